This is an optimization exercise on Yosys and OpenROAD, whose aim is small area and a short achievable clock period, not a production implementation.
RTL that was checked went through simulation tests only; none was proved equivalent to the original.
Order is by start time. A run may have started before the one above it ended, and the first run may already hold edits.
The series may have gaps, and a smaller design here may also do less where the tests do not look.
The RTL of runs 4 to 7, 10, 12 and 24 was laid out without a check of its function.
The flow treats the clock pin as an ideal source. Dropping or thinning the clock tree relies on that and would not hold on a real chip.

==> design.v <==
module mux2 #(parameter WIDTH=16)(
	input s, 
	input [WIDTH-1:0] in1, in2,
	output [WIDTH-1:0] out);
	assign out = s ? in2 : in1;
endmodule
module mux3 #(parameter WIDTH=16)(
	input[1:0] s, 
	input[WIDTH-1:0] a, b, c,
	output reg[WIDTH-1:0] out);
	always@(*) begin
		case(s)
			2'b0:  out <= a;
			2'b1:  out <= b;
			2'b10: out <= c;
			default: out <= a;
		endcase
	end
endmodule 
module mux4 #(parameter WIDTH=16)(
	input[1:0] s, 
	input[WIDTH-1:0] a, b, c, d,
	output reg[WIDTH-1:0] out);
	always@(*) begin
		case(s)
			2'b0:  out <= a;
			2'b1:  out <= b;
			2'b10: out <= c;
			2'b11: out <= d;
			default: out <= a;
		endcase
	end
endmodule 
module en_register #(parameter SIZE=16)
	(input reset, clk, en,
	input [SIZE-1:0] d, 
	output reg [SIZE-1:0] q);
	always @(posedge clk) begin
		if(~reset)
			q <= 16'b0;
		else if(en)
			q <= d;
		else
			q <= q;
	end
endmodule 
module PSR_reg
	(input reset, clk, en,
	input [1:0] cond_group1,  
	input [2:0] cond_group2,  
	output reg [1:0] final_group1, 
	output reg [2:0] final_group2
	);
	always @(posedge clk) begin
		if(!reset) begin
			final_group1 <= 2'b00;
			final_group2 <= 3'b000;
		end
		else
			begin
				if(en) begin
					final_group1 <= cond_group1;
					final_group2 <= cond_group2;
				end
				else begin
					final_group1 <= final_group1;
					final_group2 <= final_group2;
				end
			end
	end
endmodule 
`timescale 1ns / 1ns
module registerFile #(parameter SIZE = 16, REGBITS = 4) (	
	input								clk, reset,
	input 							writeEn,						 
	input[SIZE-1:0] 				writeData,					 
	input[REGBITS-1:0]			srcAddr, dstAddr,			 
	output reg[SIZE-1:0] 		readData1, readData2		 
	);
	reg [SIZE-1:0] regFile [(1<<REGBITS)-1:0];  
	integer i;
	always @(negedge clk) begin
		if(!reset) begin
			for(i = 0; i < SIZE; i = i + 1) begin 
				regFile[i] <= 0;							
			end
		end
		else begin	
			if(writeEn) begin
				regFile[dstAddr] <= writeData;	 
			end
		end
		readData1 <= regFile[dstAddr];			 
		readData2 <= regFile[srcAddr];
	end
endmodule 
module alu
(	input clk, reset, setZNL,
	input 		[3:0] aluOp,
	input     	[15:0] aluIn1, aluIn2,	 
	output reg 	[15:0] aluOut, 
	output reg	[1:0]cond_group1,	 
	output reg	[2:0] cond_group2
);
parameter WIDTH = 16;
parameter AND		=	4'b0000;
parameter OR		=	4'b0001;
parameter XOR 		= 	4'b0010;
parameter ADD 		= 	4'b0011;
parameter SUB		=	4'b0100;
parameter NOT 		= 	4'b0101;
parameter SLL 		= 	4'b0110; 	 
parameter SRL 		= 	4'b0111; 	 
reg cOut;
always@(posedge clk) begin 
	if(!reset) begin
		cond_group1 <= 2'b0;
		cond_group2 <= 3'b0;
	end
	else begin
	if(setZNL) begin
		cond_group2[2:0] <= 3'b0;
		if(aluIn1 == aluIn2)
			cond_group2[1] <= 1'b1;
	end
		casex(aluOp) 
			ADD: begin
				cond_group1[1:0] <= 2'b0;
				if ((~aluOut[WIDTH-1] & aluIn1[WIDTH-1] & aluIn2[WIDTH-1]) | (aluOut[WIDTH-1] & ~aluIn1[WIDTH-1] & ~aluIn2[WIDTH-1]))
					cond_group1[1] <= 1'b1;
				if(cOut == 1'b1)
					cond_group1[0] <= 1'b1;
			end
			SUB: begin
				cond_group1[1:0] <= 2'b0;
				if ((~aluOut[WIDTH-1] & aluIn1[WIDTH-1] & aluIn2[WIDTH-1]) | (aluOut[WIDTH-1] & ~aluIn1[WIDTH-1] & ~aluIn2[WIDTH-1]))
					cond_group1[1] <= 1'b1;  
				if(aluIn1 < aluIn2) begin
					cond_group1[0] <= 1'b1; 		 
					if(setZNL)
						cond_group2[0] <= 1'b1;  
				end	
				if($signed(aluIn1) < $signed(aluIn2))
				begin
					cond_group1[1] <= 1'b1;
					if(setZNL)
						cond_group2[2] <= 1'b1;  
				end
				if(setZNL)
					if(aluIn1 == aluIn2)
						cond_group2[1] <= 1'b1;  
				end
			endcase
	end
		end
		always@(posedge clk) begin  
			aluOut <= {WIDTH{1'b0}};
			casex(aluOp)
				AND:begin 
				aluOut <= aluIn1 & aluIn2;
			end
			OR: begin
				aluOut <= aluIn1 | aluIn2;
			end
			XOR: begin
				aluOut <= aluIn1 ^ aluIn2;
			end
			ADD: begin
				{cOut, aluOut} <= $signed(aluIn1) + $signed(aluIn2);
			end
			SUB:
			begin
				aluOut <= aluIn1 - aluIn2;					
				{cOut, aluOut} <= $signed(aluIn1) - $signed(aluIn2);
			end
			NOT:
			begin
				aluOut <= ~aluIn1;
			end
			SLL: 
			begin
				if(aluIn2[WIDTH-1])
					aluOut <= aluIn1 >> (~aluIn2+1'b1);
				else
					aluOut <= aluIn1 << aluIn2;
			end
			SRL:
			begin
				aluOut <= aluIn1 >> 1;
			end
		endcase
		if(!reset)
			cOut <= 1'b0;
	end
endmodule
module datapath #(parameter SIZE = 16) (
	input clk, reset,
	input MemW1en, RFen, PSRen, PCen, INSTRen,	 
	input Movm, A1m, setZNL,										 
	input[1:0] PCm, MAm, A2m, RWm,								 
	input[3:0] aluOp,
	output[(SIZE-1):0] memAddr, memWData,
	output memWe,
	input[(SIZE-1):0] memRData,
	output[(SIZE-1):0] instr,										 
	output[1:0] flags1out,
	output[2:0] flags2out
	);
	wire[(SIZE-1):0] PC, nextPC;											 
	wire[(SIZE-1):0] RFwrite, RFread1, RFread2;						 
	wire[(SIZE-1):0] MemWrite1, MemWrite2, MemRead1, MemRead2,
						  MemAddr1, MemAddr2;								 
	wire[(SIZE-1):0] A1MuxOut, A2MuxOut, aluOut, 					
						  LuiMuxOut, MovMuxOut, PcMuxOut, AddrOut;	 
	wire[1:0] flags1;	
	wire[2:0] flags2;
	wire[(SIZE-1):0] immd;
	assign immd = instr[7:0];  
	wire[SIZE-1:0] luiImmd;
	assign luiImmd = immd << 8;  
	wire[(SIZE-1):0] seImmd; 
	assign seImmd = instr[7] ? {{8{1'b1}},instr[7:0]} : {{8{1'b0}},instr[7:0]};  
	assign nextPC = MemAddr1 + 1'b1;  
	en_register		PC_Reg(.clk(clk), .reset(reset), .d(PcMuxOut), .q(MemAddr1), .en(PCen));
	en_register		Instr_Reg(.clk(clk), .reset(reset), .d(MemRead1), .q(instr), .en(INSTRen)); 
	assign memAddr = AddrOut;
	assign memWData = RFread1;
	assign memWe = MemW1en;
	assign MemRead1 = memRData;
	registerFile	regFile(
		.clk(clk), .reset(reset),
		.writeEn(RFen), .writeData(RFwrite),
		.srcAddr(instr[3:0]), .dstAddr(instr[11:8]),
		.readData1(RFread1), .readData2(RFread2)
	);
	alu	myAlu(
		.clk(clk), .reset(reset),
		.setZNL(setZNL),
		.aluOp(aluOp),
		.aluIn1(A1MuxOut), .aluIn2(A2MuxOut),  
		.aluOut(aluOut),
		.cond_group1(flags1), .cond_group2(flags2)
	);
	PSR_reg	psr(
		.clk(clk), .reset(reset), 
		.en(PSRen),
		.cond_group1(flags1), .cond_group2(flags2),
		.final_group1(flags1out), .final_group2(flags2out)
	);
	mux3	PCmux(
		.s(PCm),
		.a(nextPC), .b(RFread2), .c(aluOut),
		.out(PcMuxOut)
	);
	mux2	MemAddrMux(
		.s(MAm),
		.in1(MemAddr1),
		.in2(RFread2),
		.out(AddrOut)
	);
	mux4	RWritemux(
		.s(RWm),
		.a(MemRead1), .b(nextPC), .c(MovMuxOut), .d(luiImmd),
		.out(RFwrite)
	);
	mux2	MovMux(
		.s(Movm),
		.in1(A2MuxOut), .in2(aluOut),
		.out(MovMuxOut)
	);
	mux2	Alu1Mux(
		.s(A1m),
		.in1(RFread1),
		.in2(MemAddr1),
		.out(A1MuxOut)	 
	);
	mux3 	Alu2Mux(
		.s(A2m),
		.a(RFread2), .b( {instr[3:0]} ), .c( seImmd ),
		.out(A2MuxOut)	 
	);
endmodule 
module controller (
	input clk, reset,
	input[15:0] instr,	 
	input[1:0] flag1, 
	input[2:0] flag2,
	output reg RFen, PSRen,	INSTRen,		 
	output reg[3:0] AluOp,					 
	output reg PCen, setZNL,				 
	output reg[1:0] PCm, 					 
	output reg MemW1en, MemW2en,			 
	output reg Movm, A1m, MAm,					 
	output reg[1:0] A2m, RWm 				 
	); 
	wire[3:0] op, opExt; 
	assign op		= instr[15:12];
	assign opExt	= instr[7:4];
	parameter SIZE = 16;
	parameter FETCH		= 4'd0;
	parameter DECODE	= 4'd1;
	parameter REX		= 4'd2;
	parameter IEX		= 4'd3;
	parameter LEX		= 4'd4;
	parameter JEX		= 4'd5;
	parameter SEX		= 4'd6;
	parameter BEX		= 4'd7;
	parameter RWB		= 4'd8;
	parameter IWB		= 4'd9;
	parameter LWB		= 4'd10;
	parameter JWB		= 4'd11;
	parameter SWB		= 4'd12;
	parameter BWB		= 4'd13;
	parameter EXT0		= 4'b0000;
	parameter ADD		= 4'b0101;
	parameter SUB		= 4'b1001;
	parameter CMP		= 4'b1011;
	parameter AND		= 4'b0001;
	parameter OR 		= 4'b0010;
	parameter XOR		= 4'b0011;
	parameter MOV		= 4'b1101;
	parameter LSH		= 4'b1000;
	parameter E_LSH	= 4'b0100;
	parameter E_LSHI	= 4'b000x;
	parameter LUI		= 4'b1111;
	parameter LJS		= 4'b0100;
	parameter E_LOAD	= 4'b0000;
	parameter E_STORE	= 4'b0100;
	parameter B			= 4'b1100;
	parameter E_J		= 4'b1100;
	parameter E_JAL		= 4'b1000;
	parameter ALU_AND			=	4'b0000;
	parameter ALU_OR			=	4'b0001;
	parameter ALU_XOR 		= 	4'b0010;
	parameter ALU_ADD 		= 	4'b0011;
	parameter ALU_SUB			=	4'b0100;
	parameter ALU_NOT 		= 	4'b0101;
	parameter ALU_SLL 		= 	4'b0110; 	 
	parameter ALU_SRL 		= 	4'b0111; 	 
	parameter EQ		= 4'b0000;
	parameter NE		= 4'b0001;
	parameter CS		= 4'b0010;
	parameter CC		= 4'b0011;
	parameter HI		= 4'b0100;
	parameter LS		= 4'b0101;
	parameter GT		= 4'b0110;
	parameter LE		= 4'b0111;
	parameter FS		= 4'b1000;
	parameter FC		= 4'b1001;
	parameter LO		= 4'b1010;
	parameter HS		= 4'b1011;
	parameter LT		= 4'b1100;
	parameter GE		= 4'b1101;
	parameter UC		= 4'b1110;
	parameter NJ		= 4'b1111; 
	wire carry, overFlow, low, zero, neg;
	assign carry		= flag1[0];
	assign overFlow	= flag1[1];
	assign low			= flag2[0];
	assign zero			= flag2[1];
	assign neg			= flag2[2];
	reg[3:0] state, nextState;
	always @(posedge clk)
		if (~reset)	state <= FETCH;
		else			state <= nextState;
	always @(*) begin
		case(state)
			FETCH: nextState <= DECODE;
			DECODE:	case(op)  
					EXT0:	nextState <= REX;
					ADD:	nextState <= IEX;
					SUB:	nextState <= IEX;
					CMP:	nextState <= IEX;
					AND:	nextState <= IEX;
					OR:	nextState <= IEX;
					XOR:	nextState <= IEX;
					MOV:	nextState <= IEX;
					LSH:	nextState <= opExt[2] ? REX : IEX;
					LUI:	nextState <= IEX;
					LJS: case(opExt)
						E_LOAD: nextState <= LEX;
						E_STORE: nextState <= SEX;
						default: nextState <= JEX;
					endcase
					B:		nextState <= BEX;
					default: nextState <= FETCH;  
				endcase
			REX:	nextState <= RWB;
			IEX:	nextState <= IWB;
			LEX:	nextState <= LWB;
			JEX:	nextState <= JWB;
			SEX:	nextState <= SWB;
			BEX:	nextState <= BWB;
			default: nextState <= FETCH;
		endcase
	end
	always @(*) begin
		INSTRen <= 1'b0;
		MAm <= 1'b1;
		RFen <= 1'b0; PSRen <= 1'b0;
		AluOp <= 4'b0000; 
		setZNL <= 1'b0;
		PCm <= 2'b0;  
		PCen <= 1'b0;
		MemW1en <= 1'b0; MemW2en <= 1'b0;
		Movm <= 1'b0;
		A1m <= 1'b0;
		A2m <= 2'b00; RWm <= 2'b00;
		case(state)
			FETCH: begin
				INSTRen <= 1'b1;
				MAm <= 1'b0;
			end
			DECODE: begin
				MAm <= 1'b0;
				INSTRen <= 1'b1;
			end
			REX: begin
				PSRen <= 1'b1;
				case(opExt)
					AND:  AluOp <= ALU_AND;
					OR:   AluOp <= ALU_OR;
					XOR:  AluOp <= ALU_XOR;
					ADD:  AluOp <= ALU_ADD;
					SUB:  AluOp <= ALU_SUB;
					E_LSH: AluOp <= ALU_SLL;  
					CMP: begin
						AluOp <= ALU_SUB;
						setZNL <= 1'b1;
					end
					default: AluOp <= ALU_AND;
				endcase
				RWm <= 2'd2;
				A2m <= 2'b0;
				A1m <= 1'b0;
				PCm <= 2'b0;
				Movm <= (opExt == MOV) ? 1'b0 : 1'b1;
			end
			IEX: begin
				PSRen <= 1'b1;
				case(op)
					AND:  AluOp <= ALU_AND;
					OR:   AluOp <= ALU_OR;
					XOR:  AluOp <= ALU_XOR;
					ADD:  AluOp <= ALU_ADD;
					SUB:  AluOp <= ALU_SUB;
					LSH:  AluOp <= ALU_SLL;
					CMP: begin
						AluOp <= ALU_SUB;
						setZNL <= 1'b1;
					end
					default: AluOp <= ALU_AND;
				endcase
				RWm <= (op == LUI) ? 2'd3 : 2'd2;
				A2m <= 2'd2;
				A1m <= 1'b0;
				PCm <= 2'b0;
				Movm <= (op == MOV) ? 1'b0: 1'b1;
			end
			LEX: begin
				RWm <= 2'b0;
				PCm <= 2'b0;
				MAm <= 1'b1;
			end
			SEX: begin
				MAm <= 1'b1;
			end
			JEX: begin
				case(instr[11:8])
					EQ: PCm <= zero ? 2'b1 : 2'b0;
					NE: PCm <= ~zero ? 2'b1 : 2'b0;
					GE: PCm <= (neg | zero) ? 2'b1 : 2'b0;
					CS: PCm <= carry ? 2'b1 : 2'b0;
					CC: PCm <= ~carry ? 2'b1 : 2'b0;
					HI: PCm <= low ? 2'b1 : 2'b0;
					LS: PCm <= ~low ? 2'b1 : 2'b0;
					LO: PCm <= (~low & ~zero) ? 2'b1 : 2'b0;
					HS: PCm <= (low & zero) ? 2'b1 : 2'b0;
					GT: PCm <= neg ? 2'b1 : 2'b0;
					LE: PCm <= ~neg ? 2'b1 : 2'b0;
					FS: PCm <= overFlow ? 2'b1 : 2'b0;
					FC: PCm <= ~overFlow ? 2'b1 : 2'b0;
					LT: PCm <= (~neg & ~zero) ? 2'b1 : 2'b0;
					UC: PCm <= 2'b1;
					default: PCm <= 2'b0;  
				endcase
				if(opExt == E_JAL) begin
					RWm <= 2'b1;
				end
			end
			BEX: begin
				case(instr[11:8])
					EQ: PCm <= zero ? 2'd2 : 2'b0;
					NE: PCm <= ~zero ? 2'd2 : 2'b0;
					GE: PCm <= (neg | zero) ? 2'd2 : 2'b0;
					CS: PCm <= carry ? 2'd2 : 2'b0;
					CC: PCm <= ~carry ? 2'd2 : 2'b0;
					HI: PCm <= low ? 2'd2 : 2'b0;
					LS: PCm <= ~low ? 2'd2 : 2'b0;
					LO: PCm <= (~low & ~zero) ? 2'd2 : 2'b0;
					HS: PCm <= (low & zero) ? 2'd2 : 2'b0;
					GT: PCm <= neg ? 2'd2 : 2'b0;
					LE: PCm <= ~neg ? 2'd2 : 2'b0;
					FS: PCm <= overFlow ? 2'd2 : 2'b0;
					FC: PCm <= ~overFlow ? 2'd2 : 2'b0;
					LT: PCm <= (~neg & ~zero) ? 2'd2 : 2'b0;
					UC: PCm <= 2'd2;
					default: PCm <= 2'd0;  
				endcase
				A1m <= 1'b1;
				A2m <= 2'd2;
				AluOp <= ALU_ADD;
				PCm <= 2'b10;
			end
			RWB: begin
				if(opExt != CMP)
					RFen <= 1'b1;
				PCen <= 1'b1;
				PSRen <= 1'b1;
				MAm <= 1'b0;
				case(opExt)
					AND:  AluOp <= ALU_AND;
					OR:   AluOp <= ALU_OR;
					XOR:  AluOp <= ALU_XOR;
					ADD:  AluOp <= ALU_ADD;
					SUB:  AluOp <= ALU_SUB;
					CMP: begin
						AluOp <= ALU_SUB;
						setZNL <= 1'b1;
					end
					LSH: AluOp <= ALU_SLL;  
					default: AluOp <= ALU_AND;
				endcase
				RWm <= 2'd2;
				A2m <= 2'b0;
				A1m <= 1'b0;
				PCm <= 2'b0;
				Movm <= (opExt == MOV) ? 1'b0 : 1'b1;
			end
			IWB: begin
				MAm <= 1'b0;
				PSRen <= 1'b1;
				if(op != CMP)
					RFen <= 1'b1;
				case(op)
					AND:  AluOp <= ALU_AND;
					OR:   AluOp <= ALU_OR;
					XOR:  AluOp <= ALU_XOR;
					ADD:  AluOp <= ALU_ADD;
					SUB:  AluOp <= ALU_SUB;
					LSH:  AluOp <= ALU_SLL;
					CMP: begin
						AluOp <= ALU_SUB;
						setZNL <= 1'b1;
					end
					default: AluOp <= ALU_AND;
				endcase
				RWm <= (op == LUI) ? 2'd3 : 2'd2;
				A2m <= 2'd2;
				A1m <= 1'b0;
				PCen <= 1'b1;
				Movm <= (op == MOV) ? 1'b0: 1'b1;
			end
			LWB: begin
				RFen <= 1'b1;
				PCen <= 1'b1;
				RWm <= 2'b0;
				PCm <= 2'b0;
				MAm <= 1'b1;
			end
			SWB: begin
				MemW1en <= 1'b1;
				PCen <= 1'b1;
				MAm <= 1'b1;
			end
			JWB: begin
				case(instr[11:8])
					EQ: PCm <= zero ? 2'b1 : 2'b0;
					NE: PCm <= ~zero ? 2'b1 : 2'b0;
					GE: PCm <= (neg | zero) ? 2'b1 : 2'b0;
					CS: PCm <= carry ? 2'b1 : 2'b0;
					CC: PCm <= ~carry ? 2'b1 : 2'b0;
					HI: PCm <= low ? 2'b1 : 2'b0;
					LS: PCm <= ~low ? 2'b1 : 2'b0;
					LO: PCm <= (~low & ~zero) ? 2'b1 : 2'b0;
					HS: PCm <= (low & zero) ? 2'b1 : 2'b0;
					GT: PCm <= neg ? 2'b1 : 2'b0;
					LE: PCm <= ~neg ? 2'b1 : 2'b0;
					FS: PCm <= overFlow ? 2'b1 : 2'b0;
					FC: PCm <= ~overFlow ? 2'b1 : 2'b0;
					LT: PCm <= (~neg & ~zero) ? 2'b1 : 2'b0;
					UC: PCm <= 2'b1;
					default: PCm <= 2'b0;  
				endcase
				if(opExt == E_JAL) begin
					RWm <= 2'b1;
				end
				PCen <= 1'b1;
				MAm <= 1'b0;
				if(opExt == E_JAL)
					RFen <= 1'b1;
			end
			BWB: begin
				PCen <= 1'b1;
				MAm <= 1'b0;
				case(instr[11:8])
					EQ: PCm <= zero ? 2'd2 : 2'b0;
					NE: PCm <= ~zero ? 2'd2 : 2'b0;
					GE: PCm <= (neg | zero) ? 2'd2 : 2'b0;
					CS: PCm <= carry ? 2'd2 : 2'b0;
					CC: PCm <= ~carry ? 2'd2 : 2'b0;
					HI: PCm <= low ? 2'd2 : 2'b0;
					LS: PCm <= ~low ? 2'd2 : 2'b0;
					LO: PCm <= (~low & ~zero) ? 2'd2 : 2'b0;
					HS: PCm <= (low & zero) ? 2'd2 : 2'b0;
					GT: PCm <= neg ? 2'd2 : 2'b0;
					LE: PCm <= ~neg ? 2'd2 : 2'b0;
					FS: PCm <= overFlow ? 2'd2 : 2'b0;
					FC: PCm <= ~overFlow ? 2'd2 : 2'b0;
					LT: PCm <= (~neg & ~zero) ? 2'd2 : 2'b0;
					UC: PCm <= 2'd2;
					default: PCm <= 2'd0;  
				endcase
				A1m <= 1'b1;
				A2m <= 2'd2;
				AluOp <= ALU_ADD;
			end
			default: PCen <= 1'b0;  
		endcase
	end
endmodule 
module cpu_core(
	input clk, reset,
	output[15:0] mem_addr,
	output[15:0] mem_wdata,
	output mem_we,
	input[15:0] mem_rdata
	);
	wire[15:0] instr;
	wire RFen, PSRen, PCen, MemW1en, MemW2en, Movm, INSTRen, A1m, setZNL;
	wire[3:0] AluOp;
	wire[1:0] A2m, RWm, PCm;
	wire[1:0] flags1out;
	wire[2:0] flags2out;
	wire MAm;
	datapath dp(.clk(clk), .reset(reset),
		.MemW1en(MemW1en), .RFen(RFen),
		.PSRen(PSRen), .PCen(PCen), .INSTRen(INSTRen),
		.Movm(Movm), .A1m(A1m), .setZNL(setZNL),
		.PCm(PCm), .A2m(A2m), .RWm(RWm), .MAm({1'b0, MAm}),
		.aluOp(AluOp),
		.instr(instr),
		.flags1out(flags1out), .flags2out(flags2out),
		.memAddr(mem_addr), .memWData(mem_wdata),
		.memWe(mem_we), .memRData(mem_rdata)
	);
	controller cont(.clk(clk), .reset(reset),
		.instr(instr),
		.flag1(flags1out), .flag2(flags2out),
		.RFen(RFen), .PSRen(PSRen), .INSTRen(INSTRen),
		.PCen(PCen),
		.AluOp(AluOp),
		.PCm(PCm), .setZNL(setZNL),
		.MemW1en(MemW1en), .MemW2en(MemW2en),
		.Movm(Movm), .A1m(A1m), .A2m(A2m), .RWm(RWm), .MAm(MAm)
	);
endmodule
==> run.sh <==
#!/bin/bash
# synth_recipe.tcl (not shown) runs the flow's synth.tcl, then flattens the netlist and writes it again
# the make line also repeats each setting of config.mk as NAME=value (left out here)
make -C /OpenROAD-flow-scripts/flow DESIGN_CONFIG=/design/flow/config.mk WORK_HOME=/design/flow/orfs CLKGATE_MAP_FILE= SYNTH_SCRIPT=/design/flow/synth_recipe.tcl finish
==> config.mk <==
export PLATFORM = sky130hd
export DESIGN_NAME = cpu_core
export DESIGN_NICKNAME = cpu_core
export VERILOG_FILES = /design/flow/design.v
export SDC_FILE = /design/flow/constraint.sdc
export NUM_CORES = 4
export LEC_CHECK = 0
export CAP_MARGIN = 20
export CORE_MARGIN = 2
export CORE_UTILIZATION = 40
export SLEW_MARGIN = 20
==> constraint.sdc <==
create_clock -name core_clock -period 10.0 [get_ports {clk}]
set_input_delay 2.0000 -clock core_clock [delete_from_list [all_inputs] [get_ports {clk}]]
set_output_delay 2.0000 -clock core_clock [all_outputs]
set_load 0.01 [all_outputs]
==> out/metrics.cfg, run 1 <==
[global_routing]
grt_pass1_vias=19150
grt_overflow=0
grt_usage_pct=26.88
grt_max_degree=63
grt_pass1_wl_um=115400
antenna_found_initial=3

[synthesis]
synth-edff-count=256
synth-simple-area-share_pct=14.99
yosysUniqueCellTypes=89
syn-cell-area_mm2=0.02217
syn-num-nets=2171
muxShareOfSynthArea_pct=19.91
synth_cells=2098
yosys_warnings=9
syn_area_per_cell_um2=10.57
synth_most_common_cell=nor2_1
async_flop_share_pct=0
synth_area_leaders=edfxtp_1 35%, mux4_2 16%, dfxtp_1 8.6%
synth_xor_xnor_area_share_pct=1.332
synth_ff_type=edfxtp_1
yosysTopAreaCellShare_pct=34.68
ys_seq_area_share_pct=43.26
synth_top_family_by_area=multiplexers
synth_common_cells=375 x nor2_1, 256 x edfxtp_1, 160 x mux4_2, 160 x nand2_1, 129 x clkbuf_1
synthAdderAreaFrac_pct=3.172
ys_ff_latch=351
synth-compound-area-share_pct=12.72
yosysTopAreaCell=edfxtp_1

[setup_path]
required_ps=8000
cp-start-kind=register
worst_r2r_path_depth=13
setup.worst_path.class=register to primary output
worstPathArrival_ps=7140
cp_max_fo=7
cp-end-kind=primary output

[placed_design]
place_congestion=0.9368
hpwlAfterDp_um=55160
port_buffers=50

[floorplan]
rows=86
pin_count=51
initial_core_util_pct=40.32
coreArea_mm2=0.05499
dieArea_mm2=0.05732
die_w_um=239.4
die_h_um=239.4

[route]
via_per_inst=6.003
wirelength_um=76760
drt-initial-drc-count=2138
via_count=19010
drc_errors=0
drt-pass1-iter-count=8
ant_nets=0
wl_per_cell_um=24.24

[sta]
rsz0062_at_grt=no
setup_viol=0
fin_skew_ps=66.00
hold_viol_final=0
setup_tns_ps=0
max-slew-margin-rel_pct=25.88
finalMaxSlewViolations=0
tightest_slew_ps=1100

[min_path]
hold_depth=2
hold_path.class=register to register

[clocking]
cts-resized-gates=0
path_clk_slew_ps=70
hold_buffers=0
clock_path_buffers=3
cts_made_buffers=41
cts_setup_buffers=0
cts_sinks=351
cts_max_level=2
clockRootBuffer=clkbuf_16
clock_latency_ps=620
cts_tree=done

[finish]
n_fill_cell=5107
drive_gt1_share_pct=15.21
num_antenna_cells=0
areaGrowthSynthToFinish_pct=17.24
nNetsFinal=2461

[outcome]
status=complete, no violations

[run]
cap_violations=0

## sequential cells by signal, indices dropped and copies added, names as in the netlist, named ones only
signal                flops
dp.psr.final_group1       2
dp.regFile.readData1     16
cont.state                4
dp.myAlu.cond_group1      2
dp.psr.final_group2       3
dp.regFile.regFile      256
dp.myAlu.aluOut          16
dp.myAlu.cOut             1
dp.regFile.readData2     16
dp.PC_Reg.q              16
dp.Instr_Reg.q           16
## per-stage QoR
stage          utilization, %  std cells  setup WS [ps]  instance area (µm²)  hold slack [ps]
6_report                47.27       3167          862.8                25990            499.3
3_3_place_gp            42.85       2806          453.2                23560            488.4
4_1_cts                 47.24       3167          818.3                25980            497.6
3_5_place_dp            42.85       2806          511.4                23560            480.8
5_1_grt                 47.27       3167          634.9                25990            520.9
2_1_floorplan               -       2098          565.3                22170            435.8
## cell type report
type	count	area [µm²]	share of cell area [%]
Clock inverter	318	1316	5.064
Inverter	72	270.3	1.040
Clock buffer	44	1101	4.236
Sequential cell	351	9607	36.96
Multi-Input combinational cell	1494	11590	44.59
Timing Repair Buffer	140	1171	4.506
Tap cell	748	935.9	3.601
## layout by cell type, fill, tap and decap left out, drive strengths merged, types with 44 or more instances in the layout
cell type and n:
a21oi 119, buf 91, clkbuf 44, clkdlybuf4s50 49, dfxtp 95, edfxtp 256, ha 53, inv 379
mux2i 67, mux4 160, nand2 161, nor2 378, o21ai 71
## critical path, cell delays in order (launching register included)
cell and delay [ps]:
dfxtp_1 600, nand2_1 80, o21ai_0 180, clkdlybuf4s50_1 660
## kinds of logic (layout without fill, tap and decap cells)
logic type,Yosys count,in the layout
buffers and inverters,253,574
AOI/OAI and AO/OA,430,430
muxes,236,236
xor gates and xnor gates,32,32
and+or+nand+nor,741,741
adders and majority gates,55,55
DFF,351,351
## final timing paths
path	from	endpoint	slack, ps
hold / removal	dp.psr.final_group1[0]$_SDFFE_PN0P_	dp.psr.final_group1[0]$_SDFFE_PN0P_	500
hold reg to reg	dp.psr.final_group1[0]$_SDFFE_PN0P_	dp.psr.final_group1[0]$_SDFFE_PN0P_	500
setup / recovery	dp.regFile.readData2[5]$_DFF_N_	mem_addr[5]	860
setup reg to reg	dp.regFile.readData2[0]$_DFF_N_	dp.myAlu.aluOut[14]$_DFF_P_	880
## routing by layer
layer	part of all wire [%]	global-route usage, %
met1	39	33.62
met2	49	44.62
met3	8.6	5.555
met4	4.0	12.71
met5	0	0
Power of run 1 is not shown: the default activity estimate is doubtful for this run.
==> run 2: changes to the inputs <==
==> design.v (replaced) <==
module cpu_core(
	input clk, reset,
	output[15:0] mem_addr,
	output[15:0] mem_wdata,
	output mem_we,
	input[15:0] mem_rdata
	);
	localparam FETCH = 2'd0, DECODE = 2'd1, EX = 2'd2, WB = 2'd3;
	reg [1:0] ph;
	reg [15:0] instr, pc, addr_q, opa, alu_q;
	reg we_q;
	reg cout, b15_q, ult_q, eq_q;
	reg [1:0] cg1, psr1;	 
	reg [2:0] cg2, psr2;	 
	wire fetch = ph == FETCH;
	wire dec = ph == DECODE;
	wire ex = ph == EX;
	wire wb = ph == WB;
	assign mem_addr = addr_q;
	assign mem_wdata = opa;
	assign mem_we = we_q;
	wire [3:0] op = instr[15:12];
	wire [3:0] ox = instr[7:4];
	wire [3:0] rd = instr[11:8];
	wire [3:0] rs = instr[3:0];
	wire c_r = (op == 4'b0000) | (op == 4'b1000 & ox[2]);
	wire c_i = (op == 4'b0101) | (op == 4'b1001) | (op == 4'b1011) | (op == 4'b0001) |
	           (op == 4'b0010) | (op == 4'b0011) | (op == 4'b1101) | (op == 4'b1111) |
	           (op == 4'b1000 & ~ox[2]);
	wire c_l = (op == 4'b0100) & (ox == 4'b0000);
	wire c_s = (op == 4'b0100) & (ox == 4'b0100);
	wire c_j = (op == 4'b0100) & (ox != 4'b0000) & (ox != 4'b0100);
	wire c_b = (op == 4'b1100);
	wire known = c_r | c_i | c_l | c_s | c_j | c_b;
	wire c_ri = c_r | c_i;
	wire [3:0] f = c_r ? ox : op;		 
	wire f_and = f == 4'b0001, f_or = f == 4'b0010, f_xor = f == 4'b0011;
	wire f_add = f == 4'b0101, f_sub = f == 4'b1001, f_cmp = f == 4'b1011;
	wire f_sll = c_r ? (ox == 4'b0100) : (op == 4'b1000);
	wire f_mov = c_r ? (ox == 4'b1101) : (op == 4'b1101 | op == 4'b1111);
	wire lui = ~c_r & (op == 4'b1111);
	wire act = ex | wb;
	wire is_add = act & (c_ri & f_add | c_b);
	wire is_sub = act & c_ri & (f_sub | f_cmp);
	wire setznl = act & c_ri & f_cmp;
	reg [15:0] rf [0:15];
	reg [15:0] rda, rdb;
	integer i;
	always @(*) begin
		rda = 16'd0;
		rdb = 16'd0;
		for (i = 0; i < 16; i = i + 1) begin
			rda = rda | ({16{rd == i}} & rf[i]);
			rdb = rdb | ({16{rs == i}} & rf[i]);
		end
	end
	wire rf_we = wb & (c_r & ~f_cmp | c_i & ~f_cmp | c_l | c_j & (ox == 4'b1000));
	always @(posedge clk)
		for (i = 0; i < 16; i = i + 1)
			if (~reset)
				rf[i] <= 16'd0;
			else if (rf_we & (rd == i))
				rf[i] <= alu_q;
	wire [15:0] se_imm = {{8{instr[7]}}, instr[7:0]};
	wire [15:0] b = c_r ? addr_q : lui ? {instr[7:0], 8'd0} : se_imm;
	wire [15:0] a = opa;
	wire [15:0] bx = is_sub ? ~b : b;
	wire [16:0] sum = {1'b0, a} + {1'b0, bx} + {16'd0, is_sub};
	wire c16 = sum[16];
	wire sign17 = a[15] ^ bx[15] ^ c16;
	wire eq = a == b;
	wire [31:0] shl = {16'd0, a} << b[3:0];
	wire [15:0] sll = b[15] ? ((b[14:4] == 11'h7ff) ? shl[31:16] : 16'd0)
	                        : ((b[14:4] == 11'h000) ? shl[15:0] : 16'd0);
	wire [15:0] pc1 = pc + 16'd1;
	reg [15:0] res;
	always @(*) begin
		if (c_l) res = mem_rdata;
		else if (c_j) res = pc1;
		else if (c_b) res = sum[15:0];
		else if (f_mov) res = b;
		else if (f_or) res = a | b;
		else if (f_xor) res = a ^ b;
		else if (f_add | f_sub | f_cmp) res = sum[15:0];
		else if (f_sll) res = sll;
		else res = a & b;
	end
	wire rwb = wb & c_r;		 
	wire fb15 = rwb ? b15_q : b[15];
	wire fult = rwb ? ult_q : ~c16;
	wire feq = rwb ? eq_q : eq;
	wire fsgn = rwb ? cout : sign17;
	wire p15 = alu_q[15];
	wire ovf = (~p15 & a[15] & fb15) | (p15 & ~a[15] & ~fb15);
	always @(posedge clk) begin
		b15_q <= b[15];
		ult_q <= ~c16;
		eq_q <= eq;
		if (~reset) begin
			cg1 <= 2'b0;
			cg2 <= 3'b0;
			cout <= 1'b0;
		end else begin
			if (is_add) begin
				cg1 <= {ovf, cout};
				cout <= fsgn;
			end
			if (is_sub) begin
				cg1 <= {ovf | fsgn, fult};
				cout <= fsgn;
			end
			if (setznl)
				cg2 <= {fsgn, feq, fult};
		end
	end
	always @(posedge clk)
		if (~reset) begin
			psr1 <= 2'b0;
			psr2 <= 3'b0;
		end else if (act & c_ri) begin
			psr1 <= cg1;
			psr2 <= cg2;
		end
	wire carry = psr1[0], fl = psr1[1], low = psr2[0], zero = psr2[1], neg = psr2[2];
	reg cond;
	always @(*)
		case (rd)
			4'b0000: cond = zero;
			4'b0001: cond = ~zero;
			4'b0010: cond = carry;
			4'b0011: cond = ~carry;
			4'b0100: cond = low;
			4'b0101: cond = ~low;
			4'b0110: cond = neg;
			4'b0111: cond = ~neg;
			4'b1000: cond = fl;
			4'b1001: cond = ~fl;
			4'b1010: cond = ~low & ~zero;
			4'b1011: cond = low & zero;
			4'b1100: cond = ~neg & ~zero;
			4'b1101: cond = neg | zero;
			4'b1110: cond = 1'b1;
			default: cond = 1'b0;
		endcase
	wire [15:0] target = (c_j & cond) ? opa : (c_b & cond) ? alu_q : pc1;
	wire [15:0] pc_next = wb ? target : pc;
	wire next_ma = dec & known | ex & (c_l | c_s);
	always @(posedge clk) begin
		if (~reset) begin
			ph <= FETCH;
			pc <= 16'd0;
			instr <= 16'd0;
			addr_q <= 16'd0;
			we_q <= 1'b0;
		end else begin
			case (ph)
				FETCH: ph <= DECODE;
				DECODE: ph <= known ? EX : FETCH;
				EX: ph <= WB;
				default: ph <= FETCH;
			endcase
			pc <= pc_next;
			if (fetch)
				instr <= mem_rdata;
			addr_q <= next_ma ? rdb : pc_next;
			we_q <= ex & c_s;
		end
		opa <= c_b ? pc : c_j ? rdb : rda;
		alu_q <= dec ? {rda[15] & rdb[15], res[14:0]} : res;
	end
endmodule
==> out/metrics.cfg, run 2 <==
[outcome]
status=complete, no violations

[synthesis]
synth_ff_type=dfxtp_1
ys_seq_area_share_pct=33.35  ; -9.9 points
synth_cells=2702  ; +29%
syn-num-nets=2770  ; +28%
synth_common_cells=649 x nand2_1, 353 x dfxtp_1, 253 x a21boi_0
ys_ff_latch=353  ; +0.57%
async_flop_share_pct=0  ; unchanged
synth_area_leaders=dfxtp_1 33%, nand2_1 11%, a21boi_0 9.0%
synth_most_common_cell=nand2_1
syn_area_per_cell_um2=7.842  ; -26%
synth-edff-count=0  ; -100%
yosysTopAreaCell=dfxtp_1
yosysTopAreaCellShare_pct=33.35  ; -1.3 points
syn-cell-area_mm2=0.02119  ; -4.4%
yosysUniqueCellTypes=92  ; +3.4%
yosys_warnings=2  ; -7

[sta]
period_minus_slack_ps=5339
setup_tns_ps=0  ; unchanged
rsz0062_at_grt=no
clock.fmax_mhz=187.3
setup_viol=0  ; unchanged
tightest_slew_ps=1332  ; +232.3 ps
hold_viol_final=0  ; unchanged
fin_skew_ps=46.16  ; -19.84 ps
finalMaxSlewViolations=0  ; unchanged
fin_crit_sh_pct=53.39
max-slew-margin-rel_pct=11.19  ; -15 points

[global_routing]
grt_pass1_vias=20870  ; +9.0%
grt_pass1_wl_um=140300  ; +22%
antenna_found_initial=0  ; -3
grt_usage_pct=34.77  ; +7.9 points
grt_max_degree=122  ; +94%
grt_overflow=0  ; unchanged

[finish]
nNetsFinal=2690  ; +9.3%
drive_gt1_share_pct=8.258  ; -7.0 points
largest_register_ff_count=256  ; unchanged
areaGrowthSynthToFinish_pct=11.02
fin_cells=3340  ; +5.5%
final_cell_mix=647 x nand2_1, 353 x dfxtp_1, 253 x a21boi_0
post-route-util_pct=44.85  ; -2.4 points
final_common_cell=nand2_1
num_antenna_cells=0  ; unchanged
stdcell_area_mm2=0.02352  ; -9.5%
largest_register=rf

[route]
wirelength_um=97270  ; +27%
drt-pass1-iter-count=7  ; -1
drc_errors=0  ; unchanged
wl_per_cell_um=29.12  ; +20%
top_layer=met4
via_per_inst=6.638  ; +11%
ant_nets=0  ; unchanged
via_count=22170  ; +17%
route.met3.wl_um=11970  ; +81%
wl_met1_um=36190  ; +22%
route.met2.wl_um=41710  ; +12%
drt-initial-drc-count=3129  ; +46%

[setup_path]
crit_path_end=cg2[0]$_SDFFE_PN0P_
cp-start-kind=register
cpMostUsedCell=o21ai_0
r2r-end=cg2[0]$_SDFFE_PN0P_
cp_max_fo=22  ; +15
worst_r2r_path_depth=17  ; +4
setup.worst_path.class=register to register
r2r_start=instr[15]$_SDFFE_PN0P_
timing.critical_path.cells=nand2b_1, a31oi_1, buf_4, nor4b_4, buf_4, xnor2_1, inv_1, fa_1, nor2b_1, o21ai_0, a21boi_0, o21ai_0, a211oi_1, o21a_1, o21ai_0, a22oi_1, a21oi_1
cp-end-kind=register
r2r_slack_ps=4660  ; +3780 ps
cp-startpoint=instr[15]$_SDFFE_PN0P_
critPathMaxStageDelay_ps=920  ; +260 ps
critPathSlowestCell=dfxtp_1
worstPathArrival_ps=5760  ; -1380 ps
required_ps=10420  ; +2420 ps

[clocking]
clock_latency_ps=600  ; -20 ps
cts-resized-gates=0  ; unchanged
cts_tree=done
hold_buffers=0  ; unchanged
cts_sinks=353  ; +0.57%
path_clk_slew_ps=70  ; about the same
clockRootBuffer=clkbuf_16
cts_max_level=2  ; unchanged
cts_made_buffers=40  ; -2.4%
clock_path_buffers=3  ; unchanged
cts_setup_buffers=0  ; unchanged

[floorplan]
die_h_um=234.2  ; -2.2%
coreArea_mm2=0.05245  ; -4.6%
die_w_um=234.2  ; -2.2%
rows=84  ; -2.3%
initial_core_util_pct=40.40  ; +0.082 points
pin_count=51  ; unchanged
dieArea_mm2=0.05483  ; -4.4%

[placed_design]
place_congestion=0.9871  ; +5.4%
hpwlAfterDp_um=61670  ; +12%
dp_cells=3268  ; +16%
dpl_cell_area_mm2=0.02224  ; -5.6%
port_buffers=50  ; unchanged

[run]
cap_violations=0  ; unchanged

[min_path]
hp-start=rf[5][12]$_SDFFE_PN0P_
hold_path.class=register to register

## run 2: layout make-up
type                       instances  area (µm²)
clock buffer                      64        1161
clock inverter                     8       111.4
fill                            5162       28920
inverter                          53       198.9
multi-input combinational       2060       13130
sequential                       353        7067
tap                              688       860.8
timing repair buffer             114       989.7
## run 2: through the flow
stage / hold WS (ps) / worst slack [ps]
floorplan: 445.6 / 5764
global placement: 462.7 / 4803
detailed placement: 467.3 / 4750
CTS: 475.6 / 4723
global route: 493.3 / 4227
finish: 480.2 / 4661
## run 2: metal layers
layer  global-route usage (%)  up-vias
met2                    53.69     1639
met3                    9.448      490
li1                         -     9596
met5                        0        -
met4                    22.92        0
met1                    42.42    10450
## run 2: how the worst min path moves through the flow
stage,endpoint,slack [ps],cells past startpoint
global placement,rf[6][7]$_SDFFE_PN0P_,460,2
finish,rf[5][12]$_SDFFE_PN0P_,480,2
floorplan,cg2[2]$_SDFFE_PN0P_,450,2
global route,rf[6][7]$_SDFFE_PN0P_,490,2
detailed placement,rf[6][7]$_SDFFE_PN0P_,470,2
CTS,rf[6][7]$_SDFFE_PN0P_,480,2
## run 2: worst max-delay path: cells and delay by family (launching register included)
kind,cells,cell delay (ps)
AO/OA/AOI/OAI,9,2260
flip-flops,1,920
AND/OR/NAND/NOR,3,740
buffers and inverters,3,620
adder cells (fa/ha/maj),1,400
XOR/XNOR,1,250
## run 2: logic make-up (layout without fill, tap and decap cells)
family | after synthesis | count (layout) | share of synthesized area, %
DFF | 353 | 353 | 33.35
xor gates and xnor gates | 36 | 36 | 1.488
adders and majority gates | 50 | 50 | 2.988
AOI/OAI and AO/OA | 892 | 892 | 31.70
and+or+nand+nor | 1020 | 1020 | 21.41
buffers and inverters | 289 | 239 | 5.799
muxes | 62 | 62 | 3.266
Power of run 2 is not shown: the default activity estimate is doubtful for this run.
==> run 3: changes to the inputs <==
==> design.v (replaced) <==
module cpu_core(
	input clk, reset,
	output[15:0] mem_addr,
	output[15:0] mem_wdata,
	output mem_we,
	input[15:0] mem_rdata
	);
	localparam FETCH = 2'd0, DECODE = 2'd1, EX = 2'd2, WB = 2'd3;
	reg [1:0] ph;
	reg [15:0] instr, pc, addr_q, opa, opb, alu_q;
	reg we_q, rst_q;
	reg cout;
	reg [1:0] cg1, psr1;	 
	reg [2:0] cg2, psr2;	 
	wire fetch = ph == FETCH;
	wire dec = ph == DECODE;
	wire ex = ph == EX;
	wire wb = ph == WB;
	assign mem_addr = addr_q;	 
	assign mem_wdata = opa;		 
	assign mem_we = we_q;
	wire [3:0] op = instr[15:12];
	wire [3:0] ox = instr[7:4];
	wire [3:0] rd = instr[11:8];
	wire [3:0] rs = instr[3:0];
	wire c_r = (op == 4'b0000) | (op == 4'b1000 & ox[2]);
	wire c_i = (op == 4'b0101) | (op == 4'b1001) | (op == 4'b1011) | (op == 4'b0001) |
	           (op == 4'b0010) | (op == 4'b0011) | (op == 4'b1101) | (op == 4'b1111) |
	           (op == 4'b1000 & ~ox[2]);
	wire c_l = (op == 4'b0100) & (ox == 4'b0000);
	wire c_s = (op == 4'b0100) & (ox == 4'b0100);
	wire c_j = (op == 4'b0100) & (ox != 4'b0000) & (ox != 4'b0100);
	wire c_b = (op == 4'b1100);
	wire known = c_r | c_i | c_l | c_s | c_j | c_b;
	wire c_ri = c_r | c_i;
	wire [3:0] f = c_r ? ox : op;		 
	wire f_or = f == 4'b0010, f_xor = f == 4'b0011;
	wire f_add = f == 4'b0101, f_sub = f == 4'b1001, f_cmp = f == 4'b1011;
	wire f_sll = c_r ? (ox == 4'b0100) : (op == 4'b1000);
	wire lui = ~c_r & (op == 4'b1111);
	wire f_mov = c_r ? (ox == 4'b1101) : (op == 4'b1101) | lui;
	wire d_sub = c_ri & (f_sub | f_cmp);
	wire nx_act = dec & known | ex;
	reg is_add, is_sub, setznl, psr_en, rf_we;
	reg s_l, s_j, s_sum, s_mov, s_or, s_xor, s_sll;
	always @(posedge clk) begin
		is_add <= nx_act & (c_ri & f_add | c_b);
		is_sub <= nx_act & d_sub;
		setznl <= nx_act & c_ri & f_cmp;
		psr_en <= nx_act & c_ri;
		rf_we <= ex & (c_ri & ~f_cmp | c_l | c_j & (ox == 4'b1000));
		s_l <= c_l;
		s_j <= c_j;
		s_sum <= nx_act & (c_b | c_ri & (f_add | f_sub | f_cmp));
		s_mov <= c_ri & f_mov;
		s_or <= c_ri & f_or;
		s_xor <= c_ri & f_xor;
		s_sll <= c_ri & f_sll;
	end
	reg [15:0] rf [0:15];
	reg [15:0] rda, rdb;
	integer i;
	always @(*) begin
		rda = 16'd0;
		rdb = 16'd0;
		for (i = 0; i < 16; i = i + 1) begin
			rda = rda | ({16{rd == i}} & rf[i]);
			rdb = rdb | ({16{rs == i}} & rf[i]);
		end
	end
	always @(posedge clk)
		rst_q <= ~reset;
	wire [15:0] rf_d = alu_q & {16{~rst_q}};
	always @(posedge clk)
		for (i = 0; i < 16; i = i + 1)
			if (rst_q | rf_we & (rd == i))
				rf[i] <= rf_d;
	wire [15:0] se_imm = {{8{instr[7]}}, instr[7:0]};
	wire [15:0] b_src = c_r ? rdb : lui ? {instr[7:0], 8'd0} : se_imm;
	wire [15:0] a = opa;
	wire [15:0] b = opb ^ {16{is_sub}};
	wire [16:0] sum = {1'b0, a} + {1'b0, opb} + {16'd0, is_sub};
	wire c16 = sum[16];
	wire sign17 = a[15] ^ opb[15] ^ c16;	 
	wire eq = &(a ^ opb);			 
	wire [31:0] shl = {16'd0, a} << b[3:0];
	wire [15:0] sll = b[15] ? ((b[14:4] == 11'h7ff) ? shl[31:16] : 16'd0)
	                        : ((b[14:4] == 11'h000) ? shl[15:0] : 16'd0);
	wire [15:0] pc1 = pc + 16'd1;
	reg [15:0] other;
	always @(*) begin
		if (s_l) other = mem_rdata;
		else if (s_j) other = pc1;
		else if (s_mov) other = b;
		else if (s_or) other = a | b;
		else if (s_xor) other = a ^ b;
		else if (s_sll) other = sll;
		else other = a & b;
		if (dec) other[15] = rda[15] & rdb[15];
	end
	wire [15:0] res = s_sum ? sum[15:0] : other;
	wire p15 = alu_q[15];
	wire ovf = (~p15 & a[15] & b[15]) | (p15 & ~a[15] & ~b[15]);
	always @(posedge clk) begin
		if (rst_q) begin
			cg1 <= 2'b0;
			cg2 <= 3'b0;
			cout <= 1'b0;
		end else begin
			if (is_add) begin
				cg1 <= {ovf, cout};
				cout <= sign17;
			end
			if (is_sub) begin
				cg1 <= {ovf | sign17, ~c16};
				cout <= sign17;
			end
			if (setznl)
				cg2 <= {sign17, eq, ~c16};
		end
		if (rst_q) begin
			psr1 <= 2'b0;
			psr2 <= 3'b0;
		end else if (psr_en) begin
			psr1 <= cg1;
			psr2 <= cg2;
		end
	end
	wire carry = psr1[0], fl = psr1[1], low = psr2[0], zero = psr2[1], neg = psr2[2];
	reg cond;
	always @(*)
		case (rd)
			4'b0000: cond = zero;
			4'b0001: cond = ~zero;
			4'b0010: cond = carry;
			4'b0011: cond = ~carry;
			4'b0100: cond = low;
			4'b0101: cond = ~low;
			4'b0110: cond = neg;
			4'b0111: cond = ~neg;
			4'b1000: cond = fl;
			4'b1001: cond = ~fl;
			4'b1010: cond = ~low & ~zero;
			4'b1011: cond = low & zero;
			4'b1100: cond = ~neg & ~zero;
			4'b1101: cond = neg | zero;
			4'b1110: cond = 1'b1;
			default: cond = 1'b0;
		endcase
	wire [15:0] target = (c_j & cond) ? opa : (c_b & cond) ? alu_q : pc1;
	wire [15:0] pc_next = wb ? target : pc;
	wire next_ma = dec & known | ex & (c_l | c_s);
	always @(posedge clk) begin
		if (~reset) begin
			ph <= FETCH;
			pc <= 16'd0;
			addr_q <= 16'd0;
			we_q <= 1'b0;
		end else begin
			case (ph)
				FETCH: ph <= DECODE;
				DECODE: ph <= known ? EX : FETCH;
				EX: ph <= WB;
				default: ph <= FETCH;
			endcase
			pc <= pc_next;
			addr_q <= next_ma ? rdb : pc_next;
			we_q <= ex & c_s;
		end
		if (fetch)
			instr <= mem_rdata;
		opa <= c_b ? pc : c_j ? rdb : rda;
		opb <= b_src ^ {16{d_sub}};
		alu_q <= res;
	end
endmodule
==> out/metrics.cfg, run 3 <==
[clocking]
cts_sinks=379  ; +7.4%
path_clk_slew_ps=60  ; about the same
cts_setup_buffers=0  ; unchanged
hold_buffers=0  ; unchanged
clock_latency_ps=570  ; -30 ps
cts_max_level=2  ; unchanged
cts-resized-gates=0  ; unchanged
cts_made_buffers=39  ; -2.5%
clockRootBuffer=clkbuf_16
clock_path_buffers=3  ; unchanged
cts_tree=done

[synthesis]
synth_area_leaders=edfxtp_1 41%, dfxtp_1 11%, a221oi_1 4.0%
syn-cell-area_mm2=0.01991  ; -6.1%
synth_common_cells=272 x edfxtp_1, 119 x nor2_1, 116 x nand2_1
syn_area_per_cell_um2=11.14  ; +42%
synth_cells=1787  ; -34%
ys_ff_latch=379  ; +7.4%
async_flop_share_pct=0  ; unchanged
yosysUniqueCellTypes=84  ; -8.7%
synth_most_common_cell=edfxtp_1
ys_seq_area_share_pct=51.79  ; +18 points
synth_ff_type=edfxtp_1
yosys_warnings=2  ; unchanged
syn-num-nets=1857  ; -33%
yosysTopAreaCell=edfxtp_1
synth-edff-count=272  ; +272
yosysTopAreaCellShare_pct=41.03  ; +7.7 points

[global_routing]
grt_max_degree=44  ; -64%
grt_pass1_vias=16070  ; -23%
grt_overflow=0  ; unchanged
grt_usage_pct=29.95  ; -4.8 points
antenna_found_initial=2  ; +2
grt_pass1_wl_um=111300  ; -21%

[finish]
largest_register_ff_count=256  ; unchanged
areaGrowthSynthToFinish_pct=13.36
nNetsFinal=1874  ; -30%
largest_register=rf
final_cell_mix=272 x edfxtp_1, 118 x nor2_1, 116 x nand2_1
final_common_cell=edfxtp_1
drive_gt1_share_pct=9.929  ; +1.7 points

[sta]
hold_viol_final=0  ; unchanged
clock.fmax_mhz=244.8  ; +31%
setup_viol=0  ; unchanged
rsz0062_at_grt=no
setup_tns_ps=0  ; unchanged
fin_skew_ps=13.46  ; -32.69 ps
max-slew-margin-rel_pct=18.04  ; +6.8 points
period_minus_slack_ps=4086  ; -1253 ps
fin_crit_sh_pct=40.86  ; -13 points
tightest_slew_ps=1229  ; -102.7 ps
finalMaxSlewViolations=0  ; unchanged

[placed_design]
place_congestion=0.9324  ; -5.5%
port_buffers=50  ; unchanged
hpwlAfterDp_um=48980  ; -21%

[route]
wl_per_cell_um=31.22  ; +7.2%
ant_nets=0  ; unchanged
drt-pass1-iter-count=6  ; -1
drc_errors=0  ; unchanged
drt-initial-drc-count=2869  ; -8.3%
via_per_inst=6.841  ; +3.1%
wirelength_um=78000  ; -20%
via_count=17090  ; -23%

[setup_path]
worstPathArrival_ps=2090  ; -3670 ps
cp_max_fo=11  ; -50%
critPathSlowestCell=dfxtp_1
setup.worst_path.class=register to primary output
r2r-end=alu_q[1]$_DFF_P_
cp-end-kind=primary output
cp-start-kind=register
timing.critical_path.cells=clkdlybuf4s50_1
required_ps=8000  ; -2420 ps
r2r_slack_ps=6190  ; +1530 ps
worst_r2r_path_depth=8  ; -9
critPathMaxStageDelay_ps=840  ; -80 ps
critPathBufInv=1  ; -2
crit_family=flip-flops
r2r_start=is_sub$_DFF_P_

[floorplan]
initial_core_util_pct=40.58  ; +0.18 points
dieArea_mm2=0.05156  ; -6.0%
die_w_um=227.1  ; -3.0%
rows=81  ; -3.6%
pin_count=51  ; unchanged
coreArea_mm2=0.04905  ; -6.5%
die_h_um=227.1  ; -3.0%

[min_path]
hp-start=cg2[0]$_SDFFE_PP0P_
hold_path.class=register to register
hold_depth=2  ; unchanged
min_to=cg2[0]$_SDFFE_PP0P_

[outcome]
status=complete, no violations

[run]
cap_violations=0  ; unchanged

==> run 3: layer usage <==
layer	global-route usage, %	up-vias	wire [µm]
li1	-	7098	-
met1	39.69	8301	29610
met2	45.11	1385	33950
met3	8.067	303	10020
met4	15.29	2	4398
met5	0	-	15
==> run 3: worst max-delay path by stage <==
stage | from | endpoint | cells after the start
2_1_floorplan | reset | addr_q[6]$_SDFF_PN0_ | 5
4_1_cts | opa[1]$_DFF_P_ | mem_wdata[1] | 1
3_3_place_gp | reset | addr_q[11]$_SDFF_PN0_ | 5
5_1_grt | is_sub$_DFF_P_ | alu_q[14]$_DFF_P_ | 10
6_report | opa[1]$_DFF_P_ | mem_wdata[1] | 1
3_5_place_dp | reset | addr_q[11]$_SDFF_PN0_ | 5
==> run 3: tightest hold or removal path, cell delays in order (launching register included) <==
cell      delay, ps
dfxtp_1         310
nand2b_1         60
a21oi_1          60
==> run 3: through the flow <==
step	hold WS (ps)	worst slack (ps)	utilization, %	std cells	area, µm²
after floorplan	444.9	7020	-	1787	19910
after global placement	470.0	5857	43.54	2425	21360
after detailed placement	468.0	5822	43.57	2426	21370
after CTS	484.2	5918	45.93	2496	22530
after global routing	509.2	5857	46.00	2497	22560
final	480.8	5914	46.00	2498	22560
==> run 3: cell families (layout without fill, tap and decap cells) <==
| family | Yosys count | after routing | share of synthesized area, % |
|---|---|---|---|
| AO/OA/AOI/OAI | 576 | 576 | 21.86 |
| multiplexers | 50 | 50 | 3.413 |
| XOR/XNOR | 56 | 56 | 2.747 |
| AND/OR/NAND/NOR | 476 | 476 | 12.79 |
| buffers and inverters | 198 | 244 | 4.061 |
| flip-flops | 379 | 379 | 51.79 |
| adder cells (fa/ha/maj) | 52 | 52 | 3.344 |
| other | 0 | 1 | 0 |
==> run 3: layout make-up <==
class | instances | area [µm²]
Sequential cell | 379 | 10310
Fill cell | 4525 | 26490
Clock buffer | 48 | 1030
Clock inverter | 22 | 130.1
Timing Repair Buffer | 112 | 980.9
Inverter | 62 | 232.7
Multi-Input combinational cell | 1210 | 9046
Antenna cell | 1 | 2.502
Tap cell | 664 | 830.8
Power of run 3 is not shown: the default activity estimate is doubtful for this run.
==> run 4: changes to the inputs <==
--- a/design.v
+++ b/design.v
@@ -8,7 +8,7 @@
 	localparam FETCH = 2'd0, DECODE = 2'd1, EX = 2'd2, WB = 2'd3;
 	reg [1:0] ph;
 	reg [15:0] instr, pc, addr_q, opa, opb, alu_q;
-	reg we_q, rst_q;
+	reg we_q, rst_q, r15_q;
 	reg cout;
 	reg [1:0] cg1, psr1;	 
 	reg [2:0] cg2, psr2;	 
@@ -41,32 +41,32 @@
 	wire f_mov = c_r ? (ox == 4'b1101) : (op == 4'b1101) | lui;
 	wire d_sub = c_ri & (f_sub | f_cmp);
 	wire nx_act = dec & known | ex;
-	reg is_add, is_sub, setznl, psr_en, rf_we;
+	wire nx_wb = ex;
+	reg is_add, is_sub, setznl, psr_en, rf_we, imm_ovf;
 	reg s_l, s_j, s_sum, s_mov, s_or, s_xor, s_sll;
 	always @(posedge clk) begin
-		is_add <= nx_act & (c_ri & f_add | c_b);
-		is_sub <= nx_act & d_sub;
-		setznl <= nx_act & c_ri & f_cmp;
-		psr_en <= nx_act & c_ri;
-		rf_we <= ex & (c_ri & ~f_cmp | c_l | c_j & (ox == 4'b1000));
+		is_add <= nx_wb & (c_ri & f_add | c_b);
+		is_sub <= nx_wb & d_sub;
+		setznl <= nx_wb & c_ri & f_cmp;
+		psr_en <= nx_wb & c_ri;
+		imm_ovf <= c_i;
+		rf_we <= wb & (c_ri & ~f_cmp | c_l | c_j & (ox == 4'b1000));
 		s_l <= c_l;
 		s_j <= c_j;
-		s_sum <= nx_act & (c_b | c_ri & (f_add | f_sub | f_cmp));
+		s_sum <= nx_act & c_b | nx_wb & c_ri & (f_add | f_sub | f_cmp);
 		s_mov <= c_ri & f_mov;
 		s_or <= c_ri & f_or;
 		s_xor <= c_ri & f_xor;
 		s_sll <= c_ri & f_sll;
 	end
 	reg [15:0] rf [0:15];
-	reg [15:0] rda, rdb;
+	wire [3:0] ra = dec ? rs : rd;
+	reg [15:0] port;
 	integer i;
 	always @(*) begin
-		rda = 16'd0;
-		rdb = 16'd0;
-		for (i = 0; i < 16; i = i + 1) begin
-			rda = rda | ({16{rd == i}} & rf[i]);
-			rdb = rdb | ({16{rs == i}} & rf[i]);
-		end
+		port = 16'd0;
+		for (i = 0; i < 16; i = i + 1)
+			port = port | ({16{ra == i}} & rf[i]);
 	end
 	always @(posedge clk)
 		rst_q <= ~reset;
@@ -76,9 +76,11 @@
 			if (rst_q | rf_we & (rd == i))
 				rf[i] <= rf_d;
 	wire [15:0] se_imm = {{8{instr[7]}}, instr[7:0]};
-	wire [15:0] b_src = c_r ? rdb : lui ? {instr[7:0], 8'd0} : se_imm;
+	wire [15:0] b_src = (c_ri & ~c_r) ? (lui ? {instr[7:0], 8'd0} : se_imm) :
+	                    c_b ? se_imm : port;
 	wire [15:0] a = opa;
-	wire [15:0] b = opb ^ {16{is_sub}};
+	wire [15:0] b = opb;			 
+	wire b15 = opb[15] ^ is_sub;
 	wire [16:0] sum = {1'b0, a} + {1'b0, opb} + {16'd0, is_sub};
 	wire c16 = sum[16];
 	wire sign17 = a[15] ^ opb[15] ^ c16;	 
@@ -89,30 +91,30 @@
 	wire [15:0] pc1 = pc + 16'd1;
 	reg [15:0] other;
 	always @(*) begin
-		if (s_l) other = mem_rdata;
+		if (s_l) other = ex ? mem_rdata : alu_q;
 		else if (s_j) other = pc1;
 		else if (s_mov) other = b;
 		else if (s_or) other = a | b;
 		else if (s_xor) other = a ^ b;
 		else if (s_sll) other = sll;
 		else other = a & b;
-		if (dec) other[15] = rda[15] & rdb[15];
 	end
 	wire [15:0] res = s_sum ? sum[15:0] : other;
-	wire p15 = alu_q[15];
-	wire ovf = (~p15 & a[15] & b[15]) | (p15 & ~a[15] & ~b[15]);
+	wire ovf_e = imm_ovf & a[15] & b15 & ~r15_q;
+	wire ovf_w = (~sum[15] & a[15] & b15) | (sum[15] & ~a[15] & ~b15);
 	always @(posedge clk) begin
+		r15_q <= addr_q[15];		 
 		if (rst_q) begin
 			cg1 <= 2'b0;
 			cg2 <= 3'b0;
 			cout <= 1'b0;
 		end else begin
 			if (is_add) begin
-				cg1 <= {ovf, cout};
+				cg1 <= {ovf_w, sign17};
 				cout <= sign17;
 			end
 			if (is_sub) begin
-				cg1 <= {ovf | sign17, ~c16};
+				cg1 <= {ovf_w | sign17, ~c16};
 				cout <= sign17;
 			end
 			if (setznl)
@@ -122,8 +124,8 @@
 			psr1 <= 2'b0;
 			psr2 <= 3'b0;
 		end else if (psr_en) begin
-			psr1 <= cg1;
-			psr2 <= cg2;
+			psr1 <= is_add ? {ovf_e, cout} : is_sub ? {ovf_e | sign17, ~c16} : cg1;
+			psr2 <= setznl ? {sign17, eq, ~c16} : cg2;
 		end
 	end
 	wire carry = psr1[0], fl = psr1[1], low = psr2[0], zero = psr2[1], neg = psr2[2];
@@ -147,9 +149,8 @@
 			4'b1110: cond = 1'b1;
 			default: cond = 1'b0;
 		endcase
-	wire [15:0] target = (c_j & cond) ? opa : (c_b & cond) ? alu_q : pc1;
+	wire [15:0] target = (c_j & cond) ? opb : (c_b & cond) ? alu_q : pc1;
 	wire [15:0] pc_next = wb ? target : pc;
-	wire next_ma = dec & known | ex & (c_l | c_s);
 	always @(posedge clk) begin
 		if (~reset) begin
 			ph <= FETCH;
@@ -164,13 +165,15 @@
 				default: ph <= FETCH;
 			endcase
 			pc <= pc_next;
-			addr_q <= next_ma ? rdb : pc_next;
+			addr_q <= (dec & known) ? port : (ex & (c_l | c_s)) ? opb : pc_next;
 			we_q <= ex & c_s;
 		end
 		if (fetch)
 			instr <= mem_rdata;
-		opa <= c_b ? pc : c_j ? rdb : rda;
-		opb <= b_src ^ {16{d_sub}};
+		if (dec)
+			opb <= b_src ^ {16{d_sub}};
+		if (~wb)
+			opa <= c_b ? pc : port;
 		alu_q <= res;
 	end
 endmodule
==> flow/run.sh (new file) <==
#!/bin/bash
set -euo pipefail
export SETUP_SLACK_MARGIN=7
bash standard.sh > standard.log 2>&1
==> standard.sh (new file) <==
#!/bin/bash
# synth_recipe.tcl (not shown) runs the flow's synth.tcl, then flattens the netlist and writes it again
# the make line also repeats each setting of config.mk as NAME=value (left out here)
make -C /OpenROAD-flow-scripts/flow DESIGN_CONFIG=/design/flow/config.mk WORK_HOME=/design/flow/orfs CLKGATE_MAP_FILE= SYNTH_SCRIPT=/design/flow/synth_recipe.tcl "${@:-finish}"
removed: run.sh
==> out/metrics.cfg, run 4 <==
[clocking]
clock_latency_ps=550  ; -20 ps
cts_max_level=2  ; unchanged
cts_sinks=381  ; +0.53%
clockRootBuffer=clkbuf_16
cts_made_buffers=40  ; +2.6%
path_clk_slew_ps=60  ; about the same
clock_path_buffers=3  ; unchanged
cts_tree=done
hold_buffers=0  ; unchanged

[setup_path]
worstPathArrival_ps=1270  ; -820 ps
setup.worst_path.class=register to primary output
r2r_start=opa[1]$_DFFE_PP_
cp-start-kind=register
cp_max_fo=2  ; -9
cp-end-kind=primary output
critPathSlowestCell=edfxtp_1
timing.critical_path.cells=buf_2
critPathMaxStageDelay_ps=520  ; -320 ps
required_ps=8000  ; about the same
r2r_slack_ps=6890  ; +700 ps
crit_family=flip-flops
r2r-end=cg1[1]$_SDFFE_PP0P_
worst_r2r_path_depth=13  ; +5
critPathBufInv=1  ; unchanged

[finish]
final_cell_mix=320 x edfxtp_1, 103 x nor2_1, 103 x a21oi_1
largest_register_ff_count=256  ; unchanged
stdcell_area_mm2=0.02193  ; -2.8%
areaGrowthSynthToFinish_pct=18.66
final_common_cell=edfxtp_1
nNetsFinal=1705  ; -9.0%
n_fill_cell=4072  ; -10%
largest_register=rf
drive_gt1_share_pct=21.99  ; +12 points

[global_routing]
grt_pass1_vias=13500  ; -16%
grt_overflow=0  ; unchanged
grt_usage_pct=26.28  ; -3.7 points
grt_pass1_wl_um=91880  ; -17%
grt_max_degree=46  ; +4.5%
antenna_found_initial=1  ; -1

[min_path]
hp-start=addr_q[15]$_SDFF_PN0_
min_to=r15_q$_DFF_P_
hold_depth=0  ; -2
hold_path.class=register to register

[floorplan]
coreArea_mm2=0.04548  ; -7.3%
die_w_um=219.0  ; -3.6%
pin_count=51  ; unchanged
dieArea_mm2=0.04795  ; -7.0%
die_h_um=219.0  ; -3.6%
initial_core_util_pct=40.65  ; +0.066 points
rows=78  ; -3.7%

[synthesis]
yosysUniqueCellTypes=84  ; unchanged
syn-num-nets=1605  ; -14%
synth_common_cells=320 x edfxtp_1, 110 x a21oi_1, 109 x nor2_1
yosysTopAreaCell=edfxtp_1
synth_most_common_cell=edfxtp_1
ys_ff_latch=381  ; +0.53%
syn_area_per_cell_um2=11.92  ; +7.0%
ys_seq_area_share_pct=58.59  ; +6.8 points
synth_ff_type=edfxtp_1
yosys_warnings=2  ; unchanged
async_flop_share_pct=0  ; unchanged
synth-edff-count=320  ; +18%
syn-cell-area_mm2=0.01849  ; -7.1%
synth_area_leaders=edfxtp_1 52%, dfxtp_1 6.6%, a21oi_1 3.0%
yosysTopAreaCellShare_pct=51.98  ; +11 points
synth_cells=1551  ; -13%

[sta]
tightest_slew_ps=1101  ; -128.1 ps
period_minus_slack_ps=3273  ; -813.0 ps
finalMaxSlewViolations=0  ; unchanged
setup_tns_ps=0  ; unchanged
clock.fmax_mhz=305.6  ; +25%
fin_skew_ps=18.64  ; +5.181 ps
fin_crit_sh_pct=32.73  ; -8.1 points
hold_viol_final=0  ; unchanged
setup_viol=0  ; unchanged
rsz0062_at_grt=yes
max-slew-margin-rel_pct=26.58  ; +8.5 points

[route]
drt-initial-drc-count=1578  ; -45%
via_count=14400  ; -16%
wl_per_cell_um=28.44  ; -8.9%
drc_errors=0  ; unchanged
via_per_inst=6.317  ; -7.7%
wirelength_um=64850  ; -17%
drt-pass1-iter-count=6  ; unchanged
ant_nets=0  ; unchanged

[placed_design]
hpwlAfterDp_um=40930  ; -16%
place_congestion=0.9389  ; +0.70%
dpl_cell_area_mm2=0.01962  ; -8.2%
port_buffers=50  ; unchanged

[run]
cap_violations=0  ; unchanged

[outcome]
status=complete, no violations

==> run 4: final cells by class <==
type / instances / area [µm²] / area share (%)
Tap cell: 600 / 750.7 / 3.423
Timing Repair inverter: 1 / 7.507 / 0.03423
Inverter: 59 / 245.2 / 1.118
Clock inverter: 18 / 225.2 / 1.027
Multi-Input combinational cell: 1006 / 7415 / 33.80
Timing Repair Buffer: 162 / 1339 / 6.103
Clock buffer: 51 / 1094 / 4.985
Sequential cell: 381 / 10850 / 49.48
Antenna cell: 2 / 5.005 / 0.02282
==> run 4: how the worst max path moves through the flow <==
stage                            from              endpoint  slack [ps]  depth (start not counted)
global route         opa[1]$_DFFE_PP_          mem_wdata[1]        6710                          1
CTS                 opa[10]$_DFFE_PP_         mem_wdata[10]        6730                          1
global placement                reset  addr_q[0]$_SDFF_PN0_        6010                          4
finish              opa[10]$_DFFE_PP_         mem_wdata[10]        6730                          1
floorplan            opb[2]$_DFFE_PN_   cg1[1]$_SDFFE_PP0P_        7060                         11
detailed placement              reset  addr_q[0]$_SDFF_PN0_        5980                          4
==> run 4: metrics by stage <==
stage	utilization [%]	hold slack [ps]	setup slack (ps)	instances
floorplan	-	381.7	7056	1551
global placement	43.15	395.5	6005	2130
detailed placement	43.15	396.6	5979	2130
CTS	46.70	391.1	6729	2229
global route	48.22	392.1	6713	2278
finish	48.23	392.0	6727	2280
==> run 4: logic make-up (layout without fill, tap and decap cells) <==
kind of cell,count (synthesis),after routing,share of synthesized area (%)
AOI/OAI and AO/OA,478,478,18.38
buffers and inverters,166,291,3.743
adders and majority gates,36,36,2.518
other,0,2,0
and+or+nand+nor,401,403,11.25
muxes,47,47,3.533
xor gates and xnor gates,42,42,1.990
DFF,381,381,58.59
==> run 4: layer usage <==
| metal | GRT usage, % | share of wire, % | wire [µm] |
|---|---|---|---|
| met5 | 0 | 0.026 | 17 |
| met4 | 12.16 | 4.8 | 3132 |
| met1 | 34.11 | 39 | 25070 |
| met2 | 43.27 | 47 | 30720 |
| met3 | 4.144 | 9.1 | 5905 |
==> run 4: timing repair <==
item | in CTS | in global routing
buffers inserted | 29 | 46
endpoints found under the setup margin | 124 | 90
gates resized for setup | 217 | 83
pin swaps | 4 | 32
cloned | 1 | 3
Power of run 4 is not shown: the default activity estimate is doubtful for this run.
==> run 5: changes to the inputs <==
--- a/design.v
+++ b/design.v
@@ -9,6 +9,7 @@
 	reg [1:0] ph;
 	reg [15:0] instr, pc, addr_q, opa, opb, alu_q;
 	reg we_q, rst_q, r15_q;
+	reg [15:0] wdata_q;
 	reg cout;
 	reg [1:0] cg1, psr1;	 
 	reg [2:0] cg2, psr2;	 
@@ -17,7 +18,7 @@
 	wire ex = ph == EX;
 	wire wb = ph == WB;
 	assign mem_addr = addr_q;	 
-	assign mem_wdata = opa;		 
+	assign mem_wdata = wdata_q;	 
 	assign mem_we = we_q;
 	wire [3:0] op = instr[15:12];
 	wire [3:0] ox = instr[7:4];
@@ -85,7 +86,11 @@
 	wire c16 = sum[16];
 	wire sign17 = a[15] ^ opb[15] ^ c16;	 
 	wire eq = &(a ^ opb);			 
-	wire [31:0] shl = {16'd0, a} << b[3:0];
+	reg [3:0] sh_amt;
+	always @(posedge clk)
+		if (dec)
+			sh_amt <= b_src[3:0];
+	wire [31:0] shl = {16'd0, a} << sh_amt;
 	wire [15:0] sll = b[15] ? ((b[14:4] == 11'h7ff) ? shl[31:16] : 16'd0)
 	                        : ((b[14:4] == 11'h000) ? shl[15:0] : 16'd0);
 	wire [15:0] pc1 = pc + 16'd1;
@@ -174,6 +179,7 @@
 			opb <= b_src ^ {16{d_sub}};
 		if (~wb)
 			opa <= c_b ? pc : port;
+		wdata_q <= port;		 
 		alu_q <= res;
 	end
 endmodule
==> out/metrics.cfg, run 5 <==
[setup_path]
crit_family=flip-flops
r2r_slack_ps=7010  ; +120 ps
r2r_start=opb[0]$_DFFE_PN_
path_depth=1  ; unchanged
critPathSlowestCell=dfxtp_4
worst_r2r_path_depth=11  ; -2
cp-startpoint=addr_q[9]$_SDFF_PN0_
crit_path_end=mem_addr[9]
critPathMaxStageDelay_ps=380  ; -140 ps
timing.critical_path.cells=buf_6
cp_max_fo=1  ; -1
setup.worst_path.class=register to primary output
r2r-end=psr2[0]$_SDFFE_PP0P_
cp-end-kind=primary output
required_ps=8000  ; about the same
cp-start-kind=register
worstPathArrival_ps=1070  ; -200 ps
critPathBufInv=1  ; unchanged

[synthesis]
yosysTopAreaCell=edfxtp_1
synth_area_leaders=edfxtp_1 50%, dfxtp_1 7.9%, nand3_1 2.9%
synth_ff_type=edfxtp_1
syn_area_per_cell_um2=11.44  ; -4.0%
yosys_warnings=2  ; unchanged
synth_cells=1700  ; +9.6%
yosysUniqueCellTypes=89  ; +6.0%
synth_most_common_cell=edfxtp_1
synth-edff-count=324  ; +1.3%
syn-cell-area_mm2=0.01945  ; +5.2%
async_flop_share_pct=0  ; unchanged
yosysTopAreaCellShare_pct=50.02  ; -2.0 points
ys_seq_area_share_pct=57.95  ; -0.64 points
syn-num-nets=1753  ; +9.2%
ys_ff_latch=401  ; +5.2%
synth_common_cells=324 x edfxtp_1, 119 x nor2_1, 112 x nand3_1

[floorplan]
coreArea_mm2=0.04785  ; +5.2%
dieArea_mm2=0.05040  ; +5.1%
die_h_um=224.5  ; +2.5%
rows=80  ; +2.6%
initial_core_util_pct=40.65  ; about the same
pin_count=51  ; unchanged
die_w_um=224.5  ; +2.5%

[sta]
clock.fmax_mhz=325.3  ; +6.5%
rsz0062_at_grt=yes
setup_viol=0  ; unchanged
hold_viol_final=0  ; unchanged
fin_skew_ps=13.88  ; -4.767 ps
fin_crit_sh_pct=30.74  ; -2.0 points
period_minus_slack_ps=3074  ; -198.8 ps
setup_tns_ps=0  ; unchanged
tightest_slew_ps=1138  ; +36.67 ps
max-slew-margin-rel_pct=23.98  ; -2.6 points
finalMaxSlewViolations=0  ; unchanged

[global_routing]
grt_pass1_vias=14490  ; +7.3%
grt_usage_pct=26.31  ; +0.032 points
grt_max_degree=44  ; -4.3%
antenna_found_initial=1  ; unchanged
grt_pass1_wl_um=97660  ; +6.3%
grt_overflow=0  ; unchanged

[finish]
largest_register_ff_count=256  ; unchanged
seqCellArea_mm2=0.01132  ; +4.3%
nNetsFinal=1861  ; +9.1%
final_common_cell=edfxtp_1
n_fill_cell=4313  ; +5.9%
post-route-util_pct=48.37  ; +0.13 points
drive_gt1_share_pct=20.35  ; -1.6 points
multi_input_area_mm2=0.007760  ; +4.7%
largest_register=rf
final_cell_mix=324 x edfxtp_1, 115 x nor2_1, 111 x nand3_1
areaGrowthSynthToFinish_pct=18.98
num_antenna_cells=0  ; -2

[route]
wl_per_cell_um=27.71  ; -2.6%
via_count=15370  ; +6.7%
ant_nets=0  ; unchanged
drt-initial-drc-count=1879  ; +19%
via_per_inst=6.253  ; -1.0%
drc_errors=0  ; unchanged
wirelength_um=68110  ; +5.0%
drt-pass1-iter-count=6  ; unchanged

[outcome]
status=complete, no violations

[clocking]
cts_max_level=2  ; unchanged
hold_buffers=0  ; unchanged
clock_path_buffers=3  ; unchanged
clockRootBuffer=clkbuf_16
cts_tree=done
cts_made_buffers=43  ; +7.5%
path_clk_slew_ps=60  ; about the same
clock_latency_ps=590  ; +40 ps
cts_sinks=401  ; +5.2%

[run]
cap_violations=0  ; unchanged

[placed_design]
port_buffers=50  ; unchanged
hpwlAfterDp_um=44000  ; +7.5%
place_congestion=0.9903  ; +5.5%

[min_path]
hold_path.class=register to register

==> run 5: layout make-up <==
type	count	share of cell area [%]
Sequential cell	401	48.92
Clock buffer	51	4.780
Timing Repair Buffer	178	6.932
Clock inverter	29	1.238
Multi-Input combinational cell	1108	33.53
Inverter	76	1.271
Tap cell	615	3.325
==> run 5: cells by family (layout without fill, tap and decap cells) <==
logic type                 count (synthesis)  in the layout  share of synthesized area (%)
AOI/OAI and AO/OA                        448            448                          16.04
xor gates and xnor gates                  42             42                          1.891
adders and majority gates                 35             35                          2.329
buffers and inverters                    195            334                          4.124
DFF                                      401            401                          57.95
muxes                                     52             55                          3.602
and+or+nand+nor                          527            528                          14.06
==> run 5: per-stage QoR <==
stage | instances | setup WS (ps) | instance area [µm²] | hold slack (ps)
global route | 2458 | 6892 | 23140 | 386.1
floorplan | 1700 | 7165 | 19450 | 381.7
global placement | 2278 | 6006 | 20550 | 370.9
finish | 2458 | 6926 | 23140 | 373.7
CTS | 2404 | 6901 | 22480 | 382.1
detailed placement | 2278 | 5903 | 20570 | 370.2
==> run 5: routing by layer <==
layer / global-route usage, % / wire length, µm / up-vias
li1: - / - / 6706
met1: 35.67 / 27140 / 7534
met2: 41.76 / 31010 / 945
met3: 3.932 / 6331 / 183
met4: 12.28 / 3609 / 2
met5: 0 / 13 / -
==> run 5: how the worst min path moves through the flow <==
stage                           from            end  slack (ps)  cells after the start
3_5_place_dp   addr_q[15]$_SDFF_PN0_  r15_q$_DFF_P_         370                      0
3_3_place_gp   addr_q[15]$_SDFF_PN0_  r15_q$_DFF_P_         370                      0
5_1_grt        addr_q[15]$_SDFF_PN0_  r15_q$_DFF_P_         390                      0
6_report       addr_q[15]$_SDFF_PN0_  r15_q$_DFF_P_         370                      0
4_1_cts        addr_q[15]$_SDFF_PN0_  r15_q$_DFF_P_         380                      0
2_1_floorplan  addr_q[15]$_SDFF_PN0_  r15_q$_DFF_P_         380                      0
==> run 5: what timing repair did <==
action                                  CTS  global route
pin swaps                                 9            12
cloned                                    2             4
setup buffers                            44            50
endpoints found under the setup margin  127            87
resized for setup                       231            45
Power of run 5 is not shown: the default activity estimate is doubtful for this run.
==> run 6: changes to the inputs <==
--- a/config.mk
+++ b/config.mk
@@ -7,5 +7,7 @@
 export LEC_CHECK = 0
 export CAP_MARGIN = 20
 export CORE_MARGIN = 2
-export CORE_UTILIZATION = 40
+export CORE_UTILIZATION = 60
+export CTS_CLUSTER_DIAMETER = 100
+export CTS_CLUSTER_SIZE = 20
 export SLEW_MARGIN = 20
==> out/metrics.cfg, run 6 <==
[sta]
period_minus_slack_ps=3078  ; +3.580 ps
finalMaxSlewViolations=0  ; unchanged
clock.fmax_mhz=324.9  ; -0.12%
fin_skew_ps=42.21  ; +28.33 ps
fin_crit_sh_pct=30.78  ; +0.036 points
hold_viol_final=0  ; unchanged
hold_ws_ps=380.7  ; +7.022 ps
rsz0062_at_grt=yes
max-slew-margin-rel_pct=20.61  ; -3.4 points
tightest_slew_ps=1182  ; +43.76 ps
setup_tns_ps=0  ; unchanged
setup_viol=0  ; unchanged

[setup_path]
cp-end-kind=primary output
cp_max_fo=1  ; unchanged
cp-start-kind=register
setup.worst_path.class=register to primary output
critPathSlowestCell=dfxtp_4
critPathBufInv=1  ; unchanged
timing.critical_path.cells=buf_6
worstPathArrival_ps=1080  ; about the same
critPathMaxStageDelay_ps=390  ; about the same
required_ps=8000  ; about the same
crit_family=flip-flops

[global_routing]
grt_pass1_vias=14050  ; -3.1%
grt_pass1_wl_um=89790  ; -8.1%
grt_max_degree=44  ; unchanged
antenna_found_initial=0  ; -1
grt_usage_pct=36.31  ; +10 points
grt_overflow=0  ; unchanged

[synthesis]
synth-edff-count=324  ; unchanged
ys_ff_latch=401  ; unchanged
syn-cell-area_mm2=0.01945  ; unchanged
syn-num-nets=1753  ; unchanged
syn_area_per_cell_um2=11.44  ; unchanged
synth_common_cells=324 x edfxtp_1, 119 x nor2_1, 112 x nand3_1
async_flop_share_pct=0  ; unchanged
yosysTopAreaCell=edfxtp_1
synth_area_leaders=edfxtp_1 50%, dfxtp_1 7.9%, nand3_1 2.9%
ys_seq_area_share_pct=57.95  ; unchanged
synth-simple-area-share_pct=14.06  ; unchanged
synth_cells=1700  ; unchanged
synth_xor_xnor_area_share_pct=1.891  ; unchanged
synth_most_common_cell=edfxtp_1
synth-compound-area-share_pct=16.04  ; unchanged
synth_ff_type=edfxtp_1
synthAdderAreaFrac_pct=2.329  ; unchanged
synth_top_family_by_area=compound AO/OA/AOI/OAI gates
muxShareOfSynthArea_pct=3.602  ; unchanged
yosys_warnings=2  ; unchanged
yosysTopAreaCellShare_pct=50.02  ; unchanged
yosysUniqueCellTypes=89  ; unchanged

[finish]
final_common_cell=edfxtp_1
drive_gt1_share_pct=18.76  ; -1.6 points
num_antenna_cells=0  ; unchanged
fin_cells=2204  ; -10%
nNetsFinal=1837  ; -1.3%
final_cell_mix=324 x edfxtp_1, 116 x nor2_1, 111 x nand3_1
largest_register=rf
areaGrowthSynthToFinish_pct=13.76
n_fill_cell=2302  ; -47%
largest_register_ff_count=256  ; unchanged

[route]
wl_per_cell_um=28.72  ; +3.6%
drc_errors=0  ; unchanged
drt-pass1-iter-count=7  ; +1
drt-initial-drc-count=2214  ; +18%
via_count=15340  ; -0.18%
wirelength_um=63290  ; -7.1%
via_per_inst=6.961  ; +11%
ant_nets=0  ; unchanged

[clocking]
clock_path_buffers=3  ; unchanged
cts_sinks=401  ; unchanged
clockRootBuffer=clkbuf_16
cts_made_buffers=24  ; -44%
path_clk_slew_ps=90  ; +30 ps
cts_max_level=1  ; -1
hold_buffers=0  ; unchanged
cts_tree=done
clock_latency_ps=580  ; about the same

[floorplan]
coreArea_mm2=0.03172  ; -34%
die_h_um=184.0  ; -18%
rows=65  ; -19%
pin_count=51  ; unchanged
die_w_um=184.0  ; -18%
dieArea_mm2=0.03387  ; -33%
initial_core_util_pct=61.32  ; +21 points

[placed_design]
port_buffers=50  ; unchanged
place_congestion=0.9957  ; +0.55%
hpwlAfterDp_um=40590  ; -7.7%
dp_cells=2066  ; -9.3%

[outcome]
status=complete, no violations

[min_path]
hold_path.class=register to register

[run]
cap_violations=0  ; unchanged

run 6: cell counts after synthesis:
Identical to the previous run, type by type.
run 6: repair_timing:
action	in CTS	in global routing
gates cloned	1	5
pin swaps	3	24
endpoints found under the setup margin	126	84
gates resized for setup	217	64
buffers inserted	37	51
run 6: final timing paths:
kind / startpoint / endpoint / slack (ps) / depth (start not counted)
hold / removal: addr_q[15]$_SDFF_PN0_ / r15_q$_DFF_P_ / 380 / 0
hold reg to reg: addr_q[15]$_SDFF_PN0_ / r15_q$_DFF_P_ / 380 / 0
setup reg to reg: instr[10]$_DFFE_PP_ / addr_q[0]$_SDFF_PN0_ / 6960 / 14
setup / recovery: addr_q[9]$_SDFF_PN0_ / mem_addr[9] / 6920 / 1
run 6: layer usage:
layer | up-vias | global-route usage (%) | part of all wire, %
met5 | - | 0 | 0
met4 | 0 | 20.35 | 6.4
met3 | 189 | 4.596 | 10
met2 | 1106 | 57.10 | 46
met1 | 7416 | 49.31 | 37
li1 | 6632 | - | -
run 6: cell families (layout without fill, tap and decap cells):
| family | after synthesis | in the layout |
|---|---|---|
| AO/OA/AOI/OAI | 448 | 448 |
| XOR/XNOR | 42 | 42 |
| adder cells (fa/ha/maj) | 35 | 35 |
| buffers and inverters | 195 | 293 |
| flip-flops | 401 | 401 |
| multiplexers | 52 | 55 |
| AND/OR/NAND/NOR | 527 | 528 |
run 6: area by class of cell:
type	instances	area [µm²]	share of cell area, %
Clock buffer	41	685.7	3.099
Clock inverter	3	25.02	0.1131
Inverter	76	290.3	1.312
Multi-Input combinational cell	1108	7825	35.37
Sequential cell	401	11310	51.10
Tap cell	402	503.0	2.273
Timing Repair Buffer	173	1490	6.735
run 6: through the flow:
stage | setup WS (ps) | utilization [%] | instance area (µm²)
after detailed placement | 6049 | 63.98 | 20290
final | 6922 | 69.76 | 22130
after CTS | 6932 | 67.55 | 21430
after floorplan | 7165 | - | 19450
after global routing | 6857 | 69.76 | 22130
after global placement | 6085 | 63.96 | 20290
Power of run 6 is not shown: the default activity estimate is doubtful for this run.
==> run 7: changes to the inputs <==
--- a/config.mk
+++ b/config.mk
@@ -5,6 +5,7 @@
 export SDC_FILE = /design/flow/constraint.sdc
 export NUM_CORES = 4
 export LEC_CHECK = 0
+export ABC_AREA = 1
 export CAP_MARGIN = 20
 export CORE_MARGIN = 2
 export CORE_UTILIZATION = 60
==> out/metrics.cfg, run 7 <==
[sta]
hold_viol_final=0  ; unchanged
tightest_slew_ps=1115  ; -66.71 ps
period_minus_slack_ps=3053  ; -24.10 ps
setup_ws_ps=6947  ; +24.10 ps
fin_skew_ps=16.41  ; -25.80 ps
finalMaxSlewViolations=0  ; unchanged
rsz0062_at_grt=yes
setup_tns_ps=0  ; unchanged
max-slew-margin-rel_pct=25.49  ; +4.9 points
setup_viol=0  ; unchanged
fin_crit_sh_pct=30.53  ; -0.24 points
clock.fmax_mhz=327.5  ; +0.79%

[synthesis]
synth_xor_xnor_area_share_pct=0.8279  ; -1.1 points
syn_area_per_cell_um2=8.485  ; -26%
syn-cell-area_mm2=0.02010  ; +3.3%
synth_common_cells=888 x nand2_1, 324 x edfxtp_1, 216 x nand3_1
async_flop_share_pct=0  ; unchanged
synth-simple-area-share_pct=28.21  ; +14 points
yosysUniqueCellTypes=41  ; -54%
synth_top_family_by_area=simple AND/OR/NAND/NOR gates
synth-compound-area-share_pct=5.851  ; -10 points
synth_most_common_cell=nand2_1
ys_seq_area_share_pct=56.07  ; -1.9 points
synthAdderAreaFrac_pct=2.253  ; -0.075 points
yosysTopAreaCell=edfxtp_1
yosys_warnings=2  ; unchanged
yosysTopAreaCellShare_pct=48.40  ; -1.6 points
muxShareOfSynthArea_pct=0  ; -3.6 points
synth_area_leaders=edfxtp_1 48%, nand2_1 17%, dfxtp_1 7.7%
ys_ff_latch=401  ; unchanged
syn-num-nets=2422  ; +38%
synth_cells=2369  ; +39%
synth_ff_type=edfxtp_1
synth-edff-count=324  ; unchanged

[finish]
drive_gt1_share_pct=7.501  ; -11 points
num_antenna_cells=0  ; unchanged
nNetsFinal=2448  ; +33%
largest_register_ff_count=256  ; unchanged
n_fill_cell=2811  ; +22%
areaGrowthSynthToFinish_pct=8.989
largest_register=rf
final_cell_mix=885 x nand2_1, 324 x edfxtp_1, 216 x nand3_1
final_common_cell=nand2_1
post-route-util_pct=65.83  ; -3.9 points

[global_routing]
use_met2_pct=54.82  ; -2.3 points
grt_max_degree=37  ; -16%
grt_pass1_wl_um=94030  ; +4.7%
busiest_layer=met2
grt_usage_pct=35.85  ; -0.45 points
grt_overflow=0  ; unchanged
grt_pass1_vias=15600  ; +11%
antenna_found_initial=0  ; unchanged
grt_use_met1_pct=53.08  ; +3.8 points
met3_usage_pct=5.216  ; +0.62 points

[setup_path]
cp_max_fo=2  ; +1
setup.worst_path.class=register to primary output
cp-start-kind=register
critPathMaxStageDelay_ps=370  ; -20 ps
critPathSlowestCell=dfxtp_4
crit_family=flip-flops
cp-end-kind=primary output
required_ps=8000  ; about the same
worstPathArrival_ps=1050  ; -30 ps
critPathBufInv=1  ; unchanged
timing.critical_path.cells=buf_6

[route]
wirelength_um=63010  ; -0.46%
drt-initial-drc-count=2405  ; +8.6%
via_count=16950  ; +10%
wl_per_cell_um=22.02  ; -23%
ant_nets=0  ; unchanged
via_per_inst=5.925  ; -15%
drc_errors=0  ; unchanged
drt-pass1-iter-count=6  ; -1

[run]
cap_violations=0  ; unchanged

[outcome]
status=complete, no violations

[clocking]
path_clk_slew_ps=80  ; about the same
cts_sinks=401  ; unchanged
cts_made_buffers=24  ; unchanged
cts_max_level=1  ; unchanged
clockRootBuffer=clkbuf_16
cts_tree=done
clock_path_buffers=3  ; unchanged
clock_latency_ps=570  ; about the same
hold_buffers=0  ; unchanged

[floorplan]
die_w_um=187.0  ; +1.6%
dieArea_mm2=0.03498  ; +3.3%
rows=67  ; +3.1%
die_h_um=187.0  ; +1.6%
initial_core_util_pct=60.40  ; -0.92 points
pin_count=51  ; unchanged
coreArea_mm2=0.03328  ; +4.9%

[placed_design]
hpwlAfterDp_um=43420  ; +7.0%
place_congestion=0.9940  ; -0.17%
dp_worst_setup_slack_ps=6006  ; -43.65 ps
port_buffers=50  ; unchanged

[min_path]
hold_path.class=register to register

==> run 7: cell types whose count changed after synthesis, sizes merged, moves of 20 or more <==
cell | previous run | this run
nand2 | 101 | 890
clkbuf | 85 | 48
inv | 73 | 211
nor2 | 119 | 194
nand3 | 112 | 217
and3 | 23 | 0
nor2b | 24 | 0
a221oi | 27 | 0
a211oi | 20 | 0
a22o | 27 | 0
a21oi | 106 | 85
a22oi | 26 | 0
mux2i | 28 | 0
xnor2 | 26 | 1
==> run 7: logic make-up after synthesis <==
logic type | after synthesis
AO/OA/AOI/OAI | 219
XOR/XNOR | 19
adder cells (fa/ha/maj) | 35
buffers and inverters | 311
flip-flops | 401
AND/OR/NAND/NOR | 1384
==> run 7: final timing paths <==
path	from	cells after the start	end	slack (ps)
setup / recovery	addr_q[15]$_SDFF_PN0_	1	mem_addr[15]	6950
hold / removal	addr_q[15]$_SDFF_PN0_	0	r15_q$_DFF_P_	420
setup reg to reg	opb[15]$_DFFE_PN_	14	alu_q[2]$_DFFE_PP_	7050
hold reg to reg	addr_q[15]$_SDFF_PN0_	0	r15_q$_DFF_P_	420
==> run 7: per-stage QoR <==
stage | hold slack [ps] | cell area, µm² | cells
after floorplan | 381.7 | 20100 | 2369
after global placement | 418.4 | 20790 | 2791
after detailed placement | 410.7 | 20810 | 2792
after CTS | 414.8 | 21520 | 2839
after global routing | 418.0 | 21910 | 2861
final | 416.0 | 21910 | 2861
==> run 7: what timing repair did <==
item / CTS / global route
setup endpoints to repair: 131 / 105
gates resized for setup: 179 / 52
gates cloned: 1 / 0
pin swaps: 0 / 5
buffers inserted: 2 / 21
==> run 7: layout make-up <==
| cell class | instances | area (µm²) | area share (%) |
|---|---|---|---|
| Sequential cell | 401 | 11300 | 51.58 |
| Multi-Input combinational cell | 1657 | 7647 | 34.91 |
| Timing Repair Buffer | 94 | 853.3 | 3.895 |
| Inverter | 216 | 823.3 | 3.758 |
| Clock buffer | 42 | 668.1 | 3.050 |
| Tap cell | 448 | 560.5 | 2.559 |
| Clock inverter | 2 | 50.05 | 0.2285 |
| Timing Repair inverter | 1 | 5.005 | 0.02285 |
==> run 7: routing by layer <==
metal / vias to the layer above / routed length (µm)
met5: - / 0
met4: 0 / 2259
met3: 151 / 7634
met2: 1164 / 27620
met1: 7821 / 25490
li1: 7816 / -
Power of run 7 is not shown: the default activity estimate is doubtful for this run.
==> run 8: changes to the inputs <==
--- a/design.v
+++ b/design.v
@@ -51,7 +51,7 @@
 		setznl <= nx_wb & c_ri & f_cmp;
 		psr_en <= nx_wb & c_ri;
 		imm_ovf <= c_i;
-		rf_we <= wb & (c_ri & ~f_cmp | c_l | c_j & (ox == 4'b1000));
+		rf_we <= wb & c_ri & ~f_cmp | ex & (c_l | c_j & (ox == 4'b1000));
 		s_l <= c_l;
 		s_j <= c_j;
 		s_sum <= nx_act & c_b | nx_wb & c_ri & (f_add | f_sub | f_cmp);
@@ -86,17 +86,13 @@
 	wire c16 = sum[16];
 	wire sign17 = a[15] ^ opb[15] ^ c16;	 
 	wire eq = &(a ^ opb);			 
-	reg [3:0] sh_amt;
-	always @(posedge clk)
-		if (dec)
-			sh_amt <= b_src[3:0];
-	wire [31:0] shl = {16'd0, a} << sh_amt;
+	wire [31:0] shl = {16'd0, a} << b[3:0];
 	wire [15:0] sll = b[15] ? ((b[14:4] == 11'h7ff) ? shl[31:16] : 16'd0)
 	                        : ((b[14:4] == 11'h000) ? shl[15:0] : 16'd0);
 	wire [15:0] pc1 = pc + 16'd1;
 	reg [15:0] other;
 	always @(*) begin
-		if (s_l) other = ex ? mem_rdata : alu_q;
+		if (s_l) other = mem_rdata;
 		else if (s_j) other = pc1;
 		else if (s_mov) other = b;
 		else if (s_or) other = a | b;
@@ -177,8 +173,7 @@
 			instr <= mem_rdata;
 		if (dec)
 			opb <= b_src ^ {16{d_sub}};
-		if (~wb)
-			opa <= c_b ? pc : port;
+		opa <= c_b ? pc : port;
 		wdata_q <= port;		 
 		alu_q <= res;
 	end
==> out/metrics.cfg, run 8 <==
[setup_path]
r2r-end=addr_q[6]$_SDFF_PN0_
r2r_start=instr[11]$_DFFE_PP_
critPathMaxStageDelay_ps=420  ; +50 ps
timing.critical_path.cells=buf_6
cp-start-kind=register
cp-startpoint=addr_q[15]$_SDFF_PN0_
cp-end-kind=primary output
critPathBufInv=1  ; unchanged
required_ps=8000  ; about the same
crit_family=flip-flops
cp_max_fo=2  ; unchanged
r2r_slack_ps=7060  ; about the same
critPathSlowestCell=dfxtp_4
worstPathArrival_ps=1070  ; +20 ps
setup.worst_path.class=register to primary output
worst_r2r_path_depth=14  ; unchanged

[finish]
final_cell_mix=830 x nand2_1, 288 x edfxtp_1, 263 x nand3_1
nNetsFinal=2465  ; +0.69%
largest_register=rf
final_common_cell=nand2_1
areaGrowthSynthToFinish_pct=9.024  ; about the same
largest_register_ff_count=256  ; unchanged
num_antenna_cells=0  ; unchanged
drive_gt1_share_pct=8.776  ; +1.3 points

[route]
wl_met1_um=26450  ; +3.8%
via_count=17380  ; +2.5%
via_per_inst=6.056  ; +2.2%
wirelength_um=67150  ; +6.6%
drc_errors=0  ; unchanged
drt-pass1-iter-count=6  ; unchanged
ant_nets=0  ; unchanged
route.met2.wl_um=28650  ; +3.7%
top_layer=met5
route.met3.wl_um=9177  ; +20%
drt-initial-drc-count=3212  ; +34%
wl_per_cell_um=23.41  ; +6.3%

[global_routing]
grt_pass1_wl_um=96880  ; +3.0%
antenna_found_initial=1  ; +1
grt_usage_pct=38.56  ; +2.7 points
grt_overflow=0  ; unchanged
grt_pass1_vias=15870  ; +1.7%
grt_max_degree=33  ; -11%

[synthesis]
syn-cell-area_mm2=0.01981  ; -1.4%
synth_area_leaders=edfxtp_1 44%, nand2_1 16%, dfxtp_1 11%
synth_ff_type=edfxtp_1
syn-num-nets=2430  ; +0.33%
synth_cells=2376  ; +0.30%
synth-edff-count=288  ; -11%
ys_seq_area_share_pct=54.66  ; -1.4 points
async_flop_share_pct=0  ; unchanged
synth_common_cells=834 x nand2_1, 288 x edfxtp_1, 264 x nand3_1
ys_ff_latch=397  ; -1.0%
yosys_warnings=2  ; unchanged
syn_area_per_cell_um2=8.339  ; -1.7%
synth_most_common_cell=nand2_1
yosysTopAreaCell=edfxtp_1
yosysTopAreaCellShare_pct=43.65  ; -4.8 points
yosysUniqueCellTypes=43  ; +4.9%

[floorplan]
die_w_um=185.7  ; -0.70%
pin_count=51  ; unchanged
dieArea_mm2=0.03449  ; -1.4%
initial_core_util_pct=60.90  ; +0.50 points
rows=66  ; -1.5%
coreArea_mm2=0.03254  ; -2.2%
die_h_um=185.7  ; -0.70%

[clocking]
cts_made_buffers=23  ; -4.2%
clock_latency_ps=560  ; about the same
cts_sinks=397  ; -1.0%
cts_max_level=1  ; unchanged
cts_tree=done
clock_path_buffers=3  ; unchanged
path_clk_slew_ps=80  ; about the same
hold_buffers=0  ; unchanged
clockRootBuffer=clkbuf_16

[sta]
fin_crit_sh_pct=30.71  ; +0.17 points
clock.fmax_mhz=325.7  ; -0.56%
fin_skew_ps=35.23  ; +18.82 ps
finalMaxSlewViolations=0  ; unchanged
tightest_slew_ps=1170  ; +55.38 ps
period_minus_slack_ps=3071  ; +17.24 ps
setup_viol=0  ; unchanged
rsz0062_at_grt=yes
max-slew-margin-rel_pct=21.79  ; -3.7 points
hold_viol_final=0  ; unchanged
setup_tns_ps=0  ; unchanged

[min_path]
hold_depth=2  ; +2
min_to=cg1[1]$_SDFFE_PP0P_
hold_path.class=register to register
hp-start=cg1[1]$_SDFFE_PP0P_

[placed_design]
place_congestion=1.021  ; +2.8%
hpwlAfterDp_um=45510  ; +4.8%
port_buffers=50  ; unchanged

[outcome]
status=complete, no violations

[run]
cap_violations=0  ; unchanged

## run 8: changes by cell type after synthesis, moves of 10 or more
| cell | delta |
|---|---|
| a21oi_1 | +26 |
| and2_1 | -14 |
| clkbuf_1 | +10 |
| dfxtp_1 | +32 |
| edfxtp_1 | -36 |
| inv_1 | -11 |
| inv_2 | +15 |
| nand2_1 | -54 |
| nand3_1 | +48 |
| nand4_1 | -14 |
## run 8: worst max path at each step
| stage | to | slack (ps) | cells past startpoint |
|---|---|---|---|
| floorplan | cg1[1]$_SDFFE_PP0P_ | 7300 | 17 |
| global placement | we_q$_SDFF_PN0_ | 6430 | 3 |
| detailed placement | we_q$_SDFF_PN0_ | 6410 | 3 |
| CTS | mem_addr[15] | 6880 | 1 |
| global route | mem_addr[15] | 6910 | 1 |
| finish | mem_addr[15] | 6930 | 1 |
## run 8: per-layer routing
layer,up-vias,global-route usage [%]
li1,7850,-
met1,8081,57.28
met2,1264,57.38
met3,178,6.085
met4,2,14.14
met5,-,0
## run 8: what timing repair did
item / CTS / global route
endpoints found under the setup margin: 107 / 74
cloned: 2 / 3
pin swaps: 3 / 3
gates resized for setup: 170 / 42
setup buffers: 9 / 14
## run 8: per-stage QoR
step | utilization, % | instance area (µm²) | std cells | setup WS [ps] | hold WS, ps
finish | 66.39 | 21600 | 2869 | 6929 | 487.1
CTS | 65.52 | 21320 | 2851 | 6885 | 437.1
global route | 66.39 | 21600 | 2869 | 6908 | 506.8
detailed placement | 63.36 | 20620 | 2799 | 6411 | 473.6
floorplan | - | 19810 | 2376 | 7305 | 381.7
global placement | 63.34 | 20610 | 2799 | 6430 | 457.0
## run 8: logic make-up (layout without fill, tap and decap cells)
logic type               after synthesis  count (layout)  synth area share (%)
AND/OR/NAND/NOR                     1372            1374                 28.99
XOR/XNOR                              22              22                0.9725
buffers and inverters                309             358                 6.542
adder cells (fa/ha/maj)               36              36                 2.349
flip-flops                           397             397                 54.66
AO/OA/AOI/OAI                        240             240                 6.485
## run 8: area by class of cell
type / instances / area, µm²
clock buffers: 41 / 653.1
well taps: 442 / 553.0
fillers: 2739 / 10930
flip-flops and latches: 397 / 10860
repair inverters: 3 / 17.52
repair buffers: 96 / 773.2
inverters: 218 / 852.1
multi-input cells: 1672 / 7896
Power of run 8 is not shown: the default activity estimate is doubtful for this run.
==> run 9: changes to the inputs <==
==> flow/run.sh (replaced) <==
#!/bin/bash
set -euo pipefail
export SETUP_SLACK_MARGIN=7.2
export BUFFER_PORTS_ARGS="-buffer_cell sky130_fd_sc_hd__buf_4"
bash standard.sh > standard.log 2>&1
==> out/metrics.cfg, run 9 <==
[outcome]
status=complete, no violations

[route]
drt-initial-drc-count=2918  ; -9.2%
drt-pass1-iter-count=8  ; +2
drc_errors=0  ; unchanged
route.met3.wl_um=9944  ; +8.4%
route.met2.wl_um=28900  ; +0.88%
wl_per_cell_um=23.84  ; +1.8%
ant_nets=0  ; unchanged
wirelength_um=68880  ; +2.6%
top_layer=met5
wl_met1_um=26970  ; +2.0%
via_per_inst=6.134  ; +1.3%
via_count=17730  ; +2.0%

[sta]
period_minus_slack_ps=3062  ; -8.730 ps
setup_tns_ps=0  ; unchanged
finalMaxSlewViolations=0  ; unchanged
clock.fmax_mhz=326.6  ; +0.29%
setup_ws_ps=6938  ; +8.730 ps
max-slew-margin-rel_pct=23.33  ; +1.5 points
fin_skew_ps=27.98  ; -7.249 ps
setup_viol=0  ; unchanged
fin_crit_sh_pct=30.62  ; -0.087 points
rsz0062_at_grt=yes
tightest_slew_ps=1146  ; -24.60 ps
hold_viol_final=0  ; unchanged

[synthesis]
ys_ff_latch=397  ; unchanged
async_flop_share_pct=0  ; unchanged
synth_common_cells=834 x nand2_1, 288 x edfxtp_1, 264 x nand3_1
yosysTopAreaCellShare_pct=43.65  ; unchanged
yosys_warnings=2  ; unchanged
synth_cells=2376  ; unchanged
synth_most_common_cell=nand2_1
yosysUniqueCellTypes=43  ; unchanged
ys_seq_area_share_pct=54.66  ; unchanged
synth-edff-count=288  ; unchanged
synth_area_leaders=edfxtp_1 44%, nand2_1 16%, dfxtp_1 11%
syn-num-nets=2430  ; unchanged
yosysTopAreaCell=edfxtp_1
synth_ff_type=edfxtp_1
syn-cell-area_mm2=0.01981  ; unchanged
syn_area_per_cell_um2=8.339  ; unchanged

[floorplan]
die_w_um=185.7  ; unchanged
initial_core_util_pct=60.90  ; unchanged
coreArea_mm2=0.03254  ; unchanged
pin_count=51  ; unchanged
rows=66  ; unchanged
dieArea_mm2=0.03449  ; unchanged
die_h_um=185.7  ; unchanged

[min_path]
hold_path.class=register to register

[global_routing]
grt_overflow=0  ; unchanged
grt_pass1_wl_um=100100  ; +3.3%
grt_max_degree=33  ; unchanged
grt_usage_pct=39.93  ; +1.4 points
grt_pass1_vias=16060  ; +1.2%
antenna_found_initial=1  ; unchanged

[run]
cap_violations=0  ; unchanged

[setup_path]
crit_family=flip-flops
cp-startpoint=addr_q[15]$_SDFF_PN0_
cp_max_fo=2  ; unchanged
critPathBufInv=1  ; unchanged
cp-end-kind=primary output
cp-start-kind=register
worst_r2r_path_depth=12  ; -2
crit_path_end=mem_addr[15]
critPathSlowestCell=dfxtp_4
timing.critical_path.cells=buf_6
r2r_slack_ps=7240  ; +180 ps
critPathMaxStageDelay_ps=410  ; about the same
worstPathArrival_ps=1060  ; about the same
required_ps=8000  ; about the same
r2r_start=opb[4]$_DFFE_PN_
r2r-end=alu_q[2]$_DFF_P_
path_depth=1  ; unchanged
setup.worst_path.class=register to primary output

[placed_design]
dp_worst_setup_slack_ps=6417  ; +5.730 ps
port_buffers=50  ; unchanged
hpwlAfterDp_um=46790  ; +2.8%
place_congestion=1.037  ; +1.5%

[finish]
final_common_cell=nand2_1
drive_gt1_share_pct=11.76  ; +3.0 points
areaGrowthSynthToFinish_pct=11.52
largest_register=rf
final_cell_mix=826 x nand2_1, 288 x edfxtp_1, 262 x nand3_1
nNetsFinal=2485  ; +0.81%
largest_register_ff_count=256  ; unchanged
num_antenna_cells=0  ; unchanged

[clocking]
path_clk_slew_ps=90  ; about the same
hold_buffers=0  ; unchanged
clock_latency_ps=560  ; about the same
cts_max_level=1  ; unchanged
clockRootBuffer=clkbuf_16
cts_tree=done
clock_path_buffers=3  ; unchanged
cts_made_buffers=23  ; unchanged
cts_sinks=397  ; unchanged

-- run 9: cell counts after synthesis --
No cell type changed its count.
-- run 9: area by class of cell --
type                            instances  area, µm²
Sequential cell                       397      10880
Fill cell                            2723      10440
Multi-Input combinational cell       1674       8058
Timing Repair Buffer                  116       1042
Inverter                              218      904.6
Clock buffer                           40      639.4
Tap cell                              442      553.0
Clock inverter                          2      13.76
Timing Repair inverter                  1      5.005
-- run 9: worst min path at each step --
| stage | start | end | slack (ps) | depth (start not counted) |
|---|---|---|---|---|
| 2_1_floorplan | addr_q[15]$_SDFF_PN0_ | r15_q$_DFF_P_ | 380 | 0 |
| 3_3_place_gp | ph[0]$_SDFF_PN0_ | ph[0]$_SDFF_PN0_ | 460 | 1 |
| 3_5_place_dp | cg1[1]$_SDFFE_PP0P_ | cg1[1]$_SDFFE_PP0P_ | 470 | 2 |
| 4_1_cts | cg1[1]$_SDFFE_PP0P_ | cg1[1]$_SDFFE_PP0P_ | 480 | 2 |
| 5_1_grt | cg1[1]$_SDFFE_PP0P_ | cg1[1]$_SDFFE_PP0P_ | 520 | 2 |
| 6_report | cg1[1]$_SDFFE_PP0P_ | cg1[1]$_SDFFE_PP0P_ | 470 | 2 |
-- run 9: cells by family (layout without fill, tap and decap cells) --
family                     after synthesis  count (layout)  share of synthesized area (%)
buffers and inverters                  309             377                          6.542
adders and majority gates               36              36                          2.349
DFF                                    397             397                          54.66
AOI/OAI and AO/OA                      240             240                          6.485
xor gates and xnor gates                22              22                         0.9725
and+or+nand+nor                       1372            1376                          28.99
-- run 9: what timing repair did --
action | 4_1_cts | 5_1_grt
endpoints found under the setup margin | 123 | 76
pin swaps | 5 | 13
setup buffers | 19 | 26
cloned | 3 | 2
resized for setup | 99 | 69
-- run 9: metrics by stage --
step	hold slack, ps	utilization (%)	cells	instance area [µm²]
floorplan	381.7	-	2376	19810
global placement	458.2	62.91	2797	20470
detailed placement	465.8	62.96	2797	20480
CTS	478.2	66.41	2861	21610
global route	524.3	67.91	2890	22100
finish	472.8	67.91	2890	22100
-- run 9: routing by layer --
layer  vias up  GRT usage [%]
li1       7912              -
met1      8256          59.11
met2      1356          58.02
met3       202          8.589
met4         2          14.30
met5         -              0
Power of run 9 is not shown: the default activity estimate is doubtful for this run.
==> run 10: changes to the inputs <==
--- a/design.v
+++ b/design.v
@@ -9,7 +9,6 @@
 	reg [1:0] ph;
 	reg [15:0] instr, pc, addr_q, opa, opb, alu_q;
 	reg we_q, rst_q, r15_q;
-	reg [15:0] wdata_q;
 	reg cout;
 	reg [1:0] cg1, psr1;	 
 	reg [2:0] cg2, psr2;	 
@@ -18,7 +17,7 @@
 	wire ex = ph == EX;
 	wire wb = ph == WB;
 	assign mem_addr = addr_q;	 
-	assign mem_wdata = wdata_q;	 
+	assign mem_wdata = opa;		 
 	assign mem_we = we_q;
 	wire [3:0] op = instr[15:12];
 	wire [3:0] ox = instr[7:4];
@@ -174,7 +173,6 @@
 		if (dec)
 			opb <= b_src ^ {16{d_sub}};
 		opa <= c_b ? pc : port;
-		wdata_q <= port;		 
 		alu_q <= res;
 	end
 endmodule
==> flow/run.sh (replaced) <==
#!/bin/bash
set -euo pipefail
export SETUP_SLACK_MARGIN=7
bash standard.sh > standard.log 2>&1
==> out/metrics.cfg, run 10 <==
[floorplan]
dieArea_mm2=0.03353  ; -2.8%
die_h_um=183.1  ; -1.4%
initial_core_util_pct=61.00  ; +0.097 points
pin_count=51  ; unchanged
rows=65  ; -1.5%
coreArea_mm2=0.03156  ; -3.0%
die_w_um=183.1  ; -1.4%

[sta]
clock.fmax_mhz=321.4  ; -1.6%
max-slew-margin-rel_pct=22.16  ; -1.2 points
setup_tns_ps=0  ; unchanged
fin_skew_ps=19.34  ; -8.640 ps
tightest_slew_ps=1165  ; +19.08 ps
finalMaxSlewViolations=0  ; unchanged
setup_viol=0  ; unchanged
rsz0062_at_grt=yes
period_minus_slack_ps=3111  ; +49.41 ps
hold_viol_final=0  ; unchanged
fin_crit_sh_pct=31.11  ; +0.49 points

[synthesis]
yosysUniqueCellTypes=38  ; -12%
syn-cell-area_mm2=0.01925  ; -2.9%
synth_cells=2344  ; -1.3%
synth_ff_type=edfxtp_1
synth_most_common_cell=nand2_1
ys_ff_latch=381  ; -4.0%
yosysTopAreaCellShare_pct=44.93  ; +1.3 points
synth-edff-count=288  ; unchanged
syn_area_per_cell_um2=8.211  ; -1.5%
synth_area_leaders=edfxtp_1 45%, nand2_1 17%, dfxtp_1 9.7%
yosysTopAreaCell=edfxtp_1
synth_common_cells=887 x nand2_1, 288 x edfxtp_1, 222 x inv_1
yosys_warnings=2  ; unchanged
ys_seq_area_share_pct=54.61  ; about the same
async_flop_share_pct=0  ; unchanged
syn-num-nets=2398  ; -1.3%

[route]
drc_errors=0  ; unchanged
drt-initial-drc-count=2653  ; -9.1%
via_per_inst=6.040  ; -1.5%
wirelength_um=63340  ; -8.0%
ant_nets=0  ; unchanged
via_count=16990  ; -4.2%
drt-pass1-iter-count=6  ; -2
wl_per_cell_um=22.52  ; -5.5%

[clocking]
cts_made_buffers=23  ; unchanged
cts_max_level=1  ; unchanged
clock_latency_ps=540  ; -20 ps
clockRootBuffer=clkbuf_16
cts_sinks=381  ; -4.0%
path_clk_slew_ps=90  ; about the same
cts_tree=done
clock_path_buffers=3  ; unchanged

[setup_path]
worstPathArrival_ps=1110  ; +50 ps
setup.worst_path.class=register to primary output
critPathSlowestCell=dfxtp_2
cp-start-kind=register
critPathMaxStageDelay_ps=320  ; -90 ps
critPathBufInv=2  ; +1
cp-end-kind=primary output
required_ps=8000  ; about the same
crit_family=flip-flops
timing.critical_path.cells=buf_6, buf_6
cpMostUsedCell=buf_6
cp_max_fo=2  ; unchanged
r2r_slack_ps=7170  ; -70 ps

[placed_design]
dpl_cell_area_mm2=0.01998  ; -2.4%
place_congestion=1.003  ; -3.3%
port_buffers=50  ; unchanged
hpwlAfterDp_um=42670  ; -8.8%

[global_routing]
grt_overflow=0  ; unchanged
grt_pass1_vias=15560  ; -3.1%
grt_max_degree=37  ; +12%
antenna_found_initial=0  ; -1
grt_pass1_wl_um=93630  ; -6.4%
grt_usage_pct=37.81  ; -2.1 points

[finish]
final_cell_mix=882 x nand2_1, 288 x edfxtp_1, 214 x inv_1
n_fill_cell=2576  ; -5.4%
largest_register=rf
areaGrowthSynthToFinish_pct=10.48
final_common_cell=nand2_1
post-route-util_pct=67.39  ; -0.53 points
nNetsFinal=2449  ; -1.4%
drive_gt1_share_pct=8.917  ; -2.8 points
num_antenna_cells=0  ; unchanged
stdcell_area_mm2=0.02126  ; -3.8%
largest_register_ff_count=256  ; unchanged

[min_path]
hold_path.class=register to register

[run]
cap_violations=0  ; unchanged

[outcome]
status=complete, no violations

## run 10: changes by cell type after synthesis, sizes merged, moves of 4 or more
cell | previous run | this run
buf | 33 | 40
a21oi | 111 | 95
inv | 215 | 231
o21ai | 110 | 120
clkbuf | 58 | 48
nor2 | 201 | 186
o211ai | 7 | 14
nand3 | 267 | 199
nand4 | 24 | 30
and2 | 3 | 7
nand2 | 843 | 888
dfxtp | 109 | 93
## run 10: what timing repair did
item,4_1_cts,5_1_grt
buffers inserted,26,15
cloned,2,1
pin swaps,0,1
hold buffers,0,0
endpoints found under the setup margin,124,68
gates resized for setup,223,22
## run 10: per-stage QoR
step           setup WS [ps]  std cells  hold slack (ps)
2_1_floorplan           7353       2344            381.7
3_3_place_gp            6210       2727            401.8
3_5_place_dp            6152       2727            395.2
4_1_cts                 6887       2796            403.1
5_1_grt                 6867       2813            415.6
6_report                6889       2813            413.4
## run 10: final timing paths
check	start	to	cells past startpoint
setup / recovery	opa[8]$_DFF_P_	mem_wdata[8]	2
hold / removal	addr_q[15]$_SDFF_PN0_	r15_q$_DFF_P_	0
setup reg to reg	instr[8]$_DFFE_PP_	addr_q[6]$_SDFF_PN0_	14
hold reg to reg	addr_q[15]$_SDFF_PN0_	r15_q$_DFF_P_	0
## run 10: layout make-up
type | instances | area (µm²) | share of cell area [%]
tap | 402 | 503.0 | 2.365
timing repair buffer | 111 | 1015 | 4.772
timing repair inverter | 2 | 10.01 | 0.04707
clock buffer | 40 | 639.4 | 3.007
clock inverter | 1 | 20.02 | 0.09415
inverter | 232 | 902.1 | 4.242
multi-input combinational | 1644 | 7589 | 35.69
sequential | 381 | 10590 | 49.79
## run 10: layer usage
layer  track usage, %  vias to the layer above  share of wire (%)
li1                 -                     7737                  -
met1            55.08                     7915                 40
met2            57.44                     1173                 43
met3            7.188                      166                 13
met4            12.61                        0                3.8
met5                0                        -                  0
## run 10: cell families after synthesis
| kind of cell | synth area share (%) |
|---|---|
| xor gates and xnor gates | 1.001 |
| AOI/OAI and AO/OA | 6.715 |
| adders and majority gates | 2.418 |
| DFF | 54.61 |
| and+or+nand+nor | 28.38 |
| buffers and inverters | 6.878 |
Power of run 10 is not shown: the default activity estimate is doubtful for this run.
==> run 11: changes to the inputs <==
--- a/design.v
+++ b/design.v
@@ -9,6 +9,7 @@
 	reg [1:0] ph;
 	reg [15:0] instr, pc, addr_q, opa, opb, alu_q;
 	reg we_q, rst_q, r15_q;
+	reg [15:0] wdata_q;
 	reg cout;
 	reg [1:0] cg1, psr1;	 
 	reg [2:0] cg2, psr2;	 
@@ -17,7 +18,7 @@
 	wire ex = ph == EX;
 	wire wb = ph == WB;
 	assign mem_addr = addr_q;	 
-	assign mem_wdata = opa;		 
+	assign mem_wdata = wdata_q;	 
 	assign mem_we = we_q;
 	wire [3:0] op = instr[15:12];
 	wire [3:0] ox = instr[7:4];
@@ -173,6 +174,7 @@
 		if (dec)
 			opb <= b_src ^ {16{d_sub}};
 		opa <= c_b ? pc : port;
+		wdata_q <= port;		 
 		alu_q <= res;
 	end
 endmodule
==> flow/run.sh (replaced) <==
#!/bin/bash
set -euo pipefail
export SETUP_SLACK_MARGIN=7.1
export BUFFER_PORTS_ARGS="-buffer_cell sky130_fd_sc_hd__buf_4"
export POST_CTS_TCL="$PWD/flow/clock_root.tcl"
bash standard.sh > standard.log 2>&1
==> flow/clock_root.tcl (new file) <==
# Hook run at the end of the CTS step (POST_CTS_TCL). Clock tree synthesis puts
# one root buffer at the clock port, and that buffer only drives the two or
# three buffers of the tree's first level. Those buffers are driven from the
# port directly instead (the port then feeds at most three cell pins), which
# takes one buffer delay off every register's clock arrival alike.
set block [ord::get_db_block]
set clk_net [$block findNet clk]
set port_loads [$clk_net getITerms]
if { [llength $port_loads] == 1 } {
  set root [[lindex $port_loads 0] getInst]
  set master [[$root getMaster] getName]
  set out_net [[$root findITerm X] getNet]
  set loads {}
  foreach it [$out_net getITerms] {
    if { [$it getInst] != $root } { lappend loads $it }
  }
  puts "clock root $master [$root getName] drives [llength $loads] pins"
  if { [string match "sky130_fd_sc_hd__clkbuf_*" $master] && [llength $loads] <= 3 } {
    foreach it $loads {
      $it disconnect
      $it connect $clk_net
    }
    [$root findITerm A] disconnect
    [$root findITerm X] disconnect
    odb::dbInst_destroy $root
    odb::dbNet_destroy $out_net
    puts "clock root buffer removed; the port drives [llength $loads] buffers"
  }
}
==> out/metrics.cfg, run 11 <==
[route]
via_count=17650  ; +3.9%
drc_errors=0  ; unchanged
ant_nets=0  ; unchanged
drt-initial-drc-count=3095  ; +17%
wl_per_cell_um=23.79  ; +5.6%
wirelength_um=68550  ; +8.2%
via_per_inst=6.124  ; +1.4%
drt-pass1-iter-count=8  ; +2

[floorplan]
initial_core_util_pct=60.90  ; -0.097 points
rows=66  ; +1.5%
die_w_um=185.7  ; +1.4%
dieArea_mm2=0.03449  ; +2.9%
die_h_um=185.7  ; +1.4%
coreArea_mm2=0.03254  ; +3.1%
pin_count=51  ; unchanged

[run]
cap_violations=0  ; unchanged

[setup_path]
crit_family=flip-flops
worstPathArrival_ps=940  ; -170 ps
required_ps=8000  ; about the same
critPathBufInv=1  ; -1
critPathSlowestCell=dfxtp_4
timing.critical_path.cells=buf_6
r2r_slack_ps=7150  ; -20 ps
r2r_start=opb[15]$_DFFE_PN_
setup.worst_path.class=register to primary output
worst_r2r_path_depth=12  ; -2
cp-start-kind=register
cp-end-kind=primary output
r2r-end=alu_q[2]$_DFF_P_
critPathMaxStageDelay_ps=420  ; +100 ps
cp_max_fo=2  ; unchanged

[min_path]
hp-start=cg1[1]$_SDFFE_PP0P_
hold_depth=2  ; +2
min_to=cg1[1]$_SDFFE_PP0P_
hold_path.class=register to register

[outcome]
status=complete, no violations

[synthesis]
syn_area_per_cell_um2=8.339  ; +1.6%
synth_common_cells=834 x nand2_1, 288 x edfxtp_1, 264 x nand3_1
yosysTopAreaCell=edfxtp_1
syn-cell-area_mm2=0.01981  ; +2.9%
synth_ff_type=edfxtp_1
yosys_warnings=2  ; unchanged
synth_most_common_cell=nand2_1
synth_area_leaders=edfxtp_1 44%, nand2_1 16%, dfxtp_1 11%
ys_ff_latch=397  ; +4.2%
yosysTopAreaCellShare_pct=43.65  ; -1.3 points
syn-num-nets=2430  ; +1.3%
async_flop_share_pct=0  ; unchanged
synth_cells=2376  ; +1.4%
synth-edff-count=288  ; unchanged
ys_seq_area_share_pct=54.66  ; about the same
yosysUniqueCellTypes=43  ; +13%

[placed_design]
place_congestion=1.037  ; +3.4%
port_buffers=50  ; unchanged
hpwlAfterDp_um=46790  ; +9.7%

[global_routing]
grt_usage_pct=39.54  ; +1.7 points
antenna_found_initial=1  ; +1
grt_pass1_vias=15980  ; +2.7%
grt_pass1_wl_um=99350  ; +6.1%
grt_overflow=0  ; unchanged
grt_max_degree=33  ; -11%

[sta]
setup_tns_ps=0  ; unchanged
tightest_slew_ps=1223  ; +57.94 ps
fin_crit_sh_pct=29.41  ; -1.7 points
fin_skew_ps=28.96  ; +9.612 ps
setup_viol=0  ; unchanged
finalMaxSlewViolations=0  ; unchanged
rsz0062_at_grt=yes
hold_viol_final=0  ; unchanged
period_minus_slack_ps=2941  ; -170.5 ps
max-slew-margin-rel_pct=18.18  ; -4.0 points
clock.fmax_mhz=340.0  ; +5.8%

[clocking]
clock_latency_ps=430  ; -110 ps
cts_tree=done
cts_sinks=397  ; +4.2%
path_clk_slew_ps=90  ; about the same

[finish]
largest_register=rf
multi_input_area_mm2=0.007963  ; +4.9%
areaGrowthSynthToFinish_pct=10.21
seqCellArea_mm2=0.01087  ; +2.7%
num_antenna_cells=0  ; unchanged
n_fill_cell=2769  ; +7.5%
nNetsFinal=2477  ; +1.1%
final_cell_mix=830 x nand2_1, 288 x edfxtp_1, 263 x nand3_1
drive_gt1_share_pct=10.57  ; +1.7 points
final_common_cell=nand2_1
largest_register_ff_count=256  ; unchanged

==> run 11: worst max path at each step <==
stage | from | end | slack, ps | depth (start not counted)
global placement | opb[0]$_DFFE_PN_ | cg1[1]$_SDFFE_PP0P_ | 6580 | 16
global route | ph[1]$_SDFF_PN0_ | opb[14]$_DFFE_PN_ | 7040 | 17
detailed placement | opb[0]$_DFFE_PN_ | cg1[1]$_SDFFE_PP0P_ | 6420 | 16
floorplan | opb[0]$_DFFE_PN_ | cg1[1]$_SDFFE_PP0P_ | 7300 | 17
finish | addr_q[15]$_SDFF_PN0_ | mem_addr[15] | 7060 | 1
==> run 11: cell families after synthesis <==
| family | after synthesis | share of synthesized area [%] |
|---|---|---|
| xor+xnor | 22 | 0.9725 |
| simple gates | 1372 | 28.99 |
| flops | 397 | 54.66 |
| fa+ha+maj | 36 | 2.349 |
| compound gates | 240 | 6.485 |
| buf+inv | 309 | 6.542 |
==> run 11: per-stage QoR <==
step	worst slack (ps)	instance area (µm²)	util, %	hold slack [ps]	cells
after global placement	6580	20470	62.91	458.2	2797
after detailed placement	6417	20480	62.96	465.8	2797
final	7059	21840	67.12	472.0	2882
after global routing	7040	21840	67.12	523.0	2882
after floorplan	7305	19810	-	381.7	2376
==> run 11: cell type report <==
cell class	instances	area share (%)
Inverter	218	3.902
Clock inverter	2	0.06303
Timing Repair Buffer	111	4.435
Clock buffer	39	2.813
Multi-Input combinational cell	1672	36.46
Sequential cell	397	49.77
Tap cell	442	2.533
Timing Repair inverter	1	0.02292
==> run 11: per-layer routing <==
layer	GRT usage (%)	vias to the layer above	routed length, µm
met5	0	-	14
li1	-	7888	-
met2	57.49	1354	28730
met1	58.96	8206	27240
met4	14.49	2	3142
met3	7.631	199	9428
Power of run 11 is not shown: the default activity estimate is doubtful for this run.
==> run 12: changes to the inputs <==
--- a/design.v
+++ b/design.v
@@ -62,13 +62,8 @@
 	end
 	reg [15:0] rf [0:15];
 	wire [3:0] ra = dec ? rs : rd;
-	reg [15:0] port;
+	wire [15:0] port = rf[ra];
 	integer i;
-	always @(*) begin
-		port = 16'd0;
-		for (i = 0; i < 16; i = i + 1)
-			port = port | ({16{ra == i}} & rf[i]);
-	end
 	always @(posedge clk)
 		rst_q <= ~reset;
 	wire [15:0] rf_d = alu_q & {16{~rst_q}};
@@ -86,7 +81,11 @@
 	wire c16 = sum[16];
 	wire sign17 = a[15] ^ opb[15] ^ c16;	 
 	wire eq = &(a ^ opb);			 
-	wire [31:0] shl = {16'd0, a} << b[3:0];
+	wire [16:0] sh0 = b[0] ? {a, 1'b0} : {1'b0, a};
+	wire [18:0] sh1 = b[1] ? {sh0, 2'b0} : {2'b0, sh0};
+	wire [22:0] sh2 = b[2] ? {sh1, 4'b0} : {4'b0, sh1};
+	wire [30:0] sh3 = b[3] ? {sh2, 8'b0} : {8'b0, sh2};
+	wire [31:0] shl = {1'b0, sh3};
 	wire [15:0] sll = b[15] ? ((b[14:4] == 11'h7ff) ? shl[31:16] : 16'd0)
 	                        : ((b[14:4] == 11'h000) ? shl[15:0] : 16'd0);
 	wire [15:0] pc1 = pc + 16'd1;
@@ -94,11 +93,8 @@
 	always @(*) begin
 		if (s_l) other = mem_rdata;
 		else if (s_j) other = pc1;
-		else if (s_mov) other = b;
-		else if (s_or) other = a | b;
-		else if (s_xor) other = a ^ b;
 		else if (s_sll) other = sll;
-		else other = a & b;
+		else other = s_mov ? b : s_or ? a | b : s_xor ? a ^ b : a & b;
 	end
 	wire [15:0] res = s_sum ? sum[15:0] : other;
 	wire ovf_e = imm_ovf & a[15] & b15 & ~r15_q;
==> out/metrics.cfg, run 12 <==
[clocking]
clock_latency_ps=450  ; +20 ps
cts_sinks=397  ; unchanged
path_clk_slew_ps=90  ; about the same
cts_tree=done

[route]
via_per_inst=6.245  ; +2.0%
wl_per_cell_um=24.58  ; +3.3%
drt-pass1-iter-count=9  ; +1
drc_errors=0  ; unchanged
ant_nets=0  ; unchanged
wirelength_um=70180  ; +2.4%
drt-initial-drc-count=2947  ; -4.8%
via_count=17830  ; +1.0%

[setup_path]
required_ps=8000  ; about the same
cp_max_fo=1  ; -1
critPathSlowestCell=dfxtp_4
critPathBufInv=1  ; unchanged
timing.critical_path.cells=buf_6
cp-end-kind=primary output
worstPathArrival_ps=960  ; +20 ps
cp-start-kind=register
crit_family=flip-flops
setup.worst_path.class=register to primary output
critPathMaxStageDelay_ps=400  ; -20 ps

[global_routing]
grt_overflow=0  ; unchanged
grt_use_met1_pct=60.02  ; +1.1 points
antenna_found_initial=1  ; unchanged
grt_pass1_wl_um=101000  ; +1.7%
met3_usage_pct=9.025  ; +1.4 points
busiest_layer=met2
grt_max_degree=38  ; +15%
use_met2_pct=60.18  ; +2.7 points
grt_usage_pct=40.61  ; +1.1 points
grt_pass1_vias=16380  ; +2.5%

[finish]
areaGrowthSynthToFinish_pct=13.01
nNetsFinal=2449  ; -1.1%
num_antenna_cells=0  ; unchanged
n_fill_cell=2523  ; -8.9%
drive_gt1_share_pct=11.44  ; +0.86 points
largest_register_ff_count=256  ; unchanged
final_common_cell=nand2_1
final_cell_mix=750 x nand2_1, 288 x edfxtp_1, 237 x inv_1
largest_register=rf

[synthesis]
yosysTopAreaCellShare_pct=43.92  ; +0.27 points
syn-cell-area_mm2=0.01969  ; -0.61%
async_flop_share_pct=0  ; unchanged
synth-edff-count=288  ; unchanged
yosys_warnings=2  ; unchanged
synth_common_cells=758 x nand2_1, 288 x edfxtp_1, 240 x inv_1
synth_ff_type=edfxtp_1
syn_area_per_cell_um2=8.485  ; +1.7%
yosysTopAreaCell=edfxtp_1
ys_seq_area_share_pct=55.00  ; +0.34 points
synth_cells=2321  ; -2.3%
syn-num-nets=2375  ; -2.3%
synth_area_leaders=edfxtp_1 44%, nand2_1 14%, dfxtp_1 11%
yosysUniqueCellTypes=46  ; +7.0%
synth_most_common_cell=nand2_1
ys_ff_latch=397  ; unchanged

[placed_design]
port_buffers=50  ; unchanged
place_congestion=0.9883  ; -4.7%
hpwlAfterDp_um=47440  ; +1.4%

[sta]
period_minus_slack_ps=2957  ; +16.52 ps
setup_tns_ps=0  ; unchanged
rsz0062_at_grt=yes
finalMaxSlewViolations=0  ; unchanged
fin_skew_ps=49.81  ; +20.85 ps
clock.fmax_mhz=338.1  ; -0.56%
fin_crit_sh_pct=29.57  ; +0.17 points
setup_viol=0  ; unchanged
hold_viol_final=0  ; unchanged
tightest_slew_ps=1217  ; -5.337 ps
max-slew-margin-rel_pct=18.64  ; +0.46 points

[run]
cap_violations=0  ; unchanged

[min_path]
hold_path.class=register to register

[outcome]
status=complete, no violations

[floorplan]
initial_core_util_pct=60.68  ; -0.22 points
dieArea_mm2=0.03429  ; -0.60%
coreArea_mm2=0.03245  ; -0.25%
die_h_um=185.2  ; -0.30%
pin_count=51  ; unchanged
rows=66  ; unchanged
die_w_um=185.2  ; -0.30%

-- run 12: changes by cell type in the layout (fill, tap and decap cells not counted), moves of 17 or more --
cell	before	now
nor2_1	186	137
o21ai_0	86	127
nand3_1	263	203
nand2_1	830	750
inv_1	196	237
nand4_1	18	38
a21oi_1	110	93
-- run 12: layout make-up --
class	count	area (µm²)	share of cell area [%]
Timing Repair Buffer	131	1310	5.886
Tap cell	442	553.0	2.485
Clock inverter	4	83.83	0.3767
Inverter	249	950.9	4.273
Sequential cell	397	10870	48.83
Timing Repair inverter	1	5.005	0.02249
Clock buffer	39	635.6	2.856
Multi-Input combinational cell	1592	7850	35.27
-- run 12: final timing paths --
kind / slack (ps) / start / cells after the start / endpoint
hold / removal: 480 / ph[0]$_SDFF_PN0_ / 1 / ph[0]$_SDFF_PN0_
setup reg to reg: 7090 / instr[8]$_DFFE_PP_ / 12 / addr_q[7]$_SDFF_PN0_
setup / recovery: 7040 / addr_q[10]$_SDFF_PN0_ / 1 / mem_addr[10]
hold reg to reg: 480 / ph[0]$_SDFF_PN0_ / 1 / ph[0]$_SDFF_PN0_
-- run 12: stage by stage --
stage | util [%] | instances | hold WS (ps) | cell area [µm²] | setup WS (ps)
floorplan | - | 2321 | 381.7 | 19690 | 7105
global placement | 63.18 | 2752 | 380.4 | 20500 | 6654
detailed placement | 63.22 | 2753 | 377.2 | 20520 | 6527
global route | 68.58 | 2855 | 495.1 | 22260 | 7040
finish | 68.58 | 2855 | 477.6 | 22260 | 7043
-- run 12: metal layers --
| layer | vias up | wire length, µm |
|---|---|---|
| met5 | - | 18 |
| met4 | 2 | 2301 |
| met3 | 214 | 10180 |
| met2 | 1446 | 30130 |
| met1 | 8350 | 27550 |
| li1 | 7817 | - |
-- run 12: logic make-up (layout without fill, tap and decap cells) --
family	count (synthesis)	after routing	share of synthesized area, %
multiplexers	5	5	0.2542
buffers and inverters	333	424	6.608
XOR/XNOR	20	20	0.8895
adder cells (fa/ha/maj)	36	36	2.364
AO/OA/AOI/OAI	296	296	8.450
flip-flops	397	397	55.00
AND/OR/NAND/NOR	1234	1235	26.44
Power of run 12 is not shown: the default activity estimate is doubtful for this run.
==> run 13: changes to the inputs <==
--- a/design.v
+++ b/design.v
@@ -62,8 +62,13 @@
 	end
 	reg [15:0] rf [0:15];
 	wire [3:0] ra = dec ? rs : rd;
-	wire [15:0] port = rf[ra];
+	reg [15:0] port;
 	integer i;
+	always @(*) begin
+		port = 16'd0;
+		for (i = 0; i < 16; i = i + 1)
+			port = port | ({16{ra == i}} & rf[i]);
+	end
 	always @(posedge clk)
 		rst_q <= ~reset;
 	wire [15:0] rf_d = alu_q & {16{~rst_q}};
@@ -81,11 +86,7 @@
 	wire c16 = sum[16];
 	wire sign17 = a[15] ^ opb[15] ^ c16;	 
 	wire eq = &(a ^ opb);			 
-	wire [16:0] sh0 = b[0] ? {a, 1'b0} : {1'b0, a};
-	wire [18:0] sh1 = b[1] ? {sh0, 2'b0} : {2'b0, sh0};
-	wire [22:0] sh2 = b[2] ? {sh1, 4'b0} : {4'b0, sh1};
-	wire [30:0] sh3 = b[3] ? {sh2, 8'b0} : {8'b0, sh2};
-	wire [31:0] shl = {1'b0, sh3};
+	wire [31:0] shl = {16'd0, a} << b[3:0];
 	wire [15:0] sll = b[15] ? ((b[14:4] == 11'h7ff) ? shl[31:16] : 16'd0)
 	                        : ((b[14:4] == 11'h000) ? shl[15:0] : 16'd0);
 	wire [15:0] pc1 = pc + 16'd1;
@@ -93,8 +94,11 @@
 	always @(*) begin
 		if (s_l) other = mem_rdata;
 		else if (s_j) other = pc1;
+		else if (s_mov) other = b;
+		else if (s_or) other = a | b;
+		else if (s_xor) other = a ^ b;
 		else if (s_sll) other = sll;
-		else other = s_mov ? b : s_or ? a | b : s_xor ? a ^ b : a & b;
+		else other = a & b;
 	end
 	wire [15:0] res = s_sum ? sum[15:0] : other;
 	wire ovf_e = imm_ovf & a[15] & b15 & ~r15_q;
==> flow/clock_root.tcl (replaced) <==
# Hook run at the end of the CTS step (POST_CTS_TCL).
# 1. Clock tree synthesis puts one root buffer at the clock port, and that
#    buffer only drives the buffers of the tree's first level. Those buffers
#    are driven from the port directly instead.
# 2. Each first-level buffer drives about ten leaf buffers spread over half the
#    die; each is split in two (a copy of the same cell takes the half of the
#    leaves on one side, and each of the two sits at the centre of its leaves),
#    so the port drives four buffers. The tree stays balanced: every register's
#    clock still passes the same number of buffers of the same cell.
set block [ord::get_db_block]
set clk_net [$block findNet clk]

proc loads_of { net drv } {
  set loads {}
  foreach it [$net getITerms] {
    if { [$it getInst] != $drv } { lappend loads $it }
  }
  return $loads
}

proc centre { loads } {
  set sx 0
  set sy 0
  foreach it $loads {
    set b [[$it getInst] getBBox]
    set sx [expr { $sx + ([$b xMin] + [$b xMax]) / 2 }]
    set sy [expr { $sy + ([$b yMin] + [$b yMax]) / 2 }]
  }
  set n [llength $loads]
  return [list [expr { $sx / $n }] [expr { $sy / $n }]]
}

proc move_to { inst xy } {
  set b [$inst getBBox]
  set w [expr { [$b xMax] - [$b xMin] }]
  set h [expr { [$b yMax] - [$b yMin] }]
  $inst setLocation [expr { int([lindex $xy 0] - $w / 2) }] [expr { int([lindex $xy 1] - $h / 2) }]
  $inst setPlacementStatus PLACED
}

# 1. bypass the root buffer
set port_loads [$clk_net getITerms]
if { [llength $port_loads] == 1 } {
  set root [[lindex $port_loads 0] getInst]
  set master [[$root getMaster] getName]
  set out_net [[$root findITerm X] getNet]
  set loads [loads_of $out_net $root]
  puts "clock root $master [$root getName] drives [llength $loads] pins"
  if { [string match "sky130_fd_sc_hd__clkbuf_*" $master] && [llength $loads] <= 2 } {
    foreach it $loads {
      $it disconnect
      $it connect $clk_net
    }
    [$root findITerm A] disconnect
    [$root findITerm X] disconnect
    odb::dbInst_destroy $root
    odb::dbNet_destroy $out_net
    puts "clock root buffer removed; the port drives [llength $loads] buffers"

    # 2. split each first-level buffer in two
    set k 0
    foreach it [$clk_net getITerms] {
      set bi [$it getInst]
      set out [[$bi findITerm X] getNet]
      set leaves [loads_of $out $bi]
      set n [llength $leaves]
      if { $n < 4 } { continue }
      set pts {}
      set xs {}
      set ys {}
      foreach l $leaves {
        set b [[$l getInst] getBBox]
        set x [expr { ([$b xMin] + [$b xMax]) / 2 }]
        set y [expr { ([$b yMin] + [$b yMax]) / 2 }]
        lappend pts [list $l $x $y]
        lappend xs $x
        lappend ys $y
      }
      set xs [lsort -integer $xs]
      set ys [lsort -integer $ys]
      set axis [expr { ([lindex $xs end] - [lindex $xs 0]) >= ([lindex $ys end] - [lindex $ys 0]) ? 1 : 2 }]
      set sorted [lsort -integer -index $axis $pts]
      set half [expr { $n / 2 }]
      set keep {}
      set moved {}
      foreach p [lrange $sorted 0 [expr { $half - 1 }]] { lappend keep [lindex $p 0] }
      foreach p [lrange $sorted $half end] { lappend moved [lindex $p 0] }
      set newi [odb::dbInst_create $block [$bi getMaster] "clkbuf_split_$k"]
      set newn [odb::dbNet_create $block "clknet_split_$k"]
      $newn setSigType CLOCK
      [$newi findITerm A] connect $clk_net
      [$newi findITerm X] connect $newn
      foreach l $moved {
        $l disconnect
        $l connect $newn
      }
      move_to $newi [centre $moved]
      move_to $bi [centre $keep]
      puts "split [$bi getName]: [llength $keep] + [llength $moved] leaves"
      incr k
    }
    global_connect
    detailed_placement
    check_placement -verbose
  }
}
==> out/metrics.cfg, run 13 <==
[outcome]
status=complete, no violations

[setup_path]
critPathBufInv=1  ; unchanged
cp-start-kind=register
crit_family=flip-flops
setup.worst_path.class=register to primary output
worstPathArrival_ps=880  ; -80 ps
critPathSlowestCell=dfxtp_4
required_ps=8000  ; about the same
worst_r2r_path_depth=12  ; unchanged
critPathMaxStageDelay_ps=420  ; +20 ps
r2r_slack_ps=7180  ; +90 ps
cp_max_fo=2  ; +1
timing.critical_path.cells=buf_6
cp-end-kind=primary output
r2r_start=opb[15]$_DFFE_PN_
r2r-end=alu_q[2]$_DFF_P_

[min_path]
hold_path.class=register to register
hold_depth=2  ; +1
hp-start=cg1[1]$_SDFFE_PP0P_
min_to=cg1[1]$_SDFFE_PP0P_

[route]
route.met3.wl_um=9680  ; -4.9%
ant_nets=0  ; unchanged
route.met2.wl_um=28890  ; -4.1%
wl_met1_um=27150  ; -1.5%
wirelength_um=68670  ; -2.1%
drt-pass1-iter-count=7  ; -2
drt-initial-drc-count=2868  ; -2.7%
via_count=17580  ; -1.4%
top_layer=met5
drc_errors=0  ; unchanged
wl_per_cell_um=23.83  ; -3.0%
via_per_inst=6.102  ; -2.3%

[placed_design]
port_buffers=50  ; unchanged
hpwlAfterDp_um=46790  ; -1.4%
place_congestion=1.037  ; +4.9%

[synthesis]
synth_area_leaders=edfxtp_1 44%, nand2_1 16%, dfxtp_1 11%
synth_ff_type=edfxtp_1
ys_seq_area_share_pct=54.66  ; -0.34 points
synth_common_cells=834 x nand2_1, 288 x edfxtp_1, 264 x nand3_1
yosysTopAreaCellShare_pct=43.65  ; -0.27 points
yosysTopAreaCell=edfxtp_1
yosysUniqueCellTypes=43  ; -6.5%
synth-edff-count=288  ; unchanged
synth_most_common_cell=nand2_1
ys_ff_latch=397  ; unchanged
yosys_warnings=2  ; unchanged
syn_area_per_cell_um2=8.339  ; -1.7%
syn-cell-area_mm2=0.01981  ; +0.62%
synth_cells=2376  ; +2.4%
syn-num-nets=2430  ; +2.3%
async_flop_share_pct=0  ; unchanged

[sta]
tightest_slew_ps=1212  ; -5.381 ps
setup_tns_ps=0  ; unchanged
fin_skew_ps=46.42  ; -3.386 ps
fin_crit_sh_pct=28.78  ; -0.79 points
max-slew-margin-rel_pct=18.90  ; +0.26 points
finalMaxSlewViolations=0  ; unchanged
clock.fmax_mhz=347.5  ; +2.8%
rsz0062_at_grt=yes
period_minus_slack_ps=2878  ; -79.42 ps
setup_viol=0  ; unchanged
hold_viol_final=0  ; unchanged

[finish]
final_cell_mix=828 x nand2_1, 288 x edfxtp_1, 263 x nand3_1
multi_input_area_mm2=0.007961  ; +1.4%
num_antenna_cells=0  ; unchanged
seqCellArea_mm2=0.01087  ; about the same
nNetsFinal=2476  ; +1.1%
final_common_cell=nand2_1
largest_register=rf
areaGrowthSynthToFinish_pct=10.63
n_fill_cell=2755  ; +9.2%
drive_gt1_share_pct=10.58  ; -0.86 points
largest_register_ff_count=256  ; unchanged

[global_routing]
grt_pass1_vias=16010  ; -2.3%
antenna_found_initial=1  ; unchanged
grt_max_degree=33  ; -13%
grt_pass1_wl_um=99390  ; -1.6%
grt_overflow=0  ; unchanged
grt_usage_pct=39.73  ; -0.88 points

[floorplan]
coreArea_mm2=0.03254  ; +0.25%
pin_count=51  ; unchanged
initial_core_util_pct=60.90  ; +0.22 points
dieArea_mm2=0.03449  ; +0.61%
die_w_um=185.7  ; +0.30%
die_h_um=185.7  ; +0.30%
rows=66  ; unchanged

[clocking]
cts_sinks=397  ; unchanged
path_clk_slew_ps=90  ; about the same
cts_tree=done
clock_latency_ps=360  ; -90 ps

[run]
cap_violations=0  ; unchanged

run 13: changes by cell type after synthesis, moves of 14 or more:
cell	before	now
a21oi_1	94	111
buf_6	1	15
o211ai_1	23	7
nand2_1	758	834
o21ai_0	136	95
nand4_1	38	18
inv_1	240	199
nand3_1	205	264
nor2_1	154	193
run 13: cell families after synthesis:
kind of cell / share of synthesized area (%)
simple gates: 28.99
fa+ha+maj: 2.349
buf+inv: 6.542
xor+xnor: 0.9725
flops: 54.66
compound gates: 6.485
run 13: per-stage QoR:
step | hold WS, ps | cell area, µm² | cells | utilization, % | setup slack, ps
2_1_floorplan | 381.7 | 19810 | 2376 | - | 7305
3_3_place_gp | 458.2 | 20470 | 2797 | 62.91 | 6580
3_5_place_dp | 465.8 | 20480 | 2797 | 62.96 | 6417
5_1_grt | 522.9 | 21920 | 2881 | 67.37 | 7053
6_report | 471.7 | 21920 | 2881 | 67.37 | 7122
run 13: cell type report, clock buffers not listed:
cell class                 count  share of cell area [%]
buffer                         2                  0.2283
sequential                   397                   49.58
multi-input combinational   1673                   36.32
inverter                     218                   4.116
timing repair buffer         107                   4.344
timing repair inverter         1                 0.02283
clock inverter                 2                 0.06279
tap                          442                   2.523
run 13: worst max path at each step:
stage	start	to	cells past startpoint
after floorplan	opb[0]$_DFFE_PN_	cg1[1]$_SDFFE_PP0P_	17
after global placement	opb[0]$_DFFE_PN_	cg1[1]$_SDFFE_PP0P_	16
after detailed placement	opb[0]$_DFFE_PN_	cg1[1]$_SDFFE_PP0P_	16
after global routing	ph[1]$_SDFF_PN0_	opb[9]$_DFFE_PN_	18
final	addr_q[15]$_SDFF_PN0_	mem_addr[15]	1
run 13: layer usage:
layer  up-vias  GRT usage, %
met4         2         14.36
met2      1275         57.98
met1      8234         58.60
met5         -             0
met3       190         8.433
li1       7880             -
Power of run 13 is not shown: the default activity estimate is doubtful for this run.
==> run 14: changes to the inputs <==
==> flow/run.sh (replaced) <==
#!/bin/bash
set -euo pipefail
export SETUP_SLACK_MARGIN=7.1
export BUFFER_PORTS_ARGS="-buffer_cell sky130_fd_sc_hd__buf_4"
export POST_CTS_TCL="$PWD/flow/clock_root.tcl"
export CTS_ARGS="-sink_clustering_enable -repair_clock_nets -sink_clustering_size 24 -sink_clustering_max_diameter 120 -dont_use_dummy_load"
bash standard.sh > standard.log 2>&1
==> out/metrics.cfg, run 14 <==
[synthesis]
muxShareOfSynthArea_pct=0  ; unchanged
synthAdderAreaFrac_pct=2.349  ; unchanged
synth_common_cells=834 x nand2_1, 288 x edfxtp_1, 264 x nand3_1
syn_area_per_cell_um2=8.339  ; unchanged
synth-edff-count=288  ; unchanged
ys_ff_latch=397  ; unchanged
synth_top_family_by_area=simple AND/OR/NAND/NOR gates
yosysUniqueCellTypes=43  ; unchanged
yosys_warnings=2  ; unchanged
ys_seq_area_share_pct=54.66  ; unchanged
synth_xor_xnor_area_share_pct=0.9725  ; unchanged
syn-num-nets=2430  ; unchanged
yosysTopAreaCellShare_pct=43.65  ; unchanged
synth-simple-area-share_pct=28.99  ; unchanged
synth_cells=2376  ; unchanged
synth_most_common_cell=nand2_1
syn-cell-area_mm2=0.01981  ; unchanged
async_flop_share_pct=0  ; unchanged
synth_ff_type=edfxtp_1
synth_area_leaders=edfxtp_1 44%, nand2_1 16%, dfxtp_1 11%
synth-compound-area-share_pct=6.485  ; unchanged
yosysTopAreaCell=edfxtp_1

[floorplan]
die_h_um=185.7  ; unchanged
dieArea_mm2=0.03449  ; unchanged
pin_count=51  ; unchanged
coreArea_mm2=0.03254  ; unchanged
initial_core_util_pct=60.90  ; unchanged
rows=66  ; unchanged
die_w_um=185.7  ; unchanged

[finish]
final_common_cell=nand2_1
stdcell_area_mm2=0.02172  ; -0.91%
drive_gt1_share_pct=10.36  ; -0.22 points
largest_register=rf
areaGrowthSynthToFinish_pct=9.623
final_cell_mix=828 x nand2_1, 288 x edfxtp_1, 263 x nand3_1
nNetsFinal=2470  ; -0.24%
largest_register_ff_count=256  ; unchanged

[sta]
setup_tns_ps=0  ; unchanged
tightest_slew_ps=1164  ; -48.49 ps
hold_viol_final=0  ; unchanged
clock.fmax_mhz=345.8  ; -0.47%
rsz0062_at_grt=no
max-slew-margin-rel_pct=22.14  ; +3.2 points
period_minus_slack_ps=2892  ; +13.59 ps
fin_skew_ps=51.56  ; +5.145 ps
hold_ws_ps=472.2  ; +0.5690 ps
fin_crit_sh_pct=28.92  ; +0.14 points
finalMaxSlewViolations=0  ; unchanged
setup_viol=0  ; unchanged

[min_path]
hold_path.class=register to register

[setup_path]
cp-end-kind=register
timing.critical_path.cells=inv_1, nor3_1, nand3_1, nor2_1, nand2_1, nand3_1, o211ai_1, nand3_1, nand2_1, nand2_1, nand2_1, a21oi_1
required_ps=10210  ; +2210 ps
critPathMaxStageDelay_ps=640  ; +220 ps
cp_max_fo=6  ; +4
cpMostUsedCell=nand2_1
worstPathArrival_ps=3110  ; +2230 ps
setup.worst_path.class=register to register
critPathSlowestCell=edfxtp_1
cp-start-kind=register

[placed_design]
dpl_cell_area_mm2=0.02048  ; unchanged
port_buffers=50  ; unchanged
hpwlAfterDp_um=46790  ; unchanged
place_congestion=1.037  ; unchanged

[route]
drt-initial-drc-count=2993  ; +4.4%
drt-pass1-iter-count=8  ; +1
via_count=17490  ; -0.54%
wl_per_cell_um=24.10  ; +1.1%
ant_nets=0  ; unchanged
drc_errors=0  ; unchanged
wirelength_um=68870  ; +0.29%
via_per_inst=6.120  ; +0.30%

[global_routing]
antenna_found_initial=3  ; +2
grt_usage_pct=39.56  ; -0.17 points
grt_overflow=0  ; unchanged
grt_pass1_wl_um=99020  ; -0.37%
grt_max_degree=33  ; unchanged
grt_pass1_vias=15820  ; -1.2%

[clocking]
path_clk_slew_ps=100  ; about the same
clock_latency_ps=350  ; about the same
cts_sinks=397  ; unchanged

[outcome]
status=complete, no violations

[run]
cap_violations=0  ; unchanged

==> run 14: area by class of cell, clock buffers not listed <==
cell class,instances,area [µm²]
sequential,397,10870
fill,2777,10820
multi-input combinational,1674,7959
timing repair buffer,102,909.6
inverter,218,890.9
tap,442,553.0
buffer,2,50.05
timing repair inverter,2,12.51
antenna,1,2.502
==> run 14: kinds of logic (layout without fill, tap and decap cells) <==
group           count (synthesis)  count (layout)
flops                         397             397
fa+ha+maj                      36              36
other cells                     0               1
compound gates                240             240
xor+xnor                       22              22
simple gates                 1372            1376
buf+inv                       309             343
==> run 14: stage by stage <==
step                utilization, %  worst slack, ps  cells
finish                       66.76             7108   2857
global route                 66.75             7100   2856
detailed placement           62.96             6417   2797
global placement             62.91             6580   2797
floorplan                        -             7305   2376
==> run 14: final timing paths <==
check             cells after the start  slack, ps                start             endpoint
setup reg to reg                     12       7110    opb[15]$_DFFE_PN_     alu_q[2]$_DFF_P_
hold reg to reg                       2        470  cg1[1]$_SDFFE_PP0P_  cg1[1]$_SDFFE_PP0P_
hold / removal                        2        470  cg1[1]$_SDFFE_PP0P_  cg1[1]$_SDFFE_PP0P_
setup / recovery                     12       7110    opb[15]$_DFFE_PN_     alu_q[2]$_DFF_P_
==> run 14: metal layers <==
layer | share of wire [%] | vias up | track usage (%) | wire length [µm]
met1 | 39 | 8187 | 58.58 | 27040
met2 | 42 | 1264 | 57.93 | 29270
li1 | - | 7852 | - | -
met3 | 14 | 179 | 8.726 | 9846
met5 | 0.038 | - | 0 | 26
met4 | 3.9 | 4 | 12.79 | 2686
==> run 14: worst max-delay path: cells and delay by family, from the launching register on <==
kind,cells,cell delay [ps]
and+or+nand+nor,9,1560
DFF,1,640
AOI/OAI and AO/OA,2,370
buffers and inverters,1,210
Power of run 14 is not shown: the default activity estimate is doubtful for this run.
==> run 15: changes to the inputs <==
==> flow/run.sh (replaced) <==
#!/bin/bash
set -euo pipefail
export SETUP_SLACK_MARGIN=7.1
export BUFFER_PORTS_ARGS="-buffer_cell sky130_fd_sc_hd__buf_4"
export POST_CTS_TCL="$PWD/flow/clock_root.tcl"
export CTS_ARGS="-sink_clustering_enable -repair_clock_nets -sink_clustering_size 20 -sink_clustering_max_diameter 100 -dont_use_dummy_load"
bash standard.sh > standard.log 2>&1
==> out/metrics.cfg, run 15 <==
[synthesis]
syn-cell-area_mm2=0.01981  ; unchanged
ys_seq_area_share_pct=54.66  ; unchanged
yosysUniqueCellTypes=43  ; unchanged
yosys_warnings=2  ; unchanged
syn-num-nets=2430  ; unchanged
synth_common_cells=834 x nand2_1, 288 x edfxtp_1, 264 x nand3_1
async_flop_share_pct=0  ; unchanged
synth_area_leaders=edfxtp_1 44%, nand2_1 16%, dfxtp_1 11%
yosysTopAreaCellShare_pct=43.65  ; unchanged
ys_ff_latch=397  ; unchanged
synth_cells=2376  ; unchanged
synth_ff_type=edfxtp_1
synth-edff-count=288  ; unchanged
syn_area_per_cell_um2=8.339  ; unchanged
yosysTopAreaCell=edfxtp_1
synth_most_common_cell=nand2_1

[setup_path]
cp-end-kind=primary output
critPathSlowestCell=dfxtp_4
crit_family=flip-flops
worst_r2r_path_depth=12  ; unchanged
cp-start-kind=register
critPathBufInv=1  ; unchanged
crit_path_end=mem_addr[15]
timing.critical_path.cells=buf_6
cp-startpoint=addr_q[15]$_SDFF_PN0_
path_depth=1  ; -11
critPathMaxStageDelay_ps=410  ; -230 ps
r2r_start=opb[15]$_DFFE_PN_
required_ps=8000  ; -2210 ps
r2r-end=alu_q[2]$_DFF_P_
setup.worst_path.class=register to primary output
cp_max_fo=2  ; -4
r2r_slack_ps=7130  ; +20 ps
worstPathArrival_ps=870  ; -2240 ps

[route]
drt-pass1-iter-count=5  ; -3
drt-initial-drc-count=2840  ; -5.1%
drc_errors=0  ; unchanged
wl_per_cell_um=23.90  ; -0.83%
wirelength_um=68320  ; -0.80%
ant_nets=0  ; unchanged
via_count=17500  ; +0.080%
via_per_inst=6.123  ; about the same

[finish]
stdcell_area_mm2=0.02177  ; +0.24%
drive_gt1_share_pct=10.39  ; +0.033 points
areaGrowthSynthToFinish_pct=9.889
fin_cells=2858  ; +0.035%
largest_register_ff_count=256  ; unchanged
largest_register=rf
final_common_cell=nand2_1
nNetsFinal=2472  ; +0.081%
n_fill_cell=2783  ; +0.22%
num_antenna_cells=0  ; -1
final_cell_mix=828 x nand2_1, 288 x edfxtp_1, 263 x nand3_1

[sta]
finalMaxSlewViolations=0  ; unchanged
hold_ws_ps=471.7  ; -0.5330 ps
setup_tns_ps=0  ; unchanged
fin_skew_ps=48.00  ; -3.569 ps
hold_viol_final=0  ; unchanged
clock.fmax_mhz=348.0  ; +0.63%
max-slew-margin-rel_pct=22.67  ; +0.53 points
rsz0062_at_grt=yes
tightest_slew_ps=1156  ; -7.871 ps
fin_crit_sh_pct=28.73  ; -0.18 points
period_minus_slack_ps=2873  ; -18.16 ps
setup_viol=0  ; unchanged

[global_routing]
grt_pass1_vias=15970  ; +0.92%
grt_usage_pct=39.71  ; +0.15 points
grt_max_degree=33  ; unchanged
grt_pass1_wl_um=99120  ; about the same
grt_overflow=0  ; unchanged
antenna_found_initial=1  ; -2

[min_path]
hold_path.class=register to register

[placed_design]
hpwlAfterDp_um=46790  ; unchanged
place_congestion=1.037  ; unchanged
port_buffers=50  ; unchanged
dp_cells=2797  ; unchanged
dpl_cell_area_mm2=0.02048  ; unchanged

[floorplan]
die_w_um=185.7  ; unchanged
dieArea_mm2=0.03449  ; unchanged
coreArea_mm2=0.03254  ; unchanged
initial_core_util_pct=60.90  ; unchanged
pin_count=51  ; unchanged
rows=66  ; unchanged
die_h_um=185.7  ; unchanged

[run]
cap_violations=0  ; unchanged

[clocking]
path_clk_slew_ps=90  ; about the same
cts_sinks=397  ; unchanged
clock_latency_ps=350  ; about the same

[outcome]
status=complete, no violations

[run 15: final cells by class, clock buffers not listed]
cell class	instances	area, µm²	area share (%)
flip-flops and latches	397	10870	49.91
multi-input cells	1673	7951	36.52
repair buffers	103	912.1	4.189
inverters	218	883.3	4.057
well taps	442	553.0	2.540
plain buffers	2	50.05	0.2299
repair inverters	1	5.005	0.02299
[run 15: kinds of logic (layout without fill, tap and decap cells)]
group / Yosys count / in the layout / synth area share [%]
adder cells (fa/ha/maj): 36 / 36 / 2.349
AO/OA/AOI/OAI: 240 / 240 / 6.485
XOR/XNOR: 22 / 22 / 0.9725
AND/OR/NAND/NOR: 1372 / 1375 / 28.99
flip-flops: 397 / 397 / 54.66
buffers and inverters: 309 / 346 / 6.542
[run 15: metal layers]
metal  GRT usage [%]  share of wire (%)
met1           58.61                 40
met5               0              0.012
met3           8.452                 14
met4           14.55                3.9
met2           57.81                 42
[run 15: through the flow]
stage,setup WS (ps),util [%]
global route,7091,66.92
global placement,6580,62.91
detailed placement,6417,62.96
finish,7127,66.92
floorplan,7305,-
[run 15: worst min path at each step]
stage,start,endpoint,slack [ps],depth (start not counted)
after detailed placement,cg1[1]$_SDFFE_PP0P_,cg1[1]$_SDFFE_PP0P_,470,2
after global routing,ph[0]$_SDFF_PN0_,ph[0]$_SDFF_PN0_,520,1
final,cg1[1]$_SDFFE_PP0P_,cg1[1]$_SDFFE_PP0P_,470,2
after global placement,ph[0]$_SDFF_PN0_,ph[0]$_SDFF_PN0_,460,1
after floorplan,addr_q[15]$_SDFF_PN0_,r15_q$_DFF_P_,380,0
Power of run 15 is not shown: the default activity estimate is doubtful for this run.
==> run 16: changes to the inputs <==
==> flow/run.sh (replaced) <==
#!/bin/bash
set -euo pipefail
export SETUP_SLACK_MARGIN=7.25
export BUFFER_PORTS_ARGS="-buffer_cell sky130_fd_sc_hd__buf_4"
export POST_CTS_TCL="$PWD/flow/clock_root.tcl"
bash standard.sh > standard.log 2>&1
==> out/metrics.cfg, run 16 <==
[synthesis]
syn-num-nets=2430  ; unchanged
syn-cell-area_mm2=0.01981  ; unchanged
synth_cells=2376  ; unchanged
async_flop_share_pct=0  ; unchanged
synth_xor_xnor_area_share_pct=0.9725  ; unchanged
yosysTopAreaCellShare_pct=43.65  ; unchanged
synth_common_cells=834 x nand2_1, 288 x edfxtp_1, 264 x nand3_1
ys_ff_latch=397  ; unchanged
yosysUniqueCellTypes=43  ; unchanged
synthAdderAreaFrac_pct=2.349  ; unchanged
synth-compound-area-share_pct=6.485  ; unchanged
ys_seq_area_share_pct=54.66  ; unchanged
yosysTopAreaCell=edfxtp_1
synth_ff_type=edfxtp_1
muxShareOfSynthArea_pct=0  ; unchanged
synth-simple-area-share_pct=28.99  ; unchanged
synth_most_common_cell=nand2_1
yosys_warnings=2  ; unchanged
synth_area_leaders=edfxtp_1 44%, nand2_1 16%, dfxtp_1 11%
synth_top_family_by_area=simple AND/OR/NAND/NOR gates
syn_area_per_cell_um2=8.339  ; unchanged
synth-edff-count=288  ; unchanged

[global_routing]
grt_pass1_wl_um=100100  ; +1.0%
grt_pass1_vias=16100  ; +0.85%
grt_usage_pct=40.05  ; +0.34 points
grt_overflow=0  ; unchanged
antenna_found_initial=1  ; unchanged
grt_max_degree=33  ; unchanged

[finish]
fin_cells=2893  ; +1.2%
areaGrowthSynthToFinish_pct=11.54
num_antenna_cells=0  ; unchanged
n_fill_cell=2707  ; -2.7%
final_cell_mix=826 x nand2_1, 288 x edfxtp_1, 262 x nand3_1
largest_register_ff_count=256  ; unchanged
largest_register=rf
nNetsFinal=2488  ; +0.65%
final_common_cell=nand2_1
drive_gt1_share_pct=12.16  ; +1.8 points

[sta]
setup_tns_ps=0  ; unchanged
hold_viol_final=0  ; unchanged
setup_ws_ps=7128  ; +1.200 ps
tightest_slew_ps=1224  ; +68.42 ps
period_minus_slack_ps=2872  ; -1.200 ps
rsz0062_at_grt=yes
hold_ws_ps=472.9  ; +1.154 ps
fin_crit_sh_pct=28.72  ; about the same
setup_viol=0  ; unchanged
max-slew-margin-rel_pct=18.09  ; -4.6 points
fin_skew_ps=41.72  ; -6.280 ps
finalMaxSlewViolations=0  ; unchanged
clock.fmax_mhz=348.2  ; about the same

[floorplan]
dieArea_mm2=0.03449  ; unchanged
initial_core_util_pct=60.90  ; unchanged
die_w_um=185.7  ; unchanged
die_h_um=185.7  ; unchanged
rows=66  ; unchanged
coreArea_mm2=0.03254  ; unchanged
pin_count=51  ; unchanged

[route]
via_per_inst=6.155  ; +0.52%
wirelength_um=69800  ; +2.2%
drt-initial-drc-count=2950  ; +3.9%
wl_per_cell_um=24.13  ; +0.94%
drc_errors=0  ; unchanged
ant_nets=0  ; unchanged
drt-pass1-iter-count=6  ; +1
via_count=17810  ; +1.7%

[setup_path]
timing.critical_path.cells=buf_6
setup.worst_path.class=register to primary output
worstPathArrival_ps=870  ; about the same
crit_family=flip-flops
cp_max_fo=2  ; unchanged
critPathBufInv=1  ; unchanged
critPathSlowestCell=dfxtp_4
critPathMaxStageDelay_ps=410  ; about the same
cp-end-kind=primary output
required_ps=8000  ; about the same
cp-start-kind=register

[placed_design]
port_buffers=50  ; unchanged
dp_cells=2797  ; unchanged
dp_worst_setup_slack_ps=6417  ; unchanged
place_congestion=1.037  ; unchanged
hpwlAfterDp_um=46790  ; unchanged

[clocking]
clock_latency_ps=360  ; about the same
path_clk_slew_ps=90  ; about the same
cts_tree=done
cts_sinks=397  ; unchanged

[min_path]
hold_path.class=register to register

[outcome]
status=complete, no violations

[run]
cap_violations=0  ; unchanged

## run 16: cell counts after synthesis
Identical to the previous run, type by type.
## run 16: routing by layer
layer  global-route usage [%]  vias up  share of wire [%]
met5                        0        -                  0
met4                    14.11        0                4.2
met3                    8.687      202                 14
met2                    58.59     1336                 42
met1                    58.99     8351                 40
li1                         -     7917                  -
## run 16: cells by family after synthesis
group,after synthesis
AND/OR/NAND/NOR,1372
adder cells (fa/ha/maj),36
buffers and inverters,309
AO/OA/AOI/OAI,240
XOR/XNOR,22
flip-flops,397
## run 16: area by class of cell, clock buffers not listed
cell class / count / area, µm² / share of cell area [%]
plain buffers: 2 / 50.05 / 0.2265
repair buffers: 115 / 1015 / 4.592
flip-flops and latches: 397 / 10890 / 49.26
inverters: 218 / 893.4 / 4.042
well taps: 442 / 553.0 / 2.502
multi-input cells: 1675 / 8054 / 36.44
clock inverters: 2 / 13.76 / 0.06228
repair inverters: 3 / 21.27 / 0.09625
## run 16: final timing paths
kind / cells after the start / slack, ps / endpoint / start
setup / recovery: 1 / 7130 / mem_addr[15] / addr_q[15]$_SDFF_PN0_
hold / removal: 2 / 470 / cg1[1]$_SDFFE_PP0P_ / cg1[1]$_SDFFE_PP0P_
setup reg to reg: 9 / 7260 / addr_q[0]$_SDFF_PN0_ / ph[0]$_SDFF_PN0_
hold reg to reg: 2 / 470 / cg1[1]$_SDFFE_PP0P_ / cg1[1]$_SDFFE_PP0P_
## run 16: metrics by stage
step | cell area (µm²) | util [%]
after global placement | 20470 | 62.91
final | 22100 | 67.92
after floorplan | 19810 | -
after detailed placement | 20480 | 62.96
after global routing | 22100 | 67.92
Power of run 16 is not shown: the default activity estimate is doubtful for this run.
==> run 17: changes to the inputs <==
--- a/design.v
+++ b/design.v
@@ -104,7 +104,8 @@
 	wire ovf_e = imm_ovf & a[15] & b15 & ~r15_q;
 	wire ovf_w = (~sum[15] & a[15] & b15) | (sum[15] & ~a[15] & ~b15);
 	always @(posedge clk) begin
-		r15_q <= addr_q[15];		 
+		if (dec)
+			r15_q <= port[15];	 
 		if (rst_q) begin
 			cg1 <= 2'b0;
 			cg2 <= 3'b0;
==> out/metrics.cfg, run 17 <==
[synthesis]
synth_common_cells=834 x nand2_1, 289 x edfxtp_1, 264 x nand3_1
ys_seq_area_share_pct=54.68  ; about the same
yosysUniqueCellTypes=43  ; unchanged
syn-cell-area_mm2=0.01982  ; about the same
async_flop_share_pct=0  ; unchanged
syn-num-nets=2430  ; unchanged
ys_ff_latch=397  ; unchanged
yosys_warnings=2  ; unchanged
synth_most_common_cell=nand2_1
yosysTopAreaCellShare_pct=43.78  ; +0.13 points
synth_cells=2376  ; unchanged
syn_area_per_cell_um2=8.343  ; about the same
synth_area_leaders=edfxtp_1 44%, nand2_1 16%, dfxtp_1 11%
synth-edff-count=289  ; +0.35%
synth_ff_type=edfxtp_1
yosysTopAreaCell=edfxtp_1

[route]
drc_errors=0  ; unchanged
ant_nets=0  ; unchanged
drt-initial-drc-count=2846  ; -3.5%
drt-pass1-iter-count=9  ; +3
wirelength_um=68010  ; -2.6%
via_per_inst=6.083  ; -1.2%
via_count=17620  ; -1.0%
wl_per_cell_um=23.47  ; -2.7%

[setup_path]
worstPathArrival_ps=820  ; -50 ps
cp-end-kind=primary output
timing.critical_path.cells=buf_6
r2r-end=cg1[1]$_SDFFE_PP0P_
cp_max_fo=1  ; -1
required_ps=8000  ; about the same
r2r_start=opb[0]$_DFFE_PN_
r2r_slack_ps=7270  ; about the same
critPathMaxStageDelay_ps=370  ; -40 ps
critPathBufInv=1  ; unchanged
critPathSlowestCell=dfxtp_2
setup.worst_path.class=register to primary output
cp-start-kind=register
crit_family=flip-flops
worst_r2r_path_depth=17  ; +8

[sta]
rsz0062_at_grt=yes
setup_tns_ps=0  ; unchanged
finalMaxSlewViolations=0  ; unchanged
setup_ws_ps=7181  ; +53.59 ps
hold_viol_final=0  ; unchanged
period_minus_slack_ps=2819  ; -53.59 ps
setup_viol=0  ; unchanged
max-slew-margin-rel_pct=25.20  ; +7.1 points
clock.fmax_mhz=354.8  ; +1.9%
fin_skew_ps=25.75  ; -15.97 ps
tightest_slew_ps=1119  ; -104.9 ps
fin_crit_sh_pct=28.19  ; -0.54 points

[finish]
largest_register=rf
largest_register_ff_count=256  ; unchanged
seqCellArea_mm2=0.01089  ; unchanged
final_cell_mix=816 x nand2_1, 289 x edfxtp_1, 259 x nand3_1
drive_gt1_share_pct=12.51  ; +0.35 points
fin_cells=2897  ; +0.14%
areaGrowthSynthToFinish_pct=12.06
nNetsFinal=2493  ; +0.20%
final_common_cell=nand2_1
n_fill_cell=2680  ; -1.0%
num_antenna_cells=0  ; unchanged
multi_input_area_mm2=0.008065  ; +0.14%
post-route-util_pct=68.28  ; +0.35 points

[floorplan]
initial_core_util_pct=60.93  ; about the same
die_w_um=185.8  ; about the same
rows=66  ; unchanged
coreArea_mm2=0.03254  ; unchanged
die_h_um=185.8  ; about the same
dieArea_mm2=0.03451  ; about the same
pin_count=51  ; unchanged

[placed_design]
dp_worst_setup_slack_ps=6375  ; -42.04 ps
place_congestion=1.006  ; -3.0%
port_buffers=50  ; unchanged
hpwlAfterDp_um=45490  ; -2.8%
dp_cells=2798  ; +0.036%

[min_path]
hold_depth=2  ; unchanged
min_to=cg1[1]$_SDFFE_PP0P_
hold_path.class=register to register
hp-start=cg1[1]$_SDFFE_PP0P_

[global_routing]
antenna_found_initial=0  ; -1
grt_max_degree=36  ; +9.1%
grt_pass1_wl_um=98090  ; -2.0%
grt_overflow=0  ; unchanged
grt_pass1_vias=16010  ; -0.57%
grt_usage_pct=39.24  ; -0.81 points

[outcome]
status=complete, no violations

[clocking]
cts_tree=done
clock_latency_ps=340  ; -20 ps
path_clk_slew_ps=80  ; about the same
cts_sinks=397  ; unchanged

[run]
cap_violations=0  ; unchanged

==> run 17: cell count changes after synthesis <==
cell | previous run | this run
dfxtp_1 | 109 | 108
edfxtp_1 | 288 | 289
==> run 17: area by class of cell, clock buffers not listed <==
cell class,instances,share of cell area (%)
inverters,218,4.128
repair inverters,3,0.07885
plain buffers,2,0.2253
well taps,442,2.489
flip-flops and latches,397,49.00
multi-input cells,1672,36.31
repair buffers,123,4.945
==> run 17: metrics by stage <==
stage | area [µm²] | hold slack (ps)
floorplan | 19820 | 447.5
global placement | 20490 | 466.4
global route | 22220 | 501.7
finish | 22220 | 485.2
detailed placement | 20490 | 478.4
==> run 17: cell families after synthesis <==
group / after synthesis / share of synthesized area (%)
AOI/OAI and AO/OA: 240 / 6.482
xor gates and xnor gates: 22 / 0.9720
adders and majority gates: 36 / 2.348
buffers and inverters: 309 / 6.539
DFF: 397 / 54.68
and+or+nand+nor: 1372 / 28.98
==> run 17: tightest hold or removal path: stages (launching register included) <==
cell and delay (ps):
dfxtp_1 310, nand2_1 70, a21oi_1 60
==> run 17: how the worst max path moves through the flow <==
stage,start,endpoint,slack (ps),depth (start not counted)
floorplan,opb[0]$_DFFE_PN_,cg1[1]$_SDFFE_PP0P_,7300,17
global placement,opb[0]$_DFFE_PN_,cg1[1]$_SDFFE_PP0P_,6510,16
detailed placement,opb[0]$_DFFE_PN_,cg1[1]$_SDFFE_PP0P_,6370,16
global route,addr_q[13]$_SDFF_PN0_,mem_addr[13],7170,1
finish,addr_q[12]$_SDFF_PN0_,mem_addr[12],7180,1
==> run 17: metal layers <==
layer  part of all wire [%]  GRT usage (%)
met5                      0              0
met4                    4.5          16.31
met2                     42          56.82
met1                     39          57.82
met3                     14          7.787
Power of run 17 is not shown: the default activity estimate is doubtful for this run.
==> run 18: changes to the inputs <==
--- a/flow/clock_root.tcl
+++ b/flow/clock_root.tcl
@@ -2,10 +2,9 @@
 # 1. Clock tree synthesis puts one root buffer at the clock port, and that
 #    buffer only drives the buffers of the tree's first level. Those buffers
 #    are driven from the port directly instead.
-# 2. Each first-level buffer drives about ten leaf buffers spread over half the
-#    die; each is split in two (a copy of the same cell takes the half of the
-#    leaves on one side, and each of the two sits at the centre of its leaves),
-#    so the port drives four buffers. The tree stays balanced: every register's
+# 2. If the port then drives two buffers, each is split in two (a copy of the
+#    same cell takes the half of its leaves on one side, and each of the two
+#    sits at the centre of its leaves), so the port drives four buffers. The tree stays balanced: every register's
 #    clock still passes the same number of buffers of the same cell.
 set block [ord::get_db_block]
 set clk_net [$block findNet clk]
@@ -46,7 +45,7 @@
   set out_net [[$root findITerm X] getNet]
   set loads [loads_of $out_net $root]
   puts "clock root $master [$root getName] drives [llength $loads] pins"
-  if { [string match "sky130_fd_sc_hd__clkbuf_*" $master] && [llength $loads] <= 2 } {
+  if { [string match "sky130_fd_sc_hd__clkbuf_*" $master] && [llength $loads] <= 4 } {
     foreach it $loads {
       $it disconnect
       $it connect $clk_net
@@ -59,7 +58,9 @@
 
     # 2. split each first-level buffer in two
     set k 0
+    set nport [llength [$clk_net getITerms]]
     foreach it [$clk_net getITerms] {
+      if { $nport != 2 && $k == 0 } { break }
       set bi [$it getInst]
       set out [[$bi findITerm X] getNet]
       set leaves [loads_of $out $bi]
@@ -98,6 +99,7 @@
       move_to $bi [centre $keep]
       puts "split [$bi getName]: [llength $keep] + [llength $moved] leaves"
       incr k
+      incr nport
     }
     global_connect
     detailed_placement
--- a/config.mk
+++ b/config.mk
@@ -9,6 +9,6 @@
 export CAP_MARGIN = 20
 export CORE_MARGIN = 2
 export CORE_UTILIZATION = 60
-export CTS_CLUSTER_DIAMETER = 100
-export CTS_CLUSTER_SIZE = 20
+export CTS_CLUSTER_DIAMETER = 80
+export CTS_CLUSTER_SIZE = 16
 export SLEW_MARGIN = 20
==> out/metrics.cfg, run 18 <==
[route]
drc_errors=0  ; unchanged
drt-initial-drc-count=3016  ; +6.0%
via_per_inst=6.078  ; about the same
wirelength_um=68980  ; +1.4%
drt-pass1-iter-count=8  ; -1
wl_per_cell_um=23.59  ; +0.49%
via_count=17770  ; +0.85%
ant_nets=0  ; unchanged

[setup_path]
cp-start-kind=register
r2r_slack_ps=7240  ; -30 ps
worstPathArrival_ps=830  ; about the same
crit_family=flip-flops
timing.critical_path.cells=buf_6
critPathMaxStageDelay_ps=370  ; about the same
critPathSlowestCell=dfxtp_2
required_ps=8000  ; about the same
cp_max_fo=1  ; unchanged
setup.worst_path.class=register to primary output
r2r-end=psr2[2]$_SDFFE_PP0P_
critPathBufInv=1  ; unchanged
cp-end-kind=primary output
worst_r2r_path_depth=15  ; -2
r2r_start=opb[0]$_DFFE_PN_

[floorplan]
dieArea_mm2=0.03451  ; unchanged
die_w_um=185.8  ; unchanged
rows=66  ; unchanged
die_h_um=185.8  ; unchanged
initial_core_util_pct=60.93  ; unchanged
pin_count=51  ; unchanged
coreArea_mm2=0.03254  ; unchanged

[min_path]
min_to=cg1[1]$_SDFFE_PP0P_
hp-start=cg1[1]$_SDFFE_PP0P_
hold_path.class=register to register
hold_depth=2  ; unchanged

[synthesis]
yosysTopAreaCellShare_pct=43.78  ; unchanged
synth-edff-count=289  ; unchanged
synth_ff_type=edfxtp_1
syn-num-nets=2430  ; unchanged
synth-compound-area-share_pct=6.482  ; unchanged
synth_cells=2376  ; unchanged
syn-cell-area_mm2=0.01982  ; unchanged
synthAdderAreaFrac_pct=2.348  ; unchanged
ys_ff_latch=397  ; unchanged
synth_top_family_by_area=simple AND/OR/NAND/NOR gates
syn_area_per_cell_um2=8.343  ; unchanged
yosysUniqueCellTypes=43  ; unchanged
yosys_warnings=2  ; unchanged
yosysTopAreaCell=edfxtp_1
muxShareOfSynthArea_pct=0  ; unchanged
ys_seq_area_share_pct=54.68  ; unchanged
synth_most_common_cell=nand2_1
synth_area_leaders=edfxtp_1 44%, nand2_1 16%, dfxtp_1 11%
async_flop_share_pct=0  ; unchanged
synth_xor_xnor_area_share_pct=0.9720  ; unchanged
synth_common_cells=834 x nand2_1, 289 x edfxtp_1, 264 x nand3_1
synth-simple-area-share_pct=28.98  ; unchanged

[global_routing]
antenna_found_initial=0  ; unchanged
grt_overflow=0  ; unchanged
grt_max_degree=36  ; unchanged
grt_usage_pct=39.43  ; +0.19 points
grt_pass1_wl_um=98640  ; +0.56%
grt_pass1_vias=16100  ; +0.58%

[finish]
drive_gt1_share_pct=13.46  ; +0.95 points
largest_register_ff_count=256  ; unchanged
final_common_cell=nand2_1
num_antenna_cells=0  ; unchanged
final_cell_mix=816 x nand2_1, 289 x edfxtp_1, 261 x nand3_1
post-route-util_pct=69.20  ; +0.93 points
largest_register=rf
fin_cells=2924  ; +0.93%
n_fill_cell=2634  ; -1.7%
nNetsFinal=2514  ; +0.84%
areaGrowthSynthToFinish_pct=13.58

[sta]
hold_viol_final=0  ; unchanged
rsz0062_at_grt=yes
setup_tns_ps=0  ; unchanged
period_minus_slack_ps=2831  ; +12.74 ps
fin_skew_ps=47.48  ; +21.73 ps
max-slew-margin-rel_pct=23.05  ; -2.2 points
hold_ws_ps=482.7  ; -2.483 ps
tightest_slew_ps=1154  ; +35.01 ps
finalMaxSlewViolations=0  ; unchanged
clock.fmax_mhz=353.2  ; -0.45%
fin_crit_sh_pct=28.31  ; +0.13 points
setup_viol=0  ; unchanged

[clocking]
cts_sinks=397  ; unchanged
cts_tree=done
path_clk_slew_ps=70  ; about the same
clock_latency_ps=360  ; +20 ps

[run]
cap_violations=0  ; unchanged

[outcome]
status=complete, no violations

[placed_design]
port_buffers=50  ; unchanged
hpwlAfterDp_um=45490  ; unchanged
place_congestion=1.006  ; unchanged
dp_cells=2798  ; unchanged

-- run 18: cell counts after synthesis --
Identical to the previous run, type by type.
-- run 18: logic make-up after synthesis --
family | Yosys count
flip-flops | 397
AO/OA/AOI/OAI | 240
AND/OR/NAND/NOR | 1372
buffers and inverters | 309
XOR/XNOR | 22
adder cells (fa/ha/maj) | 36
-- run 18: cell type report, clock buffers not listed --
cell class / instances / area [µm²] / area share, %
Sequential cell: 397 / 10890 / 48.34
Timing Repair inverter: 3 / 17.52 / 0.07780
Multi-Input combinational cell: 1674 / 8061 / 35.80
Timing Repair Buffer: 136 / 1214 / 5.390
Clock inverter: 2 / 25.02 / 0.1111
Buffer: 2 / 50.05 / 0.2223
Tap cell: 442 / 553.0 / 2.456
Inverter: 218 / 925.9 / 4.112
-- run 18: stage by stage --
stage	worst slack [ps]	cell area (µm²)
global placement	6510	20490
global route	7127	22520
detailed placement	6375	20490
finish	7169	22520
floorplan	7305	19820
-- run 18: how the worst max path moves through the flow --
stage                                startpoint             endpoint  slack (ps)  cells after the start
after global placement         opb[0]$_DFFE_PN_  cg1[1]$_SDFFE_PP0P_        6510                     16
final                     addr_q[12]$_SDFF_PN0_         mem_addr[12]        7170                      1
after global routing           ph[1]$_SDFF_PN0_     opb[6]$_DFFE_PN_        7130                     16
after floorplan                opb[0]$_DFFE_PN_  cg1[1]$_SDFFE_PP0P_        7300                     17
after detailed placement       opb[0]$_DFFE_PN_  cg1[1]$_SDFFE_PP0P_        6370                     16
-- run 18: layer usage --
layer / GRT usage [%] / routed length [µm] / vias up
li1: - / - / 7967
met1: 57.95 / 27380 / 8279
met2: 57.07 / 28930 / 1346
met3: 7.611 / 9601 / 181
met4: 17.10 / 3064 / 0
met5: 0 / 0 / -
-- run 18: tightest hold or removal path, cell delays in order (launching register included) --
cell and delay [ps]:
dfxtp_1 300, nand2_1 70, a21oi_1 60
Power of run 18 is not shown: the default activity estimate is doubtful for this run.
==> run 19: changes to the inputs <==
==> flow/run.sh (replaced) <==
#!/bin/bash
set -euo pipefail
export SETUP_SLACK_MARGIN=7.15
export BUFFER_PORTS_ARGS="-buffer_cell sky130_fd_sc_hd__buf_4"
export POST_CTS_TCL="$PWD/flow/clock_root.tcl"
bash standard.sh > standard.log 2>&1
--- a/flow/clock_root.tcl
+++ b/flow/clock_root.tcl
@@ -2,9 +2,10 @@
 # 1. Clock tree synthesis puts one root buffer at the clock port, and that
 #    buffer only drives the buffers of the tree's first level. Those buffers
 #    are driven from the port directly instead.
-# 2. If the port then drives two buffers, each is split in two (a copy of the
-#    same cell takes the half of its leaves on one side, and each of the two
-#    sits at the centre of its leaves), so the port drives four buffers. The tree stays balanced: every register's
+# 2. Each first-level buffer drives about ten leaf buffers spread over half the
+#    die; each is split in two (a copy of the same cell takes the half of the
+#    leaves on one side, and each of the two sits at the centre of its leaves),
+#    so the port drives four buffers. The tree stays balanced: every register's
 #    clock still passes the same number of buffers of the same cell.
 set block [ord::get_db_block]
 set clk_net [$block findNet clk]
@@ -45,7 +46,7 @@
   set out_net [[$root findITerm X] getNet]
   set loads [loads_of $out_net $root]
   puts "clock root $master [$root getName] drives [llength $loads] pins"
-  if { [string match "sky130_fd_sc_hd__clkbuf_*" $master] && [llength $loads] <= 4 } {
+  if { [string match "sky130_fd_sc_hd__clkbuf_*" $master] && [llength $loads] <= 2 } {
     foreach it $loads {
       $it disconnect
       $it connect $clk_net
@@ -58,9 +59,7 @@
 
     # 2. split each first-level buffer in two
     set k 0
-    set nport [llength [$clk_net getITerms]]
     foreach it [$clk_net getITerms] {
-      if { $nport != 2 && $k == 0 } { break }
       set bi [$it getInst]
       set out [[$bi findITerm X] getNet]
       set leaves [loads_of $out $bi]
@@ -99,7 +98,6 @@
       move_to $bi [centre $keep]
       puts "split [$bi getName]: [llength $keep] + [llength $moved] leaves"
       incr k
-      incr nport
     }
     global_connect
     detailed_placement
--- a/config.mk
+++ b/config.mk
@@ -9,6 +9,6 @@
 export CAP_MARGIN = 20
 export CORE_MARGIN = 2
 export CORE_UTILIZATION = 60
-export CTS_CLUSTER_DIAMETER = 80
-export CTS_CLUSTER_SIZE = 16
+export CTS_CLUSTER_DIAMETER = 100
+export CTS_CLUSTER_SIZE = 20
 export SLEW_MARGIN = 20
==> out/metrics.cfg, run 19 <==
[outcome]
status=complete, no violations

[route]
ant_nets=0  ; unchanged
wl_per_cell_um=23.39  ; -0.83%
drt-initial-drc-count=2831  ; -6.1%
drc_errors=0  ; unchanged
drt-pass1-iter-count=6  ; -2
wirelength_um=67210  ; -2.6%
via_per_inst=6.071  ; -0.12%
via_count=17440  ; -1.9%

[clocking]
cts_sinks=397  ; unchanged
cts_tree=done
clock_latency_ps=340  ; -20 ps
path_clk_slew_ps=90  ; +20 ps

[placed_design]
port_buffers=50  ; unchanged
dp_cells=2798  ; unchanged
place_congestion=1.006  ; unchanged
hpwlAfterDp_um=45490  ; unchanged

[finish]
fin_cells=2873  ; -1.7%
areaGrowthSynthToFinish_pct=9.985
largest_register_ff_count=256  ; unchanged
final_common_cell=nand2_1
largest_register=rf
drive_gt1_share_pct=9.749  ; -3.7 points
post-route-util_pct=67.01  ; -2.2 points
final_cell_mix=830 x nand2_1, 289 x edfxtp_1, 262 x nand3_1
num_antenna_cells=0  ; unchanged
nNetsFinal=2469  ; -1.8%

[global_routing]
grt_usage_pct=39.10  ; -0.33 points
grt_overflow=0  ; unchanged
grt_max_degree=36  ; unchanged
antenna_found_initial=0  ; unchanged
grt_pass1_vias=15980  ; -0.77%
grt_pass1_wl_um=97760  ; -0.90%

[setup_path]
worst_r2r_path_depth=14  ; -1
required_ps=10220  ; +2220 ps
setup.worst_path.class=register to register
cp-start-kind=register
cp-end-kind=register
cp_max_fo=4  ; +3
r2r-end=psr2[2]$_SDFFE_PP0P_
r2r_start=opb[0]$_DFFE_PN_
worstPathArrival_ps=3050  ; +2220 ps
r2r_slack_ps=7170  ; -70 ps

[synthesis]
async_flop_share_pct=0  ; unchanged
yosys_warnings=2  ; unchanged
ys_ff_latch=397  ; unchanged
synth-edff-count=289  ; unchanged
ys_seq_area_share_pct=54.68  ; unchanged
synth_common_cells=834 x nand2_1, 289 x edfxtp_1, 264 x nand3_1
synth_most_common_cell=nand2_1
yosysTopAreaCell=edfxtp_1
yosysUniqueCellTypes=43  ; unchanged
syn-cell-area_mm2=0.01982  ; unchanged
synth_cells=2376  ; unchanged
syn-num-nets=2430  ; unchanged
synth_area_leaders=edfxtp_1 44%, nand2_1 16%, dfxtp_1 11%
syn_area_per_cell_um2=8.343  ; unchanged
synth_ff_type=edfxtp_1
yosysTopAreaCellShare_pct=43.78  ; unchanged

[floorplan]
dieArea_mm2=0.03451  ; unchanged
coreArea_mm2=0.03254  ; unchanged
die_w_um=185.8  ; unchanged
pin_count=51  ; unchanged
initial_core_util_pct=60.93  ; unchanged
die_h_um=185.8  ; unchanged
rows=66  ; unchanged

[sta]
finalMaxSlewViolations=0  ; unchanged
hold_ws_ps=484.2  ; +1.481 ps
fin_crit_sh_pct=28.25  ; -0.059 points
max-slew-margin-rel_pct=22.02  ; -1.0 points
rsz0062_at_grt=yes
period_minus_slack_ps=2825  ; -5.920 ps
setup_viol=0  ; unchanged
setup_tns_ps=0  ; unchanged
hold_viol_final=0  ; unchanged
fin_skew_ps=25.29  ; -22.18 ps
tightest_slew_ps=1167  ; +12.66 ps
clock.fmax_mhz=353.9  ; +0.21%

[min_path]
hold_path.class=register to register
hold_depth=2  ; unchanged
min_to=cg1[1]$_SDFFE_PP0P_
hp-start=cg1[1]$_SDFFE_PP0P_

[run]
cap_violations=0  ; unchanged

[run 19: changes by cell type in the layout (fill, tap and decap cells not counted), moves of 4 or more]
cell | before | now
nor2_1 | 183 | 191
dfxtp_2 | 33 | 21
nand2_2 | 22 | 10
ha_1 | 30 | 34
clkbuf_1 | 21 | 17
dfxtp_1 | 74 | 87
buf_4 | 93 | 63
nand2_1 | 816 | 830
nor2_2 | 10 | 2
clkbuf_16 | 30 | 24
nand2_4 | 4 | 0
[run 19: through the flow]
| stage | area [µm²] | worst slack (ps) |
|---|---|---|
| final | 21800 | 7175 |
| after global placement | 20490 | 6510 |
| after floorplan | 19820 | 7305 |
| after global routing | 21800 | 7109 |
| after detailed placement | 20490 | 6375 |
[run 19: kinds of logic after synthesis]
kind of cell | Yosys count | synth area share (%)
adders and majority gates | 36 | 2.348
xor gates and xnor gates | 22 | 0.9720
and+or+nand+nor | 1372 | 28.98
AOI/OAI and AO/OA | 240 | 6.482
buffers and inverters | 309 | 6.539
DFF | 397 | 54.68
[run 19: worst max-delay path by stage]
stage                           from              endpoint  slack, ps  depth (start not counted)
finish              opb[0]$_DFFE_PN_  psr2[2]$_SDFFE_PP0P_       7170                         14
detailed placement  opb[0]$_DFFE_PN_   cg1[1]$_SDFFE_PP0P_       6370                         16
global route        ph[1]$_SDFF_PN0_     opb[11]$_DFFE_PN_       7110                         17
global placement    opb[0]$_DFFE_PN_   cg1[1]$_SDFFE_PP0P_       6510                         16
floorplan           opb[0]$_DFFE_PN_   cg1[1]$_SDFFE_PP0P_       7300                         17
[run 19: final cells by class, clock buffers not listed]
type                       instances  area, µm²
multi-input combinational       1672       7914
sequential                       397      10870
tap                              442      553.0
inverter                         218      878.3
timing repair inverter             1      5.005
timing repair buffer             101      908.4
fill                            2747      10730
buffer                             2      50.05
[run 19: routing by layer]
layer	global-route usage [%]	routed length, µm	vias up
met4	16.91	2994	0
li1	-	-	7875
met2	56.15	28080	1304
met1	57.60	26530	8060
met3	7.983	9603	203
met5	0	0	-
[run 19: critical path, stage by stage, from the launching register on]
cell and delay [ps]:
edfxtp_1 520, clkinvlp_4 230, fa_1 410, inv_1 100
fa_1 220, nand3_1 90, nand3_2 100, nand2_1 80
nand3_2 120, nand2_1 80, nand2_2 120, xor2_2 210
o21ai_0 160, o21ai_0 220, inv_1 60
Power of run 19 is not shown: the default activity estimate is doubtful for this run.
==> run 20: changes to the inputs <==
==> flow/run.sh (replaced) <==
#!/bin/bash
set -euo pipefail
export SETUP_SLACK_MARGIN=7.2
export BUFFER_PORTS_ARGS="-buffer_cell sky130_fd_sc_hd__buf_4"
export POST_CTS_TCL="$PWD/flow/clock_root.tcl"
bash standard.sh > standard.log 2>&1
==> out/metrics.cfg, run 20 <==
[outcome]
status=complete, no violations

[sta]
tightest_slew_ps=1174  ; +6.993 ps
hold_viol_final=0  ; unchanged
setup_viol=0  ; unchanged
rsz0062_at_grt=yes
clock.fmax_mhz=354.4  ; +0.14%
fin_skew_ps=25.35  ; +0.06170 ps
hold_ws_ps=484.9  ; +0.6760 ps
max-slew-margin-rel_pct=21.74  ; -0.28 points
setup_tns_ps=0  ; unchanged
fin_crit_sh_pct=28.21  ; -0.040 points
period_minus_slack_ps=2821  ; -4.040 ps
finalMaxSlewViolations=0  ; unchanged

[synthesis]
syn-num-nets=2430  ; unchanged
synth-edff-count=289  ; unchanged
synth_most_common_cell=nand2_1
synth_ff_type=edfxtp_1
yosys_warnings=2  ; unchanged
yosysTopAreaCell=edfxtp_1
ys_ff_latch=397  ; unchanged
yosysTopAreaCellShare_pct=43.78  ; unchanged
syn-cell-area_mm2=0.01982  ; unchanged
syn_area_per_cell_um2=8.343  ; unchanged
synth_area_leaders=edfxtp_1 44%, nand2_1 16%, dfxtp_1 11%
synth_cells=2376  ; unchanged
yosysUniqueCellTypes=43  ; unchanged
ys_seq_area_share_pct=54.68  ; unchanged
async_flop_share_pct=0  ; unchanged
synth_common_cells=834 x nand2_1, 289 x edfxtp_1, 264 x nand3_1

[global_routing]
antenna_found_initial=0  ; unchanged
grt_usage_pct=39.17  ; +0.064 points
grt_pass1_wl_um=97930  ; +0.18%
grt_pass1_vias=16010  ; +0.17%
grt_max_degree=36  ; unchanged
grt_overflow=0  ; unchanged

[setup_path]
r2r_start=opb[0]$_DFFE_PN_
worst_r2r_path_depth=14  ; unchanged
crit_family=flip-flops
cp-start-kind=register
r2r_slack_ps=7220  ; +50 ps
cp-startpoint=addr_q[13]$_SDFF_PN0_
timing.critical_path.cells=buf_6
cp_max_fo=1  ; -3
worstPathArrival_ps=820  ; -2230 ps
path_depth=1  ; -13
critPathMaxStageDelay_ps=370  ; -150 ps
crit_path_end=mem_addr[13]
required_ps=8000  ; -2220 ps
critPathSlowestCell=dfxtp_2
r2r-end=psr2[2]$_SDFFE_PP0P_
critPathBufInv=1  ; -2
setup.worst_path.class=register to primary output
cp-end-kind=primary output

[route]
drc_errors=0  ; unchanged
via_per_inst=6.083  ; +0.20%
drt-initial-drc-count=2800  ; -1.1%
ant_nets=0  ; unchanged
wl_per_cell_um=23.45  ; +0.26%
via_count=17530  ; +0.52%
drt-pass1-iter-count=6  ; unchanged
wirelength_um=67590  ; +0.57%

[min_path]
hold_path.class=register to register
hold_depth=2  ; unchanged

[finish]
num_antenna_cells=0  ; unchanged
nNetsFinal=2478  ; +0.36%
largest_register_ff_count=256  ; unchanged
areaGrowthSynthToFinish_pct=10.74
drive_gt1_share_pct=10.86  ; +1.1 points
largest_register=rf
final_common_cell=nand2_1
final_cell_mix=825 x nand2_1, 289 x edfxtp_1, 262 x nand3_1

[clocking]
path_clk_slew_ps=90  ; about the same
clock_latency_ps=340  ; about the same
cts_sinks=397  ; unchanged
cts_tree=done

[floorplan]
die_w_um=185.8  ; unchanged
rows=66  ; unchanged
coreArea_mm2=0.03254  ; unchanged
pin_count=51  ; unchanged
die_h_um=185.8  ; unchanged
initial_core_util_pct=60.93  ; unchanged
dieArea_mm2=0.03451  ; unchanged

[placed_design]
port_buffers=50  ; unchanged
hpwlAfterDp_um=45490  ; unchanged
place_congestion=1.006  ; unchanged

[run]
cap_violations=0  ; unchanged

run 20: cell counts after synthesis:
No cell type changed its count.
run 20: layout make-up, clock buffers not listed:
| cell class | count | area [µm²] |
|---|---|---|
| sequential | 397 | 10870 |
| fill | 2720 | 10580 |
| multi-input combinational | 1672 | 7975 |
| timing repair buffer | 110 | 977.2 |
| inverter | 218 | 893.4 |
| tap | 442 | 553.0 |
| buffer | 2 | 50.05 |
| timing repair inverter | 1 | 5.005 |
run 20: how the worst min path moves through the flow:
stage                              startpoint                   to  slack [ps]
after global routing      cg1[1]$_SDFFE_PP0P_  cg1[1]$_SDFFE_PP0P_         500
after detailed placement  cg1[1]$_SDFFE_PP0P_  cg1[1]$_SDFFE_PP0P_         480
after floorplan              ph[0]$_SDFF_PN0_     ph[0]$_SDFF_PN0_         450
final                     cg1[1]$_SDFFE_PP0P_  cg1[1]$_SDFFE_PP0P_         480
after global placement       ph[0]$_SDFF_PN0_     ph[0]$_SDFF_PN0_         470
run 20: kinds of logic (layout without fill, tap and decap cells):
family                     after synthesis  in the layout  share of synthesized area (%)
DFF                                    397            397                          54.68
buffers and inverters                  309            371                          6.539
AOI/OAI and AO/OA                      240            240                          6.482
xor gates and xnor gates                22             22                         0.9720
and+or+nand+nor                       1372           1374                          28.98
adders and majority gates               36             36                          2.348
run 20: metal layers:
| metal | part of all wire, % | GRT usage (%) | vias up |
|---|---|---|---|
| met5 | 0 | 0 | - |
| met4 | 4.2 | 16.82 | 0 |
| met3 | 14 | 7.787 | 199 |
| met2 | 42 | 56.33 | 1336 |
| li1 | - | - | 7899 |
| met1 | 40 | 57.81 | 8098 |
run 20: metrics by stage:
stage	util (%)	instances	setup slack [ps]	cell area (µm²)
after global routing	67.47	2882	7141	21950
after floorplan	-	2376	7305	19820
after detailed placement	62.96	2798	6375	20490
final	67.47	2882	7179	21950
after global placement	62.96	2798	6510	20490
Power of run 20 is not shown: the default activity estimate is doubtful for this run.
==> run 21: changes to the inputs <==
--- a/config.mk
+++ b/config.mk
@@ -8,7 +8,7 @@
 export ABC_AREA = 1
 export CAP_MARGIN = 20
 export CORE_MARGIN = 2
-export CORE_UTILIZATION = 60
+export CORE_UTILIZATION = 66
 export CTS_CLUSTER_DIAMETER = 100
 export CTS_CLUSTER_SIZE = 20
 export SLEW_MARGIN = 20
==> out/metrics.cfg, run 21 <==
[global_routing]
grt_pass1_wl_um=103300  ; +5.5%
grt_pass1_vias=17230  ; +7.6%
antenna_found_initial=0  ; unchanged
grt_max_degree=36  ; unchanged
grt_usage_pct=44.97  ; +5.8 points
grt_overflow=0  ; unchanged

[synthesis]
synth_cells=2376  ; unchanged
async_flop_share_pct=0  ; unchanged
yosysTopAreaCellShare_pct=43.78  ; unchanged
syn_area_per_cell_um2=8.343  ; unchanged
synth_most_common_cell=nand2_1
synth_common_cells=834 x nand2_1, 289 x edfxtp_1, 264 x nand3_1
synth_ff_type=edfxtp_1
yosysTopAreaCell=edfxtp_1
syn-cell-area_mm2=0.01982  ; unchanged
ys_seq_area_share_pct=54.68  ; unchanged
synth-edff-count=289  ; unchanged
syn-num-nets=2430  ; unchanged
ys_ff_latch=397  ; unchanged
synth_area_leaders=edfxtp_1 44%, nand2_1 16%, dfxtp_1 11%
yosysUniqueCellTypes=43  ; unchanged
yosys_warnings=2  ; unchanged

[clocking]
path_clk_slew_ps=90  ; about the same
clock_latency_ps=340  ; about the same
cts_tree=done
cts_sinks=397  ; unchanged

[setup_path]
cp-end-kind=register
cp_max_fo=8  ; +7
setup.worst_path.class=register to register
worstPathArrival_ps=3090  ; +2270 ps
required_ps=10200  ; +2200 ps
cp-start-kind=register

[placed_design]
place_congestion=1.008  ; +0.13%
hpwlAfterDp_um=47560  ; +4.6%
port_buffers=50  ; unchanged
dp_cells=2747  ; -1.8%

[sta]
setup_viol=0  ; unchanged
hold_ws_ps=508.3  ; +23.39 ps
setup_tns_ps=0  ; unchanged
finalMaxSlewViolations=0  ; unchanged
hold_viol_final=0  ; unchanged
max-slew-margin-rel_pct=17.76  ; -4.0 points
clock.fmax_mhz=346.5  ; -2.2%
rsz0062_at_grt=yes
tightest_slew_ps=1229  ; +55.12 ps
fin_skew_ps=24.76  ; -0.5925 ps
period_minus_slack_ps=2886  ; +64.33 ps
fin_crit_sh_pct=28.86  ; +0.64 points

[route]
drt-pass1-iter-count=8  ; +2
wl_per_cell_um=25.69  ; +9.5%
drt-initial-drc-count=4100  ; +46%
via_count=18750  ; +7.0%
drc_errors=0  ; unchanged
wirelength_um=73080  ; +8.1%
via_per_inst=6.591  ; +8.3%
ant_nets=0  ; unchanged

[run]
cap_violations=0  ; unchanged

[finish]
drive_gt1_share_pct=11.57  ; +0.71 points
final_cell_mix=831 x nand2_1, 289 x edfxtp_1, 263 x nand3_1
nNetsFinal=2492  ; +0.56%
n_fill_cell=2079  ; -24%
areaGrowthSynthToFinish_pct=11.01
largest_register_ff_count=256  ; unchanged
largest_register=rf
fin_cells=2845  ; -1.3%
final_common_cell=nand2_1
post-route-util_pct=74.25  ; +6.8 points

[floorplan]
coreArea_mm2=0.02964  ; -8.9%
initial_core_util_pct=66.89  ; +6.0 points
dieArea_mm2=0.03144  ; -8.9%
die_h_um=177.3  ; -4.6%
pin_count=51  ; unchanged
rows=63  ; -4.5%
die_w_um=177.3  ; -4.6%

[outcome]
status=complete, no violations

[min_path]
hold_path.class=register to register

[run 21: path summary, 6_finish.rpt]
path	from	endpoint	slack [ps]	depth (start not counted)
hold reg to reg	cout$_SDFFE_PP0P_	cout$_SDFFE_PP0P_	510	2
setup reg to reg	instr[8]$_DFFE_PP_	addr_q[2]$_SDFF_PN0_	7110	13
hold / removal	cout$_SDFFE_PP0P_	cout$_SDFFE_PP0P_	510	2
setup / recovery	instr[8]$_DFFE_PP_	addr_q[2]$_SDFF_PN0_	7110	13
[run 21: metrics by stage]
step	setup WS, ps	area (µm²)
after floorplan	7305	19820
after global placement	6652	20430
after detailed placement	6553	20440
after global routing	7045	22000
final	7114	22010
[run 21: final cells by class, clock buffers not listed]
cell class              count  area [µm²]  area share, %
inverters                 218       873.3          3.969
flip-flops and latches    397       10890          49.47
clock inverters             2       21.27        0.09666
plain buffers               2       50.05         0.2274
multi-input cells        1675        7995          36.33
diodes                      1       2.502        0.01137
well taps                 390       488.0          2.217
repair inverters            3       21.27        0.09666
repair buffers            119        1057          4.804
[run 21: logic make-up (layout without fill, tap and decap cells)]
group           after synthesis  count (layout)  share of synthesized area [%]
compound gates              240             240                          6.482
xor+xnor                     22              22                         0.9720
fa+ha+maj                    36              36                          2.348
buf+inv                     309             382                          6.539
flops                       397             397                          54.68
other cells                   0               1                              0
simple gates               1372            1377                          28.98
[run 21: routing by layer]
layer	global-route usage, %	routed length (µm)
met5	0	0
met4	22.10	4724
met3	10.63	12140
met2	66.62	30850
met1	62.68	25370
[run 21: critical path: stages, from the launching register on]
cell      delay, ps
edfxtp_1        510
nor2_1          370
nand2_1         170
o21ai_0         250
nand2_1         270
nand3_4         310
buf_12          160
nand3_1         100
nand2_1          90
inv_1            90
nand2_1         110
nand3_1          70
nand2_1         130
a21oi_1         110
Power of run 21 is not shown: the default activity estimate is doubtful for this run.
==> run 22: changes to the inputs <==
==> flow/run.sh (replaced) <==
#!/bin/bash
set -euo pipefail
export SETUP_SLACK_MARGIN=7.25
export BUFFER_PORTS_ARGS="-buffer_cell sky130_fd_sc_hd__buf_4"
export POST_CTS_TCL="$PWD/flow/clock_root.tcl"
bash standard.sh > standard.log 2>&1
--- a/config.mk
+++ b/config.mk
@@ -8,7 +8,7 @@
 export ABC_AREA = 1
 export CAP_MARGIN = 20
 export CORE_MARGIN = 2
-export CORE_UTILIZATION = 66
+export CORE_UTILIZATION = 55
 export CTS_CLUSTER_DIAMETER = 100
 export CTS_CLUSTER_SIZE = 20
 export SLEW_MARGIN = 20
==> out/metrics.cfg, run 22 <==
[finish]
drive_gt1_share_pct=12.74  ; +1.2 points
multi_input_area_mm2=0.008024  ; +0.36%
post-route-util_pct=62.55  ; -12 points
seqCellArea_mm2=0.01089  ; about the same
largest_register_ff_count=256  ; unchanged
final_cell_mix=823 x nand2_1, 289 x edfxtp_1, 262 x nand3_1
largest_register=rf
final_common_cell=nand2_1
areaGrowthSynthToFinish_pct=12.23
nNetsFinal=2503  ; +0.44%
n_fill_cell=3070  ; +48%
num_antenna_cells=0  ; -1

[route]
drc_errors=0  ; unchanged
via_count=17600  ; -6.1%
wirelength_um=69870  ; -4.4%
drt-initial-drc-count=2533  ; -38%
drt-pass1-iter-count=6  ; -2
wl_per_cell_um=23.88  ; -7.0%
ant_nets=0  ; unchanged
via_per_inst=6.015  ; -8.7%

[synthesis]
async_flop_share_pct=0  ; unchanged
synth_most_common_cell=nand2_1
yosysUniqueCellTypes=43  ; unchanged
synth_cells=2376  ; unchanged
synth_area_leaders=edfxtp_1 44%, nand2_1 16%, dfxtp_1 11%
yosysTopAreaCellShare_pct=43.78  ; unchanged
syn_area_per_cell_um2=8.343  ; unchanged
syn-cell-area_mm2=0.01982  ; unchanged
yosys_warnings=2  ; unchanged
synth-edff-count=289  ; unchanged
syn-num-nets=2430  ; unchanged
synth_ff_type=edfxtp_1
ys_ff_latch=397  ; unchanged
ys_seq_area_share_pct=54.68  ; unchanged
synth_common_cells=834 x nand2_1, 289 x edfxtp_1, 264 x nand3_1
yosysTopAreaCell=edfxtp_1

[floorplan]
initial_core_util_pct=55.73  ; -11 points
die_h_um=193.9  ; +9.3%
die_w_um=193.9  ; +9.3%
coreArea_mm2=0.03557  ; +20%
dieArea_mm2=0.03758  ; +20%
pin_count=51  ; unchanged
rows=69  ; +9.5%

[setup_path]
worstPathArrival_ps=830  ; -2260 ps
cp_max_fo=1  ; -7
critPathMaxStageDelay_ps=370  ; -140 ps
crit_path_end=mem_addr[5]
worst_r2r_path_depth=17  ; +4
cp-start-kind=register
crit_family=flip-flops
cp-startpoint=addr_q[5]$_SDFF_PN0_
cp-end-kind=primary output
setup.worst_path.class=register to primary output
r2r_slack_ps=7220  ; +110 ps
r2r_start=ph[1]$_SDFF_PN0_
r2r-end=opb[11]$_DFFE_PN_
path_depth=1  ; -12
critPathSlowestCell=dfxtp_4
timing.critical_path.cells=buf_6
critPathBufInv=1  ; -1
required_ps=8000  ; -2200 ps

[sta]
period_minus_slack_ps=2835  ; -50.77 ps
clock.fmax_mhz=352.7  ; +1.8%
tightest_slew_ps=1069  ; -159.9 ps
hold_viol_final=0  ; unchanged
max-slew-margin-rel_pct=28.47  ; +11 points
fin_crit_sh_pct=28.35  ; -0.51 points
setup_viol=0  ; unchanged
fin_skew_ps=30.95  ; +6.187 ps
setup_ws_ps=7165  ; +50.77 ps
finalMaxSlewViolations=0  ; unchanged
rsz0062_at_grt=yes
setup_tns_ps=0  ; unchanged

[placed_design]
port_buffers=50  ; unchanged
dp_worst_setup_slack_ps=6356  ; -196.9 ps
hpwlAfterDp_um=47340  ; -0.47%
place_congestion=0.9587  ; -4.8%

[global_routing]
grt_usage_pct=36.41  ; -8.6 points
grt_max_degree=36  ; unchanged
grt_pass1_vias=15850  ; -8.0%
grt_pass1_wl_um=101800  ; -1.4%
grt_overflow=0  ; unchanged
antenna_found_initial=0  ; unchanged

[clocking]
path_clk_slew_ps=90  ; about the same
cts_tree=done
cts_sinks=397  ; unchanged
clock_latency_ps=350  ; about the same

[outcome]
status=complete, no violations

[min_path]
hold_path.class=register to register

[run]
cap_violations=0  ; unchanged

[run 22: worst min-delay path by stage]
stage	start	end	slack, ps	depth (start not counted)
2_1_floorplan	ph[0]$_SDFF_PN0_	ph[0]$_SDFF_PN0_	450	1
3_3_place_gp	ph[0]$_SDFF_PN0_	ph[0]$_SDFF_PN0_	460	1
3_5_place_dp	cg1[1]$_SDFFE_PP0P_	cg1[1]$_SDFFE_PP0P_	470	2
5_1_grt	ph[0]$_SDFF_PN0_	ph[0]$_SDFF_PN0_	520	1
6_report	cg1[1]$_SDFFE_PP0P_	cg1[1]$_SDFFE_PP0P_	490	2
[run 22: metrics by stage]
| step | cells | hold WS (ps) | instance area, µm² |
|---|---|---|---|
| floorplan | 2376 | 447.5 | 19820 |
| global placement | 2820 | 459.9 | 20530 |
| detailed placement | 2821 | 468.4 | 20560 |
| global route | 2926 | 516.2 | 22250 |
| finish | 2926 | 489.6 | 22250 |
[run 22: area by class of cell, clock buffers not listed]
class	instances	area share [%]
Inverter	218	4.010
Timing Repair Buffer	132	5.185
Buffer	2	0.2250
Sequential cell	397	48.95
Clock inverter	1	0.07874
Multi-Input combinational cell	1673	36.07
Timing Repair inverter	3	0.08436
Tap cell	461	2.593
[run 22: cells by family after synthesis]
group | count (synthesis) | synth area share, %
AO/OA/AOI/OAI | 240 | 6.482
flip-flops | 397 | 54.68
XOR/XNOR | 22 | 0.9720
adder cells (fa/ha/maj) | 36 | 2.348
buffers and inverters | 309 | 6.539
AND/OR/NAND/NOR | 1372 | 28.98
[run 22: layer usage]
| layer | GRT usage [%] | share of wire (%) | wire length (µm) | up-vias |
|---|---|---|---|---|
| li1 | - | - | - | 7957 |
| met1 | 55.68 | 42 | 29070 | 8301 |
| met2 | 52.99 | 42 | 29610 | 1180 |
| met3 | 4.627 | 12 | 8396 | 161 |
| met4 | 13.83 | 4.0 | 2798 | 0 |
| met5 | 0 | 0 | 0 | - |
Power of run 22 is not shown: the default activity estimate is doubtful for this run.
==> run 23: changes to the inputs <==
--- a/config.mk
+++ b/config.mk
@@ -8,7 +8,7 @@
 export ABC_AREA = 1
 export CAP_MARGIN = 20
 export CORE_MARGIN = 2
-export CORE_UTILIZATION = 55
+export CORE_UTILIZATION = 50
 export CTS_CLUSTER_DIAMETER = 100
 export CTS_CLUSTER_SIZE = 20
 export SLEW_MARGIN = 20
==> out/metrics.cfg, run 23 <==
[setup_path]
required_ps=8000  ; about the same
cp-start-kind=register
crit_family=flip-flops
cp_max_fo=1  ; unchanged
worst_r2r_path_depth=15  ; -2
timing.critical_path.cells=buf_6
critPathSlowestCell=dfxtp_2
cp-end-kind=primary output
r2r_slack_ps=7280  ; +60 ps
r2r-end=addr_q[6]$_SDFF_PN0_
critPathBufInv=1  ; unchanged
r2r_start=ph[1]$_SDFF_PN0_
worstPathArrival_ps=820  ; about the same
cp-startpoint=addr_q[0]$_SDFF_PN0_
setup.worst_path.class=register to primary output
critPathMaxStageDelay_ps=340  ; -30 ps

[synthesis]
synth_area_leaders=edfxtp_1 44%, nand2_1 16%, dfxtp_1 11%
yosys_warnings=2  ; unchanged
synth-simple-area-share_pct=28.98  ; unchanged
synth_most_common_cell=nand2_1
ys_seq_area_share_pct=54.68  ; unchanged
async_flop_share_pct=0  ; unchanged
syn-cell-area_mm2=0.01982  ; unchanged
synth-edff-count=289  ; unchanged
yosysUniqueCellTypes=43  ; unchanged
syn_area_per_cell_um2=8.343  ; unchanged
synth_xor_xnor_area_share_pct=0.9720  ; unchanged
yosysTopAreaCell=edfxtp_1
synth_top_family_by_area=simple AND/OR/NAND/NOR gates
synth_ff_type=edfxtp_1
synth_cells=2376  ; unchanged
synth_common_cells=834 x nand2_1, 289 x edfxtp_1, 264 x nand3_1
syn-num-nets=2430  ; unchanged
synth-compound-area-share_pct=6.482  ; unchanged
ys_ff_latch=397  ; unchanged
yosysTopAreaCellShare_pct=43.78  ; unchanged
synthAdderAreaFrac_pct=2.348  ; unchanged
muxShareOfSynthArea_pct=0  ; unchanged

[route]
wl_per_cell_um=24.12  ; +1.0%
drc_errors=0  ; unchanged
drt-initial-drc-count=2205  ; -13%
ant_nets=0  ; unchanged
via_per_inst=5.838  ; -2.9%
wirelength_um=72170  ; +3.3%
drt-pass1-iter-count=6  ; unchanged
via_count=17470  ; -0.75%

[finish]
n_fill_cell=3580  ; +17%
multi_input_area_mm2=0.008125  ; +1.3%
largest_register_ff_count=256  ; unchanged
nNetsFinal=2511  ; +0.32%
areaGrowthSynthToFinish_pct=13.82
seqCellArea_mm2=0.01089  ; about the same
final_cell_mix=816 x nand2_1, 289 x edfxtp_1, 262 x nand3_1
num_antenna_cells=0  ; unchanged
final_common_cell=nand2_1
drive_gt1_share_pct=13.86  ; +1.1 points
largest_register=rf
post-route-util_pct=57.98  ; -4.6 points
fin_cells=2992  ; +2.3%

[clocking]
path_clk_slew_ps=90  ; about the same
clock_latency_ps=370  ; +20 ps
cts_sinks=397  ; unchanged
cts_tree=done

[floorplan]
pin_count=51  ; unchanged
die_w_um=203.1  ; +4.8%
initial_core_util_pct=50.94  ; -4.8 points
die_h_um=203.1  ; +4.8%
coreArea_mm2=0.03892  ; +9.4%
dieArea_mm2=0.04126  ; +9.8%
rows=72  ; +4.3%

[sta]
tightest_slew_ps=1129  ; +59.60 ps
rsz0062_at_grt=yes
clock.fmax_mhz=354.5  ; +0.50%
hold_ws_ps=499.6  ; +10.02 ps
finalMaxSlewViolations=0  ; unchanged
fin_skew_ps=53.26  ; +22.31 ps
fin_crit_sh_pct=28.21  ; -0.14 points
max-slew-margin-rel_pct=24.57  ; -3.9 points
period_minus_slack_ps=2821  ; -14.02 ps
setup_tns_ps=0  ; unchanged
setup_viol=0  ; unchanged
hold_viol_final=0  ; unchanged

[global_routing]
grt_pass1_vias=15910  ; +0.36%
grt_max_degree=33  ; -8.3%
grt_usage_pct=34.42  ; -2.0 points
antenna_found_initial=0  ; unchanged
grt_overflow=0  ; unchanged
grt_pass1_wl_um=103500  ; +1.6%

[placed_design]
port_buffers=50  ; unchanged
dp_cells=2879  ; +2.1%
place_congestion=0.9961  ; +3.9%
hpwlAfterDp_um=48840  ; +3.2%

[min_path]
min_to=cg1[1]$_SDFFE_PP0P_
hold_depth=2  ; unchanged
hold_path.class=register to register
hp-start=cg1[1]$_SDFFE_PP0P_

[outcome]
status=complete, no violations

[run]
cap_violations=0  ; unchanged

==> run 23: cell counts after synthesis <==
Identical to the previous run, type by type.
==> run 23: metrics by stage <==
step                      area (µm²)  setup WS (ps)
after floorplan                19820           7305
after global placement         20620           6434
after detailed placement       20620           6286
after global routing           22560           7172
final                          22560           7179
==> run 23: cells by family (layout without fill, tap and decap cells) <==
family                     after synthesis  after routing
AOI/OAI and AO/OA                      240            240
adders and majority gates               36             36
buffers and inverters                  309            404
DFF                                    397            397
and+or+nand+nor                       1372           1375
xor gates and xnor gates                22             22
==> run 23: area by class of cell, clock buffers not listed <==
type | count | area share (%)
Buffer | 2 | 0.2218
Inverter | 218 | 4.181
Timing Repair inverter | 2 | 0.04991
Multi-Input combinational cell | 1673 | 36.01
Tap cell | 518 | 2.873
Timing Repair Buffer | 141 | 5.523
Clock inverter | 2 | 0.1165
Sequential cell | 397 | 48.26
==> run 23: how the worst max path moves through the flow <==
stage / end / slack (ps) / depth (start not counted)
floorplan: cg1[1]$_SDFFE_PP0P_ / 7300 / 17
global route: mem_addr[4] / 7170 / 1
global placement: cg1[1]$_SDFFE_PP0P_ / 6430 / 16
finish: mem_addr[0] / 7180 / 1
detailed placement: cg1[1]$_SDFFE_PP0P_ / 6290 / 16
==> run 23: layer usage <==
layer	vias up	share of wire, %	track usage (%)
met2	1018	43	50.62
li1	7969	-	-
met5	-	0	0
met3	137	11	4.960
met4	0	3.4	11.73
met1	8343	43	52.04
Power of run 23 is not shown: the default activity estimate is doubtful for this run.
==> run 24: changes to the inputs <==
--- a/design.v
+++ b/design.v
@@ -44,7 +44,8 @@
 	wire nx_act = dec & known | ex;
 	wire nx_wb = ex;
 	reg is_add, is_sub, setznl, psr_en, rf_we, imm_ovf;
-	reg s_l, s_j, s_sum, s_mov, s_or, s_xor, s_sll;
+	wire s_l = c_l, s_j = c_j, s_sum = (ex | wb) & c_b | wb & c_ri & (f_add | f_sub | f_cmp);
+	wire s_mov = c_ri & f_mov, s_or = c_ri & f_or, s_xor = c_ri & f_xor, s_sll = c_ri & f_sll;
 	always @(posedge clk) begin
 		is_add <= nx_wb & (c_ri & f_add | c_b);
 		is_sub <= nx_wb & d_sub;
@@ -52,13 +53,6 @@
 		psr_en <= nx_wb & c_ri;
 		imm_ovf <= c_i;
 		rf_we <= wb & c_ri & ~f_cmp | ex & (c_l | c_j & (ox == 4'b1000));
-		s_l <= c_l;
-		s_j <= c_j;
-		s_sum <= nx_act & c_b | nx_wb & c_ri & (f_add | f_sub | f_cmp);
-		s_mov <= c_ri & f_mov;
-		s_or <= c_ri & f_or;
-		s_xor <= c_ri & f_xor;
-		s_sll <= c_ri & f_sll;
 	end
 	reg [15:0] rf [0:15];
 	wire [3:0] ra = dec ? rs : rd;
--- a/config.mk
+++ b/config.mk
@@ -8,7 +8,7 @@
 export ABC_AREA = 1
 export CAP_MARGIN = 20
 export CORE_MARGIN = 2
-export CORE_UTILIZATION = 50
+export CORE_UTILIZATION = 60
 export CTS_CLUSTER_DIAMETER = 100
 export CTS_CLUSTER_SIZE = 20
 export SLEW_MARGIN = 20
==> out/metrics.cfg, run 24 <==
[outcome]
status=complete, no violations

[route]
drc_errors=0  ; unchanged
wl_per_cell_um=23.59  ; -2.2%
via_count=18250  ; +4.5%
ant_nets=0  ; unchanged
drt-pass1-iter-count=7  ; +1
via_per_inst=6.137  ; +5.1%
wirelength_um=70130  ; -2.8%
drt-initial-drc-count=2991  ; +36%

[placed_design]
hpwlAfterDp_um=45370  ; -7.1%
dpl_cell_area_mm2=0.02067  ; +0.25%
place_congestion=0.9977  ; +0.16%
port_buffers=50  ; unchanged

[finish]
num_antenna_cells=0  ; unchanged
nNetsFinal=2568  ; +2.3%
final_cell_mix=819 x nand2_1, 360 x nand3_1, 289 x edfxtp_1
largest_register_ff_count=256  ; unchanged
largest_register=rf
final_common_cell=nand2_1
stdcell_area_mm2=0.02248  ; -0.39%
drive_gt1_share_pct=11.97  ; -1.9 points
areaGrowthSynthToFinish_pct=12.49

[setup_path]
critPathBufInv=1  ; unchanged
crit_family=flip-flops
r2r-end=opb[12]$_DFFE_PN_
cp-start-kind=register
path_depth=1  ; unchanged
critPathMaxStageDelay_ps=380  ; +40 ps
worst_r2r_path_depth=16  ; +1
r2r_slack_ps=7250  ; -30 ps
required_ps=8000  ; about the same
setup.worst_path.class=register to primary output
cp-end-kind=primary output
cp_max_fo=1  ; unchanged
timing.critical_path.cells=buf_6
r2r_start=instr[3]$_DFFE_PP_
critPathSlowestCell=dfxtp_2
worstPathArrival_ps=850  ; +30 ps

[synthesis]
synth_common_cells=828 x nand2_1, 362 x nand3_1, 289 x edfxtp_1
synth_cells=2450  ; +3.1%
synth_ff_type=edfxtp_1
yosysTopAreaCell=edfxtp_1
yosys_warnings=2  ; unchanged
ys_ff_latch=390  ; -1.8%
syn-num-nets=2504  ; +3.0%
syn_area_per_cell_um2=8.155  ; -2.3%
async_flop_share_pct=0  ; unchanged
synth_area_leaders=edfxtp_1 43%, nand2_1 16%, dfxtp_1 10%
ys_seq_area_share_pct=53.55  ; -1.1 points
syn-cell-area_mm2=0.01998  ; +0.79%
yosysTopAreaCellShare_pct=43.43  ; -0.34 points
synth-edff-count=289  ; unchanged
yosysUniqueCellTypes=38  ; -12%
synth_most_common_cell=nand2_1

[min_path]
hold_depth=2  ; unchanged
min_to=cg1[1]$_SDFFE_PP0P_
hp-start=cg1[1]$_SDFFE_PP0P_
hold_path.class=register to register

[sta]
fin_skew_ps=23.61  ; -29.65 ps
finalMaxSlewViolations=0  ; unchanged
setup_viol=0  ; unchanged
rsz0062_at_grt=yes
max-slew-margin-rel_pct=17.69  ; -6.9 points
hold_ws_ps=480.0  ; -19.57 ps
period_minus_slack_ps=2848  ; +27.45 ps
setup_tns_ps=0  ; unchanged
tightest_slew_ps=1232  ; +103.0 ps
hold_viol_final=0  ; unchanged
clock.fmax_mhz=351.1  ; -0.96%
fin_crit_sh_pct=28.48  ; +0.27 points

[global_routing]
grt_overflow=0  ; unchanged
grt_usage_pct=38.06  ; +3.6 points
antenna_found_initial=0  ; unchanged
grt_pass1_vias=16450  ; +3.4%
grt_max_degree=44  ; +33%
grt_pass1_wl_um=99570  ; -3.8%

[clocking]
cts_sinks=390  ; -1.8%
path_clk_slew_ps=90  ; about the same
cts_tree=done
clock_latency_ps=360  ; about the same

[floorplan]
die_h_um=186.5  ; -8.2%
rows=66  ; -8.3%
initial_core_util_pct=61.10  ; +10 points
coreArea_mm2=0.03270  ; -16%
die_w_um=186.5  ; -8.2%
dieArea_mm2=0.03478  ; -16%
pin_count=51  ; unchanged

[run]
cap_violations=0  ; unchanged

-- run 24: cell count changes after synthesis, sizes merged, moves of 7 or more --
cell | previous run | this run
a21oi | 111 | 64
clkbuf | 58 | 32
buf | 33 | 63
nand3 | 267 | 366
dfxtp | 108 | 101
nor2 | 201 | 242
o21ai | 110 | 99
inv | 215 | 232
-- run 24: logic make-up after synthesis --
family	Yosys count	synth area share (%)
compound gates	176	4.578
xor+xnor	24	1.052
fa+ha+maj	36	2.330
buf+inv	330	7.158
flops	390	53.55
simple gates	1494	31.33
-- run 24: area by class of cell, clock buffers not listed --
cell class	count	area [µm²]
Fill cell	2663	10230
Timing Repair Buffer	123	1300
Inverter	235	934.6
Tap cell	442	553.0
Sequential cell	390	10750
Multi-Input combinational cell	1735	8200
Buffer	2	50.05
Timing Repair inverter	5	25.02
Clock inverter	2	28.78
-- run 24: worst max-delay path by stage --
stage,from,to,slack [ps]
2_1_floorplan,opb[0]$_DFFE_PN_,psr2[2]$_SDFFE_PP0P_,7280
3_3_place_gp,opb[0]$_DFFE_PN_,psr2[2]$_SDFFE_PP0P_,6350
3_5_place_dp,opb[0]$_DFFE_PN_,cg1[0]$_SDFFE_PP0P_,6270
5_1_grt,addr_q[8]$_SDFF_PN0_,mem_addr[8],7160
6_report,addr_q[13]$_SDFF_PN0_,mem_addr[13],7150
-- run 24: through the flow --
step,utilization [%],worst slack [ps],instances
2_1_floorplan,-,7283,2450
3_3_place_gp,63.05,6346,2870
3_5_place_dp,63.22,6269,2873
5_1_grt,68.73,7156,2973
6_report,68.73,7152,2973
-- run 24: metal layers --
| layer | GRT usage, % | up-vias | routed length (µm) |
|---|---|---|---|
| li1 | - | 8144 | - |
| met2 | 57.63 | 1438 | 30550 |
| met3 | 7.147 | 206 | 10110 |
| met5 | 0 | - | 0 |
| met4 | 12.42 | 0 | 2803 |
| met1 | 55.72 | 8458 | 26660 |
Power of run 24 is not shown: the default activity estimate is doubtful for this run.
==> run 25: changes to the inputs <==
--- a/design.v
+++ b/design.v
@@ -9,7 +9,6 @@
 	reg [1:0] ph;
 	reg [15:0] instr, pc, addr_q, opa, opb, alu_q;
 	reg we_q, rst_q, r15_q;
-	reg [15:0] wdata_q;
 	reg cout;
 	reg [1:0] cg1, psr1;	 
 	reg [2:0] cg2, psr2;	 
@@ -18,7 +17,7 @@
 	wire ex = ph == EX;
 	wire wb = ph == WB;
 	assign mem_addr = addr_q;	 
-	assign mem_wdata = wdata_q;	 
+	assign mem_wdata = opa;		 
 	assign mem_we = we_q;
 	wire [3:0] op = instr[15:12];
 	wire [3:0] ox = instr[7:4];
@@ -44,8 +43,7 @@
 	wire nx_act = dec & known | ex;
 	wire nx_wb = ex;
 	reg is_add, is_sub, setznl, psr_en, rf_we, imm_ovf;
-	wire s_l = c_l, s_j = c_j, s_sum = (ex | wb) & c_b | wb & c_ri & (f_add | f_sub | f_cmp);
-	wire s_mov = c_ri & f_mov, s_or = c_ri & f_or, s_xor = c_ri & f_xor, s_sll = c_ri & f_sll;
+	reg s_l, s_j, s_sum, s_mov, s_or, s_xor, s_sll;
 	always @(posedge clk) begin
 		is_add <= nx_wb & (c_ri & f_add | c_b);
 		is_sub <= nx_wb & d_sub;
@@ -53,6 +51,13 @@
 		psr_en <= nx_wb & c_ri;
 		imm_ovf <= c_i;
 		rf_we <= wb & c_ri & ~f_cmp | ex & (c_l | c_j & (ox == 4'b1000));
+		s_l <= c_l;
+		s_j <= c_j;
+		s_sum <= nx_act & c_b | nx_wb & c_ri & (f_add | f_sub | f_cmp);
+		s_mov <= c_ri & f_mov;
+		s_or <= c_ri & f_or;
+		s_xor <= c_ri & f_xor;
+		s_sll <= c_ri & f_sll;
 	end
 	reg [15:0] rf [0:15];
 	wire [3:0] ra = dec ? rs : rd;
@@ -169,7 +174,6 @@
 		if (dec)
 			opb <= b_src ^ {16{d_sub}};
 		opa <= c_b ? pc : port;
-		wdata_q <= port;		 
 		alu_q <= res;
 	end
 endmodule
==> out/metrics.cfg, run 25 <==
[route]
via_per_inst=6.081  ; -0.92%
wirelength_um=64870  ; -7.5%
ant_nets=0  ; unchanged
drt-pass1-iter-count=8  ; +1
drt-initial-drc-count=2673  ; -11%
drc_errors=0  ; unchanged
wl_per_cell_um=22.82  ; -3.2%
via_count=17280  ; -5.3%

[finish]
seqCellArea_mm2=0.01060  ; -1.4%
areaGrowthSynthToFinish_pct=11.06
final_cell_mix=906 x nand2_1, 289 x edfxtp_1, 202 x inv_1
num_antenna_cells=0  ; unchanged
drive_gt1_share_pct=11.15  ; -0.82 points
largest_register=rf
largest_register_ff_count=256  ; unchanged
multi_input_area_mm2=0.007731  ; -5.7%
n_fill_cell=2597  ; -2.5%
final_common_cell=nand2_1
nNetsFinal=2477  ; -3.5%
post-route-util_pct=67.95  ; -0.78 points

[setup_path]
crit_family=flip-flops
critPathSlowestCell=dfxtp_4
timing.critical_path.cells=buf_6
cp-end-kind=primary output
critPathBufInv=1  ; unchanged
worstPathArrival_ps=870  ; +20 ps
critPathMaxStageDelay_ps=410  ; +30 ps
cp_max_fo=2  ; +1
cp-start-kind=register
setup.worst_path.class=register to primary output
r2r_slack_ps=7310  ; +60 ps
required_ps=8000  ; about the same

[sta]
period_minus_slack_ps=2872  ; +23.09 ps
hold_viol_final=0  ; unchanged
setup_tns_ps=0  ; unchanged
fin_skew_ps=38.51  ; +14.89 ps
tightest_slew_ps=1185  ; -46.87 ps
rsz0062_at_grt=yes
finalMaxSlewViolations=0  ; unchanged
max-slew-margin-rel_pct=20.82  ; +3.1 points
clock.fmax_mhz=348.3  ; -0.80%
fin_crit_sh_pct=28.72  ; +0.23 points
setup_viol=0  ; unchanged

[placed_design]
port_buffers=50  ; unchanged
place_congestion=0.9913  ; -0.64%
hpwlAfterDp_um=42700  ; -5.9%

[floorplan]
rows=65  ; -1.5%
dieArea_mm2=0.03371  ; -3.1%
pin_count=51  ; unchanged
initial_core_util_pct=61.19  ; +0.087 points
coreArea_mm2=0.03164  ; -3.3%
die_h_um=183.6  ; -1.5%
die_w_um=183.6  ; -1.5%

[synthesis]
yosysUniqueCellTypes=38  ; unchanged
synth_most_common_cell=nand2_1
ys_ff_latch=381  ; -2.3%
synth_common_cells=916 x nand2_1, 289 x edfxtp_1, 210 x inv_1
syn-num-nets=2423  ; -3.2%
ys_seq_area_share_pct=54.35  ; +0.79 points
synth-edff-count=289  ; unchanged
synth_ff_type=edfxtp_1
yosysTopAreaCellShare_pct=44.83  ; +1.4 points
syn_area_per_cell_um2=8.171  ; +0.19%
syn-cell-area_mm2=0.01936  ; -3.1%
yosysTopAreaCell=edfxtp_1
synth_cells=2369  ; -3.3%
yosys_warnings=2  ; unchanged
async_flop_share_pct=0  ; unchanged
synth_area_leaders=edfxtp_1 45%, nand2_1 18%, dfxtp_1 9.5%

[min_path]
hold_path.class=register to register

[outcome]
status=complete, no violations

[clocking]
clock_latency_ps=350  ; about the same
cts_tree=done
path_clk_slew_ps=90  ; about the same
cts_sinks=381  ; -2.3%

[global_routing]
grt_pass1_wl_um=94850  ; -4.7%
grt_max_degree=35  ; -20%
grt_usage_pct=38.28  ; +0.21 points
grt_overflow=0  ; unchanged
antenna_found_initial=0  ; unchanged
grt_pass1_vias=15600  ; -5.2%

[run]
cap_violations=0  ; unchanged

## run 25: metal layers
metal / global-route usage (%) / routed length [µm] / vias up
li1: - / - / 7823
met5: 0 / 0 / -
met3: 9.231 / 9342 / 188
met4: 14.05 / 2565 / 0
met1: 55.73 / 25360 / 8054
met2: 55.88 / 27600 / 1217
## run 25: per-stage QoR
step	hold slack (ps)	setup slack (ps)	instances	cell area, µm²
after detailed placement	473.9	6153	2744	19900
after floorplan	443.1	7321	2369	19360
final	479.2	7129	2842	21500
after global routing	524.6	7106	2842	21500
after global placement	461.1	6194	2743	19890
## run 25: cell type report, clock buffers not listed
cell class	count	share of cell area (%)
Buffer	2	0.2328
Clock inverter	3	0.1397
Tap cell	402	2.340
Timing Repair Buffer	119	5.029
Inverter	222	4.074
Sequential cell	381	49.32
Timing Repair inverter	2	0.05820
Multi-Input combinational cell	1673	35.96
## run 25: worst reg2reg max path: stages (launching register included)
cell and delay [ps]:
edfxtp_1 350, buf_6 150, clkinvlp_4 120, buf_12 150, fa_2 380, inv_4 80, fa_2 210, nand3_1 90
nand3_2 110, nand2_1 70, nand2_2 130, buf_4 140, inv_1 50, o21ai_0 200, xor2_1 220, nand2_1 100
nand2_1 90
## run 25: kinds of logic (layout without fill, tap and decap cells)
family | Yosys count | in the layout | share of synthesized area (%)
adder cells (fa/ha/maj) | 36 | 36 | 2.405
AND/OR/NAND/NOR | 1381 | 1382 | 28.87
flip-flops | 381 | 381 | 54.35
buffers and inverters | 316 | 386 | 6.923
XOR/XNOR | 23 | 23 | 1.041
AO/OA/AOI/OAI | 232 | 232 | 6.418
## run 25: path summary, 6_finish.rpt
check	from	end	cells after the start
worst min-delay path	cg1[1]$_SDFFE_PP0P_	cg1[1]$_SDFFE_PP0P_	2
worst min register to register	cg1[1]$_SDFFE_PP0P_	cg1[1]$_SDFFE_PP0P_	2
worst max register to register	opb[0]$_DFFE_PN_	alu_q[10]$_DFF_P_	16
worst max-delay path	opa[15]$_DFF_P_	mem_wdata[15]	1
Power of run 25 is not shown: the default activity estimate is doubtful for this run.
==> run 26: changes to the inputs <==
==> flow/run.sh (replaced) <==
#!/bin/bash
set -euo pipefail
export SETUP_SLACK_MARGIN=7.15
export BUFFER_PORTS_ARGS="-buffer_cell sky130_fd_sc_hd__buf_4"
export POST_CTS_TCL="$PWD/flow/clock_root.tcl"
bash standard.sh > standard.log 2>&1
==> out/metrics.cfg, run 26 <==
[outcome]
status=complete, no violations

[finish]
nNetsFinal=2465  ; -0.48%
num_antenna_cells=0  ; unchanged
stdcell_area_mm2=0.02129  ; -0.98%
multi_input_area_mm2=0.007679  ; -0.68%
final_common_cell=nand2_1
areaGrowthSynthToFinish_pct=9.973
largest_register=rf
seqCellArea_mm2=0.01060  ; about the same
drive_gt1_share_pct=9.843  ; -1.3 points
largest_register_ff_count=256  ; unchanged
final_cell_mix=907 x nand2_1, 289 x edfxtp_1, 205 x inv_1
n_fill_cell=2608  ; +0.42%

[setup_path]
worstPathArrival_ps=880  ; about the same
cp-end-kind=primary output
cp_max_fo=2  ; unchanged
r2r-end=alu_q[14]$_DFF_P_
worst_r2r_path_depth=18  ; +2
crit_family=flip-flops
required_ps=8000  ; about the same
timing.critical_path.cells=buf_6
critPathSlowestCell=dfxtp_4
cp-startpoint=opa[8]$_DFF_P_
critPathBufInv=1  ; unchanged
cp-start-kind=register
r2r_slack_ps=7220  ; -90 ps
critPathMaxStageDelay_ps=410  ; about the same
setup.worst_path.class=register to primary output
r2r_start=opb[0]$_DFFE_PN_

[placed_design]
dpl_cell_area_mm2=0.01990  ; unchanged
place_congestion=0.9913  ; unchanged
hpwlAfterDp_um=42700  ; unchanged
port_buffers=50  ; unchanged

[synthesis]
syn-cell-area_mm2=0.01936  ; unchanged
yosysTopAreaCellShare_pct=44.83  ; unchanged
syn-num-nets=2423  ; unchanged
synth_cells=2369  ; unchanged
ys_ff_latch=381  ; unchanged
synth-edff-count=289  ; unchanged
synth_common_cells=916 x nand2_1, 289 x edfxtp_1, 210 x inv_1
syn_area_per_cell_um2=8.171  ; unchanged
yosysTopAreaCell=edfxtp_1
yosysUniqueCellTypes=38  ; unchanged
synth_most_common_cell=nand2_1
synth_area_leaders=edfxtp_1 45%, nand2_1 18%, dfxtp_1 9.5%
async_flop_share_pct=0  ; unchanged
ys_seq_area_share_pct=54.35  ; unchanged
synth_ff_type=edfxtp_1
yosys_warnings=2  ; unchanged

[route]
drc_errors=0  ; unchanged
via_per_inst=6.058  ; -0.38%
wl_per_cell_um=22.80  ; -0.12%
drt-initial-drc-count=2711  ; +1.4%
ant_nets=0  ; unchanged
via_count=17140  ; -0.80%
wirelength_um=64520  ; -0.54%
drt-pass1-iter-count=6  ; -2

[sta]
rsz0062_at_grt=yes
hold_viol_final=0  ; unchanged
finalMaxSlewViolations=0  ; unchanged
setup_tns_ps=0  ; unchanged
fin_crit_sh_pct=28.78  ; +0.063 points
tightest_slew_ps=1194  ; +8.807 ps
max-slew-margin-rel_pct=20.23  ; -0.59 points
clock.fmax_mhz=347.5  ; -0.22%
setup_viol=0  ; unchanged
fin_skew_ps=37.61  ; -0.9000 ps
period_minus_slack_ps=2878  ; +6.340 ps

[min_path]
hold_depth=2  ; unchanged
hold_path.class=register to register
hp-start=cg1[1]$_SDFFE_PP0P_
min_to=cg1[1]$_SDFFE_PP0P_

[floorplan]
coreArea_mm2=0.03164  ; unchanged
die_h_um=183.6  ; unchanged
dieArea_mm2=0.03371  ; unchanged
initial_core_util_pct=61.19  ; unchanged
rows=65  ; unchanged
die_w_um=183.6  ; unchanged
pin_count=51  ; unchanged

[global_routing]
grt_overflow=0  ; unchanged
grt_pass1_wl_um=94940  ; about the same
grt_pass1_vias=15580  ; -0.10%
antenna_found_initial=0  ; unchanged
grt_max_degree=35  ; unchanged
grt_usage_pct=38.32  ; +0.039 points

[clocking]
cts_sinks=381  ; unchanged
cts_tree=done
clock_latency_ps=350  ; about the same
path_clk_slew_ps=90  ; about the same

[run]
cap_violations=0  ; unchanged

[run 26: changes by cell type in the layout (fill, tap and decap cells not counted), sizes merged]
cell,change
nand2,-1
buf,-11
clkinvlp,-1
inv,+1
[run 26: worst min-delay path, delay by kind of cell (launching register included)]
family / cells / cell delay, ps
flip-flops: 1 / 300
AO/OA/AOI/OAI: 1 / 60
AND/OR/NAND/NOR: 1 / 70
[run 26: worst max path at each step]
stage	endpoint	depth (start not counted)
floorplan	cg1[1]$_SDFFE_PP0P_	17
global placement	psr2[2]$_SDFFE_PP0P_	14
detailed placement	psr2[2]$_SDFFE_PP0P_	14
global route	mem_wdata[12]	1
finish	mem_wdata[8]	1
[run 26: logic make-up (layout without fill, tap and decap cells)]
| kind of cell | after synthesis | count (layout) | synth area share, % |
|---|---|---|---|
| and+or+nand+nor | 1381 | 1381 | 28.87 |
| buffers and inverters | 316 | 375 | 6.923 |
| xor gates and xnor gates | 23 | 23 | 1.041 |
| DFF | 381 | 381 | 54.35 |
| adders and majority gates | 36 | 36 | 2.405 |
| AOI/OAI and AO/OA | 232 | 232 | 6.418 |
[run 26: per-layer routing]
| metal | global-route usage [%] | vias to the layer above | share of wire (%) |
|---|---|---|---|
| li1 | - | 7785 | - |
| met2 | 56.11 | 1167 | 42 |
| met1 | 55.92 | 8003 | 41 |
| met5 | 0 | - | 0 |
| met4 | 13.54 | 0 | 4.1 |
| met3 | 9.152 | 189 | 13 |
[run 26: cell type report, clock buffers not listed]
cell class	count	area share (%)
repair inverters	2	0.05878
inverters	222	4.032
clock inverters	3	0.1411
plain buffers	2	0.2351
multi-input cells	1672	36.07
repair buffers	108	4.461
flip-flops and latches	381	49.77
well taps	402	2.363
[run 26: metrics by stage]
step                instances  hold slack, ps  util (%)  setup WS (ps)
floorplan                2369           443.1         -           7321
global placement         2743           461.1     62.88           6194
detailed placement       2744           473.9     62.91           6153
global route             2830           530.8     67.29           7106
finish                   2830           478.9     67.29           7122
Power of run 26 is not shown: the default activity estimate is doubtful for this run.

==> port drivers added, routing unchanged <==
In the flow no input, the clock included, has a driving cell. The finished layouts below were timed again as built, in two steps. Step 1 sets driving cells, clkbuf_16 on the clock port and buf_2 on the other inputs (assumed; they add their load-dependent delay and slew). Step 2 also shifts input and output timing later by t, the mid clock arrival at the registers, as if the neighbouring blocks saw the same clock. Three values: no drivers, after step 1, after step 2; two values: the first two.
run | shift t [ns] | slack for setup (ns) | hold slack, ns | worst data-port slew with drivers (ns)
run 2 | 0.635 | 4.661 / 4.661 / 4.661 | 0.480 / 0.480 / 0.480 | 0.04
run 3 | 0.618 | 5.914 / 5.859 / 5.668 | 0.481 / 0.481 / 0.481 | 0.04
run 4 | 0.595 | 6.727 / 6.671 / 6.381 | 0.392 / 0.392 / 0.392 | 0.04
run 5 | 0.635 | 6.926 / 6.873 / 6.487 | 0.374 / 0.374 / 0.374 | 0.04
run 6 | 0.610 | 6.922 / 6.868 / 6.500 | 0.381 / 0.381 / 0.381 | 0.04
run 7 | 0.624 | 6.947 / 6.887 / 6.559 | 0.416 / 0.416 / 0.416 | 0.03
run 8 | 0.596 | 6.929 / 6.873 / 6.414 | 0.487 / 0.487 / 0.487 | 0.06
run 9 | 0.601 | 6.938 / 6.881 / 6.918 | 0.473 / 0.473 / 0.473 | 0.05
run 10 | 0.587 | 6.889 / 6.834 / 6.633 | 0.413 / 0.413 / 0.413 | 0.04
run 11 | 0.483 | 7.059 / 6.988 / 6.975 | 0.472 / 0.472 / 0.472 | 0.05
run 12 | 0.495 | 7.043 / 6.970 / 7.085 | 0.478 / 0.478 / 0.478 | 0.03
run 13 | 0.451 | 7.122 / 7.007 / 6.994 | 0.472 / 0.472 / 0.472 | 0.05
run 14 | 0.445 | 7.108 / 7.019 / 6.858 | 0.472 / 0.472 / 0.472 | 0.05
run 15 | 0.448 | 7.127 / 7.008 / 7.006 | 0.472 / 0.472 / 0.472 | 0.05
run 16 | 0.451 | 7.128 / 7.014 / 6.940 | 0.473 / 0.473 / 0.473 | 0.05
run 17 | 0.448 | 7.181 / 7.062 / 7.075 | 0.485 / 0.485 / 0.485 | 0.04
run 18 | 0.456 | 7.169 / 7.049 / 6.931 | 0.483 / 0.483 / 0.483 | 0.04
run 19 | 0.447 | 7.175 / 7.069 / 7.004 | 0.484 / 0.484 / 0.484 | 0.04
run 20 | 0.449 | 7.179 / 7.060 / 6.979 | 0.485 / 0.485 / 0.485 | 0.04
run 21 | 0.435 | 7.114 / 7.067 / 6.928 | 0.508 / 0.508 / 0.508 | 0.06
run 22 | 0.454 | 7.165 / 7.042 / 7.078 | 0.490 / 0.490 / 0.490 | 0.04
run 23 | 0.455 | 7.179 / 7.066 / 6.991 | 0.500 / 0.500 / 0.500 | 0.04
run 24 | 0.454 | 7.152 / 7.041 / 6.860 | 0.480 / 0.480 / 0.480 | 0.06
run 25 | 0.436 | 7.129 / 7.022 / 7.183 | 0.479 / 0.479 / 0.479 | 0.04
run 26 | 0.437 | 7.122 / 7.014 / 6.902 | 0.479 / 0.479 / 0.479 | 0.04
After both steps every run listed still meets setup and hold. For run 8, which loses most, drivers alone change the setup slack by -0.056 ns; drivers and shift together by -0.515 ns.
